This is an optimization exercise on Yosys and OpenROAD, whose aim is a short achievable clock period and few clock cycles, not a production implementation. The RTL was checked by simulation tests, not by an equivalence proof against the original design. Runs are listed by start time; runs that overlapped did not see each other's results, and the first one shown may already differ from the original design. The series may have gaps, and a smaller design here may also do less where the tests do not look. Power figures rest on the tool's default switching activity, not on a simulated workload.

### flow/run.sh
#!/bin/bash
# synth_recipe.tcl (not shown) runs the flow's synth.tcl, then flattens the netlist and writes it again
# the make line also repeats each setting of config.mk as NAME=value (left out here)
make -C /OpenROAD-flow-scripts/flow DESIGN_CONFIG=/design/flow/config.mk WORK_HOME=/design/flow/orfs CLKGATE_MAP_FILE= SYNTH_SCRIPT=/design/flow/synth_recipe.tcl finish
### flow/config.mk
export PLATFORM = sky130hd
export DESIGN_NAME = DATAPATH_CON_PIPELINE
export DESIGN_NICKNAME = DATAPATH_CON_PIPELINE
export VERILOG_FILES = /design/flow/design.v
export SDC_FILE = /design/flow/constraint.sdc
export NUM_CORES = 4
export LEC_CHECK = 0
export CAP_MARGIN = 20
export CORE_MARGIN = 2
export CORE_UTILIZATION = 40
export SLEW_MARGIN = 20
### flow/constraint.sdc
create_clock -name core_clock -period 7.5 [get_ports {clk}]
set_input_delay 1.5000 -clock core_clock [delete_from_list [all_inputs] [get_ports {clk}]]
set_output_delay 1.5000 -clock core_clock [all_outputs]
set_load 0.01 [all_outputs]
### flow/design.v
module Adder (input [31:0] a,input [31:0] b,
output [31:0] y);
assign y = a + b;
endmodule
module adder_pc(pc,pc_add);
input [31:0] pc;
output [31:0] pc_add;
assign pc_add = pc + 32'd4;
endmodule
module mux2_1(a,b,sel,out);
input [31:0] a,b;
input sel;
output [31:0]out;
assign out = (sel==1'b1) ? a : b;
endmodule
module mux2_1_5(a,b,sel,out);
input [4:0] a,b;
input sel;
output [4:0] out;
assign out= (sel) ? a : b;
endmodule
module mux_forwarding(input [31:0] Reg1,input [31:0] Alu_result,input [31:0] WB_result,input [1:0] signal_forwarding,output [31:0] result);
assign result = ( signal_forwarding== 2'b00 )? Reg1  : (signal_forwarding==2'b01) ? Alu_result : WB_result;
endmodule
module SignExtend(a,zero_ext,b);
input[15:0] a;
input zero_ext;
output reg [31:0] b;
always@(*)
begin
	b = {{16{a[15] & ~zero_ext}},{a}};
end
endmodule
module Shift_Left_Branch(input [31:0] imm,output reg [31:0]  branch_address);
always@(*)
begin
  branch_address = imm << 2;
end
endmodule 
module Shift_Left_Jump(imm, PC, jump);
input[25:0] imm;
input[3:0] PC;
output [31:0] jump;
assign jump = {PC, imm, 2'b00};
endmodule
module PC #(parameter WIDTH=8)(input clk,input  reset,input en,input [WIDTH-1:0] d,output reg [WIDTH-1:0] q); 
always @ (posedge clk)
if (reset==1'b1) 
q <= 0;
else if (en)
q <= d;
endmodule
module ALU(entr1,entr2,alu_ctrl,alu_result,zero);
input [31:0] entr1, entr2;
input [3:0] alu_ctrl;
output zero;
output reg [31:0] alu_result;
assign zero = (entr1 == entr2);
always@(*)
begin
  case(alu_ctrl) 
    4'b0000:
	    alu_result = entr1 + entr2;
    4'b0001: 
	    alu_result = entr1 - entr2;
    4'b0010: 
	    alu_result = entr1 & entr2;
    4'b0011: 
        alu_result = ~(entr1 | entr2);
    4'b0100:
        alu_result = entr1 | entr2;
    4'b0101:
        alu_result = {31'b0, ($signed(entr1) < $signed(entr2))};
    4'b0110:
        alu_result = {entr2[15:0], 16'b0};
    default:
        alu_result = entr1 + entr2;
  endcase
end
endmodule
module ALU_Control(aluOp,func,out);
input wire [3:0] aluOp;
input wire [5:0] func;
output reg [3:0] out;
always @(*)
begin
case (aluOp)
	4'b0000:  
	begin
	case (func)
	6'b100000: out = 4'b0000;  
	6'b100010: out = 4'b0001;  
	6'b100100: out = 4'b0010;  
	6'b100111: out = 4'b0011;  
	6'b100101: out = 4'b0100;  
	6'b101010: out = 4'b0101;  
	default:   out = 4'b0000;
	endcase  
	end
	4'b0100:  
	out = 4'b0000;  
	4'b0010:  
	out = 4'b0101;  
	4'b1100:  
	out = 4'b0010;  
	4'b1110:  
	out = 4'b0100;  
	4'b0001:  
	out = 4'b0110;  
	4'b0101:  
	out = 4'b0001;  
	default:
	out = 4'b0000;
endcase
end
endmodule
module Control(hazard_detected,Instruction,RegDst,Jump,Branch,BranchNe,MemRead,MemtoReg,ALUOp,MemWrite,ALUSrc,RegWrite,ZeroExt);
input hazard_detected;
input [5:0] Instruction;
output reg RegDst,Branch,BranchNe,Jump,MemtoReg,ALUSrc,RegWrite,ZeroExt;
output reg MemRead, MemWrite;
output reg [3:0] ALUOp;
always @(*)
begin
  RegDst = 1'b0;
  Jump = 1'b0;
  Branch = 1'b0;
  BranchNe = 1'b0;
  MemRead = 1'b0;
  MemtoReg = 1'b0;
  ALUOp = 4'b0100;
  MemWrite = 1'b0;
  ALUSrc = 1'b0;
  RegWrite = 1'b0;
  ZeroExt = 1'b0;
  if(hazard_detected)
  begin
  end
  else
  case (Instruction)
  6'b000000:  
  begin
    RegDst = 1'b1;
    ALUOp = 4'b0000;
    RegWrite = 1'b1;
  end
  6'b100011:  
  begin
    MemRead = 1'b1;
    MemtoReg = 1'b1;
    ALUSrc = 1'b1;
    RegWrite = 1'b1;
  end
  6'b101011:  
  begin
    MemWrite = 1'b1;
    ALUSrc = 1'b1;
  end
  6'b001010:  
  begin
    ALUOp = 4'b0010;
    ALUSrc = 1'b1;
    RegWrite = 1'b1;
  end
  6'b001111:  
  begin
    ALUOp = 4'b0001;
    ALUSrc = 1'b1;
    RegWrite = 1'b1;
  end
  6'b001000:  
  begin
    ALUSrc = 1'b1;
    RegWrite = 1'b1;
  end
  6'b001100:  
  begin
    ALUOp = 4'b1100;
    ALUSrc = 1'b1;
    RegWrite = 1'b1;
    ZeroExt = 1'b1;
  end
  6'b001101:  
  begin
    ALUOp = 4'b1110;
    ALUSrc = 1'b1;
    RegWrite = 1'b1;
    ZeroExt = 1'b1;
  end
  6'b000100:  
  begin
    Branch = 1'b1;
    ALUOp = 4'b0101;
  end
  6'b000101:  
  begin
    Branch = 1'b1;
    BranchNe = 1'b1;
    ALUOp = 4'b0101;
  end
  6'b000010:  
  begin
    Jump = 1'b1;
  end
  default: ;
  endcase
end
endmodule
module Register_File(clk, readreg1, readreg2, writereg, writedata, read_data1, read_data2, regwrite);
input clk;
input [4:0] readreg1, readreg2, writereg;  
input [31:0] writedata;  
input regwrite;  
output [31:0] read_data1, read_data2;
reg [31:0]reg_set[1:31];  
assign read_data1 = (readreg1 == 5'd0) ? 32'd0 :
                    (regwrite && writereg == readreg1) ? writedata : reg_set[readreg1];
assign read_data2 = (readreg2 == 5'd0) ? 32'd0 :
                    (regwrite && writereg == readreg2) ? writedata : reg_set[readreg2];
always @ (posedge clk) 
  if (regwrite && writereg != 5'd0) 
  reg_set[writereg] <= writedata;
endmodule
module hazard_detection(input use_src1,input use_src2,input [4:0] src1_ID,input [4:0] src2_ID,input [4:0] dest_d_e,
input mem_read_d_e,output hazard_detected);
wire exe_hazard;
assign exe_hazard = mem_read_d_e && (dest_d_e != 5'd0) &&
                    ((use_src1 && src1_ID == dest_d_e) || (use_src2 && src2_ID == dest_d_e));
assign hazard_detected = exe_hazard;
endmodule
module forwarding_EXE (input [4:0] src1_d_e,input [4:0] src2_d_e,input [4:0] dest_MEM,input [4:0] dest_WB,input WB_EN_MEM, WB_EN_WB,
output reg [1:0] val1_sel, val2_sel);
always @ (*) 
begin
  {val1_sel, val2_sel} = 0;
    if (WB_EN_MEM && dest_MEM != 5'd0 && src1_d_e == dest_MEM) val1_sel = 2'b01;
    else if (WB_EN_WB && dest_WB != 5'd0 && src1_d_e == dest_WB) val1_sel = 2'b10;
    if (WB_EN_MEM && dest_MEM != 5'd0 && src2_d_e == dest_MEM) val2_sel = 2'b01;
    else if (WB_EN_WB && dest_WB != 5'd0 && src2_d_e == dest_WB) val2_sel = 2'b10;
end
endmodule
module F_D (input clk,input rst,input STALL,input FLUSH,input [31:0] PCIn,input [31:0] instructionIn,output reg [31:0] PC,output reg [31:0] instruction);
always @ (posedge clk) begin
  if (rst || FLUSH)
  begin
    PC <= 0;
    instruction <= 0;
  end
  else 
  begin
    if (STALL)
    begin
    end
    else 
    begin
      instruction <= instructionIn;
      PC <= PCIn;
    end
  end
end 
endmodule
module D_EX(input clk,rst,flush,input [4:0] src_1,input [4:0] src_2,input [4:0] dest_in,input [31:0] Reg1_in,
input [31:0] Reg2_in,input [31:0] imm_in,input Branch_in,input BranchNe_in,
input MemtoReg_in,input MemRead_in,input MemWrite_in,input RegWrite_in,input ALUSrc_in,
input [3:0] alu_control_out_in,
input [31:0] branch_pc_in,output reg [4:0] src_1_out,output reg [4:0] src_2_out,output reg [4:0] dest_out,
output reg [31:0] Reg1_out,output reg [31:0] Reg2_out,
output reg [31:0] imm_out,output reg Branch_out,output reg BranchNe_out,
output reg MemtoReg_out,output reg MemRead_out,output reg MemWrite_out,output reg RegWrite_out,output reg ALUSrc_out,
output reg [3:0] alu_control_out_out,
output reg [31:0] branch_pc_out);
always @(posedge clk)
begin
    if (rst || flush) 
        begin
        src_1_out<=0;
        src_2_out<=0;        
        Reg1_out<=0;
        Reg2_out<=0;
        dest_out<=0;
        imm_out<=0;
        Branch_out<=0;
        BranchNe_out<=0;
        MemtoReg_out<=0;
        MemRead_out<=0;
        MemWrite_out<=0;
        RegWrite_out<=0;
        ALUSrc_out<=0;
        alu_control_out_out<=0;
        branch_pc_out<=0;
        end
    else
        begin
        src_1_out<=src_1;
        src_2_out<=src_2;
        Reg1_out<=Reg1_in;
        Reg2_out<=Reg2_in;
        dest_out<=dest_in;
        imm_out<=imm_in;
        Branch_out<=Branch_in;
        BranchNe_out<=BranchNe_in;
        MemtoReg_out<=MemtoReg_in;
        MemRead_out<=MemRead_in;
        MemWrite_out<=MemWrite_in;
        RegWrite_out<=RegWrite_in;
        ALUSrc_out<=ALUSrc_in;
        alu_control_out_out<=alu_control_out_in;
        branch_pc_out<=branch_pc_in;
        end
end
endmodule
module EX_MEM(input clk,input rst,input [4:0] dest,input memwrite,input memtoreg,input regwrite,
input [31:0] alu_result,input [31:0] store_data,
output reg [4:0] dest_out,output reg memwrite_out,output reg memtoreg_out,output reg regwrite_out,
output reg [31:0] alu_result_out,output reg [31:0] store_data_out);
always @(posedge clk)
begin
if (rst) begin
    dest_out<=0;
    memwrite_out<=0;
    memtoreg_out<=0;
    regwrite_out<=0;
    alu_result_out<=0;
    store_data_out<=0;
end
else
begin
    dest_out<=dest;
    memwrite_out<=memwrite;
    memtoreg_out<=memtoreg;
    regwrite_out<=regwrite;
    alu_result_out<=alu_result;
    store_data_out<=store_data;
end
end
endmodule
module MEM_WB(input clk,input rst,input [4:0] dest,input regwrite,input [31:0] result,
output reg [4:0] dest_out,output reg regwrite_out,output reg [31:0] result_out);
always @(posedge clk)
begin
if (rst) begin
    dest_out<=0;
    regwrite_out<=0;
    result_out<=0;
end
else
begin
    dest_out<=dest;
    regwrite_out<=regwrite;
    result_out<=result;
end
end
endmodule
module DATAPATH_CON_PIPELINE(clk,reset,imem_addr,imem_rdata,dmem_addr,dmem_wdata,dmem_we,dmem_rdata);
input clk; 
input reset;
output [31:0] imem_addr;
input  [31:0] imem_rdata;
output [31:0] dmem_addr;
output [31:0] dmem_wdata;
output dmem_we;
input  [31:0] dmem_rdata;
wire [31:0] address_final; 
wire [31:0] Out_PC; 
wire [31:0] next_pc;
wire [31:0] Instruction; 
wire RegDst,Jump,MemtoReg,ALUsrc,RegWrite,Branch,BranchNe,ZeroExt; 
wire MemRead, MemWrite; 
wire [3:0] ALUOP;
wire [4:0] writereg;
wire [31:0] read_data1,read_data2;
wire [31:0] sign_extended;
wire [3:0] alucontrol;
wire [31:0] mux_alu;
wire [31:0] alu_result;
wire zero; 
wire [31:0] Jump_address;
wire [31:0] shift_left_branch;
wire [31:0] branch_pc;
wire [31:0] mux_branch_out;
wire [31:0] DM_mux;
wire [4:0] src_1_d_e,src_2_d_e;
wire [4:0] dest_d_e;
wire [31:0] reg1_d_e;
wire [31:0] reg2_d_e;
wire [31:0] imm_d_e;
wire branch_d_e,branchne_d_e;
wire MemtoReg_d_e,MemRead_d_e,MemWrite_d_e,RegWrite_d_e,ALUsrc_d_e;
wire [3:0] alucontrol_d_e;
wire [31:0] branch_pc_d_e;
wire [4:0] dest_e_m;
wire MemWrite_e_m,MemtoReg_e_m,RegWrite_e_m;
wire [31:0] alu_result_e_m,store_data_e_m;
wire [4:0] dest_m_w;
wire RegWrite_m_w;
wire [31:0] result_m_w;
wire [31:0] PC_F_D,inst_F_D;
wire [1:0] val1,val2;
wire hazard_detected;
wire [31:0] val_1_mux_forw,val_2_mux_forw;
wire branch_taken;
wire use_src1,use_src2;
assign imem_addr = Out_PC;
assign Instruction = imem_rdata;
PC #(32)call_pc(.clk(clk),.reset(reset),.en(~hazard_detected | branch_taken),.d(next_pc),.q(Out_PC));
adder_pc call_adder_pc(.pc(Out_PC),.pc_add(address_final));
mux2_1 call_mux2_1_jump(.a(Jump_address),.b(address_final),.sel(Jump),.out(mux_branch_out));
mux2_1 call_mux2_1_branch(.a(branch_pc_d_e),.b(mux_branch_out),.sel(branch_taken),.out(next_pc));
F_D call_F_D(.clk(clk),.rst(reset),.STALL(hazard_detected),.FLUSH(branch_taken | Jump),.PCIn(address_final),.instructionIn(Instruction),.PC(PC_F_D),.instruction(inst_F_D));
Register_File call_RF(.clk(clk),.readreg1(inst_F_D[25:21]),.readreg2(inst_F_D[20:16]),
.writereg(dest_m_w),.writedata(result_m_w),.read_data1(read_data1),.read_data2(read_data2),.regwrite(RegWrite_m_w));
assign use_src1 = (inst_F_D[31:26] != 6'b000010) && (inst_F_D[31:26] != 6'b001111);
assign use_src2 = (inst_F_D[31:26] == 6'b000000) || (inst_F_D[31:26] == 6'b101011) ||
                  (inst_F_D[31:26] == 6'b000100) || (inst_F_D[31:26] == 6'b000101);
hazard_detection call_hazard(.use_src1(use_src1),.use_src2(use_src2),.src1_ID(inst_F_D[25:21]),.src2_ID(inst_F_D[20:16]),.dest_d_e(dest_d_e),
.mem_read_d_e(MemRead_d_e),.hazard_detected(hazard_detected));
Control call_Control(.hazard_detected(hazard_detected),.Instruction(inst_F_D[31:26]),.RegDst(RegDst),.Jump(Jump),.Branch(Branch),.BranchNe(BranchNe),.MemRead(MemRead),
.MemtoReg(MemtoReg),.ALUOp(ALUOP),.MemWrite(MemWrite),.ALUSrc(ALUsrc),.RegWrite(RegWrite),.ZeroExt(ZeroExt));
mux2_1_5 call_mux2_1_5bits(.a(inst_F_D[15:11]),.b(inst_F_D[20:16]),.sel(RegDst),.out(writereg));
SignExtend call_Signextend(.a(inst_F_D[15:0]),.zero_ext(ZeroExt),.b(sign_extended));
ALU_Control call_alu_control(.aluOp(ALUOP),.func(inst_F_D[5:0]),.out(alucontrol));
Shift_Left_Jump call_shift_jump(.imm(inst_F_D[25:0]),.PC(PC_F_D[31:28]),.jump(Jump_address));
Shift_Left_Branch call_shift_branch(.imm(sign_extended),.branch_address(shift_left_branch));
Adder call_adder(.a(PC_F_D),.b(shift_left_branch),.y(branch_pc));
D_EX ID_IE(.clk(clk),.rst(reset),.flush(branch_taken),.src_1(inst_F_D[25:21]),.src_2(inst_F_D[20:16]),.dest_in(writereg),
.Reg1_in(read_data1),.Reg2_in(read_data2),.imm_in(sign_extended),.Branch_in(Branch),.BranchNe_in(BranchNe),
.MemtoReg_in(MemtoReg),.MemRead_in(MemRead),.MemWrite_in(MemWrite),.RegWrite_in(RegWrite),.ALUSrc_in(ALUsrc),
.alu_control_out_in(alucontrol),.branch_pc_in(branch_pc),
.src_1_out(src_1_d_e),.src_2_out(src_2_d_e),.dest_out(dest_d_e),
.Reg1_out(reg1_d_e),.Reg2_out(reg2_d_e),.imm_out(imm_d_e),.Branch_out(branch_d_e),.BranchNe_out(branchne_d_e),
.MemtoReg_out(MemtoReg_d_e),.MemRead_out(MemRead_d_e),.MemWrite_out(MemWrite_d_e),.RegWrite_out(RegWrite_d_e),.ALUSrc_out(ALUsrc_d_e),
.alu_control_out_out(alucontrol_d_e),.branch_pc_out(branch_pc_d_e));
forwarding_EXE call_forwarding(.src1_d_e(src_1_d_e),.src2_d_e(src_2_d_e),
.dest_MEM(dest_e_m),.dest_WB(dest_m_w),.WB_EN_MEM(RegWrite_e_m),.WB_EN_WB(RegWrite_m_w),.val1_sel(val1),.val2_sel(val2));
mux_forwarding call_3_forwarding_1(.Reg1(reg1_d_e),.Alu_result(alu_result_e_m),.WB_result(result_m_w),.signal_forwarding(val1),.result(val_1_mux_forw));
mux_forwarding call_3_forwarding_2(.Reg1(reg2_d_e),.Alu_result(alu_result_e_m),.WB_result(result_m_w),.signal_forwarding(val2),.result(val_2_mux_forw));
mux2_1 mux_antes_del_alu(.a(imm_d_e),.b(val_2_mux_forw),.sel(ALUsrc_d_e),.out(mux_alu));
ALU call_ALU(.entr1(val_1_mux_forw),.entr2(mux_alu),.alu_ctrl(alucontrol_d_e),.alu_result(alu_result),.zero(zero));
assign branch_taken = branch_d_e & (zero ^ branchne_d_e);
EX_MEM call_ex_mem(.clk(clk),.rst(reset),.dest(dest_d_e),.memwrite(MemWrite_d_e),.memtoreg(MemtoReg_d_e),.regwrite(RegWrite_d_e),
.alu_result(alu_result),.store_data(val_2_mux_forw),
.dest_out(dest_e_m),.memwrite_out(MemWrite_e_m),.memtoreg_out(MemtoReg_e_m),.regwrite_out(RegWrite_e_m),
.alu_result_out(alu_result_e_m),.store_data_out(store_data_e_m));
assign dmem_addr  = alu_result_e_m;
assign dmem_wdata = store_data_e_m;
assign dmem_we    = MemWrite_e_m;
mux2_1 call_mux_data_memory(.a(dmem_rdata),.b(alu_result_e_m),.sel(MemtoReg_e_m),.out(DM_mux));
MEM_WB call_mem_wb(.clk(clk),.rst(reset),.dest(dest_e_m),.regwrite(RegWrite_e_m),.result(DM_mux),
.dest_out(dest_m_w),.regwrite_out(RegWrite_m_w),.result_out(result_m_w));
endmodule
==> key figures, run 1 <==
Clocking
  – Clock sinks: 1335
  – CTS Root Cell: clkbuf_16
  – Post_cts resized: 0
  – Post-cts hold buffer count: 0
  – Clock transition at the registers of the reported paths: 0.06 ns
  – TritonCTS clock tree: done
  – Insertion delay to the later sink of the worst-skew pair: 0.81 ns
  – H-tree depth: 4
  – Setup Buffers After CTS: 0
  – CTS Buf Count: 144
  – CTS Buffer Depth: 3

Timing
  – RSZ-0062 raised after global routing: false
  – Slew headroom: 28.4%
  – Fmax: 154 MHz
  – Final worst setup slack: 1.00 ns
  – Skew final: 0.0252 ns
  – Final hold viol count: 0
  – Final setup fails: 0
  – Final Cycle Share: 86.7%
  – Minimum clock period: 6.50 ns
  – Post-Route Setup TNS: 0 ns
  – Slew @ Worst Pin: 1.06 ns
  – Slew Limit Fails: 0

Synth
  – Asr flop ratio synth: 0%
  – Post-synthesis cell count: 4678
  – Netlist cell types: 100
  – EDFF count, synth: 992
  – Yosys reg bits: 1335
  – Post-synthesis sequential area ratio: 55.1%
  – Main synth FF type: edfxtp_1
  – Post-synth net total: 4873
  – Synth Cell Area: 0.0666 mm^2
  – YS warnings: 12
  – Top cell type's share of synthesized area: 44.7%
  – Area leader, netlist: edfxtp_1
  – Syn avg cell area: 14.2 um^2
  – Area contributors post-synth: edfxtp_1, mux4_2, dfxtp_1

Cells and area
  – Final core occ: 45.8%
  – Diodes inserted: 0
  – Final nets: 4939
  – Largest reg by FF count: call_RF.reg_set
  – Synth-to-Final Area Change: 13.6%
  – Share of layout cells above drive strength 1: 20.8%
  – Max reg flops: 992

Place
  – GPL Wtd Cong: 0.979
  – Post-DP HPWL: 125000 um
  – # port buffers: 162
  – Dpl ws: 1.16 ns

Detailed routing
  – Vias per Instance: 6.15
  – Routed length per instance: 29.7 um
  – Routed vias: 43400
  – DR pass1 iterations: 6
  – Remaining DRCs: 0
  – Initial DRC count: 5425
  – Antenna-violating nets left: 0
  – Routed wire length: 209000 um

Power and ir drop
  – Worst vdd ir: 0.253 mV
  – Leak pwr: 25.2 nW
  – Cell Pwr Density: 238 mW/mm^2

GRT
  – Largest net degree at the start of global routing: 115
  – Gr usage total: 24.4%
  – Initial antenna violation count: 3
  – GRT overflow: 0
  – Global-route wire length before repair: 301000 um
  – Vias in the first global route: 42600

Flow run
  – Max Cap Viol: 0

Critical path
  – Worst Setup End Kind: flip-flop
  – Crit path arrival time: 7.20 ns
  – CP Data Required Time: 8.20 ns
  – Worst Path Class, Setup: flip-flop to flip-flop
  – Max FO, Critical Path: 45
  – Setup crit start kind: flip-flop

Floorplan
  – I/O Pins: 163
  – Initial Utilization: 40.3%
  – Die area: 0.170 mm^2
  – Core area: 0.165 mm^2
  – Die height: 412 um
  – Die width: 412 um
  – Cell Rows: 149

Run status
  – Status: finished clean

Worst hold path
  – Hold Path Class: flip-flop to flip-flop
## cell type report
cell class	count	area, um^2
inverters	124	465
clock inverters	78	975
clock buffers	184	3870
repair buffers	270	2530
fillers	14400	89600
well taps	2189	2740
flip-flops and latches	1335	36700
multi-input cells	2869	28300
## routing by layer
metal | vias to the layer above | track usage, % | part of all wire (%)
met4 | 2 | 8.83 | 3.6
met3 | 378 | 4.69 | 8.8
met2 | 2018 | 37.9 | 46
met1 | 22500 | 34.3 | 42
met5 | - | 0 | 0.0062
li1 | 18500 | - | -
## cell families (layout without fill, tap and decap cells)
group,after synthesis,after routing,share of synthesized area [%]
flip-flops,1335,1335,55.1
buffers and inverters,474,656,2.91
AO/OA/AOI/OAI,818,818,8.06
AND/OR/NAND/NOR,970,970,6.57
adder cells (fa/ha/maj),130,130,2.47
XOR/XNOR,127,127,1.68
multiplexers,824,824,23.3
## stage by stage
stage | hold slack, ns | instance area, um^2 | cells | total power [mW]
final | 0.434 | 75600 | 7049 | 18.0
after global routing | 0.443 | 75600 | 7049 | 18.6
after CTS | 0.433 | 75600 | 7048 | 18.1
after detailed placement | 0.426 | 70700 | 6786 | 10.8
after global placement | 0.420 | 70700 | 6786 | 10.8
after floorplan | 0.414 | 66600 | 4678 | 9.93
## critical path, cell delays in order (launching register included)
cell,delay [ns]
dfxtp_1,0.34
or4_1,0.53
o21ai_1,0.19
or4_2,0.75
buf_4,0.39
o21ai_0,0.13
o21ai_0,0.84
inv_1,0.17
ha_1,0.44
nor4_1,0.42
nand3_1,0.12
nor3_1,0.52
xor2_1,0.17
nand2_2,0.14
nand2_1,0.45
or3_1,0.53
nor3b_1,0.24
## layout by cell type (no fill, tap or decap), types with 132 or more instances in the layout
master,instances
a211oi_1,132
mux2i_1,241
mux4_2,577
dfxtp_1,320
nor2_1,406
a21oi_1,266
edfxtp_1,992
clkdlybuf4s50_1,161
nand2_1,249
clkbuf_16,146
## report_power, final
part	total (mW)	internal, mW	leakage (nW)	switching, mW
registers	8.38	8.13	12.0	0.253
logic	2.30	0.964	10.9	1.33
clock network	7.34	4.24	2.34	3.10
total	18.0	13.3	25.2	4.69
## cell usage after synthesis, types with 10 or more instances
cell and instances:
buf_2 85, a211oi_1 132, nand4_1 13, o22ai_1 23, o211ai_1 14, o21a_1 57
dfxtp_1 343, clkbuf_1 228, nor2_1 438, and3_1 57, o21ai_0 115, buf_1 28
a21o_1 23, a22oi_1 11, a21oi_1 266, edfxtp_1 992, inv_1 119, o21bai_1 10
mux4_2 577, nand2_1 250, and2_1 16, a221oi_1 13, ha_1 126, a31oi_1 23
nor2b_1 27, o221ai_1 31, o31ai_1 13, nor3_1 38, nand3_1 41, xnor2_1 77
xor2_1 49, nor4_1 16, nand2b_1 15, mux2i_1 241
## final timing paths
path         slack, ns  depth (start not counted)                  to               startpoint
max               1.00                         16  ID_IE.MemtoReg_out  call_ex_mem.dest_out[1]
min               0.43                          2       call_pc.q[24]  ID_IE.branch_pc_out[24]
max reg2reg       1.00                         16  ID_IE.MemtoReg_out  call_ex_mem.dest_out[1]
min reg2reg       0.43                          2       call_pc.q[24]  ID_IE.branch_pc_out[24]
Testbench counts, summed over its fixed seeds: cycles 84,878.
==> run 2: changes to the inputs <==
==> flow/design.v (replaced) <==
module DATAPATH_CON_PIPELINE(clk,reset,imem_addr,imem_rdata,dmem_addr,dmem_wdata,dmem_we,dmem_rdata);
input clk;
input reset;
output [31:0] imem_addr;
input  [31:0] imem_rdata;
output [31:0] dmem_addr;
output [31:0] dmem_wdata;
output dmem_we;
input  [31:0] dmem_rdata;
localparam OP_R = 6'b000000, OP_ADDI = 6'b001000, OP_SLTI = 6'b001010, OP_ANDI = 6'b001100,
           OP_ORI = 6'b001101, OP_LUI = 6'b001111, OP_LW = 6'b100011, OP_SW = 6'b101011,
           OP_BEQ = 6'b000100, OP_BNE = 6'b000101, OP_J = 6'b000010;
localparam FN_ADD = 6'b100000, FN_SUB = 6'b100010, FN_AND = 6'b100100, FN_OR = 6'b100101,
           FN_NOR = 6'b100111, FN_SLT = 6'b101010;
reg  [31:0] pc;
reg  [31:0] d_inst;
reg  [31:0] d_pc4;
reg         d_valid;
reg  [31:0] x_a, x_b, x_imm, x_alt;
reg         x_a_reg, x_a_mem, x_a_wb;             
reg         x_b_imm, x_b_reg, x_b_mem, x_b_wb;    
reg         x_t_mem, x_t_wb;                      
reg         x_sub;                                
reg         x_r_sum, x_r_and, x_r_or, x_r_nor, x_r_slt;
reg         x_regwrite, x_load, x_store, x_branch, x_bne, x_pred;
reg  [4:0]  x_dest;
reg  [31:0] m_res, m_sd;
reg         m_regwrite, m_load, m_store;
reg  [4:0]  m_dest;
reg  [31:0] w_res;
reg         w_regwrite;
reg  [4:0]  w_dest;
reg  [31:0] rf [1:31];
assign imem_addr = pc;
wire [31:0] pc4 = pc + 32'd4;
wire [5:0] op = d_inst[31:26];
wire [5:0] fn = d_inst[5:0];
wire [4:0] rs = d_inst[25:21];
wire [4:0] rt = d_inst[20:16];
wire [4:0] rd = d_inst[15:11];
wire [15:0] imm16 = d_inst[15:0];
wire is_r    = (op == OP_R);
wire is_addi = (op == OP_ADDI);
wire is_slti = (op == OP_SLTI);
wire is_andi = (op == OP_ANDI);
wire is_ori  = (op == OP_ORI);
wire is_lui  = (op == OP_LUI);
wire is_lw   = (op == OP_LW);
wire is_sw   = (op == OP_SW);
wire is_beq  = (op == OP_BEQ);
wire is_bne  = (op == OP_BNE);
wire is_j    = (op == OP_J);
wire is_br   = is_beq | is_bne;
wire f_add = is_r & (fn == FN_ADD);
wire f_sub = is_r & (fn == FN_SUB);
wire f_and = is_r & (fn == FN_AND);
wire f_or  = is_r & (fn == FN_OR);
wire f_nor = is_r & (fn == FN_NOR);
wire f_slt = is_r & (fn == FN_SLT);
wire use_rs = ~is_lui & ~is_j;
wire use_rt = is_r | is_sw | is_br;
wire [4:0] dest = is_r ? rd : rt;
wire regwrite = is_r | is_addi | is_slti | is_andi | is_ori | is_lui | is_lw;
wire [31:0] rf_rs = (rs == 5'd0) ? 32'd0 : (w_regwrite && w_dest == rs) ? w_res : rf[rs];
wire [31:0] rf_rt = (rt == 5'd0) ? 32'd0 : (w_regwrite && w_dest == rt) ? w_res : rf[rt];
wire [31:0] sext = {{16{imm16[15]}}, imm16};
wire [31:0] imm_val = is_lui ? {imm16, 16'd0} : (is_andi | is_ori) ? {16'd0, imm16} : sext;
wire rs_x = (rs != 5'd0) && (rs == x_dest);
wire rt_x = (rt != 5'd0) && (rt == x_dest);
wire stall = d_valid & x_load & ((use_rs & rs_x) | (use_rt & rt_x));
wire rs_m = (rs != 5'd0) && (rs == m_dest);
wire rt_m = (rt != 5'd0) && (rt == m_dest);
wire a_mem = x_regwrite & rs_x;
wire a_wb  = ~a_mem & m_regwrite & rs_m;
wire t_mem = x_regwrite & rt_x;
wire t_wb  = ~t_mem & m_regwrite & rt_m;
wire [31:0] br_target = d_pc4 + {sext[29:0], 2'b00};
wire [31:0] j_target  = {d_pc4[31:28], d_inst[25:0], 2'b00};
wire same_src = (rs == rt);
wire pred = (is_bne & ~same_src) | (is_beq & (same_src | imm16[15]));
wire [31:0] opa = ({32{x_a_reg}} & x_a) | ({32{x_a_mem}} & m_res) | ({32{x_a_wb}} & w_res);
wire [31:0] opt = ({32{~x_t_mem & ~x_t_wb}} & x_b) | ({32{x_t_mem}} & m_res) | ({32{x_t_wb}} & w_res);
wire [31:0] opb = ({32{x_b_imm}} & x_imm) | ({32{x_b_reg}} & x_b) | ({32{x_b_mem}} & m_res) | ({32{x_b_wb}} & w_res);
wire [31:0] opb_x = opb ^ {32{x_sub}};
wire [32:0] sum = {1'b0, opa} + {1'b0, opb_x} + {32'd0, x_sub};
wire lt = (opa[31] ^ opb[31]) ? opa[31] : sum[31];
wire [31:0] alu = ({32{x_r_sum}} & sum[31:0]) | ({32{x_r_and}} & (opa & opb)) |
                  ({32{x_r_or}} & (opa | opb)) | ({32{x_r_nor}} & ~(opa | opb)) |
                  {31'd0, x_r_slt & lt};
wire eq = (opa == opt);
wire taken = x_bne ? ~eq : eq;
wire ex_redirect = x_branch & (taken ^ x_pred);
wire id_redirect = d_valid & ~stall & (is_j | (is_br & pred));
wire [31:0] id_target = is_j ? j_target : br_target;
always @(posedge clk) begin
  if (reset) pc <= 32'd0;
  else if (ex_redirect) pc <= x_alt;
  else if (stall) pc <= pc;
  else if (id_redirect) pc <= id_target;
  else pc <= pc4;
  if (reset | ex_redirect | id_redirect) d_valid <= 1'b0;
  else if (!stall) d_valid <= 1'b1;
  if (!stall) begin
    d_inst <= imem_rdata;
    d_pc4  <= pc4;
  end
  x_a     <= rf_rs;
  x_b     <= rf_rt;
  x_imm   <= imm_val;
  x_alt   <= pred ? d_pc4 : br_target;
  x_dest  <= dest;
  x_a_reg <= use_rs & ~a_mem & ~a_wb;
  x_a_mem <= use_rs & a_mem;
  x_a_wb  <= use_rs & a_wb;
  x_b_imm <= ~is_r;
  x_b_reg <= is_r & ~t_mem & ~t_wb;
  x_b_mem <= is_r & t_mem;
  x_b_wb  <= is_r & t_wb;
  x_t_mem <= t_mem;
  x_t_wb  <= t_wb;
  x_sub   <= f_sub | f_slt | is_slti;
  x_r_sum <= f_add | f_sub | is_addi | is_lui | is_lw | is_sw;
  x_r_and <= f_and | is_andi;
  x_r_or  <= f_or | is_ori;
  x_r_nor <= f_nor;
  x_r_slt <= f_slt | is_slti;
  x_bne   <= is_bne;
  x_pred  <= pred;
  if (reset | ex_redirect | stall | ~d_valid) begin
    x_regwrite <= 1'b0;
    x_load     <= 1'b0;
    x_store    <= 1'b0;
    x_branch   <= 1'b0;
  end else begin
    x_regwrite <= regwrite & (dest != 5'd0);
    x_load     <= is_lw;
    x_store    <= is_sw;
    x_branch   <= is_br;
  end
  m_res  <= alu;
  m_sd   <= opt;
  m_dest <= x_dest;
  if (reset) begin
    m_regwrite <= 1'b0;
    m_load     <= 1'b0;
    m_store    <= 1'b0;
  end else begin
    m_regwrite <= x_regwrite;
    m_load     <= x_load;
    m_store    <= x_store;
  end
  w_res  <= m_load ? dmem_rdata : m_res;
  w_dest <= m_dest;
  if (reset) w_regwrite <= 1'b0;
  else w_regwrite <= m_regwrite;
  if (w_regwrite) rf[w_dest] <= w_res;
end
assign dmem_addr  = m_res;
assign dmem_wdata = m_sd;
assign dmem_we    = m_store;
endmodule
--- a/flow/config.mk
+++ b/flow/config.mk
@@ -5,7 +5,10 @@
 export SDC_FILE = /design/flow/constraint.sdc
 export NUM_CORES = 4
 export LEC_CHECK = 0
+export ABC_CLOCK_PERIOD_IN_PS = 2500
 export CAP_MARGIN = 20
 export CORE_MARGIN = 2
 export CORE_UTILIZATION = 40
+export SETUP_SLACK_MARGIN = 4.7
 export SLEW_MARGIN = 20
+export TNS_END_PERCENT = 100
==> run 2 against run 1 <==
Setup slack gained 2.8 ns. Wire length grew 9.7%. Global-route usage grew 2.3 points. Clock power is essentially flat. Cell area grew 5.8%. Flip-flop and latch count grew 18. Final cell count shrank 0.24%.
==> key figures, run 2 <==
Run status
  – Status: finished clean

GRT
  – GRT overflow: 0
  – Vias in the first global route: 43100
  – Initial antenna violation count: 12
  – Global-route wire length before repair: 316000 um
  – Gr usage total: 26.7%
  – Largest net degree at the start of global routing: 71

Cells and area
  – Share of layout cells above drive strength 1: 34.4%
  – Commonest non-fill, non-tap cell in the layout: edfxtp_1
  – Final nets: 4877
  – Filler cells: 13400
  – Max reg flops: 992
  – Final core occ: 49.7%
  – Final cell count without fillers: 7032
  – Synth-to-Final Area Change: 23.2%
  – Commonest cells after routing, fill and taps aside: edfxtp_1, mux4_2, buf_4, nor2_1, a211oi_1

Floorplan
  – Die area: 0.166 mm^2
  – Die width: 407 um
  – Core area: 0.161 mm^2
  – Die height: 407 um
  – Initial Utilization: 40.4%
  – I/O Pins: 163
  – Cell Rows: 147

Power and ir drop
  – Pwr Total: 18.0 mW
  – Cell Pwr Density: 225 mW/mm^2
  – Combinational Power Share: 12.3%
  – Leak pwr: 28.2 nW
  – Net Sw Power: 4.48 mW
  – Clock Power Share: 40.8%
  – Sw Ratio: 24.9%
  – Sequential share of power: 46.9%
  – Int Pwr: 13.5 mW
  – Worst vdd ir: 0.245 mV

Timing
  – Final setup fails: 0
  – Final Cycle Share: 49.6%
  – Skew final: 0.0295 ns
  – Slew @ Worst Pin: 1.03 ns
  – Fmax: 269 MHz
  – Final worst setup slack: 3.78 ns
  – Post-Route Setup TNS: 0 ns
  – Minimum clock period: 3.72 ns
  – Slew headroom: 31.1%
  – Slew Limit Fails: 0
  – RSZ-0062 raised after global routing: true
  – Final hold viol count: 0

Clocking
  – Insertion delay to the later sink of the worst-skew pair: 0.81 ns
  – Clock transition at the registers of the reported paths: 0.06 ns
  – TritonCTS clock tree: done
  – Clock sinks: 1353
  – CTS Buf Count: 146
  – H-tree depth: 4
  – Post-cts hold buffer count: 0
  – CTS Root Cell: clkbuf_16
  – CTS Buffer Depth: 3

Place
  – Dpl cells: 6448
  – GPL Wtd Cong: 0.938
  – # port buffers: 162
  – Post-DP HPWL: 120000 um
  – Dpl ws: 2.91 ns

Critical path
  – Max FO, Critical Path: 64
  – Setup crit start kind: flip-flop
  – Crit path arrival time: 4.46 ns
  – Worst Path Class, Setup: flip-flop to flip-flop
  – Crit path max-delay cell type: o21ai_0
  – Worst Setup End Kind: flip-flop
  – Crit path largest cell delay: 0.55 ns
  – CP Cell Sequence: clkbuf_8, a22o_1, o21ai_0, nand4_1, nor4_1, nand4_1, xnor2_2, buf_12, nor2_4, buf_12, or4_1, a21oi_2
  – CP Data Required Time: 8.23 ns

Detailed routing
  – Remaining DRCs: 0
  – DR pass1 iterations: 10
  – Routed length per instance: 32.7 um
  – Vias per Instance: 6.44
  – Antenna-violating nets left: 0
  – Routed vias: 45300
  – Routed wire length: 230000 um
  – Initial DRC count: 6710

Synth
  – Netlist cell types: 74
  – Top cell type's share of synthesized area: 48.8%
  – Main synth FF type: edfxtp_1
  – YS warnings: 1
  – Post-synthesis cell count: 4346
  – Top cells by count, synth: edfxtp_1, mux4_2, dfxtp_1
  – Asr flop ratio synth: 0%
  – EDFF count, synth: 1056
  – Yosys reg bits: 1353
  – Area leader, netlist: edfxtp_1
  – Synth Cell Area: 0.0649 mm^2
  – Syn avg cell area: 14.9 um^2
  – Post-synth net total: 4476
  – Area contributors post-synth: edfxtp_1, mux4_2, dfxtp_1
  – Post-synthesis sequential area ratio: 58.0%
  – Most frequent cell after synthesis: edfxtp_1

Flow run
  – Max Cap Viol: 0

Worst hold path
  – Hold Path Class: flip-flop to flip-flop
==> run 2: changes by cell type after synthesis, moves of 42 or more <==
cell | before | now
mux2i_1 | 241 | 195
dfxtp_1 | 343 | 297
o21a_1 | 57 | 10
buf_1 | 28 | 70
nor2_1 | 438 | 257
a21oi_1 | 266 | 145
ha_1 | 126 | 62
mux4_2 | 577 | 512
edfxtp_1 | 992 | 1056
a22o_1 | 0 | 48
inv_1 | 119 | 69
a211oi_1 | 132 | 232
==> run 2: worst max-delay path: cells and delay by family, from the launching register on <==
family                    cells  cell delay, ns
AOI/OAI and AO/OA             3            1.03
xor gates and xnor gates      1            0.33
buffers and inverters         3            0.61
DFF                           1            0.32
and+or+nand+nor               5            1.33
==> run 2: cell type report <==
class	instances	area [um^2]	area share, %
diodes	6	15.0	0.0188
clock buffers	194	4090	5.11
clock inverters	73	732	0.915
inverters	69	280	0.350
multi-input cells	2602	27600	34.5
flip-flops and latches	1353	38000	47.5
well taps	2160	2700	3.38
repair buffers	573	6570	8.21
repair inverters	2	20.0	0.0250
==> run 2: kinds of logic after synthesis <==
group           count (synthesis)  share of synthesized area [%]
xor+xnor                      147                           1.98
simple gates                  839                           6.21
flops                        1353                           58.0
compound gates                800                           8.71
fa+ha+maj                      65                           1.27
mux                           748                           21.5
buf+inv                       394                           2.38
==> run 2: stage by stage <==
| stage | cell area (um^2) | hold WS, ns |
|---|---|---|
| after floorplan | 65400 | 0.348 |
| after global placement | 69500 | 0.351 |
| after detailed placement | 69500 | 0.358 |
| after CTS | 78200 | 0.372 |
| after global routing | 80000 | 0.392 |
| final | 80000 | 0.370 |
==> run 2: path summary, 6_finish.rpt <==
kind / from / end / slack, ns / depth (start not counted)
worst max-delay path: x_t_wb / pc[17] / 3.78 / 12
worst min-delay path: d_pc4[0] / x_alt[0] / 0.37 / 0
worst max register to register: x_t_wb / pc[17] / 3.78 / 12
worst min register to register: d_pc4[0] / x_alt[0] / 0.37 / 0
==> run 2: per-layer routing <==
metal  vias to the layer above  GRT usage (%)  wire length, um
li1                      18400              -                -
met1                     23400           37.2            88700
met2                      2980           41.1           104000
met3                       477           6.09            28400
met4                         0           9.66             8750
met5                         -              0                0
==> run 2: power groups by stage <==
stage                     Sequential, mW  Clock, mW  Combinational (mW)
after floorplan                     8.51          0                1.16
after global placement              8.63          0                1.68
after detailed placement            8.63          0                1.69
after CTS                           8.44       7.41                2.02
after global routing                8.45       7.70                2.32
final                               8.45       7.34                2.21
==> run 2: what timing repair did <==
action                                 4_1_cts  5_1_grt
setup endpoints to repair                  441      402
pin swaps                                   98       80
gates cloned                                31       19
buffers inserted                           182       79
resized for setup                          853      175
endpoints found under the hold margin        0        0
Testbench counts for the RTL of run 2, summed over its fixed seeds: cycles 82,901.
==> run 3: changes to the inputs <==
==> flow/design.v (replaced) <==
module ks_adder32(input [31:0] a, input [31:0] b, input [31:0] an, input [31:0] bn,
                  input cin, output [31:0] sum, output [31:0] g, output [31:0] t);
assign g = ~(an | bn);      
assign t = ~(an & bn);      
wire [31:0] h = a ^ b;
wire [31:0] g1, p1, g2, p2, g3, p3, g4, p4, g5, p5;
wire [31:0] gin = {g[31:1], g[0] | (t[0] & cin)};
genvar i;
generate
  for (i = 0; i < 32; i = i + 1) begin : lv
    if (i >= 1) begin : l1
      assign g1[i] = gin[i] | (t[i] & gin[i-1]);
      assign p1[i] = t[i] & t[i-1];
    end else begin : l1b
      assign g1[i] = gin[i];
      assign p1[i] = t[i];
    end
    if (i >= 2) begin : l2
      assign g2[i] = g1[i] | (p1[i] & g1[i-2]);
      assign p2[i] = p1[i] & p1[i-2];
    end else begin : l2b
      assign g2[i] = g1[i];
      assign p2[i] = p1[i];
    end
    if (i >= 4) begin : l3
      assign g3[i] = g2[i] | (p2[i] & g2[i-4]);
      assign p3[i] = p2[i] & p2[i-4];
    end else begin : l3b
      assign g3[i] = g2[i];
      assign p3[i] = p2[i];
    end
    if (i >= 8) begin : l4
      assign g4[i] = g3[i] | (p3[i] & g3[i-8]);
      assign p4[i] = p3[i] & p3[i-8];
    end else begin : l4b
      assign g4[i] = g3[i];
      assign p4[i] = p3[i];
    end
    if (i >= 16) begin : l5
      assign g5[i] = g4[i] | (p4[i] & g4[i-16]);
      assign p5[i] = p4[i] & p4[i-16];
    end else begin : l5b
      assign g5[i] = g4[i];
      assign p5[i] = p4[i];
    end
  end
endgenerate
assign sum = h ^ {g5[30:0], cin};
endmodule
module ks_adder16(input [15:0] a, input [15:0] b, output [15:0] sum, output cout);
wire [15:0] g0 = a & b;
wire [15:0] p0 = a ^ b;
wire [15:0] g1, p1, g2, p2, g3, p3, g4, p4;
genvar i;
generate
  for (i = 0; i < 16; i = i + 1) begin : lv
    if (i >= 1) begin : l1
      assign g1[i] = g0[i] | (p0[i] & g0[i-1]);
      assign p1[i] = p0[i] & p0[i-1];
    end else begin : l1b
      assign g1[i] = g0[i];
      assign p1[i] = p0[i];
    end
    if (i >= 2) begin : l2
      assign g2[i] = g1[i] | (p1[i] & g1[i-2]);
      assign p2[i] = p1[i] & p1[i-2];
    end else begin : l2b
      assign g2[i] = g1[i];
      assign p2[i] = p1[i];
    end
    if (i >= 4) begin : l3
      assign g3[i] = g2[i] | (p2[i] & g2[i-4]);
      assign p3[i] = p2[i] & p2[i-4];
    end else begin : l3b
      assign g3[i] = g2[i];
      assign p3[i] = p2[i];
    end
    if (i >= 8) begin : l4
      assign g4[i] = g3[i] | (p3[i] & g3[i-8]);
      assign p4[i] = p3[i] & p3[i-8];
    end else begin : l4b
      assign g4[i] = g3[i];
      assign p4[i] = p3[i];
    end
  end
endgenerate
assign sum = p0 ^ {g4[14:0], 1'b0};
assign cout = g4[15];
endmodule
module DATAPATH_CON_PIPELINE(clk,reset,imem_addr,imem_rdata,dmem_addr,dmem_wdata,dmem_we,dmem_rdata);
input clk;
input reset;
output [31:0] imem_addr;
input  [31:0] imem_rdata;
output [31:0] dmem_addr;
output [31:0] dmem_wdata;
output dmem_we;
input  [31:0] dmem_rdata;
localparam OP_R = 6'b000000, OP_ADDI = 6'b001000, OP_SLTI = 6'b001010, OP_ANDI = 6'b001100,
           OP_ORI = 6'b001101, OP_LUI = 6'b001111, OP_LW = 6'b100011, OP_SW = 6'b101011,
           OP_BEQ = 6'b000100, OP_BNE = 6'b000101, OP_J = 6'b000010;
localparam FN_ADD = 6'b100000, FN_SUB = 6'b100010, FN_AND = 6'b100100, FN_OR = 6'b100101,
           FN_NOR = 6'b100111, FN_SLT = 6'b101010;
reg  [31:0] pc;
reg  [31:0] d_inst;
reg  [31:0] d_pc4;
reg  [31:0] d_tgt;       
reg         d_pred;      
reg         d_valid;
reg  [31:0] x_a;         
reg  [31:0] x_an;        
reg  [31:0] x_b;         
reg  [31:0] x_opb;       
reg  [31:0] x_opbn;      
reg  [31:0] x_alt;       
reg         x_sub;       
reg         x_r_sum, x_r_and, x_r_or, x_r_nor, x_r_slt, x_r_b;
reg         x_regwrite, x_load, x_store, x_branch, x_bne, x_pred;
reg  [4:0]  x_dest;
reg  [31:0] m_res, m_sd;
reg         m_regwrite, m_load, m_store;
reg  [4:0]  m_dest;
reg  [31:0] w_res;
reg         w_regwrite;
reg  [4:0]  w_dest;
reg  [31:0] rf [1:31];
assign imem_addr = pc;
wire [31:0] pc4 = pc + 32'd4;
wire [5:0]  f_op = imem_rdata[31:26];
wire [15:0] f_imm = imem_rdata[15:0];
wire f_j   = (f_op == OP_J);
wire f_beq = (f_op == OP_BEQ);
wire f_bne = (f_op == OP_BNE);
wire f_same = (imem_rdata[25:21] == imem_rdata[20:16]);
wire f_pred = (f_bne & ~f_same) | (f_beq & (f_same | f_imm[15]));
wire [31:0] f_tgt  = pc4 + {{14{f_imm[15]}}, f_imm, 2'b00};
wire [31:0] f_jtgt = {pc4[31:28], imem_rdata[25:0], 2'b00};
wire [5:0] op = d_inst[31:26];
wire [5:0] fn = d_inst[5:0];
wire [4:0] rs = d_inst[25:21];
wire [4:0] rt = d_inst[20:16];
wire [4:0] rd = d_inst[15:11];
wire [15:0] imm16 = d_inst[15:0];
wire is_r    = (op == OP_R);
wire is_addi = (op == OP_ADDI);
wire is_slti = (op == OP_SLTI);
wire is_andi = (op == OP_ANDI);
wire is_ori  = (op == OP_ORI);
wire is_lui  = (op == OP_LUI);
wire is_lw   = (op == OP_LW);
wire is_sw   = (op == OP_SW);
wire is_beq  = (op == OP_BEQ);
wire is_bne  = (op == OP_BNE);
wire is_br   = is_beq | is_bne;
wire f_add = is_r & (fn == FN_ADD);
wire f_sub = is_r & (fn == FN_SUB);
wire f_and = is_r & (fn == FN_AND);
wire f_or  = is_r & (fn == FN_OR);
wire f_nor = is_r & (fn == FN_NOR);
wire f_slt = is_r & (fn == FN_SLT);
wire use_rs = ~is_lui & (op != OP_J);
wire use_rt = is_r | is_sw | is_br;
wire [4:0] dest = is_r ? rd : rt;
wire regwrite = is_r | is_addi | is_slti | is_andi | is_ori | is_lui | is_lw;
wire [31:0] rf_rs = (rs == 5'd0) ? 32'd0 : (w_regwrite && w_dest == rs) ? w_res : rf[rs];
wire [31:0] rf_rt = (rt == 5'd0) ? 32'd0 : (w_regwrite && w_dest == rt) ? w_res : rf[rt];
wire [31:0] imm_val = is_lui ? {imm16, 16'd0} :
                      (is_andi | is_ori) ? {16'd0, imm16} : {{16{imm16[15]}}, imm16};
wire rs_x = (rs != 5'd0) && (rs == x_dest);
wire rt_x = (rt != 5'd0) && (rt == x_dest);
wire rs_m = (rs != 5'd0) && (rs == m_dest);
wire rt_m = (rt != 5'd0) && (rt == m_dest);
wire stall = d_valid & x_load & ((use_rs & rs_x) | (use_rt & rt_x));
wire [31:0] m_val = m_load ? dmem_rdata : m_res;
wire a_ex = x_regwrite & rs_x;
wire t_ex = x_regwrite & rt_x;
wire [31:0] a_other = (m_regwrite & rs_m) ? m_val : rf_rs;
wire [31:0] t_other = (m_regwrite & rt_m) ? m_val : rf_rt;
wire [31:0] b_other = is_r ? t_other : imm_val;
wire sub = f_sub | f_slt | is_slti;
wire [31:0] sum, a_and_b, a_or_b;
ks_adder32 u_add(.a(x_a), .b(x_opb), .an(x_an), .bn(x_opbn), .cin(x_sub), .sum(sum), .g(a_and_b), .t(a_or_b));
wire lt = (x_an[31] ^ x_opbn[31]) ? sum[31] : ~x_an[31];
wire [31:0] alu = ({32{x_r_sum}} & sum) | ({32{x_r_and}} & a_and_b) |
                  ({32{x_r_or}} & a_or_b) | ({32{x_r_nor}} & ~a_or_b) |
                  ({32{x_r_b}} & x_opb) | {31'd0, x_r_slt & lt};
wire eq = (x_a == x_b);
wire mispredict = x_branch & ((eq ^ x_bne) ^ x_pred);
always @(posedge clk) begin
  if (reset) pc <= 32'd0;
  else if (mispredict) pc <= x_alt;
  else if (stall) pc <= pc;
  else if (f_j) pc <= f_jtgt;
  else if (f_pred) pc <= f_tgt;
  else pc <= pc4;
  if (reset | mispredict) d_valid <= 1'b0;
  else if (!stall) d_valid <= 1'b1;
  if (!stall) begin
    d_inst <= imem_rdata;
    d_pc4  <= pc4;
    d_tgt  <= f_tgt;
    d_pred <= f_pred;
  end
  x_a     <= a_ex ? alu : (use_rs ? a_other : 32'd0);
  x_an    <= ~(a_ex ? alu : (use_rs ? a_other : 32'd0));
  x_b     <= t_ex ? alu : t_other;
  x_opb   <= (is_r & t_ex) ? (sub ? ~alu : alu) : (sub ? ~b_other : b_other);
  x_opbn  <= (is_r & t_ex) ? (sub ? alu : ~alu) : (sub ? b_other : ~b_other);
  x_alt   <= d_pred ? d_pc4 : d_tgt;
  x_dest  <= dest;
  x_sub   <= sub;
  x_r_sum <= f_add | f_sub | is_addi | is_lw | is_sw;
  x_r_and <= f_and | is_andi;
  x_r_or  <= f_or | is_ori;
  x_r_nor <= f_nor;
  x_r_slt <= f_slt | is_slti;
  x_r_b   <= is_lui;
  x_bne   <= is_bne;
  x_pred  <= d_pred;
  if (reset | mispredict | stall | ~d_valid) begin
    x_regwrite <= 1'b0;
    x_load     <= 1'b0;
    x_store    <= 1'b0;
    x_branch   <= 1'b0;
  end else begin
    x_regwrite <= regwrite & (dest != 5'd0);
    x_load     <= is_lw;
    x_store    <= is_sw;
    x_branch   <= is_br;
  end
  m_res  <= alu;
  m_sd   <= x_b;
  m_dest <= x_dest;
  if (reset) begin
    m_regwrite <= 1'b0;
    m_load     <= 1'b0;
    m_store    <= 1'b0;
  end else begin
    m_regwrite <= x_regwrite;
    m_load     <= x_load;
    m_store    <= x_store;
  end
  w_res  <= m_val;
  w_dest <= m_dest;
  if (reset) w_regwrite <= 1'b0;
  else w_regwrite <= m_regwrite;
  if (w_regwrite) rf[w_dest] <= w_res;
end
assign dmem_addr  = m_res;
assign dmem_wdata = m_sd;
assign dmem_we    = m_store;
endmodule
==> run 3 against run 2 <==
Register-to-register slack improved by 0.06 ns. Worst hold slack got worse by 0.028 ns. Flip-flop and latch count rose by 97. Synthesized cell count is 4.3% higher. Global-route usage is 0.92 points higher. Wire length is 7.5% higher. Clock-buffer cell count rose by 2. First-iteration DRC count fell by 6.7%. Area after synthesis up 4.9%. Sequential power rose by 8.3%. Setup slack improved by 0.060 ns. Critical endpoint is now pc[30].
==> key figures, run 3 <==
Run status
  – Status: finished clean

Clocking
  – H-tree depth: 4
  – Post-cts hold buffer count: 0
  – Insertion delay to the later sink of the worst-skew pair: 0.79 ns
  – TritonCTS clock tree: done
  – Clock transition at the registers of the reported paths: 0.06 ns
  – CTS Buffer Depth: 3
  – CTS Root Cell: clkbuf_16
  – CTS Buf Count: 151
  – Clock sinks: 1450

Cells and area
  – Filler cells: 13600
  – Max reg flops: 992
  – Final nets: 5265
  – Synth-to-Final Area Change: 29.3%
  – Commonest non-fill, non-tap cell in the layout: edfxtp_1
  – Commonest cells after routing, fill and taps aside: edfxtp_1, mux4_2, buf_4, dfxtp_1, nand2_1
  – Largest reg by FF count: rf
  – Share of layout cells above drive strength 1: 43.2%

Timing
  – Final worst setup slack: 3.84 ns
  – Slew headroom: 21.6%
  – Slew @ Worst Pin: 1.18 ns
  – Fmax: 273 MHz
  – Skew final: 0.0280 ns
  – Final Cycle Share: 48.8%
  – RSZ-0062 raised after global routing: true
  – Post-Route Setup TNS: 0 ns
  – Final setup fails: 0
  – Final hold viol count: 0
  – Minimum clock period: 3.66 ns
  – Slew Limit Fails: 0

Place
  – Dpl ws: 2.44 ns
  – GPL Wtd Cong: 0.972
  – # port buffers: 162
  – Post-DP HPWL: 135000 um

Synth
  – Post-synthesis sequential area ratio: 58.6%
  – Post-synth net total: 4640
  – Most frequent cell after synthesis: edfxtp_1
  – Syn avg cell area: 15.0 um^2
  – Top cell type's share of synthesized area: 47.9%
  – YS warnings: 1
  – Top cells by count, synth: edfxtp_1, mux4_2, dfxtp_1
  – Post-synthesis cell count: 4534
  – Yosys reg bits: 1450
  – Netlist cell types: 100
  – Area leader, netlist: edfxtp_1
  – Synth Cell Area: 0.0681 mm^2
  – Asr flop ratio synth: 0%
  – Main synth FF type: edfxtp_1
  – EDFF count, synth: 1087
  – Area contributors post-synth: edfxtp_1, mux4_2, dfxtp_1

Detailed routing
  – Routed length per instance: 32.9 um
  – Routed vias: 47300
  – Routed wire length: 247000 um
  – Vias per Instance: 6.31
  – Remaining DRCs: 0
  – DR pass1 iterations: 6
  – Initial DRC count: 6258
  – Antenna-violating nets left: 0

Critical path
  – Worst Path Class, Setup: flip-flop to flip-flop
  – Setup crit start kind: flip-flop
  – Worst Setup End Kind: flip-flop
  – CP Data Required Time: 8.22 ns
  – Max FO, Critical Path: 5
  – Crit path arrival time: 4.38 ns
  – R2R cell count: 17

Power and ir drop
  – Sequential share of power: 47.2%
  – Net Sw Power: 4.93 mW
  – Int Pwr: 14.4 mW
  – Sw Ratio: 25.4%
  – Leak pwr: 30.9 nW
  – Cell Pwr Density: 220 mW/mm^2
  – Clock Power Share: 39.3%
  – Combinational Power Share: 13.5%
  – Worst vdd ir: 0.260 mV

Floorplan
  – I/O Pins: 163
  – Die area: 0.174 mm^2
  – Core area: 0.169 mm^2
  – Cell Rows: 151
  – Initial Utilization: 40.3%
  – Die height: 417 um
  – Die width: 417 um

Flow run
  – Max Cap Viol: 0

GRT
  – Initial antenna violation count: 3
  – Vias in the first global route: 46400
  – Global-route wire length before repair: 342000 um
  – GRT overflow: 0
  – Largest net degree at the start of global routing: 65
  – Gr usage total: 27.6%

Worst hold path
  – Hold path cells: 0
  – Hold Path Class: flip-flop to flip-flop
run 3: changes by cell type in the layout (fill, tap and decap cells not counted), moves of 36 or more:
cell / change
mux4_2: +40
o21ai_2: +40
or3_1: -36
buf_12: +54
dfxtp_2: +53
a21oi_1: +47
buf_4: +70
a211oi_1: -152
dfxtp_4: -37
dfxtp_1: +50
mux2i_1: -73
inv_1: +44
buf_6: +38
run 3: final timing paths:
path | startpoint | slack, ns | endpoint
worst max-delay path | pc[4] | 3.84 | pc[30]
worst max register to register | pc[4] | 3.84 | pc[30]
worst min-delay path | d_pc4[1] | 0.34 | x_alt[1]
worst min register to register | d_pc4[1] | 0.34 | x_alt[1]
run 3: kinds of logic after synthesis:
kind of cell / synth area share (%)
AOI/OAI and AO/OA: 8.10
DFF: 58.6
xor gates and xnor gates: 3.10
buffers and inverters: 2.83
adders and majority gates: 1.01
muxes: 21.4
and+or+nand+nor: 5.03
run 3: worst max-delay path: stages, from the launching register on:
cell	delay, ns
dfxtp_4	0.35
and4_4	0.24
and3_4	0.22
buf_4	0.12
and4_4	0.25
nand3_2	0.09
xnor2_2	0.18
buf_4	0.16
ha_4	0.27
o21a_1	0.17
nand3_2	0.14
nand2_2	0.11
a32oi_2	0.14
a21o_4	0.30
a2111oi_4	0.41
nor3_4	0.05
o31a_1	0.27
o21ai_1	0.10
run 3: cell type report:
class	count	area (um^2)	share of cell area, %
Sequential cell	1450	40200	45.6
Multi-Input combinational cell	2648	30300	34.4
Timing Repair Buffer	785	9400	10.7
Clock buffer	196	4120	4.68
Tap cell	2218	2780	3.15
Clock inverter	79	848	0.963
Inverter	121	505	0.574
Timing Repair inverter	2	17.5	0.0199
Antenna cell	2	5.00	0.00568
run 3: power by group through the flow:
stage / Clock (mW) / Sequential [mW] / Combinational (mW)
after floorplan: 0 / 9.18 / 1.26
after global placement: 0 / 9.33 / 1.79
after detailed placement: 0 / 9.34 / 1.80
after CTS: 7.66 / 9.14 / 2.37
after global routing: 8.00 / 9.16 / 2.73
final: 7.60 / 9.15 / 2.62
run 3: metrics by stage:
| stage | std cells | util, % | area [um^2] | power [mW] | hold slack (ns) |
|---|---|---|---|---|---|
| 4_1_cts | 7341 | 50.4 | 85300 | 19.2 | 0.344 |
| 5_1_grt | 7501 | 52.1 | 88100 | 19.9 | 0.358 |
| 6_report | 7501 | 52.1 | 88100 | 19.4 | 0.342 |
| 3_3_place_gp | 6695 | 42.9 | 72600 | 11.1 | 0.325 |
| 3_5_place_dp | 6695 | 42.9 | 72600 | 11.1 | 0.344 |
| 2_1_floorplan | 4534 | - | 68700 | 10.4 | 0.349 |
run 3: repair_timing:
item,4_1_cts,5_1_grt
setup buffers,319,147
endpoints found under the setup margin,668,349
cloned,52,10
pin swaps,212,230
gates resized for setup,1304,307
run 3: routing by layer:
layer | vias up | global-route usage [%] | wire length (um)
met3 | 577 | 5.54 | 23600
met1 | 24600 | 36.3 | 93200
li1 | 19300 | - | -
met2 | 2843 | 44.7 | 117000
met5 | - | 0 | 77
met4 | 4 | 12.1 | 12700
Testbench counts for the RTL of run 3, summed over its fixed seeds: cycles 77,897.
==> run 4: changes to the inputs <==
--- a/flow/design.v
+++ b/flow/design.v
@@ -47,45 +47,29 @@
 endgenerate
 assign sum = h ^ {g5[30:0], cin};
 endmodule
-module ks_adder16(input [15:0] a, input [15:0] b, output [15:0] sum, output cout);
-wire [15:0] g0 = a & b;
-wire [15:0] p0 = a ^ b;
-wire [15:0] g1, p1, g2, p2, g3, p3, g4, p4;
-genvar i;
+module ks_add #(parameter N = 30, parameter L = 5) (input [N-1:0] a, input [N-1:0] b, input cin, output [N-1:0] sum);
+wire [N-1:0] gg [0:L];
+wire [N-1:0] pp [0:L];
+wire [N-1:0] t = a | b;
+assign gg[0] = {a[N-1:1] & b[N-1:1], (a[0] & b[0]) | (t[0] & cin)};
+assign pp[0] = t;
+genvar k, i;
 generate
-  for (i = 0; i < 16; i = i + 1) begin : lv
-    if (i >= 1) begin : l1
-      assign g1[i] = g0[i] | (p0[i] & g0[i-1]);
-      assign p1[i] = p0[i] & p0[i-1];
-    end else begin : l1b
-      assign g1[i] = g0[i];
-      assign p1[i] = p0[i];
-    end
-    if (i >= 2) begin : l2
-      assign g2[i] = g1[i] | (p1[i] & g1[i-2]);
-      assign p2[i] = p1[i] & p1[i-2];
-    end else begin : l2b
-      assign g2[i] = g1[i];
-      assign p2[i] = p1[i];
-    end
-    if (i >= 4) begin : l3
-      assign g3[i] = g2[i] | (p2[i] & g2[i-4]);
-      assign p3[i] = p2[i] & p2[i-4];
-    end else begin : l3b
-      assign g3[i] = g2[i];
-      assign p3[i] = p2[i];
-    end
-    if (i >= 8) begin : l4
-      assign g4[i] = g3[i] | (p3[i] & g3[i-8]);
-      assign p4[i] = p3[i] & p3[i-8];
-    end else begin : l4b
-      assign g4[i] = g3[i];
-      assign p4[i] = p3[i];
+  for (k = 0; k < L; k = k + 1) begin : lvl
+    for (i = 0; i < N; i = i + 1) begin : bt
+      if (i >= (1 << k)) begin : comb
+        assign gg[k+1][i] = gg[k][i] | (pp[k][i] & gg[k][i - (1 << k)]);
+        assign pp[k+1][i] = pp[k][i] & pp[k][i - (1 << k)];
+      end else begin : pass
+        assign gg[k+1][i] = gg[k][i];
+        assign pp[k+1][i] = pp[k][i];
+      end
     end
   end
 endgenerate
-assign sum = p0 ^ {g4[14:0], 1'b0};
-assign cout = g4[15];
+wire [N-1:0] c = {gg[L][N-2:0], cin};
+wire [N-1:0] ac = a ^ c;
+assign sum = (b & ~ac) | (~b & ac);
 endmodule
 module DATAPATH_CON_PIPELINE(clk,reset,imem_addr,imem_rdata,dmem_addr,dmem_wdata,dmem_we,dmem_rdata);
 input clk;
@@ -102,10 +86,10 @@
 localparam FN_ADD = 6'b100000, FN_SUB = 6'b100010, FN_AND = 6'b100100, FN_OR = 6'b100101,
            FN_NOR = 6'b100111, FN_SLT = 6'b101010;
 reg  [31:0] pc;
+reg  [31:0] pc_n;
 reg  [31:0] d_inst;
+reg  [31:1] d_rs_oh, d_rt_oh;    
 reg  [31:0] d_pc4;
-reg  [31:0] d_tgt;       
-reg         d_pred;      
 reg         d_valid;
 reg  [31:0] x_a;         
 reg  [31:0] x_an;        
@@ -117,7 +101,8 @@
 reg         x_r_sum, x_r_and, x_r_or, x_r_nor, x_r_slt, x_r_b;
 reg         x_regwrite, x_load, x_store, x_branch, x_bne, x_pred;
 reg  [4:0]  x_dest;
-reg  [31:0] m_res, m_sd;
+reg  [31:0] m_res, m_sd;       
+reg  [31:0] m_res_n;           
 reg         m_regwrite, m_load, m_store;
 reg  [4:0]  m_dest;
 reg  [31:0] w_res;
@@ -125,21 +110,27 @@
 reg  [4:0]  w_dest;
 reg  [31:0] rf [1:31];
 assign imem_addr = pc;
-wire [31:0] pc4 = pc + 32'd4;
+wire [31:0] pc_i = ~pc_n;
+wire [31:0] pc4 = pc_i + 32'd4;
 wire [5:0]  f_op = imem_rdata[31:26];
-wire [15:0] f_imm = imem_rdata[15:0];
 wire f_j   = (f_op == OP_J);
-wire f_beq = (f_op == OP_BEQ);
-wire f_bne = (f_op == OP_BNE);
-wire f_same = (imem_rdata[25:21] == imem_rdata[20:16]);
-wire f_pred = (f_bne & ~f_same) | (f_beq & (f_same | f_imm[15]));
-wire [31:0] f_tgt  = pc4 + {{14{f_imm[15]}}, f_imm, 2'b00};
+wire [31:1] f_rs_oh, f_rt_oh;
+genvar gi;
+generate
+  for (gi = 1; gi < 32; gi = gi + 1) begin : dec
+    assign f_rs_oh[gi] = (imem_rdata[25:21] == gi);
+    assign f_rt_oh[gi] = (imem_rdata[20:16] == gi);
+  end
+endgenerate
 wire [31:0] f_jtgt = {pc4[31:28], imem_rdata[25:0], 2'b00};
 wire [5:0] op = d_inst[31:26];
 wire [5:0] fn = d_inst[5:0];
 wire [4:0] rs = d_inst[25:21];
 wire [4:0] rt = d_inst[20:16];
 wire [4:0] rd = d_inst[15:11];
+wire [31:0] d_tgt = d_pc4 + {{14{d_inst[15]}}, d_inst[15:0], 2'b00};
+wire same_src = (d_inst[25:21] == d_inst[20:16]);
+wire d_pred = ((op == OP_BNE) & ~same_src) | ((op == OP_BEQ) & (same_src | d_inst[15]));
 wire [15:0] imm16 = d_inst[15:0];
 wire is_r    = (op == OP_R);
 wire is_addi = (op == OP_ADDI);
@@ -162,8 +153,18 @@
 wire use_rt = is_r | is_sw | is_br;
 wire [4:0] dest = is_r ? rd : rt;
 wire regwrite = is_r | is_addi | is_slti | is_andi | is_ori | is_lui | is_lw;
-wire [31:0] rf_rs = (rs == 5'd0) ? 32'd0 : (w_regwrite && w_dest == rs) ? w_res : rf[rs];
-wire [31:0] rf_rt = (rt == 5'd0) ? 32'd0 : (w_regwrite && w_dest == rt) ? w_res : rf[rt];
+reg  [31:0] rd_rs, rd_rt;
+integer ri;
+always @(*) begin
+  rd_rs = 32'd0;
+  rd_rt = 32'd0;
+  for (ri = 1; ri < 32; ri = ri + 1) begin
+    rd_rs = rd_rs | ({32{d_rs_oh[ri]}} & rf[ri]);
+    rd_rt = rd_rt | ({32{d_rt_oh[ri]}} & rf[ri]);
+  end
+end
+wire [31:0] rf_rs = (w_regwrite && w_dest == rs) ? w_res : rd_rs;
+wire [31:0] rf_rt = (w_regwrite && w_dest == rt) ? w_res : rd_rt;
 wire [31:0] imm_val = is_lui ? {imm16, 16'd0} :
                       (is_andi | is_ori) ? {16'd0, imm16} : {{16{imm16[15]}}, imm16};
 wire rs_x = (rs != 5'd0) && (rs == x_dest);
@@ -171,7 +172,8 @@
 wire rs_m = (rs != 5'd0) && (rs == m_dest);
 wire rt_m = (rt != 5'd0) && (rt == m_dest);
 wire stall = d_valid & x_load & ((use_rs & rs_x) | (use_rt & rt_x));
-wire [31:0] m_val = m_load ? dmem_rdata : m_res;
+wire id_redirect = d_valid & ~stall & d_pred;
+wire [31:0] m_val = m_load ? dmem_rdata : ~m_res_n;
 wire a_ex = x_regwrite & rs_x;
 wire t_ex = x_regwrite & rt_x;
 wire [31:0] a_other = (m_regwrite & rs_m) ? m_val : rf_rs;
@@ -190,16 +192,22 @@
   if (reset) pc <= 32'd0;
   else if (mispredict) pc <= x_alt;
   else if (stall) pc <= pc;
+  else if (id_redirect) pc <= d_tgt;
   else if (f_j) pc <= f_jtgt;
-  else if (f_pred) pc <= f_tgt;
   else pc <= pc4;
-  if (reset | mispredict) d_valid <= 1'b0;
+  if (reset) pc_n <= ~32'd0;
+  else if (mispredict) pc_n <= ~x_alt;
+  else if (stall) pc_n <= pc_n;
+  else if (id_redirect) pc_n <= ~d_tgt;
+  else if (f_j) pc_n <= ~f_jtgt;
+  else pc_n <= ~pc4;
+  if (reset | mispredict | id_redirect) d_valid <= 1'b0;
   else if (!stall) d_valid <= 1'b1;
   if (!stall) begin
     d_inst <= imem_rdata;
+    d_rs_oh <= f_rs_oh;
+    d_rt_oh <= f_rt_oh;
     d_pc4  <= pc4;
-    d_tgt  <= f_tgt;
-    d_pred <= f_pred;
   end
   x_a     <= a_ex ? alu : (use_rs ? a_other : 32'd0);
   x_an    <= ~(a_ex ? alu : (use_rs ? a_other : 32'd0));
@@ -229,6 +237,7 @@
     x_branch   <= is_br;
   end
   m_res  <= alu;
+  m_res_n <= ~alu;
   m_sd   <= x_b;
   m_dest <= x_dest;
   if (reset) begin
==> run 4 against run 3 <==
Area after synthesis shrank 5.2%. Clock-buffer cell count grew 6. Power is 1.7% higher. Fmax is 15% higher. Global-route usage grew 7.5 points. Critical path type unchanged. Critical endpoint is now pc[23]. Sequential share of layout area grew 5.7 points. Final cell count up 5.4%. Worst hold slack improved by 0.0074 ns. First-iteration DRC count rose by 110%. Register-to-register slack better by 0.47 ns.
==> key figures, run 4 <==
Cells and area
  – Final cell count without fillers: 7908
  – Final Cell Area: 0.0822 mm^2
  – Max reg flops: 992
  – Commonest cells after routing, fill and taps aside: edfxtp_1, a22oi_1, buf_4, dfxtp_1, a22o_1
  – Share of layout cells above drive strength 1: 26.0%
  – Largest reg by FF count: rf
  – Synth-to-Final Area Change: 27.3%
  – Filler cells: 13400
  – Commonest non-fill, non-tap cell in the layout: edfxtp_1
  – Final nets: 5712

Synth
  – Area contributors post-synth: edfxtp_1, dfxtp_1, a22oi_1
  – Post-synthesis sequential area ratio: 64.9%
  – Post-Synth Simple-Gate Area: 8.07%
  – Post-synthesis cell count: 5100
  – Post-Synth XOR/XNOR Area: 3.08%
  – Syn avg cell area: 12.7 um^2
  – Main synth FF type: edfxtp_1
  – Compound-Gate Fraction of Synth Area: 19.4%
  – Synth Cell Area: 0.0646 mm^2
  – EDFF count, synth: 1118
  – Asr flop ratio synth: 0%
  – Top cells by count, synth: edfxtp_1, dfxtp_1, a22oi_1
  – Adder-cell share of the synthesized area: 0.870%
  – Area leader, netlist: edfxtp_1
  – Netlist cell types: 91
  – YS warnings: 1
  – Most frequent cell after synthesis: edfxtp_1
  – Post-synth net total: 5199
  – Main combinational cell family by area after synthesis: compound AO/OA/AOI/OAI gates
  – Post-synthesis mux area share: 0.697%
  – Top cell type's share of synthesized area: 52.0%
  – Yosys reg bits: 1535

Critical path
  – R2R cell count: 14
  – Crit path arrival time: 3.88 ns
  – Max FO, Critical Path: 7
  – Setup crit start kind: flip-flop
  – Worst Setup End Kind: flip-flop
  – Worst Path Class, Setup: flip-flop to flip-flop
  – CP Data Required Time: 8.19 ns

GRT
  – Gr usage total: 35.1%
  – Initial antenna violation count: 8
  – Largest net degree at the start of global routing: 68
  – GRT overflow: 0
  – Global-route wire length before repair: 405000 um
  – Vias in the first global route: 52400

Detailed routing
  – Metal3 WL: 55900 um
  – Remaining DRCs: 0
  – Routed vias: 56300
  – Vias per Instance: 7.12
  – Routed length per instance: 38.8 um
  – WL met2: 121000 um
  – Routed wire length: 307000 um
  – Met1 wire length: 103000 um
  – Uppermost layer routed: met5
  – Initial DRC count: 13300
  – DR pass1 iterations: 11
  – Antenna-violating nets left: 0

Power and ir drop
  – Combinational Power Share: 10.4%
  – Worst vdd ir: 0.249 mV
  – Leak pwr: 29.4 nW
  – Clock Power Share: 40.9%
  – Pwr Total: 19.7 mW
  – Net Sw Power: 4.96 mW
  – Sequential share of power: 48.7%
  – Cell Pwr Density: 240 mW/mm^2
  – Sw Ratio: 25.2%
  – Int Pwr: 14.7 mW

Timing
  – Post-Route Setup TNS: 0 ns
  – Minimum clock period: 3.19 ns
  – Skew final: 0.0550 ns
  – RSZ-0062 raised after global routing: true
  – Slew Limit Fails: 0
  – Slew @ Worst Pin: 1.24 ns
  – Final hold viol count: 0
  – Final worst setup slack: 4.31 ns
  – Final Cycle Share: 42.5%
  – Slew headroom: 17.2%
  – Final setup fails: 0
  – Fmax: 314 MHz

Floorplan
  – Die area: 0.165 mm^2
  – I/O Pins: 163
  – Cell Rows: 147
  – Die height: 406 um
  – Die width: 406 um
  – Initial Utilization: 40.3%
  – Core area: 0.160 mm^2

Place
  – Dpl ws: 3.46 ns
  – Dpl cells: 7269
  – GPL Wtd Cong: 0.946
  – Post-DP HPWL: 162000 um
  – # port buffers: 162
  – Post-DP Area: 0.0694 mm^2

Clocking
  – CTS Buffer Depth: 3
  – Clock transition at the registers of the reported paths: 0.07 ns
  – TritonCTS clock tree: done
  – CTS Buf Count: 157
  – Post-cts hold buffer count: 0
  – Clock sinks: 1535
  – Insertion delay to the later sink of the worst-skew pair: 0.82 ns
  – CTS Root Cell: clkbuf_16
  – H-tree depth: 4

Run status
  – Status: finished clean

Flow run
  – Max Cap Viol: 0

Worst hold path
  – Hold path cells: 0
  – Hold Path Class: flip-flop to flip-flop
[run 4: cell count changes in the layout (fill, tap and decap cells not counted), sizes merged, moves of 54 or more]
cell    change
a22o      +266
a222oi     +59
dfxtp      +54
nand4     +123
a221oi    +279
nor3       +58
mux2i     -110
a22oi     +309
mux4      -552
buf        -95
[run 4: stage by stage]
stage	util (%)	hold slack, ns
6_report	51.3	0.350
5_1_grt	51.2	0.355
4_1_cts	49.2	0.354
3_5_place_dp	43.3	0.356
3_3_place_gp	43.3	0.351
2_1_floorplan	-	0.349
[run 4: what timing repair did]
item | 4_1_cts | 5_1_grt
gates cloned | 17 | 21
buffers inserted | 176 | 131
gates resized for setup | 1082 | 421
pin swaps | 218 | 246
setup endpoints to repair | 563 | 364
[run 4: path summary, 6_finish.rpt]
check,endpoint,slack [ns],from
max,pc[23],4.31,d_inst[20]
min,m_sd[0],0.35,x_b[0]
max reg2reg,pc[23],4.31,d_inst[20]
min reg2reg,m_sd[0],0.35,x_b[0]
[run 4: logic make-up (layout without fill, tap and decap cells)]
kind of cell	Yosys count	count (layout)
other cells	0	10
mux	45	45
xor+xnor	227	227
compound gates	1641	1641
buf+inv	509	1146
simple gates	1096	1097
fa+ha+maj	47	47
flops	1535	1535
[run 4: area by class of cell]
type | count | area, um^2 | share of cell area (%)
clock buffers | 202 | 4290 | 5.21
inverters | 167 | 681 | 0.828
diodes | 10 | 25.0 | 0.0304
clock inverters | 82 | 847 | 1.03
multi-input cells | 3057 | 24100 | 29.3
flip-flops and latches | 1535 | 42100 | 51.2
well taps | 2160 | 2700 | 3.29
repair buffers | 691 | 7370 | 8.96
repair inverters | 4 | 77.6 | 0.0943
[run 4: power by group through the flow]
| stage | clock network, mW | registers, mW | logic (mW) |
|---|---|---|---|
| 2_1_floorplan | 0 | 9.68 | 0.827 |
| 3_3_place_gp | 0 | 9.76 | 1.45 |
| 3_5_place_dp | 0 | 9.76 | 1.45 |
| 4_1_cts | 8.01 | 9.58 | 1.76 |
| 5_1_grt | 8.35 | 9.62 | 2.11 |
| 6_report | 8.05 | 9.60 | 2.05 |
[run 4: per-layer routing]
metal  vias up  global-route usage, %
met5         -                  0.357
met4        18                   22.7
met3      1802                   15.9
met2      6066                   48.4
met1     27100                   44.3
li1      21300                      -
[run 4: worst max-delay path, stage by stage, from the launching register on]
cell and delay (ns):
edfxtp_1 0.44, buf_4 0.16, or4_4 0.41, o211ai_1 0.18
buf_4 0.16, nor4_4 0.05, o21ai_2 0.20, nand2_2 0.09
or2_4 0.28, buf_12 0.16, or4_4 0.41, a21oi_2 0.13
nor3b_1 0.09, a21oi_2 0.22, a21oi_2 0.09
Testbench counts for the RTL of run 4, summed over its fixed seeds: cycles 82,054.
==> run 5: changes to the inputs <==
--- a/flow/design.v
+++ b/flow/design.v
@@ -71,6 +71,20 @@
 wire [N-1:0] ac = a ^ c;
 assign sum = (b & ~ac) | (~b & ac);
 endmodule
+module incdec #(parameter N = 14) (input [N-1:0] a, output [N-1:0] inc, output [N-1:0] dec);
+genvar i;
+generate
+  for (i = 0; i < N; i = i + 1) begin : bt
+    if (i == 0) begin : b0
+      assign inc[i] = ~a[i];
+      assign dec[i] = ~a[i];
+    end else begin : bn
+      assign inc[i] = a[i] ^ (&a[i-1:0]);
+      assign dec[i] = a[i] ^ ~(|a[i-1:0]);
+    end
+  end
+endgenerate
+endmodule
 module DATAPATH_CON_PIPELINE(clk,reset,imem_addr,imem_rdata,dmem_addr,dmem_wdata,dmem_we,dmem_rdata);
 input clk;
 input reset;
@@ -86,10 +100,13 @@
 localparam FN_ADD = 6'b100000, FN_SUB = 6'b100010, FN_AND = 6'b100100, FN_OR = 6'b100101,
            FN_NOR = 6'b100111, FN_SLT = 6'b101010;
 reg  [31:0] pc;
-reg  [31:0] pc_n;
+reg  [31:0] pc4;
 reg  [31:0] d_inst;
 reg  [31:1] d_rs_oh, d_rt_oh;    
-reg  [31:0] d_pc4;
+reg         d_haz;               
+reg  [31:0] d_pc4, d_pc8;    
+reg  [15:0] d_tlo;           
+reg         d_tc;            
 reg         d_valid;
 reg  [31:0] x_a;         
 reg  [31:0] x_an;        
@@ -97,6 +114,7 @@
 reg  [31:0] x_opb;       
 reg  [31:0] x_opbn;      
 reg  [31:0] x_alt;       
+reg  [31:0] x_alt4;      
 reg         x_sub;       
 reg         x_r_sum, x_r_and, x_r_or, x_r_nor, x_r_slt, x_r_b;
 reg         x_regwrite, x_load, x_store, x_branch, x_bne, x_pred;
@@ -108,12 +126,17 @@
 reg  [31:0] w_res;
 reg         w_regwrite;
 reg  [4:0]  w_dest;
+reg  [31:1] w_we;        
 reg  [31:0] rf [1:31];
 assign imem_addr = pc;
-wire [31:0] pc_i = ~pc_n;
-wire [31:0] pc4 = pc_i + 32'd4;
+wire [31:0] pc8 = pc4 + 32'd4;
+wire [16:0] f_tlo = {1'b0, pc4[17:2]} + {1'b0, imem_rdata[15:0]};
+wire [31:0] f_jtgt  = {pc4[31:28], imem_rdata[25:0], 2'b00};
+wire [31:0] f_jtgt4 = f_jtgt + 32'd4;
 wire [5:0]  f_op = imem_rdata[31:26];
 wire f_j   = (f_op == OP_J);
+wire f_use_rs = (f_op != OP_LUI) & ~f_j;
+wire f_use_rt = (f_op == OP_R) | (f_op == OP_SW) | (f_op == OP_BEQ) | (f_op == OP_BNE);
 wire [31:1] f_rs_oh, f_rt_oh;
 genvar gi;
 generate
@@ -122,13 +145,16 @@
     assign f_rt_oh[gi] = (imem_rdata[20:16] == gi);
   end
 endgenerate
-wire [31:0] f_jtgt = {pc4[31:28], imem_rdata[25:0], 2'b00};
 wire [5:0] op = d_inst[31:26];
 wire [5:0] fn = d_inst[5:0];
 wire [4:0] rs = d_inst[25:21];
 wire [4:0] rt = d_inst[20:16];
 wire [4:0] rd = d_inst[15:11];
-wire [31:0] d_tgt = d_pc4 + {{14{d_inst[15]}}, d_inst[15:0], 2'b00};
+wire [13:0] d_up = d_pc4[31:18];
+wire [13:0] d_upp, d_upm;
+incdec #(.N(14)) u_up(.a(d_up), .inc(d_upp), .dec(d_upm));
+wire [31:0] d_tgt = {(d_tc == d_inst[15]) ? d_up : d_tc ? d_upp : d_upm, d_tlo, 2'b00};
+wire [31:0] d_tgt4 = d_tgt + 32'd4;
 wire same_src = (d_inst[25:21] == d_inst[20:16]);
 wire d_pred = ((op == OP_BNE) & ~same_src) | ((op == OP_BEQ) & (same_src | d_inst[15]));
 wire [15:0] imm16 = d_inst[15:0];
@@ -171,7 +197,7 @@
 wire rt_x = (rt != 5'd0) && (rt == x_dest);
 wire rs_m = (rs != 5'd0) && (rs == m_dest);
 wire rt_m = (rt != 5'd0) && (rt == m_dest);
-wire stall = d_valid & x_load & ((use_rs & rs_x) | (use_rt & rt_x));
+wire stall = d_valid & x_load & d_haz;
 wire id_redirect = d_valid & ~stall & d_pred;
 wire [31:0] m_val = m_load ? dmem_rdata : ~m_res_n;
 wire a_ex = x_regwrite & rs_x;
@@ -189,25 +215,37 @@
 wire eq = (x_a == x_b);
 wire mispredict = x_branch & ((eq ^ x_bne) ^ x_pred);
 always @(posedge clk) begin
-  if (reset) pc <= 32'd0;
-  else if (mispredict) pc <= x_alt;
-  else if (stall) pc <= pc;
-  else if (id_redirect) pc <= d_tgt;
-  else if (f_j) pc <= f_jtgt;
-  else pc <= pc4;
-  if (reset) pc_n <= ~32'd0;
-  else if (mispredict) pc_n <= ~x_alt;
-  else if (stall) pc_n <= pc_n;
-  else if (id_redirect) pc_n <= ~d_tgt;
-  else if (f_j) pc_n <= ~f_jtgt;
-  else pc_n <= ~pc4;
+  if (reset) begin
+    pc  <= 32'd0;
+    pc4 <= 32'd4;
+  end else if (mispredict) begin
+    pc  <= x_alt;
+    pc4 <= x_alt4;
+  end else if (stall) begin
+    pc  <= pc;
+    pc4 <= pc4;
+  end else if (id_redirect) begin
+    pc  <= d_tgt;
+    pc4 <= d_tgt4;
+  end else if (f_j) begin
+    pc  <= f_jtgt;
+    pc4 <= f_jtgt4;
+  end else begin
+    pc  <= pc4;
+    pc4 <= pc8;
+  end
   if (reset | mispredict | id_redirect) d_valid <= 1'b0;
   else if (!stall) d_valid <= 1'b1;
   if (!stall) begin
     d_inst <= imem_rdata;
     d_rs_oh <= f_rs_oh;
     d_rt_oh <= f_rt_oh;
+    d_haz   <= is_lw & (rt != 5'd0) & ((f_use_rs & (imem_rdata[25:21] == rt)) |
+                                       (f_use_rt & (imem_rdata[20:16] == rt)));
     d_pc4  <= pc4;
+    d_pc8  <= pc8;
+    d_tlo  <= f_tlo[15:0];
+    d_tc   <= f_tlo[16];
   end
   x_a     <= a_ex ? alu : (use_rs ? a_other : 32'd0);
   x_an    <= ~(a_ex ? alu : (use_rs ? a_other : 32'd0));
@@ -215,6 +253,7 @@
   x_opb   <= (is_r & t_ex) ? (sub ? ~alu : alu) : (sub ? ~b_other : b_other);
   x_opbn  <= (is_r & t_ex) ? (sub ? alu : ~alu) : (sub ? b_other : ~b_other);
   x_alt   <= d_pred ? d_pc4 : d_tgt;
+  x_alt4  <= d_pred ? d_pc8 : d_tgt4;
   x_dest  <= dest;
   x_sub   <= sub;
   x_r_sum <= f_add | f_sub | is_addi | is_lw | is_sw;
@@ -253,7 +292,10 @@
   w_dest <= m_dest;
   if (reset) w_regwrite <= 1'b0;
   else w_regwrite <= m_regwrite;
-  if (w_regwrite) rf[w_dest] <= w_res;
+  for (ri = 1; ri < 32; ri = ri + 1)
+    w_we[ri] <= ~reset & m_regwrite & (m_dest == ri);
+  for (ri = 1; ri < 32; ri = ri + 1)
+    if (w_we[ri]) rf[ri] <= w_res;
 end
 assign dmem_addr  = m_res;
 assign dmem_wdata = m_sd;
--- a/flow/config.mk
+++ b/flow/config.mk
@@ -5,7 +5,7 @@
 export SDC_FILE = /design/flow/constraint.sdc
 export NUM_CORES = 4
 export LEC_CHECK = 0
-export ABC_CLOCK_PERIOD_IN_PS = 2500
+export ABC_AREA = 1
 export CAP_MARGIN = 20
 export CORE_MARGIN = 2
 export CORE_UTILIZATION = 40
==> run 5 against run 4 <==
Core utilization fell by 3.1 points. Die area rose by 14%. Register-to-register slack gained 0.25 ns. Critical path depth shrank 2. Largest cell class unchanged. Highest routed layer unchanged.
==> key figures, run 5 <==
Run status
  – Status: finished clean

Detailed routing
  – Routed length per instance: 31.1 um
  – Vias per Instance: 6.21
  – Initial DRC count: 11900
  – Remaining DRCs: 0
  – Antenna-violating nets left: 0
  – Routed vias: 66400
  – Routed wire length: 333000 um
  – DR pass1 iterations: 9

Synth
  – Yosys reg bits: 1644
  – YS warnings: 2
  – Syn avg cell area: 9.47 um^2
  – Most frequent cell after synthesis: nand2_1
  – Area contributors post-synth: edfxtp_1, nand2_1, dfxtp_1
  – Area leader, netlist: edfxtp_1
  – Synth Cell Area: 0.0737 mm^2
  – Netlist cell types: 67
  – Asr flop ratio synth: 0%
  – Post-synthesis cell count: 7775
  – Post-synth net total: 7863
  – Top cell type's share of synthesized area: 47.5%
  – Post-synthesis sequential area ratio: 60.5%
  – Top cells by count, synth: nand2_1, edfxtp_1, inv_1
  – EDFF count, synth: 1166
  – Main synth FF type: edfxtp_1

Clocking
  – CTS Buffer Depth: 3
  – Clock sinks: 1644
  – Clock transition at the registers of the reported paths: 0.06 ns
  – TritonCTS clock tree: done
  – CTS Buf Count: 174
  – Insertion delay to the later sink of the worst-skew pair: 0.87 ns
  – H-tree depth: 4
  – Post-cts hold buffer count: 0
  – CTS Root Cell: clkbuf_16

Cells and area
  – Final nets: 8164
  – Commonest non-fill, non-tap cell in the layout: nand2_1
  – Synth-to-Final Area Change: 19.7%
  – Share of layout cells above drive strength 1: 14.5%
  – Max reg flops: 992
  – Final Cell Area: 0.0882 mm^2
  – Filler cells: 16900
  – Largest reg by FF count: rf
  – Commonest cells after routing, fill and taps aside: nand2_1, edfxtp_1, inv_1, nand3_1, nor2_1

GRT
  – Vias in the first global route: 61400
  – Largest net degree at the start of global routing: 81
  – Initial antenna violation count: 13
  – Gr usage total: 34.1%
  – Global-route wire length before repair: 453000 um
  – GRT overflow: 0

Critical path
  – Crit path arrival time: 3.70 ns
  – Crit path max-delay cell type: nor4_4
  – Worst Path Class, Setup: flip-flop to flip-flop
  – Crit path largest cell delay: 0.57 ns
  – Delay-heaviest family, CP: simple AND/OR/NAND/NOR gates
  – R2R cell count: 12
  – Reg2reg setup slack: 4.56 ns
  – Setup crit start kind: flip-flop
  – R2r endpoint: x_opbn[15]
  – FF-to-FF Start: d_rt_oh[24]
  – CP dominant cell by count: nand3_2
  – Buf+Inv Stages, Crit Path: 2
  – CP Data Required Time: 8.26 ns
  – Max FO, Critical Path: 13
  – CP Cell Sequence: buf_12, buf_16, nand2_1, nand4_1, nor4_4, nand3_2, o21ai_2, a21oi_2, or2_1, nand3_1, nand3_2, and2_1
  – Worst Setup End Kind: flip-flop

Place
  – Post-DP Area: 0.0786 mm^2
  – # port buffers: 162
  – GPL Wtd Cong: 0.986
  – Post-DP HPWL: 191000 um

Floorplan
  – Core area: 0.183 mm^2
  – Die width: 433 um
  – Cell Rows: 157
  – Die area: 0.188 mm^2
  – I/O Pins: 163
  – Die height: 433 um
  – Initial Utilization: 40.2%

Power and ir drop
  – Int Pwr: 15.5 mW
  – Worst vdd ir: 0.181 mV
  – Clock Power Share: 41.9%
  – Net Sw Power: 5.51 mW
  – Combinational Power Share: 9.3%
  – Cell Pwr Density: 238 mW/mm^2
  – Sw Ratio: 26.2%
  – Leak pwr: 34.1 nW
  – Sequential share of power: 48.8%

Worst hold path
  – Worst Min Path Start: x_b[8]
  – Hold path cells: 0
  – Worst hold endpoint: m_sd[8]
  – Hold Path Class: flip-flop to flip-flop

Timing
  – Final Cycle Share: 39.2%
  – Slew Limit Fails: 0
  – Skew final: 0.0831 ns
  – Final setup fails: 0
  – Final hold viol count: 0
  – Slew headroom: 17.9%
  – Fmax: 340 MHz
  – Slew @ Worst Pin: 1.23 ns
  – Minimum clock period: 2.94 ns
  – RSZ-0062 raised after global routing: true
  – Post-Route Setup TNS: 0 ns

Flow run
  – Max Cap Viol: 0
-- run 5: how the worst max path moves through the flow --
stage                     slack (ns)      endpoint      startpoint  cells past startpoint
after floorplan                 4.11     d_tlo[14]   imem_rdata[0]                     15
after global placement          2.81        pc[20]  imem_rdata[30]                     12
after detailed placement        2.78       pc4[14]  imem_rdata[30]                     10
after CTS                       4.62  imem_addr[2]           pc[2]                      1
after global routing            4.61  imem_addr[2]           pc[2]                      1
final                           4.56    x_opbn[15]     d_rt_oh[24]                     12
-- run 5: metal layers --
metal / GRT usage, % / part of all wire, % / up-vias
met1: 43.5 / 35 / 31800
li1: - / - / 27500
met5: 0 / 0.024 / -
met3: 11.3 / 15 / 1328
met4: 22.1 / 7.6 / 10
met2: 49.5 / 42 / 5741
-- run 5: area by class of cell --
type                            count  area [um^2]  share of cell area [%]
Inverter                          515         2100                    2.39
Tap cell                         2464         3080                    3.50
Clock inverter                     93          975                    1.11
Timing Repair Buffer              484         5290                    6.00
Antenna cell                       14         35.0                  0.0397
Clock buffer                      226         4800                    5.44
Sequential cell                  1644        44800                    50.8
Multi-Input combinational cell   5254        27100                    30.7
Timing Repair inverter              3         35.0                  0.0397
-- run 5: power groups by stage --
stage	clock, mW	sequential [mW]	combinational, mW
floorplan	0	10.4	0.958
global placement	0	10.4	1.70
detailed placement	0	10.4	1.71
CTS	8.81	10.2	1.78
global route	9.17	10.3	2.06
finish	8.82	10.3	1.95
-- run 5: logic make-up (layout without fill, tap and decap cells) --
family / after synthesis / in the layout / synth area share, %
AND/OR/NAND/NOR: 3968 / 3972 / 22.6
flip-flops: 1644 / 1644 / 60.5
AO/OA/AOI/OAI: 1080 / 1080 / 9.65
buffers and inverters: 881 / 1321 / 4.66
XOR/XNOR: 180 / 180 / 2.14
adder cells (fa/ha/maj): 22 / 22 / 0.384
other: 0 / 14 / 0
-- run 5: metrics by stage --
step	hold slack (ns)	setup WS (ns)	power, mW	utilization (%)	std cells
3_5_place_dp	0.355	2.78	12.1	43.0	10200
3_3_place_gp	0.354	2.81	12.1	42.9	10200
6_report	0.354	4.56	21.0	48.2	10700
2_1_floorplan	0.326	4.11	11.3	-	7775
5_1_grt	0.359	4.61	21.5	48.2	10700
4_1_cts	0.356	4.62	20.8	47.1	10600
-- run 5: repair_timing --
action	4_1_cts	5_1_grt
gates cloned	10	11
gates resized for setup	850	358
pin swaps	26	65
setup endpoints to repair	355	297
buffers inserted	61	67
Testbench counts for the RTL of run 5, summed over its fixed seeds: cycles 82,054.
==> run 6: changes to the inputs <==
--- a/flow/design.v
+++ b/flow/design.v
@@ -104,6 +104,10 @@
 reg  [31:0] d_inst;
 reg  [31:1] d_rs_oh, d_rt_oh;    
 reg         d_haz;               
+reg         d_rs_x, d_rs_m, d_rs_w;  
+reg         d_rt_x, d_rt_m, d_rt_w;  
+reg         d_ftaken;            
+reg         d_fbad;              
 reg  [31:0] d_pc4, d_pc8;    
 reg  [15:0] d_tlo;           
 reg         d_tc;            
@@ -137,6 +141,16 @@
 wire f_j   = (f_op == OP_J);
 wire f_use_rs = (f_op != OP_LUI) & ~f_j;
 wire f_use_rt = (f_op == OP_R) | (f_op == OP_SW) | (f_op == OP_BEQ) | (f_op == OP_BNE);
+wire [4:0] f_rs = imem_rdata[25:21];
+wire [4:0] f_rt = imem_rdata[20:16];
+wire f_same = (f_rs == f_rt);
+wire f_pred = ((f_op == OP_BNE) & ~f_same) | ((f_op == OP_BEQ) & (f_same | imem_rdata[15]));
+wire f_take = f_pred & (imem_rdata[15:8] == {8{imem_rdata[7]}});
+wire [8:0] f_lo  = {1'b0, pc4[9:2]} + {1'b0, imem_rdata[7:0]};
+wire [8:0] f_lo4 = {1'b0, pc8[9:2]} + {1'b0, imem_rdata[7:0]};
+wire [31:0] f_btgt  = {pc4[31:10], f_lo[7:0], 2'b00};
+wire [31:0] f_btgt4 = {pc8[31:10], f_lo4[7:0], 2'b00};
+wire f_bad = (f_lo[8] != imem_rdata[7]) | (f_lo4[8] != imem_rdata[7]);
 wire [31:1] f_rs_oh, f_rt_oh;
 genvar gi;
 generate
@@ -189,21 +203,17 @@
     rd_rt = rd_rt | ({32{d_rt_oh[ri]}} & rf[ri]);
   end
 end
-wire [31:0] rf_rs = (w_regwrite && w_dest == rs) ? w_res : rd_rs;
-wire [31:0] rf_rt = (w_regwrite && w_dest == rt) ? w_res : rd_rt;
+wire [31:0] rf_rs = (w_regwrite & d_rs_w) ? w_res : rd_rs;
+wire [31:0] rf_rt = (w_regwrite & d_rt_w) ? w_res : rd_rt;
 wire [31:0] imm_val = is_lui ? {imm16, 16'd0} :
                       (is_andi | is_ori) ? {16'd0, imm16} : {{16{imm16[15]}}, imm16};
-wire rs_x = (rs != 5'd0) && (rs == x_dest);
-wire rt_x = (rt != 5'd0) && (rt == x_dest);
-wire rs_m = (rs != 5'd0) && (rs == m_dest);
-wire rt_m = (rt != 5'd0) && (rt == m_dest);
 wire stall = d_valid & x_load & d_haz;
-wire id_redirect = d_valid & ~stall & d_pred;
+wire id_redirect = d_valid & ~stall & d_pred & (~d_ftaken | d_fbad);
 wire [31:0] m_val = m_load ? dmem_rdata : ~m_res_n;
-wire a_ex = x_regwrite & rs_x;
-wire t_ex = x_regwrite & rt_x;
-wire [31:0] a_other = (m_regwrite & rs_m) ? m_val : rf_rs;
-wire [31:0] t_other = (m_regwrite & rt_m) ? m_val : rf_rt;
+wire a_ex = x_regwrite & d_rs_x;
+wire t_ex = x_regwrite & d_rt_x;
+wire [31:0] a_other = (m_regwrite & d_rs_m) ? m_val : rf_rs;
+wire [31:0] t_other = (m_regwrite & d_rt_m) ? m_val : rf_rt;
 wire [31:0] b_other = is_r ? t_other : imm_val;
 wire sub = f_sub | f_slt | is_slti;
 wire [31:0] sum, a_and_b, a_or_b;
@@ -230,6 +240,9 @@
   end else if (f_j) begin
     pc  <= f_jtgt;
     pc4 <= f_jtgt4;
+  end else if (f_take) begin
+    pc  <= f_btgt;
+    pc4 <= f_btgt4;
   end else begin
     pc  <= pc4;
     pc4 <= pc8;
@@ -240,12 +253,26 @@
     d_inst <= imem_rdata;
     d_rs_oh <= f_rs_oh;
     d_rt_oh <= f_rt_oh;
-    d_haz   <= is_lw & (rt != 5'd0) & ((f_use_rs & (imem_rdata[25:21] == rt)) |
-                                       (f_use_rt & (imem_rdata[20:16] == rt)));
+    d_haz   <= is_lw & (rt != 5'd0) & ((f_use_rs & (f_rs == rt)) | (f_use_rt & (f_rt == rt)));
     d_pc4  <= pc4;
     d_pc8  <= pc8;
     d_tlo  <= f_tlo[15:0];
     d_tc   <= f_tlo[16];
+    d_ftaken <= f_take;
+    d_fbad   <= f_bad;
+    d_rs_x <= (f_rs != 5'd0) & (f_rs == dest);
+    d_rt_x <= (f_rt != 5'd0) & (f_rt == dest);
+    d_rs_m <= (f_rs != 5'd0) & (f_rs == x_dest);
+    d_rt_m <= (f_rt != 5'd0) & (f_rt == x_dest);
+    d_rs_w <= (f_rs != 5'd0) & (f_rs == m_dest);
+    d_rt_w <= (f_rt != 5'd0) & (f_rt == m_dest);
+  end else begin
+    d_rs_x <= 1'b0;
+    d_rt_x <= 1'b0;
+    d_rs_m <= d_rs_x;
+    d_rt_m <= d_rt_x;
+    d_rs_w <= d_rs_m;
+    d_rt_w <= d_rt_m;
   end
   x_a     <= a_ex ? alu : (use_rs ? a_other : 32'd0);
   x_an    <= ~(a_ex ? alu : (use_rs ? a_other : 32'd0));
==> run 6 against run 5 <==
Clock-buffer cell count is 17 higher. Flip-flop and latch count increased by 3. Power increased by 1.4%. Core utilization up 0.083 points. Sequential share of layout area is 0.57 points lower. Setup slack gained 0.0092 ns. Area after synthesis is 1.2% higher. Global-route usage increased by 1.2 points. Non-clock buffer count up 25. Largest power group unchanged. Clock power increased by 2.3%. First-iteration DRC count rose by 7.7%. Still clean on timing, DRC and antenna. Largest cell class unchanged. Sequential power is essentially flat.
==> key figures, run 6 <==
Critical path
  – Reg2reg setup slack: 4.57 ns
  – Buf+Inv Stages, Crit Path: 3
  – Setup crit start kind: flip-flop
  – Cell depth of the worst setup path: 13
  – CP dominant cell by count: nand2_1
  – Crit path arrival time: 3.68 ns
  – Worst Path Class, Setup: flip-flop to flip-flop
  – Max FO, Critical Path: 22
  – R2r endpoint: x_opb[15]
  – CP Data Required Time: 8.25 ns
  – Worst Setup EP: x_opb[15]
  – Crit path max-delay cell type: a221oi_1
  – Crit path launch: d_rt_oh[11]
  – CP Cell Sequence: buf_4, buf_8, a221oi_1, nand4_1, nor2_1, nand2_2, nand2_1, nand3_1, nand2_1, xor2_1, nand2_1, o21ai_2, inv_2
  – FF-to-FF Start: d_rt_oh[11]
  – R2R cell count: 13
  – Worst Setup End Kind: flip-flop
  – Crit path largest cell delay: 0.41 ns
  – Delay-heaviest family, CP: simple AND/OR/NAND/NOR gates

Timing
  – Final Cycle Share: 39.1%
  – Slew headroom: 14.8%
  – Final hold viol count: 0
  – Hold slack: 0.351 ns
  – Post-Route Setup TNS: 0 ns
  – Minimum clock period: 2.93 ns
  – RSZ-0062 raised after global routing: true
  – Slew @ Worst Pin: 1.26 ns
  – Final setup fails: 0
  – Slew Limit Fails: 0
  – Skew final: 0.0744 ns
  – Fmax: 341 MHz

Detailed routing
  – DR pass1 iterations: 12
  – Antenna-violating nets left: 0
  – Routed wire length: 354000 um
  – Routed vias: 68400
  – Initial DRC count: 12800
  – Routed length per instance: 32.4 um
  – Remaining DRCs: 0
  – Vias per Instance: 6.28

Synth
  – Main synth FF type: edfxtp_1
  – Syn avg cell area: 9.39 um^2
  – YS warnings: 2
  – Top cell type's share of synthesized area: 47.1%
  – Synth Cell Area: 0.0745 mm^2
  – Netlist cell types: 67
  – Post-synth net total: 8032
  – Area contributors post-synth: edfxtp_1, nand2_1, dfxtp_1
  – Top cells by count, synth: nand2_1, edfxtp_1, inv_1
  – Area leader, netlist: edfxtp_1
  – Yosys reg bits: 1647
  – Asr flop ratio synth: 0%
  – EDFF count, synth: 1168
  – Most frequent cell after synthesis: nand2_1
  – Post-synthesis cell count: 7934
  – Post-synthesis sequential area ratio: 59.9%

Clocking
  – H-tree depth: 4
  – Clock sinks: 1647
  – CTS Root Cell: clkbuf_16
  – Insertion delay to the later sink of the worst-skew pair: 0.87 ns
  – CTS Buf Count: 173
  – Post-cts hold buffer count: 0
  – Clock transition at the registers of the reported paths: 0.06 ns
  – CTS Buffer Depth: 3
  – TritonCTS clock tree: done

Floorplan
  – Core area: 0.185 mm^2
  – I/O Pins: 163
  – Die width: 436 um
  – Cell Rows: 158
  – Die area: 0.190 mm^2
  – Die height: 436 um
  – Initial Utilization: 40.2%

Cells and area
  – Largest reg by FF count: rf
  – Footprint of the multi-input gates: 0.0275 mm^2
  – Commonest non-fill, non-tap cell in the layout: nand2_1
  – Filler cells: 17000
  – Commonest cells after routing, fill and taps aside: nand2_1, edfxtp_1, inv_1, nor2_1, o21ai_0
  – Max reg flops: 992
  – Sequential cell area: 0.0449 mm^2
  – Final Cell Area: 0.0894 mm^2
  – Final nets: 8355
  – Synth-to-Final Area Change: 20.0%
  – Share of layout cells above drive strength 1: 14.5%
  – Final core occ: 48.3%

Power and ir drop
  – Worst vdd ir: 0.257 mV
  – Sequential share of power: 48.2%
  – Leak pwr: 34.8 nW
  – Pwr Total: 21.3 mW
  – Net Sw Power: 5.53 mW
  – Combinational Power Share: 9.5%
  – Int Pwr: 15.8 mW
  – Clock Power Share: 42.3%
  – Cell Pwr Density: 239 mW/mm^2
  – Sw Ratio: 25.9%

Place
  – GPL Wtd Cong: 0.965
  – Post-DP Area: 0.0796 mm^2
  – # port buffers: 162
  – Post-DP HPWL: 200000 um

GRT
  – Largest net degree at the start of global routing: 84
  – GRT busiest layer: met2
  – Met1 usage: 45.7%
  – Vias in the first global route: 62800
  – Grt met3 use: 13.2%
  – Gr usage total: 35.4%
  – Global-route wire length before repair: 475000 um
  – GRT overflow: 0
  – Initial antenna violation count: 14
  – Met2 usage: 49.7%

Run status
  – Status: finished clean

Worst hold path
  – Hold Path Class: flip-flop to flip-flop

Flow run
  – Max Cap Viol: 0
-- run 6: final cells by class --
cell class | count | share of cell area [%]
diodes | 12 | 0.0336
flip-flops and latches | 1647 | 50.2
multi-input cells | 5344 | 30.8
repair inverters | 2 | 0.0168
clock inverters | 81 | 1.12
inverters | 580 | 2.60
clock buffers | 243 | 5.47
repair buffers | 509 | 6.34
well taps | 2480 | 3.47
-- run 6: power by group through the flow --
stage	clock network (mW)	registers (mW)	logic (mW)
final	9.02	10.3	2.02
after CTS	8.98	10.3	1.84
after global placement	0	10.5	1.77
after floorplan	0	10.4	0.995
after detailed placement	0	10.5	1.78
after global routing	9.34	10.3	2.13
-- run 6: worst min path at each step --
stage | startpoint | endpoint | slack [ns] | cells after the start
global placement | x_dest[4] | m_dest[4] | 0.34 | 0
finish | x_b[8] | m_sd[8] | 0.35 | 0
floorplan | x_dest[4] | m_dest[4] | 0.33 | 0
global route | x_b[21] | m_sd[21] | 0.36 | 0
detailed placement | x_b[8] | m_sd[8] | 0.35 | 0
CTS | x_b[21] | m_sd[21] | 0.36 | 0
-- run 6: metrics by stage --
step / setup slack (ns) / std cells
after floorplan: 4.14 / 7934
after global placement: 2.89 / 10400
after detailed placement: 2.87 / 10400
after CTS: 4.59 / 10800
after global routing: 4.60 / 10900
final: 4.57 / 10900
-- run 6: per-layer routing --
layer	part of all wire (%)	wire length (um)	vias to the layer above
met4	7.9	27800	12
met2	40	143000	6210
li1	-	-	28100
met3	16	56400	1481
met5	0.059	210	-
met1	36	126000	32600
-- run 6: what timing repair did --
action	4_1_cts	5_1_grt
gates resized for setup	861	391
cloned	8	18
endpoints found under the setup margin	453	314
buffers inserted	48	80
pin swaps	16	54
-- run 6: logic make-up after synthesis --
kind of cell             count (synthesis)  share of synthesized area [%]
AND/OR/NAND/NOR                       4009                           22.7
XOR/XNOR                               178                           2.09
AO/OA/AOI/OAI                         1124                           9.84
adder cells (fa/ha/maj)                 32                          0.557
buffers and inverters                  944                           4.92
flip-flops                            1647                           59.9
Testbench counts for the RTL of run 6, summed over its fixed seeds: cycles 77,981.
==> run 7: changes to the inputs <==
--- a/flow/config.mk
+++ b/flow/config.mk
@@ -8,7 +8,7 @@
 export ABC_AREA = 1
 export CAP_MARGIN = 20
 export CORE_MARGIN = 2
-export CORE_UTILIZATION = 40
+export CORE_UTILIZATION = 65
 export SETUP_SLACK_MARGIN = 4.7
 export SLEW_MARGIN = 20
 export TNS_END_PERCENT = 100
==> run 7 against run 6 <==
Register-to-register slack got worse by 0.08 ns. Cell area decreased by 1.9%. Critical path depth decreased by 2.
==> key figures, run 7 <==
Run status
  – Status: finished clean

Synth
  – Post-synthesis cell count: 7934
  – EDFF count, synth: 1168
  – Area leader, netlist: edfxtp_1
  – Syn avg cell area: 9.39 um^2
  – Asr flop ratio synth: 0%
  – Post-synth net total: 8032
  – Area contributors post-synth: edfxtp_1, nand2_1, dfxtp_1
  – Yosys reg bits: 1647
  – Compound-Gate Fraction of Synth Area: 9.84%
  – Top cell type's share of synthesized area: 47.1%
  – YS warnings: 2
  – Most frequent cell after synthesis: nand2_1
  – Synth Cell Area: 0.0745 mm^2
  – Top cells by count, synth: nand2_1, edfxtp_1, inv_1
  – Netlist cell types: 67
  – Post-synthesis sequential area ratio: 59.9%
  – Post-synthesis mux area share: 0%
  – Adder-cell share of the synthesized area: 0.557%
  – Main combinational cell family by area after synthesis: simple AND/OR/NAND/NOR gates
  – Post-Synth Simple-Gate Area: 22.7%
  – Post-Synth XOR/XNOR Area: 2.09%
  – Main synth FF type: edfxtp_1

Power and ir drop
  – Worst vdd ir: 0.318 mV
  – Leak pwr: 34.7 nW
  – Cell Pwr Density: 241 mW/mm^2
  – Pwr Total: 21.2 mW

GRT
  – Global-route wire length before repair: 453000 um
  – Initial antenna violation count: 14
  – GRT overflow: 0
  – Gr usage total: 54.8%
  – Largest net degree at the start of global routing: 159
  – Vias in the first global route: 65500

Floorplan
  – Initial Utilization: 65.3%
  – Core area: 0.114 mm^2
  – Die height: 343 um
  – Cell Rows: 124
  – Die area: 0.117 mm^2
  – I/O Pins: 163
  – Die width: 343 um

Critical path
  – Crit path launch: d_rs_oh[30]
  – Max FO, Critical Path: 16
  – Worst Setup EP: x_an[11]
  – R2r endpoint: x_an[11]
  – Crit path arrival time: 3.71 ns
  – Worst Setup End Kind: flip-flop
  – Setup crit start kind: flip-flop
  – CP Data Required Time: 8.20 ns
  – Reg2reg setup slack: 4.49 ns
  – Worst Path Class, Setup: flip-flop to flip-flop
  – FF-to-FF Start: d_rs_oh[30]
  – R2R cell count: 11

Place
  – # port buffers: 162
  – Post-DP HPWL: 187000 um
  – Post-DP Area: 0.0782 mm^2
  – GPL Wtd Cong: 1.03

Timing
  – RSZ-0062 raised after global routing: true
  – Minimum clock period: 3.01 ns
  – Slew headroom: 14.2%
  – Final Cycle Share: 40.2%
  – Slew Limit Fails: 0
  – Post-Route Setup TNS: 0 ns
  – Final setup fails: 0
  – Fmax: 332 MHz
  – Skew final: 0.0427 ns
  – Slew @ Worst Pin: 1.29 ns
  – Final hold viol count: 0

Clocking
  – Insertion delay to the later sink of the worst-skew pair: 0.83 ns
  – CTS Buf Count: 168
  – TritonCTS clock tree: done
  – Post-cts hold buffer count: 0
  – Clock transition at the registers of the reported paths: 0.07 ns
  – CTS Buffer Depth: 3
  – CTS Root Cell: clkbuf_16
  – Clock sinks: 1647
  – H-tree depth: 4

Flow run
  – Max Cap Viol: 0

Detailed routing
  – DR pass1 iterations: 14
  – Routed length per instance: 33.9 um
  – Routed wire length: 337000 um
  – Routed vias: 71800
  – Remaining DRCs: 0
  – Vias per Instance: 7.23
  – Initial DRC count: 16800
  – Antenna-violating nets left: 0

Cells and area
  – Final core occ: 76.9%
  – Final nets: 8358
  – Synth-to-Final Area Change: 17.7%
  – Filler cells: 7664
  – Final Cell Area: 0.0877 mm^2
  – Largest reg by FF count: rf
  – Share of layout cells above drive strength 1: 14.2%
  – Commonest cells after routing, fill and taps aside: nand2_1, edfxtp_1, inv_1, nor2_1, dfxtp_1
  – Commonest non-fill, non-tap cell in the layout: nand2_1
  – Max reg flops: 992

Worst hold path
  – Hold Path Class: flip-flop to flip-flop
run 7: through the flow:
step / hold slack [ns] / cells / setup WS [ns]
after floorplan: 0.331 / 7934 / 4.14
after global placement: 0.338 / 9412 / 2.98
after detailed placement: 0.351 / 9414 / 2.88
after CTS: 0.356 / 9820 / 4.66
after global routing: 0.367 / 9920 / 4.55
final: 0.358 / 9931 / 4.49
run 7: worst max-delay path, cell delays in order, from the launching register on:
cell	delay [ns]
edfxtp_1	0.35
buf_4	0.43
buf_4	0.55
a22o_1	0.21
nand3b_1	0.10
nor4_1	0.06
nand2_1	0.08
o21ai_0	0.25
a21oi_1	0.27
o21ai_0	0.22
o21ai_0	0.30
inv_1	0.06
run 7: repair_timing:
action                     in CTS  in global routing
pin swaps                      33                 82
resized for setup             810                355
buffers inserted               78                 81
cloned                         12                 16
setup endpoints to repair     339                209
run 7: layout make-up:
type	count	area, um^2	share of cell area (%)
sequential	1647	44800	51.1
multi-input combinational	5348	27800	31.8
timing repair buffer	510	4930	5.62
clock buffer	221	4710	5.37
inverter	580	2340	2.67
tap	1512	1890	2.16
clock inverter	95	1120	1.28
timing repair inverter	5	41.3	0.0471
antenna	13	32.5	0.0371
run 7: how the worst min path moves through the flow:
stage / start / to / slack [ns] / cells after the start
finish: x_dest[4] / m_dest[4] / 0.36 / 0
global route: x_b[22] / m_sd[22] / 0.37 / 0
CTS: x_dest[4] / m_dest[4] / 0.36 / 0
detailed placement: x_dest[4] / m_dest[4] / 0.35 / 0
global placement: x_dest[4] / m_dest[4] / 0.34 / 0
floorplan: x_dest[4] / m_dest[4] / 0.33 / 0
run 7: report_power, final:
| group | switching, mW | internal, mW |
|---|---|---|
| registers | 0.263 | 10.0 |
| logic | 1.41 | 0.623 |
| clock network | 3.80 | 5.05 |
run 7: cells by family after synthesis:
kind of cell,Yosys count
buffers and inverters,944
xor gates and xnor gates,178
AOI/OAI and AO/OA,1124
adders and majority gates,32
and+or+nand+nor,4009
DFF,1647
run 7: layer usage:
metal  vias to the layer above  track usage, %  part of all wire (%)
li1                      28100               -                     -
met1                     32700            65.4                    30
met2                      8241            73.7                    39
met3                      2699            28.0                    20
met4                        20            44.5                    11
met5                         -            1.64                  0.13
==> run 8: changes to the inputs <==
--- a/flow/design.v
+++ b/flow/design.v
@@ -203,17 +203,17 @@
     rd_rt = rd_rt | ({32{d_rt_oh[ri]}} & rf[ri]);
   end
 end
-wire [31:0] rf_rs = (w_regwrite & d_rs_w) ? w_res : rd_rs;
-wire [31:0] rf_rt = (w_regwrite & d_rt_w) ? w_res : rd_rt;
+wire [31:0] rf_rs = d_rs_w ? w_res : rd_rs;
+wire [31:0] rf_rt = d_rt_w ? w_res : rd_rt;
 wire [31:0] imm_val = is_lui ? {imm16, 16'd0} :
                       (is_andi | is_ori) ? {16'd0, imm16} : {{16{imm16[15]}}, imm16};
 wire stall = d_valid & x_load & d_haz;
 wire id_redirect = d_valid & ~stall & d_pred & (~d_ftaken | d_fbad);
 wire [31:0] m_val = m_load ? dmem_rdata : ~m_res_n;
-wire a_ex = x_regwrite & d_rs_x;
-wire t_ex = x_regwrite & d_rt_x;
-wire [31:0] a_other = (m_regwrite & d_rs_m) ? m_val : rf_rs;
-wire [31:0] t_other = (m_regwrite & d_rt_m) ? m_val : rf_rt;
+wire a_ex = d_rs_x;
+wire t_ex = d_rt_x;
+wire [31:0] a_other = d_rs_m ? m_val : rf_rs;
+wire [31:0] t_other = d_rt_m ? m_val : rf_rt;
 wire [31:0] b_other = is_r ? t_other : imm_val;
 wire sub = f_sub | f_slt | is_slti;
 wire [31:0] sum, a_and_b, a_or_b;
@@ -224,29 +224,13 @@
                   ({32{x_r_b}} & x_opb) | {31'd0, x_r_slt & lt};
 wire eq = (x_a == x_b);
 wire mispredict = x_branch & ((eq ^ x_bne) ^ x_pred);
+wire mp_eq = x_branch & ~(x_bne ^ x_pred);     
+wire mp_ne = x_branch & (x_bne ^ x_pred);      
+wire [31:0] pc_nx  = stall ? pc  : id_redirect ? d_tgt  : f_j ? f_jtgt  : f_take ? f_btgt  : pc4;
+wire [31:0] pc4_nx = stall ? pc4 : id_redirect ? d_tgt4 : f_j ? f_jtgt4 : f_take ? f_btgt4 : pc8;
 always @(posedge clk) begin
-  if (reset) begin
-    pc  <= 32'd0;
-    pc4 <= 32'd4;
-  end else if (mispredict) begin
-    pc  <= x_alt;
-    pc4 <= x_alt4;
-  end else if (stall) begin
-    pc  <= pc;
-    pc4 <= pc4;
-  end else if (id_redirect) begin
-    pc  <= d_tgt;
-    pc4 <= d_tgt4;
-  end else if (f_j) begin
-    pc  <= f_jtgt;
-    pc4 <= f_jtgt4;
-  end else if (f_take) begin
-    pc  <= f_btgt;
-    pc4 <= f_btgt4;
-  end else begin
-    pc  <= pc4;
-    pc4 <= pc8;
-  end
+  pc  <= reset ? 32'd0 : eq ? (mp_eq ? x_alt : pc_nx) : (mp_ne ? x_alt : pc_nx);
+  pc4 <= reset ? 32'd4 : eq ? (mp_eq ? x_alt4 : pc4_nx) : (mp_ne ? x_alt4 : pc4_nx);
   if (reset | mispredict | id_redirect) d_valid <= 1'b0;
   else if (!stall) d_valid <= 1'b1;
   if (!stall) begin
@@ -260,19 +244,19 @@
     d_tc   <= f_tlo[16];
     d_ftaken <= f_take;
     d_fbad   <= f_bad;
-    d_rs_x <= (f_rs != 5'd0) & (f_rs == dest);
-    d_rt_x <= (f_rt != 5'd0) & (f_rt == dest);
-    d_rs_m <= (f_rs != 5'd0) & (f_rs == x_dest);
-    d_rt_m <= (f_rt != 5'd0) & (f_rt == x_dest);
-    d_rs_w <= (f_rs != 5'd0) & (f_rs == m_dest);
-    d_rt_w <= (f_rt != 5'd0) & (f_rt == m_dest);
+    d_rs_x <= d_valid & regwrite & (f_rs != 5'd0) & (f_rs == dest);
+    d_rt_x <= d_valid & regwrite & (f_rt != 5'd0) & (f_rt == dest);
+    d_rs_m <= x_regwrite & (f_rs == x_dest);
+    d_rt_m <= x_regwrite & (f_rt == x_dest);
+    d_rs_w <= m_regwrite & (f_rs == m_dest);
+    d_rt_w <= m_regwrite & (f_rt == m_dest);
   end else begin
     d_rs_x <= 1'b0;
     d_rt_x <= 1'b0;
     d_rs_m <= d_rs_x;
     d_rt_m <= d_rt_x;
-    d_rs_w <= d_rs_m;
-    d_rt_w <= d_rt_m;
+    d_rs_w <= d_rs_m & m_regwrite;
+    d_rt_w <= d_rt_m & m_regwrite;
   end
   x_a     <= a_ex ? alu : (use_rs ? a_other : 32'd0);
   x_an    <= ~(a_ex ? alu : (use_rs ? a_other : 32'd0));
--- a/flow/config.mk
+++ b/flow/config.mk
@@ -8,7 +8,7 @@
 export ABC_AREA = 1
 export CAP_MARGIN = 20
 export CORE_MARGIN = 2
-export CORE_UTILIZATION = 65
+export CORE_UTILIZATION = 45
 export SETUP_SLACK_MARGIN = 4.7
 export SLEW_MARGIN = 20
 export TNS_END_PERCENT = 100
==> run 8 against run 7 <==
Clock-buffer cell count grew 7. Sequential share of layout area grew 0.42 points. Sequential power is essentially flat. Largest cell class unchanged. Via count shrank 7.4%. Flip-flop and latch count shrank 1. Highest routed layer unchanged. Global-route usage shrank 16 points. Clock power shrank 2%.
==> key figures, run 8 <==
Worst hold path
  – Worst Min Path Start: x_b[7]
  – Hold path cells: 0
  – Hold Path Class: flip-flop to flip-flop
  – Worst hold endpoint: m_sd[7]

Cells and area
  – Largest reg by FF count: rf
  – Final core occ: 53.4%
  – Commonest cells after routing, fill and taps aside: nand2_1, edfxtp_1, inv_1, nor2_1, dfxtp_1
  – Synth-to-Final Area Change: 17.8%
  – Final nets: 8161
  – Commonest non-fill, non-tap cell in the layout: nand2_1
  – Max reg flops: 992
  – Filler cells: 14500
  – Share of layout cells above drive strength 1: 13.7%
  – Footprint of the multi-input gates: 0.0273 mm^2
  – Sequential cell area: 0.0448 mm^2

Clocking
  – H-tree depth: 4
  – Insertion delay to the later sink of the worst-skew pair: 0.84 ns
  – CTS Buffer Depth: 3
  – CTS Buf Count: 175
  – Clock sinks: 1646
  – TritonCTS clock tree: done
  – CTS Root Cell: clkbuf_16
  – Clock transition at the registers of the reported paths: 0.06 ns

Detailed routing
  – Routed length per instance: 32.5 um
  – Routed vias: 66500
  – Initial DRC count: 12800
  – Routed wire length: 337000 um
  – Vias per Instance: 6.40
  – Remaining DRCs: 0
  – DR pass1 iterations: 9
  – Antenna-violating nets left: 0

Critical path
  – Worst Path Class, Setup: flip-flop to flip-flop
  – Buf+Inv Stages, Crit Path: 2
  – R2R cell count: 14
  – Reg2reg setup slack: 4.58 ns
  – FF-to-FF Start: d_rt_oh[8]
  – Worst Setup End Kind: flip-flop
  – R2r endpoint: x_opbn[25]
  – Crit path largest cell delay: 0.59 ns
  – CP dominant cell by count: nand2_1
  – Crit path arrival time: 3.64 ns
  – Crit path max-delay cell type: edfxtp_1
  – CP Cell Sequence: buf_12, buf_12, nand2_1, nand2_1, a221oi_1, nand4_1, nor2_1, nand2_1, nand2_4, o21ai_1, or2_2, nand3_1, nand3_1, and2_1
  – Setup crit start kind: flip-flop
  – Max FO, Critical Path: 8
  – CP Data Required Time: 8.22 ns
  – Delay-heaviest family, CP: simple AND/OR/NAND/NOR gates

GRT
  – Vias in the first global route: 60900
  – Global-route wire length before repair: 456000 um
  – Gr usage total: 38.5%
  – GRT overflow: 0
  – Largest net degree at the start of global routing: 83
  – Initial antenna violation count: 22

Floorplan
  – Die width: 409 um
  – Die area: 0.167 mm^2
  – Die height: 409 um
  – Core area: 0.163 mm^2
  – Cell Rows: 148
  – I/O Pins: 163
  – Initial Utilization: 45.4%

Power and ir drop
  – Leak pwr: 33.6 nW
  – Pwr Total: 20.9 mW
  – Worst vdd ir: 0.251 mV
  – Cell Pwr Density: 240 mW/mm^2

Timing
  – Hold slack: 0.348 ns
  – RSZ-0062 raised after global routing: true
  – Minimum clock period: 2.92 ns
  – Slew @ Worst Pin: 1.19 ns
  – Skew final: 0.0481 ns
  – Fmax: 342 MHz
  – Final Cycle Share: 39.0%
  – Post-Route Setup TNS: 0 ns
  – Slew headroom: 20.5%
  – Final setup fails: 0
  – Final worst setup slack: 4.58 ns
  – Slew Limit Fails: 0
  – Final hold viol count: 0

Place
  – Post-DP HPWL: 190000 um
  – Dpl ws: 2.92 ns
  – GPL Wtd Cong: 0.975
  – # port buffers: 162

Synth
  – Post-synth net total: 7891
  – Main synth FF type: edfxtp_1
  – YS warnings: 2
  – Top cells by count, synth: nand2_1, edfxtp_1, dfxtp_1
  – Netlist cell types: 69
  – Area leader, netlist: edfxtp_1
  – Synth Cell Area: 0.0739 mm^2
  – Yosys reg bits: 1646
  – Area contributors post-synth: edfxtp_1, nand2_1, dfxtp_1
  – Asr flop ratio synth: 0%
  – Post-synthesis cell count: 7793
  – Post-synthesis sequential area ratio: 60.4%
  – Top cell type's share of synthesized area: 47.5%
  – Syn avg cell area: 9.48 um^2
  – Most frequent cell after synthesis: nand2_1
  – EDFF count, synth: 1168

Flow run
  – Max Cap Viol: 0

Run status
  – Status: finished clean
[run 8: cell type report]
type,count,area share (%)
well taps,2175,3.12
flip-flops and latches,1646,51.5
repair buffers,452,5.41
clock buffers,228,5.51
repair inverters,1,0.00718
multi-input cells,5322,31.3
inverters,465,2.15
clock inverters,97,0.964
diodes,10,0.0287
[run 8: through the flow]
| step | std cells | cell area (um^2) |
|---|---|---|
| 5_1_grt | 10400 | 87100 |
| 2_1_floorplan | 7793 | 74200 |
| 3_5_place_dp | 9939 | 78500 |
| 4_1_cts | 10300 | 85100 |
| 3_3_place_gp | 9937 | 78400 |
| 6_report | 10400 | 87100 |
[run 8: cell families after synthesis]
kind of cell	after synthesis	share of synthesized area, %
xor gates and xnor gates	173	2.05
muxes	2	0.0271
DFF	1646	60.4
and+or+nand+nor	3943	22.6
AOI/OAI and AO/OA	1166	9.97
buffers and inverters	831	4.37
adders and majority gates	32	0.562
[run 8: worst max path at each step]
stage | from | end | slack (ns) | cells past startpoint
after detailed placement | imem_rdata[31] | pc4[2] | 2.92 | 12
after global routing | d_tc | pc4[30] | 4.57 | 17
after CTS | d_rt_oh[19] | x_opb[13] | 4.62 | 13
after floorplan | imem_rdata[0] | d_fbad | 4.34 | 13
final | d_rt_oh[8] | x_opbn[25] | 4.58 | 14
after global placement | imem_rdata[29] | pc4[2] | 2.92 | 12
[run 8: timing repair]
action | CTS | global route
resized for setup | 795 | 340
buffers inserted | 31 | 68
hold buffers | 0 | 0
setup endpoints to repair | 439 | 250
pin swaps | 8 | 55
cloned | 6 | 16
[run 8: metal layers]
metal,GRT usage [%],vias to the layer above,part of all wire [%]
li1,-,27600,-
met1,50.1,31700,36
met2,55.1,5761,41
met3,13.1,1416,15
met4,24.2,24,7.8
met5,0,-,0.048
[run 8: power by group]
| part | total [mW] | switching (mW) | internal (mW) | leakage (nW) |
|---|---|---|---|---|
| combinational | 1.92 | 1.32 | 0.598 | 15.6 |
| clock | 8.68 | 3.83 | 4.84 | 2.78 |
| sequential | 10.3 | 0.271 | 10.0 | 15.2 |
| total | 20.9 | 5.42 | 15.4 | 33.6 |
Testbench counts for the RTL of run 8, summed over its fixed seeds: cycles 77,981.
==> run 9: changes to the inputs <==
--- a/flow/design.v
+++ b/flow/design.v
@@ -193,6 +193,13 @@
 wire use_rt = is_r | is_sw | is_br;
 wire [4:0] dest = is_r ? rd : rt;
 wire regwrite = is_r | is_addi | is_slti | is_andi | is_ori | is_lui | is_lw;
+wire [31:1] d_rs_dec, d_rt_dec;
+generate
+  for (gi = 1; gi < 32; gi = gi + 1) begin : ddec
+    assign d_rs_dec[gi] = (rs == gi);
+    assign d_rt_dec[gi] = (rt == gi);
+  end
+endgenerate
 reg  [31:0] rd_rs, rd_rt;
 integer ri;
 always @(*) begin
@@ -235,8 +242,6 @@
   else if (!stall) d_valid <= 1'b1;
   if (!stall) begin
     d_inst <= imem_rdata;
-    d_rs_oh <= f_rs_oh;
-    d_rt_oh <= f_rt_oh;
     d_haz   <= is_lw & (rt != 5'd0) & ((f_use_rs & (f_rs == rt)) | (f_use_rt & (f_rt == rt)));
     d_pc4  <= pc4;
     d_pc8  <= pc8;
@@ -258,6 +263,8 @@
     d_rs_w <= d_rs_m & m_regwrite;
     d_rt_w <= d_rt_m & m_regwrite;
   end
+  d_rs_oh <= stall ? d_rs_dec : f_rs_oh;
+  d_rt_oh <= stall ? d_rt_dec : f_rt_oh;
   x_a     <= a_ex ? alu : (use_rs ? a_other : 32'd0);
   x_an    <= ~(a_ex ? alu : (use_rs ? a_other : 32'd0));
   x_b     <= t_ex ? alu : t_other;
==> run 9 against run 8 <==
Sequential share of layout area shrank 0.20 points. Core utilization shrank 0.22 points. Area after synthesis shrank 0.12%. Global-route usage shrank 0.72 points. Sequential power is essentially flat. Critical path depth grew 1. Clock skew shrank 0.011 ns. Register-to-register slack is essentially flat. First-iteration DRC count shrank 11%. Critical endpoint is now x_opb[30].
==> key figures, run 9 <==
Run status
  – Status: finished clean

Place
  – # port buffers: 162
  – Dpl ws: 2.64 ns
  – GPL Wtd Cong: 0.978
  – Post-DP Area: 0.0782 mm^2
  – Post-DP HPWL: 194000 um
  – Dpl cells: 10000

Critical path
  – Crit path max-delay cell type: or2_2
  – FF-to-FF Start: d_rt_oh[1]
  – CP dominant cell by count: nand2_1
  – Reg2reg setup slack: 4.58 ns
  – Crit path largest cell delay: 0.33 ns
  – Worst Setup End Kind: flip-flop
  – Worst Path Class, Setup: flip-flop to flip-flop
  – CP Data Required Time: 8.22 ns
  – Setup crit start kind: flip-flop
  – Crit path launch: d_rt_oh[1]
  – Crit path arrival time: 3.64 ns
  – Max FO, Critical Path: 11
  – R2R cell count: 15
  – CP Cell Sequence: buf_4, clkinvlp_4, buf_6, o22ai_1, nor3_1, nand3_1, nor3_2, nand2_2, nand2_4, o21ai_1, or2_2, nand2_1, nand2_1, nand3_1, nand2_1
  – R2r endpoint: x_opb[30]

Cells and area
  – Sequential cell area: 0.0444 mm^2
  – Final cell count without fillers: 10500
  – Share of layout cells above drive strength 1: 13.8%
  – Commonest cells after routing, fill and taps aside: nand2_1, edfxtp_1, inv_1, nor2_1, dfxtp_1
  – Final Cell Area: 0.0866 mm^2
  – Synth-to-Final Area Change: 17.4%
  – Final nets: 8226
  – Max reg flops: 992
  – Commonest non-fill, non-tap cell in the layout: nand2_1
  – Footprint of the multi-input gates: 0.0276 mm^2
  – Filler cells: 14500
  – Largest reg by FF count: rf

Detailed routing
  – DR pass1 iterations: 9
  – Routed wire length: 330000 um
  – Routed length per instance: 31.5 um
  – Routed vias: 66300
  – Initial DRC count: 11400
  – Vias per Instance: 6.34
  – Remaining DRCs: 0
  – Antenna-violating nets left: 0

Timing
  – RSZ-0062 raised after global routing: true
  – Final Cycle Share: 38.9%
  – Skew final: 0.0366 ns
  – Minimum clock period: 2.92 ns
  – Slew Limit Fails: 0
  – Final hold viol count: 0
  – Slew headroom: 20.3%
  – Final setup fails: 0
  – Post-Route Setup TNS: 0 ns
  – Slew @ Worst Pin: 1.19 ns
  – Final worst setup slack: 4.58 ns
  – Fmax: 343 MHz

Synth
  – Synth Cell Area: 0.0738 mm^2
  – Post-synth net total: 8037
  – Post-synthesis sequential area ratio: 59.6%
  – Main synth FF type: edfxtp_1
  – Top cell type's share of synthesized area: 45.0%
  – Area leader, netlist: edfxtp_1
  – Post-synthesis cell count: 7939
  – Syn avg cell area: 9.30 um^2
  – Area contributors post-synth: edfxtp_1, dfxtp_1, nand2_1
  – Netlist cell types: 73
  – Asr flop ratio synth: 0%
  – EDFF count, synth: 1106
  – YS warnings: 2
  – Top cells by count, synth: nand2_1, edfxtp_1, dfxtp_1
  – Most frequent cell after synthesis: nand2_1
  – Yosys reg bits: 1646

Clocking
  – CTS Buffer Depth: 3
  – H-tree depth: 4
  – Clock transition at the registers of the reported paths: 0.06 ns
  – Post-cts hold buffer count: 0
  – TritonCTS clock tree: done
  – CTS Buf Count: 175
  – Clock sinks: 1646
  – CTS Root Cell: clkbuf_16
  – Insertion delay to the later sink of the worst-skew pair: 0.85 ns

Flow run
  – Max Cap Viol: 0

Floorplan
  – I/O Pins: 163
  – Core area: 0.163 mm^2
  – Initial Utilization: 45.4%
  – Die height: 409 um
  – Cell Rows: 148
  – Die width: 409 um
  – Die area: 0.167 mm^2

GRT
  – GRT overflow: 0
  – Gr usage total: 37.8%
  – Global-route wire length before repair: 450000 um
  – Largest net degree at the start of global routing: 78
  – Vias in the first global route: 61000
  – Initial antenna violation count: 17

Power and ir drop
  – Worst vdd ir: 0.244 mV
  – Pwr Total: 21.0 mW
  – Leak pwr: 33.5 nW
  – Cell Pwr Density: 243 mW/mm^2

Worst hold path
  – Hold path cells: 0
  – Worst Min Path Start: x_b[15]
  – Hold Path Class: flip-flop to flip-flop
  – Worst hold endpoint: m_sd[15]
[run 9: changes by cell type in the layout (fill, tap and decap cells not counted), sizes merged, moves of 37 or more]
| cell | delta |
|---|---|
| buf | -64 |
| edfxtp | -62 |
| inv | +61 |
| o21ai | +37 |
| dfxtp | +62 |
| nand2 | +42 |
[run 9: timing repair]
item / CTS / global route
setup buffers: 17 / 53
pin swaps: 15 / 48
gates cloned: 9 / 11
endpoints found under the setup margin: 432 / 309
resized for setup: 876 / 287
[run 9: power breakdown]
part           internal (mW)  switching [mW]  total [mW]
clock network           5.03            3.80        8.83
logic                  0.622            1.34        1.96
registers               9.94           0.314        10.3
[run 9: worst max path at each step]
stage | slack, ns | to
2_1_floorplan | 4.23 | d_tlo[15]
3_3_place_gp | 2.61 | pc4[2]
3_5_place_dp | 2.64 | pc4[2]
4_1_cts | 4.62 | dmem_wdata[27]
5_1_grt | 4.60 | dmem_wdata[27]
6_report | 4.58 | x_opb[30]
[run 9: kinds of logic after synthesis]
family          synth area share (%)
simple gates                    22.5
flops                           59.6
compound gates                  10.5
buf+inv                         4.75
xor+xnor                        2.07
fa+ha+maj                      0.563
[run 9: layout make-up]
class                   instances  area share [%]
diodes                         11          0.0318
clock inverters                88           0.972
clock buffers                 240            5.69
multi-input cells            5394            31.9
repair inverters                2          0.0202
repair buffers                381            4.47
flip-flops and latches       1646            51.3
inverters                     528            2.50
well taps                    2175            3.14
[run 9: routing by layer]
layer | GRT usage [%] | wire length [um] | part of all wire (%) | vias to the layer above
li1 | - | - | - | 27800
met1 | 50.6 | 121000 | 37 | 31800
met2 | 54.1 | 136000 | 41 | 5514
met3 | 11.4 | 49500 | 15 | 1183
met4 | 22.1 | 23400 | 7.1 | 24
met5 | 0 | 162 | 0.049 | -
[run 9: worst max-delay path, delay by kind of cell (launching register included)]
kind	cells	cell delay (ns)
simple gates	10	1.61
buf+inv	3	0.61
flops	1	0.30
compound gates	2	0.27
[run 9: through the flow]
step	hold slack, ns	util [%]
floorplan	0.331	-
global placement	0.356	48.0
detailed placement	0.352	48.0
CTS	0.346	52.2
global route	0.352	53.2
finish	0.354	53.2
Testbench counts for the RTL of run 9, summed over its fixed seeds: cycles 77,981.
==> run 10: changes to the inputs <==
--- a/flow/config.mk
+++ b/flow/config.mk
@@ -8,7 +8,7 @@
 export ABC_AREA = 1
 export CAP_MARGIN = 20
 export CORE_MARGIN = 2
-export CORE_UTILIZATION = 45
-export SETUP_SLACK_MARGIN = 4.7
+export CORE_UTILIZATION = 40
+export SETUP_SLACK_MARGIN = 5.0
 export SLEW_MARGIN = 20
 export TNS_END_PERCENT = 100
==> run 10 against run 9 <==
Clock power grew 0.9%. Final cell count is 5.7% higher. Worst hold slack improved by 0.013 ns. Synthesized cell count is the same. Non-clock buffer count rose by 295. Largest cell class unchanged. Core utilization is 2.6 points lower. Via count up 4.1%. Critical endpoint is now imem_addr[24]. Critical path type is now flip-flop to primary output.
==> key figures, run 10 <==
Place
  – Dpl ws: 2.69 ns
  – GPL Wtd Cong: 0.970
  – Post-DP Area: 0.0785 mm^2
  – Dpl cells: 10300
  – Post-DP HPWL: 191000 um
  – # port buffers: 162

Power and ir drop
  – Clock Power Share: 41.5%
  – Leak pwr: 35.9 nW
  – Cell Pwr Density: 232 mW/mm^2
  – Int Pwr: 15.8 mW
  – Worst vdd ir: 0.191 mV
  – Sw Ratio: 26.2%
  – Combinational Power Share: 10.9%
  – Net Sw Power: 5.64 mW
  – Sequential share of power: 47.7%
  – Pwr Total: 21.5 mW

Detailed routing
  – DR pass1 iterations: 10
  – Routed length per instance: 31.7 um
  – Routed wire length: 351000 um
  – Routed vias: 69000
  – Antenna-violating nets left: 0
  – Remaining DRCs: 0
  – Initial DRC count: 12700
  – Vias per Instance: 6.24

Timing
  – Fmax: 355 MHz
  – RSZ-0062 raised after global routing: true
  – Slew @ Worst Pin: 1.22 ns
  – Final hold viol count: 0
  – Hold slack: 0.367 ns
  – Final worst setup slack: 4.68 ns
  – Slew headroom: 19.0%
  – Post-Route Setup TNS: 0 ns
  – Minimum clock period: 2.82 ns
  – Final setup fails: 0
  – Skew final: 0.0752 ns
  – Slew Limit Fails: 0
  – Final Cycle Share: 37.6%

Floorplan
  – Cell Rows: 157
  – Die height: 434 um
  – Die width: 434 um
  – I/O Pins: 163
  – Initial Utilization: 40.3%
  – Die area: 0.188 mm^2
  – Core area: 0.183 mm^2

Worst hold path
  – Hold path cells: 0
  – Worst hold endpoint: m_sd[9]
  – Hold Path Class: flip-flop to flip-flop
  – Worst Min Path Start: x_b[9]

GRT
  – Initial antenna violation count: 18
  – Global-route wire length before repair: 465000 um
  – Gr usage total: 35.2%
  – Largest net degree at the start of global routing: 96
  – Vias in the first global route: 62800
  – GRT overflow: 0

Synth
  – Yosys reg bits: 1646
  – Most frequent cell after synthesis: nand2_1
  – Post-synthesis sequential area ratio: 59.6%
  – Top cells by count, synth: nand2_1, edfxtp_1, dfxtp_1
  – Netlist cell types: 73
  – Syn avg cell area: 9.30 um^2
  – Post-synth net total: 8037
  – EDFF count, synth: 1106
  – Asr flop ratio synth: 0%
  – YS warnings: 2
  – Post-synthesis cell count: 7939
  – Area contributors post-synth: edfxtp_1, dfxtp_1, nand2_1
  – Area leader, netlist: edfxtp_1
  – Top cell type's share of synthesized area: 45.0%
  – Main synth FF type: edfxtp_1
  – Synth Cell Area: 0.0738 mm^2

Critical path
  – Max FO, Critical Path: 2
  – FF-to-FF Start: x_b[15]
  – Buf+Inv Stages, Crit Path: 1
  – CP Cell Sequence: buf_6
  – Reg2reg setup slack: 4.83 ns
  – CP Data Required Time: 6.00 ns
  – Worst Path Class, Setup: flip-flop to primary output
  – Delay-heaviest family, CP: flip-flops
  – R2r endpoint: pc[2]
  – Worst Setup End Kind: primary output
  – R2R cell count: 14
  – Crit path arrival time: 1.32 ns
  – Setup crit start kind: flip-flop
  – Crit path max-delay cell type: dfxtp_4
  – Crit path largest cell delay: 0.39 ns

Cells and area
  – Final core occ: 50.6%
  – Commonest non-fill, non-tap cell in the layout: nand2_1
  – Final nets: 8526
  – Max reg flops: 992
  – Filler cells: 16200
  – Synth-to-Final Area Change: 25.7%
  – Sequential cell area: 0.0445 mm^2
  – Share of layout cells above drive strength 1: 20.7%
  – Final Cell Area: 0.0928 mm^2
  – Largest reg by FF count: rf
  – Final cell count without fillers: 11100
  – Commonest cells after routing, fill and taps aside: nand2_1, edfxtp_1, inv_1, nor2_1, dfxtp_1
  – Footprint of the multi-input gates: 0.0295 mm^2

Clocking
  – H-tree depth: 4
  – Insertion delay to the later sink of the worst-skew pair: 0.83 ns
  – CTS Root Cell: clkbuf_16
  – Clock sinks: 1646
  – Clock transition at the registers of the reported paths: 0.06 ns
  – CTS Buffer Depth: 3
  – TritonCTS clock tree: done
  – CTS Buf Count: 175

Flow run
  – Max Cap Viol: 0

Run status
  – Status: finished clean
[run 10: cell counts after synthesis]
No cell type changed its count.
[run 10: cell families (layout without fill, tap and decap cells)]
group / Yosys count / count (layout) / share of synthesized area, %
xor gates and xnor gates: 174 / 174 / 2.07
AOI/OAI and AO/OA: 1229 / 1229 / 10.5
buffers and inverters: 905 / 1532 / 4.75
and+or+nand+nor: 3953 / 3962 / 22.5
adders and majority gates: 32 / 32 / 0.563
other: 0 / 19 / 0
DFF: 1646 / 1646 / 59.6
[run 10: power by group through the flow]
stage	registers [mW]	logic, mW	clock network (mW)
final	10.2	2.33	8.91
after detailed placement	10.4	1.77	0
after floorplan	10.3	1.01	0
after CTS	10.2	1.97	8.91
after global routing	10.3	2.45	9.26
after global placement	10.4	1.76	0
[run 10: area by class of cell]
type,count,area share [%]
tap,2464,3.32
inverter,528,2.44
clock buffer,247,5.35
clock inverter,77,0.907
multi-input combinational,5397,31.8
timing repair buffer,676,8.17
antenna,19,0.0512
sequential,1646,47.9
timing repair inverter,4,0.0378
[run 10: worst reg2reg max path, delay by kind of cell (launching register included)]
family,cells,cell delay [ns]
simple gates,8,1.34
buf+inv,4,0.56
flops,1,0.36
xor+xnor,1,0.20
compound gates,1,0.12
[run 10: repair_timing]
action,CTS,global route
hold buffers,0,0
setup buffers,147,199
pin swaps,103,232
resized for setup,1255,610
hold endpoints to repair,0,0
gates cloned,24,24
endpoints found under the setup margin,515,405
[run 10: routing by layer]
metal,share of wire [%],up-vias,GRT usage [%]
met5,0.071,-,0
met4,8.2,22,21.8
met3,17,1470,12.6
met2,40,6133,49.3
met1,35,33000,46.1
li1,-,28400,-
[run 10: how the worst max path moves through the flow]
stage,startpoint,endpoint,depth (start not counted)
final,pc[24],imem_addr[24],1
after global placement,imem_rdata[22],pc4[2],18
after floorplan,imem_rdata[2],d_tlo[15],13
after detailed placement,imem_rdata[22],pc4[2],18
after global routing,m_sd[10],dmem_wdata[10],1
after CTS,pc[1],imem_addr[1],1
==> run 11: changes to the inputs <==
--- a/flow/config.mk
+++ b/flow/config.mk
@@ -8,7 +8,7 @@
 export ABC_AREA = 1
 export CAP_MARGIN = 20
 export CORE_MARGIN = 2
-export CORE_UTILIZATION = 40
+export CORE_UTILIZATION = 55
 export SETUP_SLACK_MARGIN = 5.0
 export SLEW_MARGIN = 20
 export TNS_END_PERCENT = 100
==> run 11 against run 10 <==
Wire length increased by 1.6%. Still clean on timing, DRC and antenna. Non-clock buffer count grew 51. Area after synthesis is the same. Final cell count is 5.7% lower. Register-to-register slack got worse by 0.03 ns. Worst hold slack worse by 0.023 ns. Largest power group unchanged. Global-route usage increased by 13 points. Flip-flop and latch count unchanged.
==> key figures, run 11 <==
Run status
  – Status: finished clean

Timing
  – Post-Route Setup TNS: 0 ns
  – Fmax: 354 MHz
  – Skew final: 0.0463 ns
  – Slew Limit Fails: 0
  – Final setup fails: 0
  – Final hold viol count: 0
  – Final Cycle Share: 37.7%
  – Slew headroom: 13.8%
  – Minimum clock period: 2.83 ns
  – Slew @ Worst Pin: 1.29 ns
  – RSZ-0062 raised after global routing: true

GRT
  – Global-route wire length before repair: 459000 um
  – Gr usage total: 48.0%
  – Initial antenna violation count: 25
  – Vias in the first global route: 62700
  – Largest net degree at the start of global routing: 87
  – GRT overflow: 0

Cells and area
  – Final core occ: 69.6%
  – Synth-to-Final Area Change: 25.7%
  – Commonest cells after routing, fill and taps aside: nand2_1, edfxtp_1, inv_1, nor2_1, buf_4
  – Final Cell Area: 0.0928 mm^2
  – Final nets: 8577
  – Commonest non-fill, non-tap cell in the layout: nand2_1
  – Largest reg by FF count: rf
  – Share of layout cells above drive strength 1: 21.6%
  – Final cell count without fillers: 10400
  – Max reg flops: 992

Synth
  – Compound-Gate Fraction of Synth Area: 10.5%
  – Adder-cell share of the synthesized area: 0.563%
  – Post-Synth XOR/XNOR Area: 2.07%
  – YS warnings: 2
  – Synth Cell Area: 0.0738 mm^2
  – Post-synth net total: 8037
  – Area leader, netlist: edfxtp_1
  – Yosys reg bits: 1646
  – Top cells by count, synth: nand2_1, edfxtp_1, dfxtp_1
  – Area contributors post-synth: edfxtp_1, dfxtp_1, nand2_1
  – Most frequent cell after synthesis: nand2_1
  – Asr flop ratio synth: 0%
  – Main combinational cell family by area after synthesis: simple AND/OR/NAND/NOR gates
  – Post-synthesis sequential area ratio: 59.6%
  – Syn avg cell area: 9.30 um^2
  – Post-synthesis cell count: 7939
  – EDFF count, synth: 1106
  – Post-synthesis mux area share: 0%
  – Main synth FF type: edfxtp_1
  – Netlist cell types: 73
  – Post-Synth Simple-Gate Area: 22.5%
  – Top cell type's share of synthesized area: 45.0%

Clocking
  – Clock transition at the registers of the reported paths: 0.07 ns
  – CTS Root Cell: clkbuf_16
  – TritonCTS clock tree: done
  – CTS Buffer Depth: 3
  – H-tree depth: 4
  – Insertion delay to the later sink of the worst-skew pair: 0.86 ns
  – CTS Buf Count: 174
  – Clock sinks: 1646

Critical path
  – Crit path max-delay cell type: dfxtp_4
  – Reg2reg setup slack: 4.80 ns
  – Crit path largest cell delay: 0.38 ns
  – Crit path arrival time: 1.33 ns
  – Worst Setup End Kind: primary output
  – Delay-heaviest family, CP: flip-flops
  – Cell depth of the worst setup path: 1
  – Max FO, Critical Path: 2
  – R2R cell count: 11
  – R2r endpoint: x_opb[24]
  – Crit path launch: pc[0]
  – CP Cell Sequence: buf_6
  – CP Data Required Time: 6.00 ns
  – FF-to-FF Start: d_rt_oh[30]
  – Buf+Inv Stages, Crit Path: 1
  – Worst Path Class, Setup: flip-flop to primary output
  – Setup crit start kind: flip-flop

Detailed routing
  – DR pass1 iterations: 13
  – Remaining DRCs: 0
  – Initial DRC count: 13600
  – Routed wire length: 357000 um
  – Routed length per instance: 34.2 um
  – Routed vias: 71300
  – Vias per Instance: 6.84
  – Antenna-violating nets left: 0

Place
  – GPL Wtd Cong: 0.968
  – # port buffers: 162
  – Post-DP HPWL: 186000 um
  – Post-DP Area: 0.0777 mm^2
  – Dpl cells: 9637

Floorplan
  – Die height: 370 um
  – Die area: 0.137 mm^2
  – Die width: 370 um
  – I/O Pins: 163
  – Core area: 0.133 mm^2
  – Initial Utilization: 55.4%
  – Cell Rows: 134

Worst hold path
  – Worst hold endpoint: m_sd[31]
  – Worst Min Path Start: x_b[31]
  – Hold Path Class: flip-flop to flip-flop
  – Hold path cells: 0

Power and ir drop
  – Pwr Total: 21.5 mW
  – Leak pwr: 36.3 nW
  – Worst vdd ir: 0.194 mV
  – Cell Pwr Density: 232 mW/mm^2

Flow run
  – Max Cap Viol: 0
[run 11: cell counts after synthesis]
Identical to the previous run, type by type.
[run 11: per-stage QoR]
| stage | setup WS [ns] | hold slack (ns) |
|---|---|---|
| floorplan | 4.23 | 0.331 |
| CTS | 4.65 | 0.347 |
| detailed placement | 2.75 | 0.342 |
| finish | 4.67 | 0.344 |
| global route | 4.67 | 0.364 |
| global placement | 2.76 | 0.342 |
[run 11: worst max-delay path by stage]
| stage | end | slack [ns] |
|---|---|---|
| 2_1_floorplan | d_tlo[15] | 4.23 |
| 3_3_place_gp | pc4[2] | 2.76 |
| 3_5_place_dp | pc4[2] | 2.75 |
| 4_1_cts | imem_addr[1] | 4.65 |
| 5_1_grt | imem_addr[0] | 4.67 |
| 6_report | imem_addr[0] | 4.67 |
[run 11: area by class of cell]
cell class / instances / area, um^2
clock buffer: 237 / 4940
multi-input combinational: 5397 / 29600
clock inverter: 89 / 917
inverter: 528 / 2210
tap: 1768 / 2210
timing repair inverter: 5 / 46.3
antenna: 30 / 75.1
sequential: 1646 / 44400
fill: 10100 / 40500
timing repair buffer: 727 / 8350
[run 11: logic make-up (layout without fill, tap and decap cells)]
kind of cell             count (synthesis)  count (layout)
AO/OA/AOI/OAI                         1229            1229
buffers and inverters                  905            1586
XOR/XNOR                               174             174
adder cells (fa/ha/maj)                 32              32
flip-flops                            1646            1646
AND/OR/NAND/NOR                       3953            3962
other                                    0              30
[run 11: what timing repair did]
action | in CTS | in global routing
hold buffers | 0 | 0
buffers inserted | 166 | 207
gates cloned | 24 | 37
pin swaps | 101 | 291
setup endpoints to repair | 493 | 358
resized for setup | 1203 | 693
[run 11: per-layer routing]
| layer | track usage [%] | up-vias | routed length [um] |
|---|---|---|---|
| met4 | 33.6 | 45 | 33200 |
| li1 | - | 28500 | - |
| met2 | 65.2 | 7072 | 139000 |
| met3 | 20.1 | 1935 | 64100 |
| met5 | 1.82 | - | 1000 |
| met1 | 61.6 | 33700 | 119000 |
[run 11: power breakdown]
group	switching, mW	leakage, nW	total [mW]	internal, mW
logic	1.51	18.4	2.34	0.822
registers	0.291	15.0	10.2	9.94
clock network	3.79	2.86	8.93	5.14
total	5.59	36.3	21.5	15.9
==> run 12: changes to the inputs <==
--- a/flow/design.v
+++ b/flow/design.v
@@ -103,6 +103,7 @@
 reg  [31:0] pc4;
 reg  [31:0] d_inst;
 reg  [31:1] d_rs_oh, d_rt_oh;    
+reg  [31:1] d_rs_ohn, d_rt_ohn;  
 reg         d_haz;               
 reg         d_rs_x, d_rs_m, d_rs_w;  
 reg         d_rt_x, d_rt_m, d_rt_w;  
@@ -206,12 +207,10 @@
   rd_rs = 32'd0;
   rd_rt = 32'd0;
   for (ri = 1; ri < 32; ri = ri + 1) begin
-    rd_rs = rd_rs | ({32{d_rs_oh[ri]}} & rf[ri]);
-    rd_rt = rd_rt | ({32{d_rt_oh[ri]}} & rf[ri]);
+    rd_rs = rd_rs | ({{16{~d_rs_ohn[ri]}}, {16{d_rs_oh[ri]}}} & rf[ri]);
+    rd_rt = rd_rt | ({{16{~d_rt_ohn[ri]}}, {16{d_rt_oh[ri]}}} & rf[ri]);
   end
 end
-wire [31:0] rf_rs = d_rs_w ? w_res : rd_rs;
-wire [31:0] rf_rt = d_rt_w ? w_res : rd_rt;
 wire [31:0] imm_val = is_lui ? {imm16, 16'd0} :
                       (is_andi | is_ori) ? {16'd0, imm16} : {{16{imm16[15]}}, imm16};
 wire stall = d_valid & x_load & d_haz;
@@ -219,9 +218,16 @@
 wire [31:0] m_val = m_load ? dmem_rdata : ~m_res_n;
 wire a_ex = d_rs_x;
 wire t_ex = d_rt_x;
-wire [31:0] a_other = d_rs_m ? m_val : rf_rs;
-wire [31:0] t_other = d_rt_m ? m_val : rf_rt;
-wire [31:0] b_other = is_r ? t_other : imm_val;
+wire sa_m  = use_rs & ~d_rs_x & d_rs_m;
+wire sa_w  = use_rs & ~d_rs_x & ~d_rs_m & d_rs_w;
+wire sa_rf = use_rs & ~d_rs_x & ~d_rs_m & ~d_rs_w;
+wire st_m  = ~d_rt_x & d_rt_m;
+wire st_w  = ~d_rt_x & ~d_rt_m & d_rt_w;
+wire st_rf = ~d_rt_x & ~d_rt_m & ~d_rt_w;
+wire [31:0] a_other = ({32{sa_m}} & m_val) | ({32{sa_w}} & w_res) | ({32{sa_rf}} & rd_rs);
+wire [31:0] t_other = ({32{st_m}} & m_val) | ({32{st_w}} & w_res) | ({32{st_rf}} & rd_rt);
+wire [31:0] b_other = ({32{is_r & st_m}} & m_val) | ({32{is_r & st_w}} & w_res) |
+                      ({32{is_r & st_rf}} & rd_rt) | ({32{~is_r}} & imm_val);
 wire sub = f_sub | f_slt | is_slti;
 wire [31:0] sum, a_and_b, a_or_b;
 ks_adder32 u_add(.a(x_a), .b(x_opb), .an(x_an), .bn(x_opbn), .cin(x_sub), .sum(sum), .g(a_and_b), .t(a_or_b));
@@ -265,8 +271,10 @@
   end
   d_rs_oh <= stall ? d_rs_dec : f_rs_oh;
   d_rt_oh <= stall ? d_rt_dec : f_rt_oh;
-  x_a     <= a_ex ? alu : (use_rs ? a_other : 32'd0);
-  x_an    <= ~(a_ex ? alu : (use_rs ? a_other : 32'd0));
+  d_rs_ohn <= ~(stall ? d_rs_dec : f_rs_oh);
+  d_rt_ohn <= ~(stall ? d_rt_dec : f_rt_oh);
+  x_a     <= a_ex ? alu : a_other;
+  x_an    <= ~(a_ex ? alu : a_other);
   x_b     <= t_ex ? alu : t_other;
   x_opb   <= (is_r & t_ex) ? (sub ? ~alu : alu) : (sub ? ~b_other : b_other);
   x_opbn  <= (is_r & t_ex) ? (sub ? alu : ~alu) : (sub ? b_other : ~b_other);
--- a/flow/config.mk
+++ b/flow/config.mk
@@ -8,7 +8,7 @@
 export ABC_AREA = 1
 export CAP_MARGIN = 20
 export CORE_MARGIN = 2
-export CORE_UTILIZATION = 55
+export CORE_UTILIZATION = 40
 export SETUP_SLACK_MARGIN = 5.0
 export SLEW_MARGIN = 20
 export TNS_END_PERCENT = 100
==> run 12 against run 11 <==
Final cell count increased by 9.3%. Non-clock buffer count decreased by 20. Setup slack about the same. Worst hold slack improved by 0.017 ns. Clock-buffer cell count decreased by 8. Clock skew decreased by 0.0079 ns. Global-route usage decreased by 12 points.
==> key figures, run 12 <==
Cells and area
  – Final core occ: 50.2%
  – Share of layout cells above drive strength 1: 20.6%
  – Synth-to-Final Area Change: 25.0%
  – Final nets: 8819
  – Commonest cells after routing, fill and taps aside: nand2_1, edfxtp_1, inv_1, nor2_1, dfxtp_1
  – Commonest non-fill, non-tap cell in the layout: nand2_1
  – Largest reg by FF count: rf
  – Max reg flops: 992

Timing
  – Final Cycle Share: 37.7%
  – Final hold viol count: 0
  – Slew headroom: 19.8%
  – Minimum clock period: 2.83 ns
  – Skew final: 0.0383 ns
  – RSZ-0062 raised after global routing: true
  – Fmax: 354 MHz
  – Slew @ Worst Pin: 1.20 ns
  – Post-Route Setup TNS: 0 ns
  – Slew Limit Fails: 0
  – Hold slack: 0.361 ns
  – Final worst setup slack: 4.67 ns
  – Final setup fails: 0

Synth
  – Main synth FF type: edfxtp_1
  – Top cell type's share of synthesized area: 43.7%
  – Post-synth net total: 8274
  – Area contributors post-synth: edfxtp_1, dfxtp_1, nand2_1
  – Area leader, netlist: edfxtp_1
  – Netlist cell types: 69
  – Post-synthesis cell count: 8176
  – Synth Cell Area: 0.0761 mm^2
  – Post-synthesis sequential area ratio: 59.5%
  – YS warnings: 2
  – Asr flop ratio synth: 0%
  – Top cells by count, synth: nand2_1, edfxtp_1, inv_1
  – EDFF count, synth: 1106
  – Most frequent cell after synthesis: nand2_1
  – Yosys reg bits: 1708
  – Syn avg cell area: 9.30 um^2

Power and ir drop
  – Sw Ratio: 26.3%
  – Leak pwr: 37.0 nW
  – Cell Pwr Density: 234 mW/mm^2
  – Net Sw Power: 5.87 mW
  – Pwr Total: 22.3 mW
  – Sequential share of power: 47.2%
  – Int Pwr: 16.4 mW
  – Clock Power Share: 42.6%
  – Worst vdd ir: 0.185 mV
  – Combinational Power Share: 10.1%

Clocking
  – CTS Buf Count: 181
  – CTS Root Cell: clkbuf_16
  – Insertion delay to the later sink of the worst-skew pair: 0.85 ns
  – TritonCTS clock tree: done
  – H-tree depth: 4
  – Clock sinks: 1708
  – CTS Buffer Depth: 3
  – Post-cts hold buffer count: 0
  – Clock transition at the registers of the reported paths: 0.06 ns

Floorplan
  – Die width: 440 um
  – Die area: 0.194 mm^2
  – Core area: 0.190 mm^2
  – Cell Rows: 160
  – Die height: 440 um
  – Initial Utilization: 40.1%
  – I/O Pins: 163

Critical path
  – Worst Setup End Kind: primary output
  – Crit path arrival time: 1.33 ns
  – Cell depth of the worst setup path: 1
  – Max FO, Critical Path: 2
  – R2R cell count: 8
  – Buf+Inv Stages, Crit Path: 1
  – Crit path max-delay cell type: dfxtp_4
  – Crit path largest cell delay: 0.38 ns
  – Setup crit start kind: flip-flop
  – Worst Path Class, Setup: flip-flop to primary output
  – Delay-heaviest family, CP: flip-flops
  – CP Data Required Time: 6.00 ns
  – CP Cell Sequence: buf_6

GRT
  – Met1 usage: 45.2%
  – Met2 usage: 51.9%
  – Grt met3 use: 11.1%
  – Global-route wire length before repair: 484000 um
  – GRT overflow: 0
  – Gr usage total: 35.5%
  – Initial antenna violation count: 16
  – GRT busiest layer: met2
  – Largest net degree at the start of global routing: 103
  – Vias in the first global route: 64000

Detailed routing
  – DR pass1 iterations: 8
  – Antenna-violating nets left: 0
  – Vias per Instance: 6.16
  – Routed vias: 70200
  – Remaining DRCs: 0
  – Routed wire length: 364000 um
  – Routed length per instance: 31.9 um
  – Initial DRC count: 12200

Place
  – # port buffers: 162
  – Post-DP HPWL: 215000 um
  – GPL Wtd Cong: 0.989
  – Dpl ws: 2.86 ns

Flow run
  – Max Cap Viol: 0

Run status
  – Status: finished clean

Worst hold path
  – Hold path cells: 0
  – Hold Path Class: flip-flop to flip-flop
run 12: cell types whose count changed after synthesis, sizes merged, moves of 54 or more:
| cell | previous run | this run |
|---|---|---|
| nand2 | 2698 | 2339 |
| o22ai | 30 | 108 |
| nand3 | 341 | 414 |
| o21ai | 455 | 521 |
| nor2 | 466 | 520 |
| inv | 522 | 814 |
| dfxtp | 540 | 602 |
run 12: final timing paths:
kind | from | end | slack, ns
worst max register to register | d_rs_oh[9] | x_a[2] | 4.90
worst min-delay path | x_b[23] | m_sd[23] | 0.36
worst max-delay path | pc[0] | imem_addr[0] | 4.67
worst min register to register | x_b[23] | m_sd[23] | 0.36
run 12: cell families (layout without fill, tap and decap cells):
logic type / count (synthesis) / after routing / share of synthesized area [%]
AND/OR/NAND/NOR: 3704 / 3711 / 20.6
AO/OA/AOI/OAI: 1370 / 1370 / 11.4
buffers and inverters: 1198 / 1891 / 6.06
XOR/XNOR: 164 / 164 / 1.89
flip-flops: 1708 / 1708 / 59.5
other: 0 / 9 / 0
adder cells (fa/ha/maj): 32 / 32 / 0.546
run 12: stage by stage:
step | std cells | cell area (um^2)
final | 11400 | 95100
after global routing | 11400 | 95100
after CTS | 11200 | 90800
after detailed placement | 10700 | 81200
after global placement | 10700 | 81200
after floorplan | 8176 | 76700
run 12: timing repair:
item | CTS | global route
cloned | 24 | 21
endpoints found under the setup margin | 602 | 388
pin swaps | 74 | 228
gates resized for setup | 1114 | 693
setup buffers | 175 | 163
run 12: layer usage:
metal,wire length (um),up-vias
met5,193,-
met4,30400,24
met3,52200,1514
met2,151000,5762
met1,130000,33600
li1,-,29300
run 12: area by class of cell:
| cell class | instances | area (um^2) |
|---|---|---|
| multi-input combinational | 5277 | 29300 |
| tap | 2511 | 3140 |
| sequential | 1708 | 45700 |
| clock inverter | 109 | 1220 |
| timing repair buffer | 707 | 7180 |
| clock buffer | 229 | 4980 |
| timing repair inverter | 7 | 66.3 |
| antenna | 9 | 22.5 |
| inverter | 839 | 3560 |
| fill | 17100 | 94500 |
run 12: power by group through the flow:
stage | sequential [mW] | combinational (mW) | clock (mW)
6_report | 10.5 | 2.26 | 9.51
5_1_grt | 10.6 | 2.37 | 9.87
4_1_cts | 10.5 | 1.98 | 9.48
3_5_place_dp | 10.7 | 1.84 | 0
3_3_place_gp | 10.7 | 1.83 | 0
2_1_floorplan | 10.7 | 1.01 | 0
Testbench counts for the RTL of run 12, summed over its fixed seeds: cycles 77,981.
==> run 13: changes to the inputs <==
--- a/flow/design.v
+++ b/flow/design.v
@@ -100,10 +100,10 @@
 localparam FN_ADD = 6'b100000, FN_SUB = 6'b100010, FN_AND = 6'b100100, FN_OR = 6'b100101,
            FN_NOR = 6'b100111, FN_SLT = 6'b101010;
 reg  [31:0] pc;
+reg  [31:0] pc_n;
 reg  [31:0] pc4;
 reg  [31:0] d_inst;
 reg  [31:1] d_rs_oh, d_rt_oh;    
-reg  [31:1] d_rs_ohn, d_rt_ohn;  
 reg         d_haz;               
 reg         d_rs_x, d_rs_m, d_rs_w;  
 reg         d_rt_x, d_rt_m, d_rt_w;  
@@ -207,10 +207,12 @@
   rd_rs = 32'd0;
   rd_rt = 32'd0;
   for (ri = 1; ri < 32; ri = ri + 1) begin
-    rd_rs = rd_rs | ({{16{~d_rs_ohn[ri]}}, {16{d_rs_oh[ri]}}} & rf[ri]);
-    rd_rt = rd_rt | ({{16{~d_rt_ohn[ri]}}, {16{d_rt_oh[ri]}}} & rf[ri]);
+    rd_rs = rd_rs | ({32{d_rs_oh[ri]}} & rf[ri]);
+    rd_rt = rd_rt | ({32{d_rt_oh[ri]}} & rf[ri]);
   end
 end
+wire [31:0] rf_rs = d_rs_w ? w_res : rd_rs;
+wire [31:0] rf_rt = d_rt_w ? w_res : rd_rt;
 wire [31:0] imm_val = is_lui ? {imm16, 16'd0} :
                       (is_andi | is_ori) ? {16'd0, imm16} : {{16{imm16[15]}}, imm16};
 wire stall = d_valid & x_load & d_haz;
@@ -218,16 +220,9 @@
 wire [31:0] m_val = m_load ? dmem_rdata : ~m_res_n;
 wire a_ex = d_rs_x;
 wire t_ex = d_rt_x;
-wire sa_m  = use_rs & ~d_rs_x & d_rs_m;
-wire sa_w  = use_rs & ~d_rs_x & ~d_rs_m & d_rs_w;
-wire sa_rf = use_rs & ~d_rs_x & ~d_rs_m & ~d_rs_w;
-wire st_m  = ~d_rt_x & d_rt_m;
-wire st_w  = ~d_rt_x & ~d_rt_m & d_rt_w;
-wire st_rf = ~d_rt_x & ~d_rt_m & ~d_rt_w;
-wire [31:0] a_other = ({32{sa_m}} & m_val) | ({32{sa_w}} & w_res) | ({32{sa_rf}} & rd_rs);
-wire [31:0] t_other = ({32{st_m}} & m_val) | ({32{st_w}} & w_res) | ({32{st_rf}} & rd_rt);
-wire [31:0] b_other = ({32{is_r & st_m}} & m_val) | ({32{is_r & st_w}} & w_res) |
-                      ({32{is_r & st_rf}} & rd_rt) | ({32{~is_r}} & imm_val);
+wire [31:0] a_other = d_rs_m ? m_val : rf_rs;
+wire [31:0] t_other = d_rt_m ? m_val : rf_rt;
+wire [31:0] b_other = is_r ? t_other : imm_val;
 wire sub = f_sub | f_slt | is_slti;
 wire [31:0] sum, a_and_b, a_or_b;
 ks_adder32 u_add(.a(x_a), .b(x_opb), .an(x_an), .bn(x_opbn), .cin(x_sub), .sum(sum), .g(a_and_b), .t(a_or_b));
@@ -239,10 +234,11 @@
 wire mispredict = x_branch & ((eq ^ x_bne) ^ x_pred);
 wire mp_eq = x_branch & ~(x_bne ^ x_pred);     
 wire mp_ne = x_branch & (x_bne ^ x_pred);      
-wire [31:0] pc_nx  = stall ? pc  : id_redirect ? d_tgt  : f_j ? f_jtgt  : f_take ? f_btgt  : pc4;
+wire [31:0] pc_nx  = stall ? ~pc_n : id_redirect ? d_tgt  : f_j ? f_jtgt  : f_take ? f_btgt  : pc4;
 wire [31:0] pc4_nx = stall ? pc4 : id_redirect ? d_tgt4 : f_j ? f_jtgt4 : f_take ? f_btgt4 : pc8;
 always @(posedge clk) begin
   pc  <= reset ? 32'd0 : eq ? (mp_eq ? x_alt : pc_nx) : (mp_ne ? x_alt : pc_nx);
+  pc_n <= ~(reset ? 32'd0 : eq ? (mp_eq ? x_alt : pc_nx) : (mp_ne ? x_alt : pc_nx));
   pc4 <= reset ? 32'd4 : eq ? (mp_eq ? x_alt4 : pc4_nx) : (mp_ne ? x_alt4 : pc4_nx);
   if (reset | mispredict | id_redirect) d_valid <= 1'b0;
   else if (!stall) d_valid <= 1'b1;
@@ -271,10 +267,8 @@
   end
   d_rs_oh <= stall ? d_rs_dec : f_rs_oh;
   d_rt_oh <= stall ? d_rt_dec : f_rt_oh;
-  d_rs_ohn <= ~(stall ? d_rs_dec : f_rs_oh);
-  d_rt_ohn <= ~(stall ? d_rt_dec : f_rt_oh);
-  x_a     <= a_ex ? alu : a_other;
-  x_an    <= ~(a_ex ? alu : a_other);
+  x_a     <= a_ex ? alu : (use_rs ? a_other : 32'd0);
+  x_an    <= ~(a_ex ? alu : (use_rs ? a_other : 32'd0));
   x_b     <= t_ex ? alu : t_other;
   x_opb   <= (is_r & t_ex) ? (sub ? ~alu : alu) : (sub ? ~b_other : b_other);
   x_opbn  <= (is_r & t_ex) ? (sub ? alu : ~alu) : (sub ? b_other : ~b_other);
==> run 13 against run 12 <==
Non-clock buffer count decreased by 39. Fmax decreased by 0.67%. Core utilization about the same. Global-route usage increased by 0.79 points. Register-to-register slack got worse by 0.05 ns. Synthesized cell count decreased by 2.7%. Clock power decreased by 3.7%. Final cell count decreased by 2.8%. Clock skew increased by 0.039 ns. Via count increased by 0.16%. Area after synthesis decreased by 2.5%. Die area decreased by 2.5%. Largest power group unchanged. Highest routed layer unchanged.
==> key figures, run 13 <==
Run status
  – Status: finished clean

Floorplan
  – Die height: 435 um
  – I/O Pins: 163
  – Initial Utilization: 40.1%
  – Cell Rows: 158
  – Die width: 435 um
  – Core area: 0.185 mm^2
  – Die area: 0.189 mm^2

Synth
  – Most frequent cell after synthesis: nand2_1
  – Asr flop ratio synth: 0%
  – Top cells by count, synth: nand2_1, edfxtp_1, dfxtp_1
  – YS warnings: 2
  – Yosys reg bits: 1678
  – Main synth FF type: edfxtp_1
  – Post-synthesis cell count: 7957
  – Top cell type's share of synthesized area: 44.8%
  – Post-synth net total: 8055
  – Area leader, netlist: edfxtp_1
  – Post-synthesis sequential area ratio: 60.2%
  – Area contributors post-synth: edfxtp_1, dfxtp_1, nand2_1
  – Netlist cell types: 63
  – EDFF count, synth: 1106
  – Syn avg cell area: 9.32 um^2
  – Synth Cell Area: 0.0742 mm^2

Power and ir drop
  – Worst vdd ir: 0.222 mV
  – Cell Pwr Density: 235 mW/mm^2
  – Leak pwr: 36.1 nW

Detailed routing
  – Vias per Instance: 6.34
  – Routed length per instance: 32.8 um
  – DR pass1 iterations: 10
  – Routed wire length: 363000 um
  – Antenna-violating nets left: 0
  – Routed vias: 70300
  – Remaining DRCs: 0
  – Initial DRC count: 13300

Clocking
  – CTS Root Cell: clkbuf_16
  – Clock transition at the registers of the reported paths: 0.06 ns
  – CTS Buf Count: 176
  – H-tree depth: 4
  – Insertion delay to the later sink of the worst-skew pair: 0.87 ns
  – TritonCTS clock tree: done
  – CTS Buffer Depth: 3
  – Clock sinks: 1678

Timing
  – Final hold viol count: 0
  – Slew headroom: 19.4%
  – Hold slack: 0.354 ns
  – Slew @ Worst Pin: 1.21 ns
  – Final setup fails: 0
  – Fmax: 351 MHz
  – Skew final: 0.0777 ns
  – Post-Route Setup TNS: 0 ns
  – RSZ-0062 raised after global routing: true
  – Final Cycle Share: 37.9%
  – Slew Limit Fails: 0
  – Minimum clock period: 2.84 ns

Flow run
  – Max Cap Viol: 0

Critical path
  – CP Cell Sequence: buf_6
  – Worst Path Class, Setup: flip-flop to primary output
  – Setup crit start kind: flip-flop
  – FF-to-FF Start: d_rt_oh[30]
  – Worst Setup EP: imem_addr[0]
  – Cell depth of the worst setup path: 1
  – Buf+Inv Stages, Crit Path: 1
  – Reg2reg setup slack: 4.85 ns
  – Crit path max-delay cell type: dfxtp_4
  – Crit path arrival time: 1.34 ns
  – R2r endpoint: x_opb[13]
  – Crit path launch: pc[0]
  – CP Data Required Time: 6.00 ns
  – Crit path largest cell delay: 0.39 ns
  – Worst Setup End Kind: primary output
  – R2R cell count: 13
  – Max FO, Critical Path: 1
  – Delay-heaviest family, CP: flip-flops

Cells and area
  – Largest reg by FF count: rf
  – Share of layout cells above drive strength 1: 19.2%
  – Synth-to-Final Area Change: 25.0%
  – Max reg flops: 992
  – Commonest cells after routing, fill and taps aside: nand2_1, edfxtp_1, inv_1, nor2_1, dfxtp_1
  – Commonest non-fill, non-tap cell in the layout: nand2_1
  – Final nets: 8535

GRT
  – Gr usage total: 36.3%
  – Largest net degree at the start of global routing: 83
  – GRT overflow: 0
  – Vias in the first global route: 63600
  – Global-route wire length before repair: 480000 um
  – Initial antenna violation count: 13

Place
  – GPL Wtd Cong: 0.976
  – # port buffers: 162
  – Post-DP HPWL: 186000 um

Worst hold path
  – Hold Path Class: flip-flop to flip-flop
==> run 13: per-layer routing <==
metal  track usage (%)  vias to the layer above  part of all wire (%)
met1              47.0                    33500                    35
li1                  -                    28500                     -
met3              13.6                     1540                    17
met2              50.9                     6739                    40
met5             0.205                        -                 0.014
met4              23.3                        8                   8.1
==> run 13: cell families (layout without fill, tap and decap cells) <==
group | after synthesis | in the layout | synth area share (%)
adder cells (fa/ha/maj) | 32 | 32 | 0.560
flip-flops | 1678 | 1678 | 60.2
AND/OR/NAND/NOR | 4038 | 4044 | 22.7
XOR/XNOR | 185 | 185 | 2.18
buffers and inverters | 863 | 1486 | 4.43
AO/OA/AOI/OAI | 1160 | 1160 | 9.92
multiplexers | 1 | 1 | 0.0135
other | 0 | 12 | 0
==> run 13: layout make-up <==
class | count | area [um^2]
clock inverters | 87 | 1030
repair buffers | 668 | 7640
well taps | 2480 | 3100
repair inverters | 3 | 26.3
flip-flops and latches | 1678 | 45000
multi-input cells | 5422 | 28900
fillers | 16500 | 92100
clock buffers | 240 | 4910
inverters | 488 | 2070
diodes | 12 | 30.0
==> run 13: worst reg2reg max path: cells and delay by family (launching register included) <==
| family | cells | cell delay (ns) |
|---|---|---|
| buffers and inverters | 2 | 0.24 |
| AO/OA/AOI/OAI | 3 | 0.77 |
| AND/OR/NAND/NOR | 8 | 1.25 |
| flip-flops | 1 | 0.32 |
==> run 13: what timing repair did <==
item / CTS / global route
setup endpoints to repair: 533 / 394
cloned: 28 / 15
hold buffers: 0 / 0
setup buffers: 141 / 197
pin swaps: 100 / 187
resized for setup: 1175 / 577
hold endpoints to repair: 0 / 0
==> run 13: worst min path at each step <==
stage / startpoint / endpoint / slack, ns / cells past startpoint
after floorplan: x_b[10] / m_sd[10] / 0.35 / 0
after global placement: x_b[15] / m_sd[15] / 0.36 / 0
after detailed placement: x_b[23] / m_sd[23] / 0.36 / 0
after CTS: x_b[15] / m_sd[15] / 0.36 / 0
after global routing: x_b[23] / m_sd[23] / 0.37 / 0
final: x_b[21] / m_sd[21] / 0.35 / 0
==> run 13: power by group <==
group          internal (mW)  total [mW]  switching (mW)
clock                   5.23        9.16            3.93
combinational          0.752        2.21            1.46
sequential              10.1        10.4           0.297
total                   16.1        21.8            5.68
==> run 13: through the flow <==
stage	cell area [um^2]	worst slack, ns	total power, mW	util (%)	cells
after floorplan	74700	4.28	11.5	-	7957
after global placement	79000	3.00	12.3	42.7	10400
after detailed placement	79000	3.01	12.3	42.7	10400
after CTS	88600	4.63	21.4	48.0	10900
after global routing	92700	4.63	22.2	50.2	11100
final	92700	4.66	21.8	50.2	11100
Testbench counts for the RTL of run 13, summed over its fixed seeds: cycles 77,981.

[what the ideal ports hide]
The flow's constraints put no driver on any port. The routed layouts listed below were extracted and timed again, unchanged, in two steps. Step 1 (the two cells are an assumption about what drives the block):
set clk [get_ports {clk}]
set_driving_cell -lib_cell sky130_fd_sc_hd__clkbuf_16 $clk
set_driving_cell -lib_cell sky130_fd_sc_hd__buf_2 [delete_from_list [all_inputs] $clk]
Step 2 adds t to the input delays and takes it off the output delays; t is the mean of the earliest and latest rising clock arrival at the registers after step 1. Input paths then give back, and output paths get back, about the clock's delay inside the block. a / b / c = ideal ports / drivers / drivers and shift; a / b = the first two.
run	t, ns	setup slack, ns	worst setup path at the end	cell pins on the clock port's net
run 1	0.885	1.001 / 1.001 / 1.001	register to register	1
run 2	0.879	3.778 / 3.778 / 3.778	register to register	1
run 3	0.869	3.837 / 3.837 / 3.143	input to register	1
run 4	0.873	4.312 / 4.312 / 3.757	input to register	1
run 5	0.920	4.562 / 4.536 / 3.787	input to register	1
run 6	0.921	4.571 / 4.544 / 3.800	input to register	1
run 7	0.889	4.488 / 4.488 / 3.905	input to register	1
run 8	0.901	4.577 / 4.577 / 3.822	input to register	1
run 9	0.924	4.585 / 4.533 / 3.892	input to register	1
run 10	0.881	4.681 / 4.596 / 3.918	input to register	1
run 11	0.914	4.674 / 4.593 / 3.905	input to register	1
run 12	0.928	4.674 / 4.580 / 4.026	input to register	1
run 13	0.910	4.655 / 4.573 / 4.020	input to register	1
After both steps setup and hold are still met in every run listed. The setup slack of run 5, which loses most, moves by -0.026 ns with the drivers and by -0.775 ns with both steps.
